From an optimization exercise on the open Yosys and OpenROAD flow, aimed at small area; shortcuts taken in it are not production practice.
RTL that was checked went through simulation tests only; none was proved equivalent to the original.
The runs stand in the order in which they began. Some may have run side by side, so a run need not build on the results above it, and the first need not be the original design.
Some runs may be left out. An edit can pass the tests and still lose a function that they never use.
The RTL of run 2 was laid out without a check of its function.
Power is estimated from default activity; no workload was simulated.

==> flow/design.v <==
`timescale 1ns / 1ps
module Clockslow(
    input clk,
    input rst,
    output tick
    );
    integer num;
always @(posedge clk or posedge rst) begin
    if (rst)
        num <= 0;
    else if (num == 62_500)begin
        num <= 0;
    end
    else
        num <= num + 1;
end
assign tick = (num == 62_500);
endmodule
`timescale 1ns / 1ps
module debouncer(
    input btn,
    input clk,
    input rst,
    input en,
    output wire btnsig
    );
    reg q0, q1, q2;
    always @(posedge clk or posedge rst)begin
        if (rst) begin
            q0 <= 1'b0;
            q1 <= 1'b0;
            q2 <= 1'b0;
        end
        else if (en) begin
            q0 <= btn;
            q1 <= q0;
            q2 <= q1;
        end
    end
    assign btnsig = q2;
endmodule
 	`timescale 1ns / 1ps
module vga_controller(
    input clk_100MHz,    
    input reset,         
    output video_on,     
    output hsync,        
    output vsync,        
    output [9:0] x,      
    output [9:0] y       
    );
    parameter HD = 640;              
    parameter HF = 48;               
    parameter HB = 16;               
    parameter HR = 96;               
    parameter HMAX = HD+HF+HB+HR-1;  
    parameter VD = 480;              
    parameter VF = 10;               
    parameter VB = 33;               
    parameter VR = 2;                
    parameter VMAX = VD+VF+VB+VR-1;  
    reg [9:0] h_count_reg, h_count_next;
    reg [9:0] v_count_reg, v_count_next;
    reg v_sync_reg, h_sync_reg;
    wire v_sync_next, h_sync_next;
    always @(posedge clk_100MHz or posedge reset)
        if(reset) begin
            v_count_reg <= 0;
            h_count_reg <= 0;
            v_sync_reg  <= 1'b0;
            h_sync_reg  <= 1'b0;
        end
        else begin
            v_count_reg <= v_count_next;
            h_count_reg <= h_count_next;
            v_sync_reg  <= v_sync_next;
            h_sync_reg  <= h_sync_next;
        end
    always @(posedge clk_100MHz or posedge reset)       
        if(reset)
            h_count_next <= 0;
        else
            if(h_count_next == HMAX)                  
                h_count_next <= 0;
            else
                h_count_next <= h_count_next + 1;         
    always @(posedge clk_100MHz or posedge reset)
        if(reset)
            v_count_next <= 0;
        else
            if(h_count_next == HMAX)                  
                if((v_count_next == VMAX))            
                    v_count_next <= 0;
                else
                    v_count_next <= v_count_next + 1;
    assign h_sync_next = (h_count_reg >= (HD+HB) && h_count_reg <= (HD+HB+HR-1));
    assign v_sync_next = (v_count_reg >= (VD+VB) && v_count_reg <= (VD+VB+VR-1));
    assign video_on = (h_count_reg < HD) && (v_count_reg < VD);  
    assign hsync  = h_sync_reg;
    assign vsync  = v_sync_reg;
    assign x      = h_count_reg;
    assign y      = v_count_reg;
endmodule
module displaycontrol(
input clk_100MHz,
input btnL,
input btnR,
input rst,  
input video_on,
input [9:0] x,
input [9:0] y,
output reg[11:0] rgb
);
    parameter xmax = 639;
    parameter ymax = 479;
    wire refresh_tick;
    assign refresh_tick = ((y >= 481) && (y <= 488) && (x == 0)) ? 1 : 0;  
    parameter wall_height = 45;
    parameter goal_left = 259;
    parameter goal_right = 379;
    reg [9:0] padleftnext, pad_left;
    parameter pad_width = 100;
    parameter pad_top = 400;
    parameter pad_bot = 410;
    parameter pad_speed = 2;
    reg [9:0] gkleftnext, gk_left;
    parameter gk_width = 30;
    parameter gk_top = 40;
    parameter gk_bot = 70;
    parameter gk_speed = 1;
    reg gk_direction;
    reg [9:0] ballnextl, ball_left;
    reg [9:0] balltopnext, ball_top;
    parameter ball_size = 12;
    reg h_ball;
    reg v_ball;
    reg h_ball_next, v_ball_next;
    parameter ball_speed_h = 1;
    parameter ball_speed_v = 3;
    wire [9:0] ball_l, ball_r, ball_t, ball_b; 
    wire [9:0] pad_l, pad_r;
    wire [9:0] gk_l, gk_r;
    wire wall_on, ball_on, gk_on, pad_on;
    wire bounds;
    assign bounds = ((ball_b <= 0) || (ball_t >= ymax)) ? 1 : 0;
   assign ball_l = ball_left;
   assign ball_r = ball_left + ball_size;
   assign ball_t = ball_top;
   assign ball_b = ball_top + ball_size; 
   assign pad_l = pad_left;
   assign pad_r = pad_left + pad_width; 
   assign gk_l = gk_left;
   assign gk_r = gk_left + gk_width;
  assign wall_on = (y <= wall_height && ((x <= goal_left) || (x >= goal_right))) ? 1 : 0;
  assign ball_on = ((y <= ball_b) && (y >= ball_t) && (x <= ball_r) && (x >= ball_l)) ? 1 : 0;
  assign gk_on = ((y <= gk_bot) && (y >= gk_top) && (x <= gk_r) && (x >= gk_l)) ? 1 : 0;
  assign pad_on = ((y <= pad_bot) && (y >= pad_top) && (x <= pad_r) && (x >= pad_l)) ? 1 : 0;
    always @(posedge clk_100MHz or posedge rst)begin
        if (rst)begin
            pad_left <= 10'd269;
            gk_left <= 10'd304;
            ball_left <= xmax/2;
            ball_top <= ymax/2;
            h_ball <= 1;
            v_ball <= 1;
        end
        else if (bounds)begin
            ball_left <= xmax/2;
            ball_top <= ymax/2;
            h_ball <= ~h_ball;
            v_ball <= 0;
        end
        else begin
            pad_left <= padleftnext;
            gk_left <= gkleftnext;
            ball_left <= ballnextl;
            ball_top <= balltopnext;
            h_ball <= h_ball_next;
            v_ball <= v_ball_next;
        end     
    end
    always @(*)begin 
        padleftnext = pad_left;        
        if (refresh_tick)begin                 
                if (btnR && (pad_left <= 537))                    
                        padleftnext = pad_left + pad_speed;
                else if (btnR && (pad_left > 537))
                        padleftnext = 539;
                else if (btnL && (pad_left >= 2))
                    padleftnext = pad_left - pad_speed;
                else if (btnL & (pad_left < 2))
                    padleftnext = 0;                    
        end
    end    
    reg gk_dir_new;
    always @(*)begin
            gk_dir_new = gk_direction;
            if (gk_l <= goal_left & (gk_direction == 1))
                gk_dir_new = 0;
            else if (gk_r >= goal_right & (gk_direction == 0))
                gk_dir_new = 1;
    end
    always @(posedge clk_100MHz or posedge rst)begin 
        if (rst) begin
            gk_direction <= 0;
            gkleftnext <= 10'd304;
        end
        else begin
            if (refresh_tick) begin
                gk_direction <= gk_dir_new;
                if (gk_dir_new == 0)
                    gkleftnext <= gk_left + gk_speed;
                else
                    gkleftnext <= gk_left - gk_speed;        
            end
        end
    end
    reg h_ball_new, v_ball_new;
    reg [9:0] ballnextl_new, balltopnext_new;
    always @(*)begin  
         h_ball_new = h_ball;
         v_ball_new = v_ball;
        if (ball_t <= wall_height && ((ball_l <= goal_left) || (ball_r >= goal_right)))begin
            v_ball_new = 0;
        end
        if (ball_l <= 0)
            h_ball_new = 0;
        if  (ball_r >= xmax)
            h_ball_new = 1;
        if ((ball_t <= gk_bot) && (ball_b >= gk_top) && (ball_l <= gk_r) && (ball_r >= gk_l))begin
            v_ball_new = 0;
        end
        if ((ball_b >= pad_top) && (ball_t <= pad_bot) && (ball_l <= pad_r) && (ball_r >= pad_l))begin
            v_ball_new = 1;
            if((ball_left + 6) <= (pad_l + 50))
                h_ball_new = 1;
            else
                h_ball_new = 0;
        end
        if (h_ball == 0)
            ballnextl_new = ball_left + ball_speed_h;
        else
            ballnextl_new = ball_left - ball_speed_h;    
        if (v_ball == 0)
            balltopnext_new = ball_top + ball_speed_v;   
        else
            balltopnext_new = ball_top - ball_speed_v;
    end
    always @(posedge clk_100MHz or posedge rst)begin
        if (rst) begin
            ballnextl <= xmax/2;
            balltopnext <= ymax/2;
            h_ball_next <= 1;
            v_ball_next <= 1;
        end
        else if (bounds) begin  
            ballnextl <= xmax/2;
            balltopnext <= ymax/2;
            h_ball_next <= ~h_ball;
            v_ball_next <= 0;
        end
        else if (refresh_tick) begin
            ballnextl <= ballnextl_new;
            balltopnext <= balltopnext_new;
            h_ball_next <= h_ball_new;
            v_ball_next <= v_ball_new;
        end
    end
    always @(*) begin  
        if (~video_on)            
            rgb = 12'h000;
        else begin
            if (ball_on)
                rgb = 12'hFFF;
            else if (wall_on)
                rgb = 12'h444;            
           else if (gk_on)
                rgb = 12'h22F;
           else if (pad_on)
                rgb = 12'hFFF;            
            else
                rgb = 12'h0E1;
        end      
    end
 endmodule
`timescale 1ns / 1ps
module top(
input btnL,
input btnR,
input rst,
input clk,
output [11:0] rgb,
output hsync,
output vsync
    );
wire btnLsig, btnRsig;
reg [11:0] rgbreg;
wire [11:0] rgbnext;
wire [9:0] x_out, y_out;
wire slow_tick, vid_on;
Clockslow cs(
    .clk(clk),
    .rst(rst),
    .tick(slow_tick));
vga_controller vgacon(
    .clk_100MHz(clk),
    .reset(rst),        
    .video_on(vid_on),   
    .hsync(hsync),       
    .vsync(vsync),
    .x(x_out),
    .y(y_out)
    );      
debouncer d1(
    .btn(btnL),
    .clk(clk),
    .rst(rst),
    .en(slow_tick),
    .btnsig(btnLsig)
    );
debouncer d0(
    .btn(btnR),
    .clk(clk),
    .rst(rst),
    .en(slow_tick),
    .btnsig(btnRsig)
    );
displaycontrol dc(
    .clk_100MHz(clk),
    .btnL(btnLsig),
    .btnR(btnRsig),
    .rst(rst),
    .video_on(vid_on),
    .x(x_out),
    .y(y_out),
    .rgb(rgbnext));
always @(posedge clk)begin
    rgbreg <= rgbnext;
end
assign rgb = rgbreg;
endmodule
==> flow/run.sh <==
#!/bin/bash
# synth_recipe.tcl (not shown) runs the flow's synth.tcl, then flattens the netlist and writes it again
# the make line also repeats each setting of config.mk as NAME=value (left out here)
make -C /OpenROAD-flow-scripts/flow DESIGN_CONFIG=/design/flow/config.mk WORK_HOME=/design/flow/orfs CLKGATE_MAP_FILE= SYNTH_SCRIPT=/design/flow/synth_recipe.tcl finish
==> flow/config.mk <==
export PLATFORM = sky130hd
export DESIGN_NAME = top
export DESIGN_NICKNAME = top
export VERILOG_FILES = /design/flow/design.v
export SDC_FILE = /design/flow/constraint.sdc
export NUM_CORES = 4
export LEC_CHECK = 0
export CAP_MARGIN = 20
export CORE_MARGIN = 2
export CORE_UTILIZATION = 40
export SLEW_MARGIN = 20
==> flow/constraint.sdc <==
create_clock -name core_clock -period 10.0 [get_ports {clk}]
set_input_delay 2.0000 -clock core_clock [delete_from_list [all_inputs] [get_ports {clk}]]
set_output_delay 2.0000 -clock core_clock [all_outputs]
set_load 0.01 [all_outputs]
==> results.json, run 1 <==
{
  "worstPathRequired_ns": 10.30,
  "synth.area.mux_share_pct": 0.9994,
  "grt_pass1_vias": 8874,
  "syn_nets": 1451,
  "cts.repair.resized": 0,
  "synth-simple-area-share_pct": 18.46,
  "largest_register_ffs": 32,
  "hold_viol_final": 0,
  "worstSkewPairLatency_ns": 0.44,
  "wl_per_cell_um": 16.98,
  "io_pins": 18,
  "fmax_mhz": 220.2,
  "root_buffer": "clkbuf_16",
  "grt_max_degree": 87,
  "regMostFlops": "cs.num",
  "setup_tns_ns": 0,
  "drc_errors": 0,
  "synth-xor-area-share_pct": 7.591,
  "ys_warn_count": 5,
  "ctsHoldBuffers": 0,
  "crit_fanout": 10,
  "drt_first_pass_iters": 5,
  "period_share_pct": 45.41,
  "grt_setup_unrepaired": "false",
  "synthFlopType": "dfrtp_1",
  "clkSinkCount": 162,
  "cap_violations": 0,
  "post-cts-setup-buffers": 0,
  "die_h_um": 175.5,
  "setup_violations": 0,
  "grt_pass1_wl_um": 47350,
  "cts_made_buffers": 17,
  "synthTopCellsByArea": "dfrtp_1 24%, ha_1 18%, dfstp_2 9.4%",
  "cp-start-kind": "flip-flop",
  "cts_tree": "built",
  "drt_wl_total_um": 28550,
  "dr.first_iter.drc_count": 656,
  "track_usage_pct": 19.22,
  "ant_nets": 0,
  "core_area_um2": 28860,
  "die_area_um2": 30810,
  "place_congestion": 0.8774,
  "finalCriticalPeriod_ns": 4.541,
  "synth_top_family_by_area": "simple AND/OR/NAND/NOR gates",
  "layout_commonest_cell": "ha_1",
  "fp.dieW_um": 175.5,
  "synthesis.area_um2": 11770,
  "synth_top_area_cell": "dfrtp_1",
  "layout-area-overhead-vs-synth_pct": 9.855,
  "fin_nets": 1456,
  "final_cell_mix": "165 x ha_1, 113 x dfrtp_1, 104 x nand2_1",
  "cp-end-kind": "flip-flop",
  "worstMarginPinSlew_ns": 0.9636,
  "antenna_found_initial": 0,
  "ys_ff_latch": 162,
  "initial_core_util_pct": 40.78,
  "yosysSeqAreaShare_pct": 34.59,
  "h-tree-depth": 4,
  "finalCoreUtilization_pct": 44.80,
  "slew_violations": 0,
  "dp_hpwl_um": 20920,
  "clockBufferDepth": 2,
  "rows": 62,
  "async_flop_share_pct": 95.68,
  "io_buffers": 17,
  "gr-total-overflow": 0,
  "synth_top_area_share_pct": 24.03,
  "num_antenna_cells": 0,
  "yosys.area_share.adder_pct": 18.05,
  "ys_types": 80,
  "clk_pin_slew_worst_paths_ns": 0.07,
  "drive_gt1_share_pct": 8.173,
  "hold_class": "reg -> reg",
  "critPathKind": "reg -> reg",
  "relSlewSlack_pct": 35.76,
  "finalClockSkew_ns": 0.01553,
  "syn_inst": 1279,
  "status": "finished clean",
  "synth_area_per_cell_um2": 9.202,
  "viasPerCell": 5.629,
  "num_vias": 9463,
  "synth_edf_count": 0,
  "crit_arrival_ns": 4.84,
  "synth_compound_area_share_pct": 16.65
}
logic make-up after synthesis:
logic type / Yosys count
buf+inv: 106
compound gates: 308
fa+ha+maj: 168
mux: 11
flops: 162
simple gates: 422
xor+xnor: 102
synthesized netlist by cell type (10+ instances only):
cell type and instances:
a21o_1 24, o21ai_0 74, o21ai_1 10, nor3_1 26, nor4_1 17, xor2_1 33, nand2b_1 32, ha_1 165
dfrtp_1 113, nor2_1 85, nand4_1 25, nand2_1 104, a31oi_1 17, xnor2_1 69, nor2b_1 13, o211ai_1 21
inv_1 68, a211oi_1 13, nand3_1 45, dfstp_2 42, clkbuf_1 25, and3_1 17, a21oi_1 77
final timing paths:
| path | slack, ns | end | cells past startpoint | from |
|---|---|---|---|---|
| setup / recovery | 5.46 | dc.gkleftnext[9]$_DFFE_PP0P_ | 15 | dc.gk_left[1]$_DFFE_PP0N_ |
| setup reg to reg | 5.46 | dc.gkleftnext[9]$_DFFE_PP0P_ | 15 | dc.gk_left[1]$_DFFE_PP0N_ |
| hold reg to reg | 0.43 | vgacon.h_count_reg[1]$_DFF_PP0_ | 0 | vgacon.h_count_next[1]$_DFF_PP0_ |
| hold / removal | 0.43 | vgacon.h_count_reg[1]$_DFF_PP0_ | 0 | vgacon.h_count_next[1]$_DFF_PP0_ |
| max in group asynchronous | 6.53 | dc.gkleftnext[2]$_DFFE_PP0P_ | 3 | rst |
| min in group asynchronous | 2.04 | cs.num[24]$_DFF_PP0_ | 2 | rst |
layer usage:
layer / up-vias / track usage [%] / wire length [um]
li1: 4675 / - / -
met1: 4579 / 27.73 / 14100
met2: 171 / 29.61 / 12740
met3: 38 / 3.290 / 1232
met4: 0 / 5.510 / 476
met5: - / 0 / 0
through the flow:
step | area (um2) | worst slack (ns) | hold slack (ns) | cells
6_report | 12930 | 5.459 | 0.4345 | 1681
5_1_grt | 12930 | 5.149 | 0.4542 | 1681
4_1_cts | 12930 | 5.508 | 0.4410 | 1681
3_5_place_dp | 12320 | 5.533 | 0.4136 | 1649
3_3_place_gp | 12320 | 5.600 | 0.4134 | 1649
2_1_floorplan | 11770 | 3.891 | 0.3796 | 1279
worst max-delay path: stages, from the launching register on:
cell and delay (ns):
dfrtp_1 0.50, inv_1 0.16, ha_1 0.28, or3b_1 0.25, or4b_1 0.45, o311ai_1 0.11, a31oi_1 0.11, a21oi_1 0.79
ha_1 0.37, a21o_1 0.20, a41oi_1 0.21, o21ai_0 0.16, o31ai_1 0.39, o21ai_0 0.19, xor2_1 0.16, o21ai_1 0.08
final cells by class:
cell class / count / area [um2]
flip-flops and latches: 162 / 4071
clock buffers: 19 / 442.9
clock inverters: 13 / 167.7
multi-input cells: 1011 / 7291
well taps: 384 / 480.5
fillers: 2825 / 15930
inverters: 70 / 267.8
repair buffers: 22 / 207.7
Power of run 1 is not shown: the default activity estimate is doubtful for this run.
==> run 2, diff against run 1 <==
==> flow/design.v (replaced) <==
module Clockslow(
    input clk,
    input rst,
    output tick
    );
    reg [15:0] num;
    assign tick = (num == 16'h348B);
    wire fb = num[15] ^ num[11] ^ num[2] ^ num[0] ^ tick;
    always @(posedge clk or posedge rst)
        if (rst) num <= 16'h6916;
        else     num <= {num[14:0], fb};
endmodule
module debouncer(
    input btn,
    input clk,
    input rst,
    input en,
    output wire btnsig
    );
    reg q0, q1, q2;
    always @(posedge clk or posedge rst)
        if (rst) begin
            q0 <= 1'b0; q1 <= 1'b0; q2 <= 1'b0;
        end else if (en) begin
            q0 <= btn; q1 <= q0; q2 <= q1;
        end
    assign btnsig = q2;
endmodule
module vga_controller(
    input clk_100MHz,
    input reset,
    output video_on,
    output hsync,
    output vsync,
    output [9:0] x,
    output [9:0] y
    );
    reg [9:0] h, v;
    reg hold;
    wire hend = h[9] & h[8] & h[4] & h[3] & h[2] & h[1] & h[0];
    wire vend = v[9] & v[3] & v[2];
    reg [9:0] hinc, vinc;
    integer i;
    reg c;
    always @(*) begin
        c = ~hold;
        for (i = 0; i < 10; i = i + 1) begin hinc[i] = h[i] ^ c; c = c & h[i]; end
        c = 1'b1;
        for (i = 0; i < 10; i = i + 1) begin vinc[i] = v[i] ^ c; c = c & v[i]; end
    end
    always @(posedge clk_100MHz or posedge reset)
        if (reset) begin
            h <= 0; v <= 0; hold <= 1'b1;
        end else begin
            hold <= 1'b0;
            h <= hend ? 10'd0 : hinc;
            if (hend) v <= vend ? 10'd0 : vinc;
        end
    wire h0 = (h == 10'd0);
    assign hsync = h[9] & ~h[8] & ((h[7:0] >= 8'd145) & (h[7:0] <= 8'd240));
    assign vsync = v[9] & ~v[3] & ~v[2] & (h0 ? v[1] : (v[1] ^ v[0]));
    assign video_on = ~(h[9] & (h[8] | h[7])) & ~v[9] & ~(v[8] & v[7] & v[6] & v[5]);
    assign x = h;
    assign y = v;
endmodule
module displaycontrol(
input clk_100MHz,
input btnL,
input btnR,
input rst,
input video_on,
input [9:0] x,
input [9:0] y,
output [11:0] rgb
);
    function le10(input [9:0] a, input [9:0] b);
        integer i;
        reg r;
        begin
            r = 1'b1;
            for (i = 0; i < 10; i = i + 1) r = a[i] ? (b[i] & r) : (b[i] | r);
            le10 = r;
        end
    endfunction
    function [9:0] add10(input [9:0] a, input [9:0] k);
        integer i;
        reg c;
        begin
            c = 1'b0;
            for (i = 0; i < 10; i = i + 1) begin
                add10[i] = a[i] ^ k[i] ^ c;
                c = (a[i] & k[i]) | (c & (a[i] ^ k[i]));
            end
        end
    endfunction
    function [9:0] step10(input [9:0] q, input dn, input en);
        integer i;
        reg t;
        begin
            t = en;
            for (i = 0; i < 10; i = i + 1) begin
                step10[i] = q[i] ^ t;
                t = t & (q[i] ^ dn);
            end
        end
    endfunction
    wire x0 = (x == 10'd0);
    wire refresh_tick = x0 && ((y == 10'd488) || (y[9:3] == 7'b0111100 && y[2:0] != 3'b000));
    reg [8:0] pad_hi;       
    reg pad_lo;             
    reg [6:0] gk7;          
    reg gk_direction;
    reg [9:0] ball_left;
    reg [8:0] ball_top;     
    reg h_ball, v_ball;
    wire [9:0] pad_left = {pad_hi, pad_lo};
    wire [9:0] gk_left = {3'b010, gk7};
    wire [9:0] bt = {1'b0, ball_top};
    wire [9:0] ball_r = add10(ball_left, 10'd12);
    wire [9:0] ball_b = add10(bt, 10'd12);
    wire [9:0] pad_r = add10(pad_left, 10'd100);
    wire [9:0] gk_r = {3'b010, gk7 + 7'd30};
    wire ball_x = le10(x, ball_r) && le10(ball_left, x);
    wire gk_x = le10(x, gk_r) && le10(gk_left, x);
    wire pad_x = le10(x, pad_r) && le10(pad_left, x);
    wire wall_on = le10(y, 10'd45) && (le10(x, 10'd259) || le10(10'd379, x));
    wire ball_on = le10(y, ball_b) && le10(bt, y) && ball_x;
    wire gk_on = le10(y, 10'd70) && le10(10'd40, y) && gk_x;
    wire pad_on = le10(y, 10'd410) && le10(10'd400, y) && pad_x;
    wire c_white = video_on & (ball_on | (~wall_on & ~gk_on & pad_on));
    wire c_grey  = video_on & ~ball_on & wall_on;
    wire c_blue  = video_on & ~ball_on & ~wall_on & gk_on;
    wire c_green = video_on & ~ball_on & ~wall_on & ~gk_on & ~pad_on;
    reg q_white, q_grey, q_blue, q_green;
    reg ov_gk, ov_pad;
    always @(posedge clk_100MHz) begin
        q_white <= c_white; q_grey <= c_grey; q_blue <= c_blue; q_green <= c_green;
        ov_gk <= ~x0 & (ov_gk | (ball_x & gk_x));
        ov_pad <= ~x0 & (ov_pad | (ball_x & pad_x));
    end
    assign rgb[11] = q_white;
    assign rgb[10] = q_white | q_grey;
    assign rgb[9]  = q_white | q_blue;
    assign rgb[8]  = q_white;
    assign rgb[7]  = q_white | q_green;
    assign rgb[6]  = q_white | q_grey | q_green;
    assign rgb[5]  = q_white | q_blue | q_green;
    assign rgb[4]  = q_white;
    assign rgb[3]  = q_white | q_blue;
    assign rgb[2]  = q_white | q_grey | q_blue;
    assign rgb[1]  = q_white | q_blue;
    assign rgb[0]  = q_white | q_blue | q_green;
    wire pad_max = pad_hi[8] & pad_hi[3] & pad_hi[2] & pad_hi[0];   
    wire pad_min = (pad_hi == 9'd0);
    wire pad_up = btnR & ~pad_max;
    wire pad_dn = ~btnR & btnL & ~pad_min;
    wire gk_at_left = (gk7[6:2] == 5'd0);                             
    wire gk_at_right = gk7[6] & gk7[4] & gk7[3] & gk7[2] & gk7[0];    
    wire gk_dir_new = gk_direction ? ~gk_at_left : gk_at_right;
    wire wall_hit = le10(bt, 10'd45) && (le10(ball_left, 10'd259) || le10(10'd379, ball_r));
    wire gk_hit = le10(bt, 10'd70) && le10(10'd40, ball_b) && ov_gk;
    wire pad_hit = le10(10'd400, ball_b) && le10(bt, 10'd410) && ov_pad;
    wire pad_hleft = le10(ball_left, add10(pad_left, 10'd44));
    reg h_ball_new, v_ball_new;
    always @(*) begin
        h_ball_new = h_ball;
        v_ball_new = v_ball;
        if (wall_hit) v_ball_new = 1'b0;
        if (ball_left == 10'd0) h_ball_new = 1'b0;
        if (le10(10'd639, ball_r)) h_ball_new = 1'b1;
        if (gk_hit) v_ball_new = 1'b0;
        if (pad_hit) begin
            v_ball_new = 1'b1;
            h_ball_new = pad_hleft;
        end
    end
    wire out = v_ball ? (ball_top[8:2] == 7'd0)                                            
                      : (ball_top[8] & ball_top[7] & ball_top[6] & ball_top[4] & ball_top[3] & ball_top[2]);  
    wire [9:0] pad_next = step10({1'b0, pad_hi}, pad_dn, pad_up | pad_dn);
    wire [9:0] gk_next = step10({3'b000, gk7}, gk_dir_new, 1'b1);
    wire [9:0] bl_next = step10(ball_left, h_ball, 1'b1);
    wire [9:0] bt_next = add10(bt, v_ball ? 10'h3FD : 10'h003);
    always @(posedge clk_100MHz or posedge rst)
        if (rst) begin
            pad_hi <= 9'd134;
            pad_lo <= 1'b1;
            gk7 <= 7'd48;
            gk_direction <= 1'b0;
            ball_left <= 10'd319;
            ball_top <= 9'd239;
            h_ball <= 1'b1;
            v_ball <= 1'b1;
        end else if (refresh_tick) begin
            pad_hi <= pad_next[8:0];
            if (btnR & pad_max) pad_lo <= 1'b1;
            else if (~btnR & btnL & pad_min) pad_lo <= 1'b0;
            gk_direction <= gk_dir_new;
            gk7 <= gk_next[6:0];
            if (out) begin
                ball_left <= 10'd319;
                ball_top <= 9'd239;
                h_ball <= ~h_ball_new;
                v_ball <= 1'b0;
            end else begin
                ball_left <= bl_next;
                ball_top <= bt_next[8:0];
                h_ball <= h_ball_new;
                v_ball <= v_ball_new;
            end
        end
endmodule
`timescale 1ns / 1ps
module top(
input btnL,
input btnR,
input rst,
input clk,
output [11:0] rgb,
output hsync,
output vsync
    );
wire btnLsig, btnRsig;
wire [9:0] x_out, y_out;
wire slow_tick, vid_on;
Clockslow cs(.clk(clk), .rst(rst), .tick(slow_tick));
vga_controller vgacon(
    .clk_100MHz(clk), .reset(rst), .video_on(vid_on),
    .hsync(hsync), .vsync(vsync), .x(x_out), .y(y_out));
debouncer d1(.btn(btnL), .clk(clk), .rst(rst), .en(slow_tick), .btnsig(btnLsig));
debouncer d0(.btn(btnR), .clk(clk), .rst(rst), .en(slow_tick), .btnsig(btnRsig));
displaycontrol dc(
    .clk_100MHz(clk), .btnL(btnLsig), .btnR(btnRsig), .rst(rst),
    .video_on(vid_on), .x(x_out), .y(y_out), .rgb(rgb));
endmodule
==> run 2 against run 1 <==
Flip-flop and latch count down 74. Die area decreased by 45%. Non-clock buffer count is 2 lower. Global-route usage is 0.17 points lower. Critical endpoint is now vsync. Routed wire length fell by 47%. Maximum frequency grew 0.31%. Final area shrank 47%. Critical path depth is 10 lower. Synthesized cell count down 43%. Sequential share of layout area up 0.58 points. Utilization down 1.1 points.
==> results.json, run 2 <==
{
  "status": "finished clean",
  "relSlewSlack_pct": 50.67,
  "ys_warn_count": 4,
  "cts_made_buffers": 9,
  "cp-start-kind": "flip-flop",
  "synth_top_area_share_pct": 20.34,
  "reg2reg_depth": 15,
  "core_area_um2": 15770,
  "cp-end-kind": "output pin",
  "worstMarginPinSlew_ns": 0.7399,
  "hold_class": "reg -> reg",
  "dr.first_iter.drc_count": 391,
  "period_share_pct": 45.27,
  "fin_nets": 770,
  "regMostFlops": "cs.num",
  "h-tree-depth": 3,
  "grt_pass1_wl_um": 25660,
  "rows": 46,
  "cts.repair.resized": 0,
  "leakage_uw": 0.002892,
  "io_pins": 18,
  "synthesis.area_um2": 6396,
  "grt_setup_unrepaired": "false",
  "worstSkewPairLatency_ns": 0.35,
  "synth_commonest_cells": "62 x inv_1, 57 x nand2_1, 52 x dfrtp_1, 52 x nor2_1, 46 x ha_1",
  "wl_per_cell_um": 16.26,
  "clockBufferDepth": 2,
  "yosysSeqAreaShare_pct": 34.55,
  "fmax_mhz": 220.9,
  "initial_core_util_pct": 40.56,
  "hold_end": "cs.num[14]$_DFF_PP1_",
  "drive_gt1_share_pct": 10.45,
  "ctsHoldBuffers": 0,
  "fp.dieW_um": 130.5,
  "ys_ff_latch": 88,
  "ir_drop_v": 0.00008445,
  "antenna_found_initial": 0,
  "fillCellCount": 1548,
  "io_buffers": 17,
  "pwr-share-seq_pct": 44.0,
  "place_congestion": 0.8959,
  "setup_tns_ns": 0,
  "synth_top_area_cell": "dfrtp_1",
  "gr-total-overflow": 0,
  "final_cell_mix": "61 x inv_1, 57 x nand2_1, 52 x nor2_1, 52 x dfrtp_1, 46 x ha_1",
  "worstPathRequired_ns": 8.00,
  "yosysMostFrequentCell": "inv_1",
  "intPower_uw": 657.0,
  "critPathKind": "reg -> out",
  "hp-start": "cs.num[13]$_DFF_PP1_",
  "async_flop_share_pct": 93.18,
  "viasPerCell": 5.601,
  "synth_area_per_cell_um2": 8.798,
  "p_total_uw": 968.8,
  "swShare_pct": 32.19,
  "dp_hpwl_um": 11090,
  "die_area_um2": 17020,
  "power_switching_uw": 311.8,
  "setup_violations": 0,
  "ant_nets": 0,
  "whs_path_depth": 0,
  "regToRegEndpoint": "dc.ball_top[8]$_DFFE_PP0P_",
  "post-cts-setup-buffers": 0,
  "root_buffer": "clkbuf_16",
  "multi_input_area_um2": 3680,
  "slew_violations": 0,
  "crit_fanout": 12,
  "synthTopCellsByArea": "dfrtp_1 20%, dfstp_2 12%, ha_1 9.0%",
  "synthFlopType": "dfrtp_1",
  "clk_pin_slew_worst_paths_ns": 0.07,
  "finalCriticalPeriod_ns": 4.527,
  "finalClockSkew_ns": 0.008369,
  "hold_ws_ns": 0.3670,
  "syn_nets": 784,
  "num_vias": 5231,
  "largest_register_ffs": 16,
  "layout_commonest_cell": "inv_1",
  "layout-area-overhead-vs-synth_pct": 7.727,
  "die_h_um": 130.5,
  "num_antenna_cells": 0,
  "p_per_area_nw_per_um2": 140.6,
  "clkSinkCount": 88,
  "drc_errors": 0,
  "seq_area_um2": 2210,
  "track_usage_pct": 19.04,
  "cts_tree": "built",
  "r2r_setup_slack_ns": 5.58,
  "grt_max_degree": 83,
  "p_comb_share_pct": 21.5,
  "drt_first_pass_iters": 5,
  "hold_viol_final": 0,
  "cap_violations": 0,
  "drt_wl_total_um": 15190,
  "clock_power_share_pct": 34.5,
  "ys_types": 81,
  "synth_edf_count": 0,
  "syn_inst": 727,
  "crit_arrival_ns": 2.53,
  "reg2reg_from": "dc.v_ball$_DFFE_PP1P_",
  "grt_pass1_vias": 5121
}
==> run 2: cell families after synthesis <==
family / after synthesis / synth area share [%]
AOI/OAI and AO/OA: 176 / 18.41
xor gates and xnor gates: 37 / 5.066
adders and majority gates: 65 / 13.13
buffers and inverters: 109 / 7.922
DFF: 88 / 34.55
muxes: 8 / 1.369
other: 1 / 0.05863
and+or+nand+nor: 243 / 19.50
==> run 2: how the worst max path moves through the flow <==
stage / from / end / slack (ns) / cells past startpoint
after floorplan: dc.v_ball$_DFFE_PP1P_ / dc.ball_top[8]$_DFFE_PP0P_ / 5.86 / 15
after global placement: dc.v_ball$_DFFE_PP1P_ / dc.ball_top[8]$_DFFE_PP0P_ / 5.70 / 15
after detailed placement: dc.v_ball$_DFFE_PP1P_ / dc.ball_top[8]$_DFFE_PP0P_ / 5.59 / 15
after CTS: vgacon.h[7]$_DFF_PP0_ / vsync / 5.49 / 5
after global routing: vgacon.h[7]$_DFF_PP0_ / vsync / 5.33 / 5
final: vgacon.h[7]$_DFF_PP0_ / vsync / 5.47 / 5
==> run 2: through the flow <==
stage	instances	cell area (um2)	setup slack (ns)	utilization [%]
floorplan	727	6396	5.862	-
global placement	918	6594	5.704	41.81
detailed placement	918	6594	5.591	41.81
CTS	934	6887	5.489	43.67
global route	934	6890	5.326	43.69
finish	934	6890	5.473	43.69
==> run 2: cell type report <==
| type | count | area share (%) |
|---|---|---|
| multi-input combinational | 530 | 53.40 |
| timing repair buffer | 20 | 2.851 |
| inverter | 64 | 3.505 |
| clock inverter | 7 | 0.9806 |
| tap | 216 | 3.922 |
| clock buffer | 9 | 3.269 |
| sequential | 88 | 32.07 |
==> run 2: power by group through the flow <==
| stage | clock network [uW] | registers (uW) | logic (uW) |
|---|---|---|---|
| after floorplan | 0 | 394 | 176 |
| after global placement | 0 | 428 | 205 |
| after detailed placement | 0 | 431 | 209 |
| after CTS | 346 | 425 | 210 |
| after global routing | 358 | 432 | 231 |
| final | 334 | 426 | 209 |
==> run 2: worst max-delay path, cell delays in order, from the launching register on <==
cell	delay, ns
dfrtp_1	0.52
nor4_1	0.36
and3_1	0.34
mux2i_1	0.11
nor4_1	0.25
clkdlybuf4s50_1	0.60
==> run 2: layer usage <==
metal	track usage, %	part of all wire (%)	wire, um	vias to the layer above
met2	32.03	48	7260	127
met1	25.03	46	6956	2531
met5	0	0	0	-
met3	3.094	4.1	629	24
met4	6.696	2.3	345	0
li1	-	-	-	2549
==> run 3, diff against run 2 <==
==> flow/design.v (replaced) <==
module Clockslow(
    input clk,
    input rst,
    output tick
    );
    reg [15:0] num;
    assign tick = (num == 16'h348B);
    wire fb = num[15] ^ num[11] ^ num[2] ^ num[0] ^ tick;
    always @(posedge clk or posedge rst)
        if (rst) num <= 16'h6916;
        else     num <= {num[14:0], fb};
endmodule
module debouncer(
    input btn,
    input clk,
    input rst,
    input en,
    output wire btnsig
    );
    reg q0, q1, q2;
    always @(posedge clk or posedge rst)
        if (rst) begin
            q0 <= 1'b0; q1 <= 1'b0; q2 <= 1'b0;
        end else if (en) begin
            q0 <= btn; q1 <= q0; q2 <= q1;
        end
    assign btnsig = q2;
endmodule
module vga_controller(
    input clk_100MHz,
    input reset,
    output video_on,
    output hsync,
    output vsync,
    output [9:0] x,
    output [7:0] yq,
    output [1:0] yr
    );
    function le8(input [7:0] a, input [7:0] b);
        integer i;
        reg r;
        begin
            r = 1'b1;
            for (i = 0; i < 8; i = i + 1) r = a[i] ? (b[i] & r) : (b[i] | r);
            le8 = r;
        end
    endfunction
    reg [9:0] h;
    reg [7:0] q;
    reg [1:0] r;
    reg hold;
    wire hend = h[9] & h[8] & h[4] & h[3] & h[2] & h[1] & h[0];
    wire r2 = r[1];
    wire vclr = hend & r2 & q[7] & q[5] & q[3] & q[2] & q[1];
    reg [9:0] hinc;
    reg [7:0] qinc;
    integer i;
    reg c;
    always @(*) begin
        c = ~hold;
        for (i = 0; i < 10; i = i + 1) begin hinc[i] = h[i] ^ c; c = c & h[i]; end
        c = hend & r2;
        for (i = 0; i < 8; i = i + 1) begin qinc[i] = q[i] ^ c; c = c & q[i]; end
    end
    always @(posedge clk_100MHz or posedge reset)
        if (reset) begin
            h <= 0; q <= 0; r <= 0; hold <= 1'b1;
        end else begin
            hold <= 1'b0;
            h <= {hinc[9] & ~hend, hinc[8] & ~hend, hinc[7:6], hinc[5] & ~hend, hinc[4:0]};
            q <= vclr ? 8'd0 : qinc;
            if (hend) r <= {r[0], ~r[1] & ~r[0]};
        end
    wire h0 = (h == 10'd0);
    wire hs_rng = le8(8'd145, h[7:0]) & le8(h[7:0], 8'd240);
    assign hsync = h[9] & ~h[8] & hs_rng;
    assign vsync = (q == 8'd171) & (h0 ? (r != 2'd0) : ~r[1]);
    assign video_on = ~(h[9] & (h[8] | h[7])) & le8(q, 8'd159);
    assign x = h;
    assign yq = q;
    assign yr = r;
endmodule
module displaycontrol(
input clk_100MHz,
input btnL,
input btnR,
input rst,
input video_on,
input [9:0] x,
input [7:0] yq,      
input [1:0] yr,
output [11:0] rgb
);
    function le10(input [9:0] a, input [9:0] b);
        integer i;
        reg r;
        begin
            r = 1'b1;
            for (i = 0; i < 10; i = i + 1) r = a[i] ? (b[i] & r) : (b[i] | r);
            le10 = r;
        end
    endfunction
    function le8(input [7:0] a, input [7:0] b);
        integer i;
        reg r;
        begin
            r = 1'b1;
            for (i = 0; i < 8; i = i + 1) r = a[i] ? (b[i] & r) : (b[i] | r);
            le8 = r;
        end
    endfunction
    function [9:0] add10(input [9:0] a, input [9:0] k);
        integer i;
        reg c;
        begin
            c = 1'b0;
            for (i = 0; i < 10; i = i + 1) begin
                add10[i] = a[i] ^ k[i] ^ c;
                c = (a[i] & k[i]) | (c & (a[i] ^ k[i]));
            end
        end
    endfunction
    function [9:0] step10(input [9:0] q, input dn, input en);
        integer i;
        reg t;
        begin
            t = en;
            for (i = 0; i < 10; i = i + 1) begin
                step10[i] = q[i] ^ t;
                t = t & (q[i] ^ dn);
            end
        end
    endfunction
    wire x0 = (x == 10'd0);
    wire x1 = (x == 10'd1);
    wire hend = (x == 10'd799);
    wire r0 = (yr == 2'd0), r2 = yr[1];
    wire vlast = (yq == 8'd174) & r2;
    wire refresh_tick = x0 && (((yq == 8'd160) & ~r0) | (yq == 8'd161) | (yq == 8'd162));
    reg [8:0] pad_hi;       
    reg pad_lo;             
    reg [6:0] gk7;          
    reg gk_direction;
    reg [9:0] ball_left;
    reg [7:0] bk;           
    reg h_ball, v_ball;
    wire [9:0] pad_left = {pad_hi, pad_lo};
    wire pad_zero = (pad_left == 10'd0);
    wire bl_zero = (ball_left == 10'd0);
    wire [3:0] bl_end = ball_left[3:0] + 4'd12;
    wire b_start = (x == ball_left) | (x1 & bl_zero);
    wire b_endm = (x[3:0] == bl_end);
    reg b_run;
    wire b_on = b_start | b_run;
    wire [4:0] gk_end = gk7[4:0] + 5'd30;
    wire g_start = (x == {3'b010, gk7});
    wire g_endm = (x[4:0] == gk_end);
    reg g_run;
    wire g_on = g_start | g_run;
    wire [6:0] pad_end = pad_left[6:0] + 7'd100;
    wire [6:0] pad_mid = pad_left[6:0] + 7'd44;
    wire p_start = (x == pad_left) | (x1 & pad_zero);
    wire p_endm = (x[6:0] == pad_end);
    wire p_midm = (x[6:0] == pad_mid);
    reg p_run, pl_run;
    wire p_on = p_start | p_run;
    wire pl_on = p_start | pl_run;
    wire y_start = (yq == bk) & r2;
    wire y_endm = (yq[1:0] == bk[1:0]) & (yq[2] ^ bk[2]) & r2;
    reg y_run;
    wire y_on = y_start | y_run;
    always @(posedge clk_100MHz) begin
        b_run <= ~hend & ~b_endm & (b_run | (b_start & ~refresh_tick));
        g_run <= ~g_endm & (g_run | g_start);
        p_run <= ~p_endm & (p_run | (p_start & ~refresh_tick));
        pl_run <= ~p_midm & (pl_run | (p_start & ~refresh_tick));
    end
    always @(posedge clk_100MHz or posedge rst)
        if (rst) y_run <= 1'b0;
        else if (hend) y_run <= ~vlast & ~y_endm & (y_run | y_start);
    wire wall_on = (le8(yq, 8'd14) | ((yq == 8'd15) & r0)) && (le10(x, 10'd259) || le10(10'd379, x));
    wire ball_on = y_on & b_on;
    wire gk_on = (((yq == 8'd13) & ~r0) | (le8(8'd14, yq) & le8(yq, 8'd22)) | ((yq == 8'd23) & ~r2)) && g_on;
    wire pad_on = (((yq == 8'd133) & ~r0) | (le8(8'd134, yq) & le8(yq, 8'd136))) && p_on;
    wire c_grey  = ~ball_on & wall_on;
    wire c_blue  = ~ball_on & ~wall_on & gk_on;
    wire c_green = ~ball_on & ~wall_on & ~gk_on & ~pad_on;
    reg s1, s2, s3;
    reg ov_gk, ov_pad, ov_pl;
    always @(posedge clk_100MHz) begin
        s1 <= video_on & ~c_green;
        s2 <= video_on & ~c_grey;
        s3 <= video_on & ~c_blue;
        ov_gk <= ~x0 & (ov_gk | (b_on & g_on));
        ov_pad <= ~x0 & (ov_pad | (b_on & p_on));
        ov_pl <= ~x0 & (ov_pl | (b_on & pl_on));
    end
    wire wa = s1 & s3, wb = s1 & s2, wg = s2 & s3, w = s1 & s2 & s3;
    assign rgb = {w, wa, wb, w, wg, s3, s2, w, wb, s1, wb, s2};
    wire pad_max = pad_hi[8] & pad_hi[3] & pad_hi[2] & pad_hi[0];   
    wire pad_min = (pad_hi == 9'd0);
    wire pad_up = btnR & ~pad_max;
    wire pad_dn = ~btnR & btnL & ~pad_min;
    wire gk_at_left = (gk7[6:2] == 5'd0);                             
    wire gk_at_right = gk7[6] & gk7[4] & gk7[3] & gk7[2] & gk7[0];    
    wire gk_dir_new = gk_direction ? ~gk_at_left : gk_at_right;
    wire bl_in = le10(ball_left, 10'd1011);    
    wire wall_hit = le8(bk, 8'd14) && (le10(ball_left, 10'd259) || (le10(10'd367, ball_left) && bl_in));
    wire gk_hit = le8(bk, 8'd22) && le8(8'd9, bk) && ov_gk;        
    wire pad_hit = le8(8'd129, bk) && le8(bk, 8'd136) && ov_pad;   
    reg h_ball_new, v_ball_new;
    always @(*) begin
        h_ball_new = h_ball;
        v_ball_new = v_ball;
        if (wall_hit) v_ball_new = 1'b0;
        if (bl_zero) h_ball_new = 1'b0;
        if (le10(10'd627, ball_left) && bl_in) h_ball_new = 1'b1;
        if (gk_hit) v_ball_new = 1'b0;
        if (pad_hit) begin
            v_ball_new = 1'b1;
            h_ball_new = ov_pl;
        end
    end
    wire out = v_ball ? (bk == 8'd0) : (bk[7] & bk[4] & bk[3] & bk[2] & bk[1]);
    wire [9:0] pad_next = step10({1'b0, pad_hi}, pad_dn, pad_up | pad_dn);
    wire [9:0] gk_next = step10({3'b000, gk7}, gk_dir_new, 1'b1);
    wire [9:0] bl_next = step10(ball_left, h_ball, 1'b1);
    wire [9:0] bk_next = step10({2'b00, bk}, v_ball, 1'b1);
    always @(posedge clk_100MHz or posedge rst)
        if (rst) begin
            pad_hi <= 9'd134;
            pad_lo <= 1'b1;
            gk7 <= 7'd48;
            gk_direction <= 1'b0;
            ball_left <= 10'd319;
            bk <= 8'd79;
            h_ball <= 1'b1;
            v_ball <= 1'b1;
        end else if (refresh_tick) begin
            pad_hi <= pad_next[8:0];
            if (btnR & pad_max) pad_lo <= 1'b1;
            else if (~btnR & btnL & pad_min) pad_lo <= 1'b0;
            gk_direction <= gk_dir_new;
            gk7 <= gk_next[6:0];
            if (out) begin
                ball_left <= 10'd319;
                bk <= 8'd79;
                h_ball <= ~h_ball_new;
                v_ball <= 1'b0;
            end else begin
                ball_left <= bl_next;
                bk <= bk_next[7:0];
                h_ball <= h_ball_new;
                v_ball <= v_ball_new;
            end
        end
endmodule
`timescale 1ns / 1ps
module top(
input btnL,
input btnR,
input rst,
input clk,
output [11:0] rgb,
output hsync,
output vsync
    );
wire btnLsig, btnRsig;
wire [9:0] x_out;
wire [7:0] yq;
wire [1:0] yr;
wire slow_tick, vid_on;
Clockslow cs(.clk(clk), .rst(rst), .tick(slow_tick));
vga_controller vgacon(
    .clk_100MHz(clk), .reset(rst), .video_on(vid_on),
    .hsync(hsync), .vsync(vsync), .x(x_out), .yq(yq), .yr(yr));
debouncer d1(.btn(btnL), .clk(clk), .rst(rst), .en(slow_tick), .btnsig(btnLsig));
debouncer d0(.btn(btnR), .clk(clk), .rst(rst), .en(slow_tick), .btnsig(btnRsig));
displaycontrol dc(
    .clk_100MHz(clk), .btnL(btnLsig), .btnR(btnRsig), .rst(rst),
    .video_on(vid_on), .x(x_out), .yq(yq), .yr(yr), .rgb(rgb));
endmodule
--- a/flow/config.mk
+++ b/flow/config.mk
@@ -8,4 +8,5 @@
 export CAP_MARGIN = 20
 export CORE_MARGIN = 2
 export CORE_UTILIZATION = 40
+export CTS_BUF_LIST = sky130_fd_sc_hd__clkbuf_8
 export SLEW_MARGIN = 20
==> run 3 against run 2 <==
Still clean on timing, DRC and antenna. Power is 13% lower. Global-route usage is 2.1 points lower. Area after synthesis is 13% lower. Critical path depth stayed put. Die area is 12% lower. Sequential power is 3% higher. Sequential share of layout area is 6.6 points higher. First-iteration DRC count is 30% lower. Worst hold slack better by 0.0087 ns. Final cell count is 21% lower. Critical path type unchanged.
==> results.json, run 3 <==
{
  "status": "finished clean",
  "clkSinkCount": 92,
  "reg_top3": "cs.num x16, dc.ball_left x10, vgacon.h x10",
  "crit_family": "simple AND/OR/NAND/NOR gates",
  "h-tree-depth": 3,
  "ctsHoldBuffers": 0,
  "layout_commonest_cell": "dfrtp_1",
  "crit_path_end": "vsync",
  "ys_ff_latch": 92,
  "die_h_um": 122.1,
  "fp.dieW_um": 122.1,
  "track_usage_pct": 16.98,
  "num_vias": 4036,
  "slew_violations": 0,
  "critical_path_buf_inv_count": 1,
  "synthTopCellsByArea": "dfrtp_1 24%, dfstp_2 13%, xnor2_1 7.2%",
  "cap_violations": 0,
  "finalInstanceArea_um2": 5913,
  "io_pins": 18,
  "die_area_um2": 14900,
  "final_cell_mix": "54 x dfrtp_1, 46 x xnor2_1, 39 x xor2_1",
  "worstSkewPairLatency_ns": 0.39,
  "layout-area-overhead-vs-synth_pct": 6.012,
  "power_switching_uw": 270.4,
  "ys_warn_count": 4,
  "critPathKind": "reg -> out",
  "initial_core_util_pct": 40.50,
  "ir_drop_v": 0.00005943,
  "rows": 43,
  "drt_wl_total_um": 11700,
  "intPower_uw": 573.3,
  "drive_gt1_share_pct": 13.13,
  "relSlewSlack_pct": 41.27,
  "grt_setup_unrepaired": "false",
  "synth_edf_count": 0,
  "post-cts-setup-buffers": 0,
  "startpoint": "vgacon.h[1]$_DFF_PP0_",
  "hold_ws_ns": 0.3757,
  "yosysSeqAreaShare_pct": 41.00,
  "grt_pass1_vias": 3939,
  "drt_first_pass_iters": 4,
  "synth_area_per_cell_um2": 9.667,
  "clock_power_share_pct": 32.1,
  "fin_cells": 736,
  "r2r_setup_slack_ns": 7.17,
  "fmax_mhz": 199.3,
  "reg2reg_from": "vgacon.h[4]$_DFF_PP0_",
  "dpl-instance-area_um2": 5703,
  "cp.depth": 5,
  "cts_tree": "built",
  "finalClockSkew_ns": 0.01531,
  "finalCriticalPeriod_ns": 5.019,
  "largest_register_ffs": 16,
  "setup_violations": 0,
  "cp_cell_sequence": "nor4_2 -> and3_1 -> mux2_2 -> nor4_1 -> clkdlybuf4s50_1",
  "synthFlopType": "dfrtp_1",
  "dp_hpwl_um": 8318,
  "synth_commonest_cells": "54 x dfrtp_1, 46 x xnor2_1, 39 x xor2_1, 37 x nand2_1, 32 x nor2_1",
  "antenna_found_initial": 0,
  "yosysMostFrequentCell": "dfrtp_1",
  "reg2reg_depth": 13,
  "synth_top_area_cell": "dfrtp_1",
  "swShare_pct": 32.05,
  "regToRegEndpoint": "vgacon.q[7]$_DFF_PP0_",
  "core_area_um2": 13770,
  "p_per_area_nw_per_um2": 142.7,
  "cp-start-kind": "flip-flop",
  "period_share_pct": 50.19,
  "fillCellCount": 1388,
  "cts.repair.resized": 0,
  "ant_nets": 0,
  "ys_types": 73,
  "p_comb_share_pct": 15.7,
  "crit_arrival_ns": 3.02,
  "root_buffer": "clkbuf_8",
  "whs_path_depth": 0,
  "wl_per_cell_um": 15.89,
  "dp.cells": 720,
  "cp_slowest_cell": "clkdlybuf4s50_1",
  "dr.first_iter.drc_count": 272,
  "cp-end-kind": "output pin",
  "grt_max_degree": 83,
  "gr-total-overflow": 0,
  "worstMarginPinSlew_ns": 0.8810,
  "cts_made_buffers": 9,
  "syn_inst": 577,
  "max_stage_delay_ns": 0.62,
  "synth_top_area_share_pct": 24.23,
  "viasPerCell": 5.484,
  "crit_fanout": 9,
  "clockBufferDepth": 2,
  "regMostFlops": "cs.num",
  "setup_tns_ns": 0,
  "syn_nets": 602,
  "fin_nets": 576,
  "clk_pin_slew_worst_paths_ns": 0.10,
  "hold_viol_final": 0,
  "hold_class": "reg -> reg",
  "num_antenna_cells": 0,
  "grt_pass1_wl_um": 19940,
  "pwr-share-seq_pct": 52.2,
  "place_congestion": 0.8677,
  "async_flop_share_pct": 89.13,
  "synthesis.area_um2": 5578,
  "drc_errors": 0,
  "io_buffers": 17,
  "leakage_uw": 0.002553,
  "worstPathRequired_ns": 8.00
}
run 3: cell count changes in the layout (fill, tap and decap cells not counted), moves of 9 or more:
| cell | delta |
|---|---|
| ha_1 | -25 |
| a21oi_1 | -17 |
| xnor2_1 | +15 |
| xor2_1 | +33 |
| clkbuf_16 | -9 |
| inv_1 | -42 |
| nand2_1 | -20 |
| nor2_1 | -20 |
| nand3_1 | -10 |
| o21ai_0 | -22 |
| clkbuf_8 | +9 |
| maj3_1 | -9 |
run 3: layout make-up:
type	instances	area [um2]	share of cell area, %
timing repair buffer	19	188.9	3.195
clock buffer	9	123.9	2.095
sequential	92	2287	38.68
tap	180	225.2	3.809
clock inverter	7	82.58	1.397
inverter	19	72.57	1.227
multi-input combinational	410	2933	49.60
run 3: worst min path at each step:
stage | to | slack (ns) | startpoint
after detailed placement | cs.num[2]$_DFF_PP1_ | 0.36 | cs.num[1]$_DFF_PP1_
after floorplan | cs.num[4]$_DFF_PP1_ | 0.35 | cs.num[3]$_DFF_PP0_
after CTS | cs.num[2]$_DFF_PP1_ | 0.38 | cs.num[1]$_DFF_PP1_
after global routing | cs.num[2]$_DFF_PP1_ | 0.39 | cs.num[1]$_DFF_PP1_
final | cs.num[14]$_DFF_PP1_ | 0.38 | cs.num[13]$_DFF_PP1_
after global placement | cs.num[2]$_DFF_PP1_ | 0.36 | cs.num[1]$_DFF_PP1_
run 3: metal layers:
| metal | global-route usage, % | share of wire (%) | vias to the layer above |
|---|---|---|---|
| met1 | 22.45 | 47 | 1974 |
| met3 | 3.933 | 3.6 | 21 |
| met4 | 6.034 | 2.2 | 0 |
| li1 | - | - | 1964 |
| met5 | 0 | 0 | - |
| met2 | 27.30 | 47 | 77 |
run 3: metrics by stage:
stage | util (%) | setup slack [ns] | total power [uW]
4_1_cts | 42.91 | 4.999 | 852.0
3_3_place_gp | 41.41 | 5.514 | 574.6
3_5_place_dp | 41.41 | 5.436 | 579.8
2_1_floorplan | - | 5.938 | 554.5
6_report | 42.93 | 4.981 | 843.7
5_1_grt | 42.93 | 4.857 | 894.1
run 3: kinds of logic after synthesis:
logic type / share of synthesized area [%]
muxes: 2.580
and+or+nand+nor: 19.99
xor gates and xnor gates: 13.35
other: 0.06723
DFF: 41.01
AOI/OAI and AO/OA: 11.89
buffers and inverters: 6.415
adders and majority gates: 4.711
run 3: power groups by stage:
| stage | clock [uW] | combinational (uW) | sequential (uW) |
|---|---|---|---|
| final | 271 | 132 | 440 |
| after global placement | 0 | 131 | 444 |
| after CTS | 279 | 133 | 440 |
| after detailed placement | 0 | 133 | 447 |
| after global routing | 295 | 153 | 446 |
| after floorplan | 0 | 148 | 406 |
==> run 4, diff against run 3 <==
==> flow/flow/run.sh (new file) <==
#!/bin/bash
# Own layout flow: the standard ORFS flow (standard.sh), with
#  - an area-oriented ABC mapping script (flow/abc_area.script) in place of
#    ORFS's, and no separate half/full-adder extraction before ABC,
#  - port buffers made of the smallest buffer,
#  - clock tree synthesis without dummy loads.
# The registers, their names and cell types are the standard synthesis's.
set -euo pipefail
W=$(pwd)
rm -rf "$W/scripts"
cp -r "$FLOW_HOME/scripts" "$W/scripts"
cp "$W/flow/abc_area.script" "$W/scripts/abc_area.script"
bash "$W/standard.sh" \
    SCRIPTS_DIR="$W/scripts" \
    ABC_AREA=1 \
    ADDER_MAP_FILE= \
    BUFFER_PORTS_ARGS="-buffer_cell sky130_fd_sc_hd__buf_1" \
    CTS_ARGS="-sink_clustering_enable -repair_clock_nets -buf_list sky130_fd_sc_hd__clkbuf_8 -dont_use_dummy_load" \
    finish > "$W/orfs_make.log" 2>&1
==> flow/flow/abc_area.script (new file) <==
strash
dc2
dch
amap
topo
==> flow/standard.sh (new file) <==
#!/bin/bash
# synth_recipe.tcl (not shown) runs the flow's synth.tcl, then flattens the netlist and writes it again
# the make line also repeats each setting of config.mk as NAME=value (left out here)
make -C /OpenROAD-flow-scripts/flow DESIGN_CONFIG=/design/flow/config.mk WORK_HOME=/design/flow/orfs CLKGATE_MAP_FILE= SYNTH_SCRIPT=/design/flow/synth_recipe.tcl "${@:-finish}"
--- a/flow/config.mk
+++ b/flow/config.mk
@@ -5,6 +5,7 @@
 export SDC_FILE = /design/flow/constraint.sdc
 export NUM_CORES = 4
 export LEC_CHECK = 0
+export ABC_AREA = 1
 export CAP_MARGIN = 20
 export CORE_MARGIN = 2
 export CORE_UTILIZATION = 40
removed: flow/run.sh
==> run 4 against run 3 <==
Still clean on timing, DRC and antenna. Final cell count rose by 7.3%. Critical path depth rose by 2. Utilization rose by 0.80 points. Non-clock buffer count fell by 1. Clock-buffer cell count did not move. Flip-flop and latch count did not move. Via count rose by 13%. Clock power fell by 25%. Clock skew rose by 0.0060 ns. Register-to-register slack got worse by 1.0 ns. First-iteration DRC count rose by 29%. Critical endpoint unchanged. Highest routed layer unchanged.
==> results.json, run 4 <==
{
  "status": "finished clean",
  "drc_errors": 0,
  "period_share_pct": 41.42,
  "setup_tns_ns": 0,
  "fmax_mhz": 241.4,
  "synth_commonest_cells": "117 x nor2_1, 102 x clkinv_1, 54 x dfrtp_1, 38 x nand2_1, 33 x o21ai_0",
  "finalCriticalPeriod_ns": 4.142,
  "ant_nets": 0,
  "syn_nets": 611,
  "largest_register_ffs": 16,
  "synthFlopType": "dfrtp_1",
  "ctsHoldBuffers": 0,
  "gr-total-overflow": 0,
  "antenna_found_initial": 0,
  "grt_pass1_vias": 4448,
  "fillCellCount": 1215,
  "p_per_area_nw_per_um2": 146.0,
  "synthesis.area_um2": 4948,
  "slew_violations": 0,
  "finalCoreUtilization_pct": 43.73,
  "h-tree-depth": 3,
  "cp-start-kind": "flip-flop",
  "pwr-share-seq_pct": 54.6,
  "drt_wl_total_um": 13180,
  "num_antenna_cells": 0,
  "num_vias": 4574,
  "hold_class": "reg -> reg",
  "fp.dieW_um": 115.2,
  "drt_first_pass_iters": 5,
  "ys_types": 43,
  "worstMarginPinSlew_ns": 0.8517,
  "hp-start": "cs.num[13]$_DFF_PP1_",
  "startpoint": "vgacon.h[6]$_DFF_PP0_",
  "reg2reg_from": "vgacon.q[7]$_DFF_PP0_",
  "layout_commonest_cell": "nor2_1",
  "ys_ff_latch": 92,
  "clk_pin_slew_worst_paths_ns": 0.09,
  "crit_arrival_ns": 2.14,
  "final_cell_mix": "117 x nor2_1, 101 x clkinv_1, 54 x dfrtp_1",
  "wl_per_cell_um": 16.68,
  "worstPathRequired_ns": 8.00,
  "swShare_pct": 32.03,
  "die_h_um": 115.2,
  "regMostFlops": "cs.num",
  "relSlewSlack_pct": 41.75,
  "critPathKind": "reg -> out",
  "hold_viol_final": 0,
  "clock_power_share_pct": 26.4,
  "syn_inst": 607,
  "p_comb_share_pct": 18.9,
  "place_congestion": 0.9264,
  "io_buffers": 17,
  "reg_top3": "cs.num x16, dc.ball_left x10, vgacon.h x10",
  "setup_violations": 0,
  "cap_violations": 0,
  "grt_max_degree": 83,
  "clockBufferDepth": 2,
  "die_area_um2": 13280,
  "yosysSeqAreaShare_pct": 46.22,
  "synthTopCellsByArea": "dfrtp_1 27%, dfstp_2 15%, nor2_1 8.9%",
  "rows": 40,
  "root_buffer": "clkbuf_8",
  "synth_edf_count": 0,
  "finalClockSkew_ns": 0.02134,
  "grt_pass1_wl_um": 22000,
  "clkSinkCount": 92,
  "initial_core_util_pct": 41.03,
  "layout-area-overhead-vs-synth_pct": 6.599,
  "intPower_uw": 523.5,
  "cts.repair.resized": 0,
  "yosysMostFrequentCell": "nor2_1",
  "io_pins": 18,
  "async_flop_share_pct": 89.13,
  "cts_made_buffers": 9,
  "ys_warn_count": 4,
  "grt_setup_unrepaired": "false",
  "dr.first_iter.drc_count": 352,
  "cp-end-kind": "output pin",
  "crit_fanout": 8,
  "ir_drop_v": 0.00009883,
  "viasPerCell": 5.790,
  "synth_area_per_cell_um2": 8.152,
  "synth_top_area_cell": "dfrtp_1",
  "synth_top_area_share_pct": 27.31,
  "drive_gt1_share_pct": 6.431,
  "fin_nets": 628,
  "cts_tree": "built",
  "dp_hpwl_um": 9820,
  "core_area_um2": 12060,
  "worstSkewPairLatency_ns": 0.38,
  "post-cts-setup-buffers": 0,
  "track_usage_pct": 21.34,
  "power_switching_uw": 246.7,
  "leakage_uw": 0.001917
}
-- run 4: changes by cell type in the layout (fill, tap and decap cells not counted), sizes merged, moves of 15 or more --
cell / before / now
and2: 15 / 0
buf: 2 / 18
clkdlybuf4s50: 17 / 0
clkinv: 2 / 102
ha: 21 / 0
inv: 23 / 0
nor2: 33 / 117
o221ai: 2 / 22
o22ai: 3 / 31
xnor2: 46 / 0
xor2: 39 / 1
-- run 4: cell type report --
type | instances | area [um2] | share of cell area, %
Tap cell | 168 | 210.2 | 3.985
Sequential cell | 92 | 2287 | 43.36
Inverter | 102 | 384.1 | 7.282
Clock buffer | 9 | 123.9 | 2.348
Multi-Input combinational cell | 401 | 2195 | 41.60
Timing Repair Buffer | 18 | 75.07 | 1.423
-- run 4: logic make-up after synthesis --
kind of cell              after synthesis  share of synthesized area (%)
xor gates and xnor gates                1                         0.1770
buffers and inverters                 114                          9.558
DFF                                    92                          46.22
other                                   1                        0.07578
and+or+nand+nor                       223                          20.08
AOI/OAI and AO/OA                     176                          23.89
-- run 4: critical path, cell delays in order, from the launching register on --
cell      delay, ns
dfrtp_1        0.45
clkinv_1       0.28
nand4_1        0.20
nor2_1         0.06
nand2_1        0.12
clkinv_1       0.15
a221oi_1       0.32
buf_1          0.19
-- run 4: final timing paths --
check	endpoint	slack (ns)	depth (start not counted)
worst max-delay path	vsync	5.86	7
worst min-delay path	cs.num[14]$_DFF_PP1_	0.37	0
worst max register to register	dc.gk7[6]$_DFFE_PP0P_	6.14	13
worst min register to register	cs.num[14]$_DFF_PP1_	0.37	0
max in group asynchronous	vgacon.q[5]$_DFF_PP0_	7.65	3
min in group asynchronous	cs.num[3]$_DFF_PP0_	1.78	3
-- run 4: per-stage QoR --
| step | instances | worst slack (ns) | total power, uW | hold WS [ns] | instance area (um2) |
|---|---|---|---|---|---|
| CTS | 790 | 5.842 | 776.6 | 0.3734 | 5271 |
| detailed placement | 781 | 6.175 | 569.6 | 0.3588 | 5147 |
| global route | 790 | 5.680 | 809.8 | 0.3851 | 5275 |
| finish | 790 | 5.858 | 770.2 | 0.3736 | 5275 |
| floorplan | 607 | 6.646 | 527.0 | 0.3464 | 4949 |
| global placement | 781 | 6.333 | 564.1 | 0.3550 | 5141 |
-- run 4: per-layer routing --
layer / track usage [%] / vias up / routed length, um / part of all wire (%)
met4: 10.20 / 0 / 323 / 2.5
met5: 0 / - / 0 / 0
li1: - / 2218 / - / -
met1: 27.82 / 2176 / 5923 / 45
met3: 4.112 / 27 / 639 / 4.8
met2: 34.24 / 153 / 6295 / 48
-- run 4: power by group through the flow --
stage	logic, uW	clock network [uW]	registers [uW]
detailed placement	143	0	427
global placement	140	0	425
finish	146	204	421
CTS	143	213	420
global route	160	225	424
floorplan	110	0	417
==> run 5, diff against run 4 <==
--- a/flow/design.v
+++ b/flow/design.v
@@ -48,7 +48,7 @@
     reg [9:0] h;
     reg [7:0] q;
     reg [1:0] r;
-    reg hold;
+    reg run;    
     wire hend = h[9] & h[8] & h[4] & h[3] & h[2] & h[1] & h[0];
     wire r2 = r[1];
     wire vclr = hend & r2 & q[7] & q[5] & q[3] & q[2] & q[1];
@@ -57,16 +57,16 @@
     integer i;
     reg c;
     always @(*) begin
-        c = ~hold;
+        c = run;
         for (i = 0; i < 10; i = i + 1) begin hinc[i] = h[i] ^ c; c = c & h[i]; end
         c = hend & r2;
         for (i = 0; i < 8; i = i + 1) begin qinc[i] = q[i] ^ c; c = c & q[i]; end
     end
     always @(posedge clk_100MHz or posedge reset)
         if (reset) begin
-            h <= 0; q <= 0; r <= 0; hold <= 1'b1;
+            h <= 0; q <= 0; r <= 0; run <= 1'b0;
         end else begin
-            hold <= 1'b0;
+            run <= 1'b1;
             h <= {hinc[9] & ~hend, hinc[8] & ~hend, hinc[7:6], hinc[5] & ~hend, hinc[4:0]};
             q <= vclr ? 8'd0 : qinc;
             if (hend) r <= {r[0], ~r[1] & ~r[0]};
@@ -137,13 +137,19 @@
     wire r0 = (yr == 2'd0), r2 = yr[1];
     wire vlast = (yq == 8'd174) & r2;
     wire refresh_tick = x0 && (((yq == 8'd160) & ~r0) | (yq == 8'd161) | (yq == 8'd162));
-    reg [8:0] pad_hi;       
-    reg pad_lo;             
-    reg [6:0] gk7;          
+    reg [8:0] pad_hi_x;     
+    reg pad_lo_x;           
+    reg [6:0] gk7_x;        
     reg gk_direction;
-    reg [9:0] ball_left;
-    reg [7:0] bk;           
-    reg h_ball, v_ball;
+    reg [9:0] ball_left_x;
+    reg [7:0] bk_x;         
+    reg h_ball_x, v_ball_x;
+    wire [8:0] pad_hi = pad_hi_x ^ 9'd134;
+    wire pad_lo = ~pad_lo_x;
+    wire [6:0] gk7 = gk7_x ^ 7'd48;
+    wire [9:0] ball_left = ball_left_x ^ 10'd319;
+    wire [7:0] bk = bk_x ^ 8'd79;
+    wire h_ball = ~h_ball_x, v_ball = ~v_ball_x;
     wire [9:0] pad_left = {pad_hi, pad_lo};
     wire pad_zero = (pad_left == 10'd0);
     wire bl_zero = (ball_left == 10'd0);
@@ -228,30 +234,30 @@
     wire [9:0] bk_next = step10({2'b00, bk}, v_ball, 1'b1);
     always @(posedge clk_100MHz or posedge rst)
         if (rst) begin
-            pad_hi <= 9'd134;
-            pad_lo <= 1'b1;
-            gk7 <= 7'd48;
+            pad_hi_x <= 9'd0;
+            pad_lo_x <= 1'b0;
+            gk7_x <= 7'd0;
             gk_direction <= 1'b0;
-            ball_left <= 10'd319;
-            bk <= 8'd79;
-            h_ball <= 1'b1;
-            v_ball <= 1'b1;
+            ball_left_x <= 10'd0;
+            bk_x <= 8'd0;
+            h_ball_x <= 1'b0;
+            v_ball_x <= 1'b0;
         end else if (refresh_tick) begin
-            pad_hi <= pad_next[8:0];
-            if (btnR & pad_max) pad_lo <= 1'b1;
-            else if (~btnR & btnL & pad_min) pad_lo <= 1'b0;
+            pad_hi_x <= pad_next[8:0] ^ 9'd134;
+            if (btnR & pad_max) pad_lo_x <= 1'b0;
+            else if (~btnR & btnL & pad_min) pad_lo_x <= 1'b1;
             gk_direction <= gk_dir_new;
-            gk7 <= gk_next[6:0];
+            gk7_x <= gk_next[6:0] ^ 7'd48;
             if (out) begin
-                ball_left <= 10'd319;
-                bk <= 8'd79;
-                h_ball <= ~h_ball_new;
-                v_ball <= 1'b0;
+                ball_left_x <= 10'd0;
+                bk_x <= 8'd0;
+                h_ball_x <= h_ball_new;
+                v_ball_x <= 1'b1;
             end else begin
-                ball_left <= bl_next;
-                bk <= bk_next[7:0];
-                h_ball <= h_ball_new;
-                v_ball <= v_ball_new;
+                ball_left_x <= bl_next ^ 10'd319;
+                bk_x <= bk_next[7:0] ^ 8'd79;
+                h_ball_x <= ~h_ball_new;
+                v_ball_x <= ~v_ball_new;
             end
         end
 endmodule
--- a/flow/flow/run.sh
+++ b/flow/flow/run.sh
@@ -15,5 +15,5 @@
     ABC_AREA=1 \
     ADDER_MAP_FILE= \
     BUFFER_PORTS_ARGS="-buffer_cell sky130_fd_sc_hd__buf_1" \
-    CTS_ARGS="-sink_clustering_enable -repair_clock_nets -buf_list sky130_fd_sc_hd__clkbuf_8 -dont_use_dummy_load" \
+    CTS_ARGS="-sink_clustering_enable -repair_clock_nets -buf_list sky130_fd_sc_hd__clkbuf_8 -dont_use_dummy_load -sink_clustering_size 30 -sink_clustering_max_diameter 100" \
     finish > "$W/orfs_make.log" 2>&1
==> run 5 against run 4 <==
Sequential power down 3%. Final cell count down 2.3%. Global-route usage down 1.4 points. Clock skew up 0.0013 ns. Die area down 1.1%. Critical endpoint unchanged. Largest cell class unchanged.
==> results.json, run 5 <==
{
  "dr.first_iter.drc_count": 435,
  "clkSinkCount": 92,
  "fillCellCount": 1207,
  "antenna_found_initial": 0,
  "synth_top_area_cell": "dfrtp_1",
  "initial_core_util_pct": 40.88,
  "clockBufferDepth": 2,
  "cts_made_buffers": 9,
  "synthesis.area_um2": 4890,
  "slew_violations": 0,
  "dp_hpwl_um": 9148,
  "cts_tree": "built",
  "critPathKind": "reg -> out",
  "regMostFlops": "cs.num",
  "io_buffers": 17,
  "crit_arrival_ns": 2.15,
  "grt_pass1_vias": 4238,
  "num_antenna_cells": 0,
  "grt_setup_unrepaired": "false",
  "fin_nets": 631,
  "post-cts-setup-buffers": 0,
  "core_area_um2": 11960,
  "status": "finished clean",
  "synth_commonest_cells": "120 x nor2_1, 106 x clkinv_1, 75 x dfrtp_1, 39 x o21ai_0, 34 x nand2_1",
  "ys_types": 39,
  "cp-end-kind": "output pin",
  "setup_tns_ns": 0,
  "h-tree-depth": 3,
  "ys_ff_latch": 92,
  "layout-area-overhead-vs-synth_pct": 6.372,
  "cts.repair.resized": 0,
  "layout_commonest_cell": "nor2_1",
  "drt_wl_total_um": 12450,
  "yosysSeqAreaShare_pct": 46.24,
  "fp.dieW_um": 114.6,
  "hold_viol_final": 0,
  "drive_gt1_share_pct": 3.360,
  "final_cell_mix": "119 x nor2_1, 105 x clkinv_1, 75 x dfrtp_1",
  "drt_first_pass_iters": 5,
  "worstPathRequired_ns": 8.00,
  "relSlewSlack_pct": 42.10,
  "fin_cells": 772,
  "finalCriticalPeriod_ns": 4.154,
  "p_per_area_nw_per_um2": 143.0,
  "clk_pin_slew_worst_paths_ns": 0.08,
  "root_buffer": "clkbuf_8",
  "ir_drop_v": 0.0001447,
  "setup_violations": 0,
  "cap_violations": 0,
  "place_congestion": 0.9780,
  "ant_nets": 0,
  "async_flop_share_pct": 89.13,
  "synthFlopType": "dfrtp_1",
  "grt_max_degree": 83,
  "crit_fanout": 7,
  "period_share_pct": 41.54,
  "worstSkewPairLatency_ns": 0.38,
  "finalClockSkew_ns": 0.02262,
  "hold_class": "reg -> reg",
  "num_vias": 4500,
  "die_area_um2": 13130,
  "synth_area_per_cell_um2": 8.042,
  "io_pins": 18,
  "reg2reg_depth": 15,
  "largest_register_ffs": 16,
  "reg_top3": "cs.num x16, dc.ball_left_x x10, vgacon.h x10",
  "grt_pass1_wl_um": 20710,
  "synth_edf_count": 0,
  "rows": 40,
  "worstMarginPinSlew_ns": 0.8619,
  "ys_warn_count": 4,
  "syn_inst": 608,
  "drc_errors": 0,
  "gr-total-overflow": 0,
  "fmax_mhz": 240.7,
  "cp-start-kind": "flip-flop",
  "wl_per_cell_um": 16.12,
  "syn_nets": 612,
  "leakage_uw": 0.001968,
  "dp.cells": 763,
  "viasPerCell": 5.829,
  "track_usage_pct": 19.96,
  "synthTopCellsByArea": "dfrtp_1 38%, nor2_1 9.2%, clkinv_1 8.1%",
  "ctsHoldBuffers": 0,
  "hold_ws_ns": 0.3719,
  "synth_top_area_share_pct": 38.38,
  "whs_path_depth": 0,
  "die_h_um": 114.6,
  "yosysMostFrequentCell": "nor2_1"
}
run 5: final cells by class:
class	instances	area [um2]	share of cell area, %
clock buffers	9	123.9	2.382
multi-input cells	398	2143	41.21
flip-flops and latches	92	2261	43.47
repair buffers	20	90.09	1.732
inverters	106	399.1	7.674
well taps	147	183.9	3.536
run 5: cells by family (layout without fill, tap and decap cells):
| group | count (synthesis) | in the layout | share of synthesized area [%] |
|---|---|---|---|
| and+or+nand+nor | 215 | 215 | 18.88 |
| other | 1 | 1 | 0.07669 |
| xor gates and xnor gates | 1 | 1 | 0.1792 |
| AOI/OAI and AO/OA | 181 | 181 | 24.64 |
| DFF | 92 | 92 | 46.24 |
| buffers and inverters | 118 | 135 | 9.980 |
run 5: final timing paths:
check / slack, ns / to / startpoint
min in group asynchronous: 1.79 / cs.num[6]$_DFF_PP0_ / rst
setup reg to reg: 6.74 / dc.bk_x[4]$_DFFE_PP0P_ / vgacon.h[6]$_DFF_PP0_
max in group asynchronous: 7.67 / vgacon.q[4]$_DFF_PP0_ / rst
hold reg to reg: 0.37 / cs.num[2]$_DFF_PP1_ / cs.num[1]$_DFF_PP1_
setup / recovery: 5.85 / vsync / vgacon.h[6]$_DFF_PP0_
hold / removal: 0.37 / cs.num[2]$_DFF_PP1_ / cs.num[1]$_DFF_PP1_
run 5: critical path, stage by stage, from the launching register on:
cell and delay (ns):
dfrtp_1 0.46, clkinv_1 0.25, nand4_1 0.18, nor2_1 0.06
nand2_1 0.11, clkinv_1 0.15, a221oi_1 0.38, buf_1 0.19
run 5: power breakdown:
| part | internal (uW) | switching [uW] |
|---|---|---|
| combinational | 44.1 | 90.5 |
| sequential | 385 | 25.4 |
| clock | 80.7 | 118 |
| total | 510 | 234 |
run 5: per-stage QoR:
stage / total power, uW / setup WS, ns / utilization (%) / instance area, um2
global placement: 542.3 / 6.369 / 42.40 / 5071
CTS: 750.3 / 5.858 / 43.43 / 5195
finish: 743.6 / 5.846 / 43.48 / 5201
global route: 785.8 / 5.693 / 43.48 / 5201
floorplan: 511.8 / 6.640 / - / 4890
detailed placement: 546.6 / 6.274 / 42.40 / 5071
run 5: routing by layer:
metal	GRT usage, %	vias up	share of wire [%]
met1	26.19	2127	45
met2	32.27	139	48
li1	-	2211	-
met5	0	-	0
met4	7.236	0	2.0
met3	4.606	23	5.0
==> run 6, diff against run 5 <==
--- a/flow/flow/run.sh
+++ b/flow/flow/run.sh
@@ -15,5 +15,5 @@
     ABC_AREA=1 \
     ADDER_MAP_FILE= \
     BUFFER_PORTS_ARGS="-buffer_cell sky130_fd_sc_hd__buf_1" \
-    CTS_ARGS="-sink_clustering_enable -repair_clock_nets -buf_list sky130_fd_sc_hd__clkbuf_8 -dont_use_dummy_load -sink_clustering_size 30 -sink_clustering_max_diameter 100" \
+    CTS_ARGS="-sink_clustering_enable -repair_clock_nets -buf_list {sky130_fd_sc_hd__clkbuf_4 sky130_fd_sc_hd__clkbuf_8} -dont_use_dummy_load -sink_clustering_size 15" \
     finish > "$W/orfs_make.log" 2>&1
==> run 6 against run 5 <==
Clock skew is the same. Maximum frequency is the same. Still clean. Synthesized cell count is the same. Largest power group unchanged. Register-to-register slack about the same. Flip-flop and latch count unchanged.
==> results.json, run 6 <==
{
  "postLayoutSetupSlackWorst_ns": 5.846,
  "dp_hpwl_um": 9148,
  "track_usage_pct": 19.96,
  "worstPathRequired_ns": 8.00,
  "post-cts-setup-buffers": 0,
  "drc_errors": 0,
  "grt_pass1_wl_um": 20710,
  "cp-end-kind": "output pin",
  "place_congestion": 0.9780,
  "ctsHoldBuffers": 0,
  "worstMarginPinSlew_ns": 0.8619,
  "drt_first_pass_iters": 5,
  "ys_types": 39,
  "ys_warn_count": 4,
  "viasPerCell": 5.829,
  "fillCellCount": 1207,
  "cts.repair.resized": 0,
  "period_share_pct": 41.54,
  "synth_commonest_cells": "120 x nor2_1, 106 x clkinv_1, 75 x dfrtp_1, 39 x o21ai_0, 34 x nand2_1",
  "fp.dieW_um": 114.6,
  "crit_fanout": 7,
  "die_area_um2": 13130,
  "root_buffer": "clkbuf_8",
  "clkSinkCount": 92,
  "layout_commonest_cell": "nor2_1",
  "leakage_uw": 0.001968,
  "status": "finished clean",
  "async_flop_share_pct": 89.13,
  "setup_violations": 0,
  "fin_nets": 631,
  "synthTopCellsByArea": "dfrtp_1 38%, nor2_1 9.2%, clkinv_1 8.1%",
  "dr.first_iter.drc_count": 435,
  "synth_top_area_share_pct": 38.38,
  "cts_tree": "built",
  "h-tree-depth": 3,
  "largest_register_ffs": 16,
  "cp_cell_sequence": "clkinv_1 -> nand4_1 -> nor2_1 -> nand2_1 -> clkinv_1 -> a221oi_1 -> buf_1",
  "finalCriticalPeriod_ns": 4.154,
  "layout-area-overhead-vs-synth_pct": 6.372,
  "synth_edf_count": 0,
  "final_cell_mix": "119 x nor2_1, 105 x clkinv_1, 75 x dfrtp_1",
  "critical_path_buf_inv_count": 3,
  "hold_ws_ns": 0.3719,
  "slew_violations": 0,
  "clockBufferDepth": 2,
  "core_area_um2": 11960,
  "reg_top3": "cs.num x16, dc.ball_left_x x10, vgacon.h x10",
  "hold_class": "reg -> reg",
  "clk_pin_slew_worst_paths_ns": 0.08,
  "rows": 40,
  "die_h_um": 114.6,
  "ys_ff_latch": 92,
  "initial_core_util_pct": 40.88,
  "synthesis.area_um2": 4890,
  "worstSkewPairLatency_ns": 0.38,
  "num_vias": 4500,
  "wl_per_cell_um": 16.12,
  "grt_pass1_vias": 4238,
  "fmax_mhz": 240.7,
  "hold_viol_final": 0,
  "num_antenna_cells": 0,
  "yosysMostFrequentCell": "nor2_1",
  "yosysSeqAreaShare_pct": 46.24,
  "dp_slack_ns": 6.274,
  "cp.depth": 7,
  "crit_family": "buffers and inverters",
  "whs_path_depth": 0,
  "drt_wl_total_um": 12450,
  "reg2reg_depth": 15,
  "dp.cells": 763,
  "grt_max_degree": 83,
  "finalClockSkew_ns": 0.02262,
  "critPathKind": "reg -> out",
  "gr-total-overflow": 0,
  "cp-start-kind": "flip-flop",
  "cap_violations": 0,
  "max_stage_delay_ns": 0.46,
  "regMostFlops": "cs.num",
  "fin_cells": 772,
  "cp_slowest_cell": "dfrtp_1",
  "ir_drop_v": 0.0001447,
  "grt_setup_unrepaired": "false",
  "crit_arrival_ns": 2.15,
  "p_per_area_nw_per_um2": 143.0,
  "io_pins": 18,
  "relSlewSlack_pct": 42.10,
  "antenna_found_initial": 0,
  "io_buffers": 17,
  "synth_area_per_cell_um2": 8.042,
  "syn_nets": 612,
  "drive_gt1_share_pct": 3.360,
  "setup_tns_ns": 0,
  "synthFlopType": "dfrtp_1",
  "crit_top_cell": "clkinv_1",
  "cts_made_buffers": 9,
  "synth_top_area_cell": "dfrtp_1",
  "syn_inst": 608,
  "ant_nets": 0
}
==> run 6: cell counts after synthesis <==
No cell type changed its count.
==> run 6: final timing paths <==
kind | from | end | slack [ns]
worst max-delay path | vgacon.h[6]$_DFF_PP0_ | vsync | 5.85
worst min-delay path | cs.num[1]$_DFF_PP1_ | cs.num[2]$_DFF_PP1_ | 0.37
worst max register to register | vgacon.h[6]$_DFF_PP0_ | dc.bk_x[4]$_DFFE_PP0P_ | 6.74
worst min register to register | cs.num[1]$_DFF_PP1_ | cs.num[2]$_DFF_PP1_ | 0.37
max in group asynchronous | rst | vgacon.q[4]$_DFF_PP0_ | 7.67
min in group asynchronous | rst | cs.num[6]$_DFF_PP0_ | 1.79
==> run 6: area by class of cell <==
| cell class | count | area [um2] | area share, % |
|---|---|---|---|
| flip-flops and latches | 92 | 2261 | 43.47 |
| multi-input cells | 398 | 2143 | 41.21 |
| inverters | 106 | 399.1 | 7.674 |
| well taps | 147 | 183.9 | 3.536 |
| clock buffers | 9 | 123.9 | 2.382 |
| repair buffers | 20 | 90.09 | 1.732 |
==> run 6: logic make-up (layout without fill, tap and decap cells) <==
logic type	count (synthesis)	in the layout	synth area share, %
AND/OR/NAND/NOR	215	215	18.88
AO/OA/AOI/OAI	181	181	24.64
buffers and inverters	118	135	9.980
flip-flops	92	92	46.24
other	1	1	0.07669
XOR/XNOR	1	1	0.1792
==> run 6: metal layers <==
metal  global-route usage [%]  part of all wire (%)  vias up
li1                         -                     -     2211
met4                    7.236                   2.0        0
met2                    32.27                    48      139
met5                        0                     0        -
met1                    26.19                    45     2127
met3                    4.606                   5.0       23
==> run 6: where the power goes <==
part / switching (uW) / internal (uW)
clock: 118 / 80.7
combinational: 90.5 / 44.1
sequential: 25.4 / 385
==> run 6: through the flow <==
step	util [%]	instance area, um2	total power (uW)
2_1_floorplan	-	4890	511.8
3_3_place_gp	42.40	5071	542.3
3_5_place_dp	42.40	5071	546.6
4_1_cts	43.43	5195	750.3
5_1_grt	43.48	5201	785.8
6_report	43.48	5201	743.6
==> run 7, diff against run 6 <==
--- a/flow/flow/run.sh
+++ b/flow/flow/run.sh
@@ -15,5 +15,5 @@
     ABC_AREA=1 \
     ADDER_MAP_FILE= \
     BUFFER_PORTS_ARGS="-buffer_cell sky130_fd_sc_hd__buf_1" \
-    CTS_ARGS="-sink_clustering_enable -repair_clock_nets -buf_list {sky130_fd_sc_hd__clkbuf_4 sky130_fd_sc_hd__clkbuf_8} -dont_use_dummy_load -sink_clustering_size 15" \
+    CTS_ARGS="-sink_clustering_enable -repair_clock_nets -root_buf sky130_fd_sc_hd__clkbuf_8 -buf_list sky130_fd_sc_hd__clkbuf_4 -dont_use_dummy_load" \
     finish > "$W/orfs_make.log" 2>&1
==> run 7 against run 6 <==
Flip-flop and latch count unchanged. Power is the same. Area after synthesis unchanged. Worst hold slack unchanged. Die area unchanged. Worst setup slack unchanged. First-iteration DRC count unchanged. Utilization did not move. Largest power group unchanged. Clock skew unchanged. Routed wire length stayed put. Still clean. Clock power about the same.
==> results.json, run 7 <==
{
  "dp.cells": 763,
  "finalClockSkew_ns": 0.02262,
  "viasPerCell": 5.829,
  "worstMarginPinSlew_ns": 0.8619,
  "antenna_found_initial": 0,
  "ys_ff_latch": 92,
  "clockBufferDepth": 2,
  "yosys.area_share.adder_pct": 0,
  "wl_per_cell_um": 16.12,
  "clkSinkCount": 92,
  "synth_area_per_cell_um2": 8.042,
  "crit_arrival_ns": 2.15,
  "relSlewSlack_pct": 42.10,
  "grt_setup_unrepaired": "false",
  "cap_violations": 0,
  "synthTopCellsByArea": "dfrtp_1 38%, nor2_1 9.2%, clkinv_1 8.1%",
  "core_area_um2": 11960,
  "p_per_area_nw_per_um2": 143.0,
  "synth.area.mux_share_pct": 0,
  "layout-area-overhead-vs-synth_pct": 6.372,
  "final_cell_mix": "119 x nor2_1, 105 x clkinv_1, 75 x dfrtp_1",
  "synth_top_area_share_pct": 38.38,
  "clk_pin_slew_worst_paths_ns": 0.08,
  "synthesis.area_um2": 4890,
  "h-tree-depth": 3,
  "cp-start-kind": "flip-flop",
  "largest_register_ffs": 16,
  "drt_first_pass_iters": 5,
  "drt_wl_total_um": 12450,
  "synth_commonest_cells": "120 x nor2_1, 106 x clkinv_1, 75 x dfrtp_1, 39 x o21ai_0, 34 x nand2_1",
  "dp_hpwl_um": 9148,
  "ys_warn_count": 4,
  "synth_top_area_cell": "dfrtp_1",
  "syn_inst": 608,
  "cts.repair.resized": 0,
  "finalCriticalPeriod_ns": 4.154,
  "synth_top_family_by_area": "compound AO/OA/AOI/OAI gates",
  "gr-total-overflow": 0,
  "grt_pass1_wl_um": 20710,
  "syn_nets": 612,
  "hold_viol_final": 0,
  "leakage_uw": 0.001968,
  "initial_core_util_pct": 40.88,
  "critPathKind": "reg -> out",
  "fin_nets": 631,
  "synth_edf_count": 0,
  "synth-simple-area-share_pct": 18.88,
  "die_h_um": 114.6,
  "fin_cells": 772,
  "yosysMostFrequentCell": "nor2_1",
  "cp-end-kind": "output pin",
  "io_pins": 18,
  "cts_tree": "built",
  "die_area_um2": 13130,
  "num_vias": 4500,
  "drc_errors": 0,
  "ant_nets": 0,
  "fmax_mhz": 240.7,
  "num_antenna_cells": 0,
  "slew_violations": 0,
  "place_congestion": 0.9780,
  "worstPathRequired_ns": 8.00,
  "setup_violations": 0,
  "status": "finished clean",
  "synthFlopType": "dfrtp_1",
  "grt_pass1_vias": 4238,
  "ctsHoldBuffers": 0,
  "io_buffers": 17,
  "async_flop_share_pct": 89.13,
  "worstSkewPairLatency_ns": 0.38,
  "root_buffer": "clkbuf_8",
  "yosysSeqAreaShare_pct": 46.24,
  "setup_tns_ns": 0,
  "drive_gt1_share_pct": 3.360,
  "reg_top3": "cs.num x16, dc.ball_left_x x10, vgacon.h x10",
  "crit_fanout": 7,
  "synth_compound_area_share_pct": 24.64,
  "ys_types": 39,
  "cts_made_buffers": 9,
  "rows": 40,
  "regMostFlops": "cs.num",
  "dr.first_iter.drc_count": 435,
  "synth-xor-area-share_pct": 0.1791,
  "layout_commonest_cell": "nor2_1",
  "track_usage_pct": 19.96,
  "fp.dieW_um": 114.6,
  "grt_max_degree": 83,
  "hold_class": "reg -> reg",
  "period_share_pct": 41.54,
  "post-cts-setup-buffers": 0,
  "ir_drop_v": 0.0001447
}
run 7: worst max-delay path, cell delays in order, from the launching register on:
cell and delay [ns]:
dfrtp_1 0.46, clkinv_1 0.25, nand4_1 0.18, nor2_1 0.06
nand2_1 0.11, clkinv_1 0.15, a221oi_1 0.38, buf_1 0.19
run 7: path summary, 6_finish.rpt:
path                       slack [ns]                     end  cells past startpoint                  start
setup / recovery                 5.85                   vsync                      7  vgacon.h[6]$_DFF_PP0_
hold / removal                   0.37     cs.num[2]$_DFF_PP1_                      0    cs.num[1]$_DFF_PP1_
setup reg to reg                 6.74  dc.bk_x[4]$_DFFE_PP0P_                     15  vgacon.h[6]$_DFF_PP0_
hold reg to reg                  0.37     cs.num[2]$_DFF_PP1_                      0    cs.num[1]$_DFF_PP1_
max in group asynchronous        7.67   vgacon.q[4]$_DFF_PP0_                      3                    rst
min in group asynchronous        1.79     cs.num[6]$_DFF_PP0_                      3                    rst
run 7: cell type report:
type | instances | area (um2)
Tap cell | 147 | 183.9
Sequential cell | 92 | 2261
Timing Repair Buffer | 20 | 90.09
Inverter | 106 | 399.1
Fill cell | 1207 | 6760
Multi-Input combinational cell | 398 | 2143
Clock buffer | 9 | 123.9
run 7: power breakdown:
part	total [uW]	internal, uW	leakage (uW)	switching [uW]
combinational	135	44.1	0.000721	90.5
clock	199	80.7	0.0000647	118
sequential	410	385	0.00118	25.4
total	744	510	0.00197	234
run 7: layer usage:
layer,global-route usage (%),part of all wire (%),wire [um],vias to the layer above
met5,0,0,0,-
met4,7.236,2.0,252,0
met3,4.606,5.0,620,23
met2,32.27,48,5985,139
met1,26.19,45,5587,2127
li1,-,-,-,2211
run 7: through the flow:
stage	area, um2	hold WS (ns)	setup WS, ns	total power, uW	utilization, %
floorplan	4890	0.3464	6.640	511.8	-
global placement	5071	0.3525	6.369	542.3	42.40
detailed placement	5071	0.3579	6.274	546.6	42.40
CTS	5195	0.3750	5.858	750.3	43.43
global route	5201	0.3814	5.693	785.8	43.48
finish	5201	0.3719	5.846	743.6	43.48
run 7: logic make-up after synthesis:
group,count (synthesis)
simple gates,215
compound gates,181
buf+inv,118
flops,92
xor+xnor,1
other cells,1
==> run 8, diff against run 7 <==
--- a/flow/flow/run.sh
+++ b/flow/flow/run.sh
@@ -15,5 +15,5 @@
     ABC_AREA=1 \
     ADDER_MAP_FILE= \
     BUFFER_PORTS_ARGS="-buffer_cell sky130_fd_sc_hd__buf_1" \
-    CTS_ARGS="-sink_clustering_enable -repair_clock_nets -root_buf sky130_fd_sc_hd__clkbuf_8 -buf_list sky130_fd_sc_hd__clkbuf_4 -dont_use_dummy_load" \
+    CTS_ARGS="-sink_clustering_enable -repair_clock_nets -root_buf sky130_fd_sc_hd__clkbuf_16 -buf_list sky130_fd_sc_hd__clkbuf_2 -dont_use_dummy_load" \
     finish > "$W/orfs_make.log" 2>&1
==> run 8 against run 7 <==
Still clean. Maximum frequency increased by 0.47%. Area after synthesis unchanged. Register-to-register slack got worse by 0.02 ns. Clock-buffer cell count unchanged. Routed wire length about the same. Final area increased by 1.9%. Critical path type unchanged. Highest routed layer unchanged.
==> results.json, run 8 <==
{
  "cts_made_buffers": 9,
  "setup_tns_ns": 0,
  "synthTopCellsByArea": "dfrtp_1 38%, nor2_1 9.2%, clkinv_1 8.1%",
  "clockBufferDepth": 2,
  "finalCriticalPeriod_ns": 4.135,
  "crit_arrival_ns": 2.13,
  "fin_cells": 772,
  "synth_edf_count": 0,
  "regMostFlops": "cs.num",
  "io_pins": 18,
  "cap_violations": 0,
  "slew_violations": 0,
  "synth_compound_area_share_pct": 24.64,
  "reg_top3": "cs.num x16, dc.ball_left_x x10, vgacon.h x10",
  "clkSinkCount": 92,
  "syn_nets": 612,
  "cts_tree": "built",
  "drt_wl_total_um": 12440,
  "cp-end-kind": "output pin",
  "wl_per_cell_um": 16.12,
  "grt_setup_unrepaired": "false",
  "post-cts-setup-buffers": 0,
  "drt_first_pass_iters": 5,
  "yosys.area_share.adder_pct": 0,
  "ys_warn_count": 4,
  "hold_class": "reg -> reg",
  "die_h_um": 114.6,
  "synth-xor-area-share_pct": 0.1791,
  "grt_pass1_vias": 4222,
  "critPathKind": "reg -> out",
  "place_congestion": 0.9780,
  "critical_path_buf_inv_count": 3,
  "cp.depth": 7,
  "synth_area_per_cell_um2": 8.042,
  "ctsHoldBuffers": 0,
  "startpoint": "vgacon.h[4]$_DFF_PP0_",
  "rows": 40,
  "layout-area-overhead-vs-synth_pct": 8.444,
  "yosysMostFrequentCell": "nor2_1",
  "num_vias": 4500,
  "intPower_uw": 587.9,
  "antenna_found_initial": 0,
  "swShare_pct": 29.36,
  "crit_top_cell": "clkinv_1",
  "status": "finished clean",
  "cp_slowest_cell": "dfrtp_1",
  "dr.first_iter.drc_count": 393,
  "synth_top_area_share_pct": 38.38,
  "reg2reg_from": "vgacon.h[4]$_DFF_PP0_",
  "synthesis.area_um2": 4890,
  "hold_viol_final": 0,
  "dp.cells": 763,
  "dp_slack_ns": 6.274,
  "final_cell_mix": "119 x nor2_1, 105 x clkinv_1, 75 x dfrtp_1",
  "fmax_mhz": 241.8,
  "clk_pin_slew_worst_paths_ns": 0.06,
  "hp-start": "cs.num[1]$_DFF_PP1_",
  "worstSkewPairLatency_ns": 0.35,
  "p_comb_share_pct": 16.1,
  "p_per_area_nw_per_um2": 156.9,
  "cp_cell_sequence": "clkinv_1 -> nand4_1 -> nor2_1 -> nand2_1 -> clkinv_1 -> a221oi_1 -> buf_1",
  "period_share_pct": 41.35,
  "crit_fanout": 8,
  "fillCellCount": 1196,
  "worstMarginPinSlew_ns": 0.8412,
  "gr-total-overflow": 0,
  "crit_family": "buffers and inverters",
  "synth_commonest_cells": "120 x nor2_1, 106 x clkinv_1, 75 x dfrtp_1, 39 x o21ai_0, 34 x nand2_1",
  "cp-start-kind": "flip-flop",
  "drc_errors": 0,
  "reg2reg_depth": 15,
  "fp.dieW_um": 114.6,
  "power_switching_uw": 244.3,
  "largest_register_ffs": 16,
  "die_area_um2": 13130,
  "num_antenna_cells": 0,
  "synth_top_area_cell": "dfrtp_1",
  "ant_nets": 0,
  "ys_types": 39,
  "ir_drop_v": 0.0001223,
  "leakage_uw": 0.002014,
  "layout_commonest_cell": "nor2_1",
  "worstPathRequired_ns": 8.00,
  "async_flop_share_pct": 89.13,
  "finalClockSkew_ns": 0.01551,
  "initial_core_util_pct": 40.88,
  "h-tree-depth": 3,
  "yosysSeqAreaShare_pct": 46.24,
  "track_usage_pct": 19.91,
  "io_buffers": 17,
  "viasPerCell": 5.829,
  "clock_power_share_pct": 34.4,
  "core_area_um2": 11960,
  "syn_inst": 608,
  "setup_violations": 0,
  "whs_path_depth": 0,
  "grt_max_degree": 83,
  "synth.area.mux_share_pct": 0,
  "pwr-share-seq_pct": 49.4,
  "grt_pass1_wl_um": 20780,
  "drive_gt1_share_pct": 3.360,
  "fin_nets": 631,
  "synth-simple-area-share_pct": 18.88,
  "finalCoreUtilization_pct": 44.33,
  "postLayoutSetupSlackWorst_ns": 5.865,
  "root_buffer": "clkbuf_16",
  "dp_hpwl_um": 9148,
  "max_stage_delay_ns": 0.44,
  "synth_top_family_by_area": "compound AO/OA/AOI/OAI gates",
  "cts.repair.resized": 0,
  "relSlewSlack_pct": 43.49,
  "ys_ff_latch": 92,
  "synthFlopType": "dfrtp_1"
}
-- run 8: changes by cell type in the layout (fill, tap and decap cells not counted) --
cell,previous run,this run
clkbuf_16,0,9
clkbuf_8,9,0
-- run 8: cell type report --
| class | count | area (um2) | share of cell area, % |
|---|---|---|---|
| multi-input combinational | 398 | 2143 | 40.42 |
| clock buffer | 9 | 225.2 | 4.247 |
| timing repair buffer | 20 | 90.09 | 1.699 |
| sequential | 92 | 2261 | 42.64 |
| inverter | 106 | 399.1 | 7.527 |
| tap | 147 | 183.9 | 3.469 |
-- run 8: logic make-up (layout without fill, tap and decap cells) --
group                  count (synthesis)  after routing
AND/OR/NAND/NOR                      215            215
flip-flops                            92             92
XOR/XNOR                               1              1
AO/OA/AOI/OAI                        181            181
buffers and inverters                118            135
other                                  1              1
-- run 8: stage by stage --
step | power [uW] | hold WS, ns | cell area, um2
2_1_floorplan | 511.8 | 0.3464 | 4890
3_3_place_gp | 542.3 | 0.3525 | 5071
3_5_place_dp | 546.6 | 0.3579 | 5071
4_1_cts | 837.4 | 0.3711 | 5296
5_1_grt | 873.3 | 0.3760 | 5303
6_report | 832.2 | 0.3689 | 5303
-- run 8: final timing paths --
path,to,slack (ns)
min reg2reg,cs.num[2]$_DFF_PP1_,0.37
min,cs.num[2]$_DFF_PP1_,0.37
min in group asynchronous,cs.num[6]$_DFF_PP0_,1.84
max in group asynchronous,vgacon.q[6]$_DFF_PP0_,7.64
max reg2reg,dc.bk_x[4]$_DFFE_PP0P_,6.72
max,vsync,5.87
-- run 8: power by group through the flow --
stage / Sequential [uW] / Combinational (uW) / Clock [uW]
after floorplan: 409 / 103 / 0
after global placement: 414 / 129 / 0
after detailed placement: 416 / 130 / 0
after CTS: 410 / 132 / 296
after global routing: 413 / 150 / 310
final: 411 / 134 / 287
-- run 8: worst reg2reg max path, cell delays in order, from the launching register on --
cell       delay [ns]
dfrtp_1          0.44
clkinv_1         0.26
nand4_1          0.19
nor2_1           0.06
nand2_1          0.11
clkinv_1         0.15
o2111ai_1        0.12
buf_4            0.25
clkinv_1         0.48
o221ai_1         0.30
clkinv_1         0.15
o21ai_0          0.18
clkinv_1         0.15
o21ai_0          0.13
nor2_1           0.07
a211oi_1         0.17
-- run 8: layer usage --
metal  track usage (%)  vias to the layer above  routed length [um]
li1                  -                     2205                   -
met1             26.45                     2147                5675
met2             32.62                      126                5962
met3             4.341                       22                 601
met4             5.935                        0                 204
met5                 0                        -                   0
==> run 9, diff against run 8 <==
--- a/flow/flow/run.sh
+++ b/flow/flow/run.sh
@@ -15,5 +15,5 @@
     ABC_AREA=1 \
     ADDER_MAP_FILE= \
     BUFFER_PORTS_ARGS="-buffer_cell sky130_fd_sc_hd__buf_1" \
-    CTS_ARGS="-sink_clustering_enable -repair_clock_nets -root_buf sky130_fd_sc_hd__clkbuf_16 -buf_list sky130_fd_sc_hd__clkbuf_2 -dont_use_dummy_load" \
+    CTS_ARGS="-sink_clustering_enable -repair_clock_nets -buf_list sky130_fd_sc_hd__clkbuf_8 -dont_use_dummy_load" \
     finish > "$W/orfs_make.log" 2>&1
==> run 9 against run 8 <==
Clock skew increased by 0.0071 ns. Critical path depth unchanged. Clock power decreased by 31%.
==> results.json, run 9 <==
{
  "status": "finished clean",
  "wl_per_cell_um": 16.12,
  "yosysMostFrequentCell": "nor2_1",
  "cp-end-kind": "output pin",
  "cts_tree": "built",
  "ctsHoldBuffers": 0,
  "track_usage_pct": 19.96,
  "drc_errors": 0,
  "finalInstanceArea_um2": 5201,
  "synthTopCellsByArea": "dfrtp_1 38%, nor2_1 9.2%, clkinv_1 8.1%",
  "relSlewSlack_pct": 42.10,
  "synthFlopType": "dfrtp_1",
  "clockBufferDepth": 2,
  "period_share_pct": 41.54,
  "crit_fanout": 7,
  "drive_gt1_share_pct": 3.360,
  "setup_violations": 0,
  "fillCellCount": 1207,
  "io_buffers": 17,
  "critical_path_buf_inv_count": 3,
  "async_flop_share_pct": 89.13,
  "drt_wl_total_um": 12450,
  "dp_hpwl_um": 9148,
  "synth_area_per_cell_um2": 8.042,
  "synth_top_family_by_area": "compound AO/OA/AOI/OAI gates",
  "fin_nets": 631,
  "synth.area.mux_share_pct": 0,
  "use_met1_pct": 26.19,
  "grt-busiest-layer": "met2",
  "core_area_um2": 11960,
  "cp-start-kind": "flip-flop",
  "place_congestion": 0.9780,
  "grt_pass1_vias": 4238,
  "reg_top3": "cs.num x16, dc.ball_left_x x10, vgacon.h x10",
  "yosys.area_share.adder_pct": 0,
  "post-cts-setup-buffers": 0,
  "gr-total-overflow": 0,
  "grt_use_met3_pct": 4.606,
  "crit_arrival_ns": 2.15,
  "syn_nets": 612,
  "root_buffer": "clkbuf_8",
  "cp_slowest_cell": "dfrtp_1",
  "dpl-instance-area_um2": 5071,
  "slew_violations": 0,
  "synth-simple-area-share_pct": 18.88,
  "setup_tns_ns": 0,
  "cp_cell_sequence": "clkinv_1 -> nand4_1 -> nor2_1 -> nand2_1 -> clkinv_1 -> a221oi_1 -> buf_1",
  "num_antenna_cells": 0,
  "yosysSeqAreaShare_pct": 46.24,
  "max_stage_delay_ns": 0.46,
  "synth_compound_area_share_pct": 24.64,
  "grt_max_degree": 83,
  "antenna_found_initial": 0,
  "critPathKind": "reg -> out",
  "cts.repair.resized": 0,
  "die_area_um2": 13130,
  "crit_top_cell": "clkinv_1",
  "dr.first_iter.drc_count": 435,
  "syn_inst": 608,
  "ant_nets": 0,
  "ys_types": 39,
  "num_vias": 4500,
  "regMostFlops": "cs.num",
  "grt_setup_unrepaired": "false",
  "largest_register_ffs": 16,
  "io_pins": 18,
  "worstSkewPairLatency_ns": 0.38,
  "leakage_uw": 0.001968,
  "p_per_area_nw_per_um2": 143.0,
  "ir_drop_v": 0.0001447,
  "rows": 40,
  "layout_commonest_cell": "nor2_1",
  "cts_made_buffers": 9,
  "ys_ff_latch": 92,
  "cap_violations": 0,
  "finalCriticalPeriod_ns": 4.154,
  "initial_core_util_pct": 40.88,
  "viasPerCell": 5.829,
  "layout-area-overhead-vs-synth_pct": 6.372,
  "synthesis.area_um2": 4890,
  "finalCoreUtilization_pct": 43.48,
  "die_h_um": 114.6,
  "finalClockSkew_ns": 0.02262,
  "synth_top_area_cell": "dfrtp_1",
  "clkSinkCount": 92,
  "ys_warn_count": 4,
  "drt_first_pass_iters": 5,
  "grt_pass1_wl_um": 20710,
  "hold_class": "reg -> reg",
  "worstPathRequired_ns": 8.00,
  "fp.dieW_um": 114.6,
  "hold_viol_final": 0,
  "worstMarginPinSlew_ns": 0.8619,
  "synth_top_area_share_pct": 38.38,
  "synth-xor-area-share_pct": 0.1791,
  "synth_commonest_cells": "120 x nor2_1, 106 x clkinv_1, 75 x dfrtp_1, 39 x o21ai_0, 34 x nand2_1",
  "fmax_mhz": 240.7,
  "h-tree-depth": 3,
  "gr-usage-met2_pct": 32.27,
  "clk_pin_slew_worst_paths_ns": 0.08,
  "crit_family": "buffers and inverters",
  "final_cell_mix": "119 x nor2_1, 105 x clkinv_1, 75 x dfrtp_1",
  "synth_edf_count": 0
}
run 9: cell counts after synthesis:
Identical to the previous run, type by type.
run 9: worst paths after layout:
path / startpoint / end / slack (ns) / cells past startpoint
min in group asynchronous: rst / cs.num[6]$_DFF_PP0_ / 1.79 / 3
worst min register to register: cs.num[1]$_DFF_PP1_ / cs.num[2]$_DFF_PP1_ / 0.37 / 0
worst max-delay path: vgacon.h[6]$_DFF_PP0_ / vsync / 5.85 / 7
max in group asynchronous: rst / vgacon.q[4]$_DFF_PP0_ / 7.67 / 3
worst max register to register: vgacon.h[6]$_DFF_PP0_ / dc.bk_x[4]$_DFFE_PP0P_ / 6.74 / 15
worst min-delay path: cs.num[1]$_DFF_PP1_ / cs.num[2]$_DFF_PP1_ / 0.37 / 0
run 9: power by group:
group | switching, uW | leakage (uW) | internal (uW)
Sequential | 25.4 | 0.00118 | 385
Clock | 118 | 0.0000647 | 80.7
Combinational | 90.5 | 0.000721 | 44.1
run 9: final cells by class:
class / count / area [um2] / share of cell area [%]
flip-flops and latches: 92 / 2261 / 43.47
repair buffers: 20 / 90.09 / 1.732
multi-input cells: 398 / 2143 / 41.21
inverters: 106 / 399.1 / 7.674
clock buffers: 9 / 123.9 / 2.382
well taps: 147 / 183.9 / 3.536
run 9: cell families (layout without fill, tap and decap cells):
kind of cell,Yosys count,count (layout)
buffers and inverters,118,135
flip-flops,92,92
AO/OA/AOI/OAI,181,181
other,1,1
XOR/XNOR,1,1
AND/OR/NAND/NOR,215,215
run 9: through the flow:
stage,total power [uW],hold WS [ns],cells,worst slack (ns)
2_1_floorplan,511.8,0.3464,608,6.640
3_3_place_gp,542.3,0.3525,763,6.369
3_5_place_dp,546.6,0.3579,763,6.274
4_1_cts,750.3,0.3750,772,5.858
5_1_grt,785.8,0.3814,772,5.693
6_report,743.6,0.3719,772,5.846
run 9: routing by layer:
layer  wire length [um]  share of wire, %
met2               5985                48
met3                620               5.0
met1               5587                45
met5                  0                 0
met4                252               2.0
==> run 10, diff against run 9 <==
--- a/flow/flow/run.sh
+++ b/flow/flow/run.sh
@@ -15,5 +15,5 @@
     ABC_AREA=1 \
     ADDER_MAP_FILE= \
     BUFFER_PORTS_ARGS="-buffer_cell sky130_fd_sc_hd__buf_1" \
-    CTS_ARGS="-sink_clustering_enable -repair_clock_nets -buf_list sky130_fd_sc_hd__clkbuf_8 -dont_use_dummy_load" \
+    CTS_ARGS="-sink_clustering_enable -repair_clock_nets -root_buf sky130_fd_sc_hd__clkbuf_8 -tree_buf sky130_fd_sc_hd__clkbuf_4 -buf_list sky130_fd_sc_hd__clkbuf_4 -dont_use_dummy_load" \
     finish > "$W/orfs_make.log" 2>&1
==> run 10 against run 9 <==
Still clean on timing, DRC and antenna. Register-to-register slack barely moved. Sequential power about the same. Global-route usage unchanged. Non-clock buffer count unchanged. Worst setup slack unchanged. Critical path depth unchanged. Combinational power barely moved. Sequential share of layout area unchanged. Maximum frequency unchanged. Via count unchanged. Critical path type unchanged.
==> results.json, run 10 <==
{
  "status": "finished clean",
  "crit_top_cell": "clkinv_1",
  "dp_hpwl_um": 9148,
  "slew_violations": 0,
  "whs_path_depth": 0,
  "grt_pass1_wl_um": 20710,
  "rows": 40,
  "die_h_um": 114.6,
  "ys_ff_latch": 92,
  "cts.repair.resized": 0,
  "antenna_found_initial": 0,
  "yosysMostFrequentCell": "nor2_1",
  "regToRegEndpoint": "dc.bk_x[4]$_DFFE_PP0P_",
  "postLayoutSetupSlackWorst_ns": 5.846,
  "drt_first_pass_iters": 5,
  "leakage_uw": 0.001968,
  "seq_area_um2": 2261,
  "viasPerCell": 5.829,
  "drive_gt1_share_pct": 3.360,
  "synth-xor-area-share_pct": 0.1791,
  "relSlewSlack_pct": 42.10,
  "synth_area_per_cell_um2": 8.042,
  "fmax_mhz": 240.7,
  "cap_violations": 0,
  "h-tree-depth": 3,
  "post-cts-setup-buffers": 0,
  "ctsHoldBuffers": 0,
  "dpl-instance-area_um2": 5071,
  "yosysSeqAreaShare_pct": 46.24,
  "fin_nets": 631,
  "p_comb_share_pct": 18.1,
  "drt_wl_total_um": 12450,
  "fp.dieW_um": 114.6,
  "setup_violations": 0,
  "cts_tree": "built",
  "synth_compound_area_share_pct": 24.64,
  "ir_drop_v": 0.0001447,
  "layout-area-overhead-vs-synth_pct": 6.372,
  "power_switching_uw": 234.0,
  "ys_warn_count": 4,
  "ant_nets": 0,
  "synthFlopType": "dfrtp_1",
  "gr-total-overflow": 0,
  "synth-simple-area-share_pct": 18.88,
  "yosys.area_share.adder_pct": 0,
  "synthesis.area_um2": 4890,
  "clkSinkCount": 92,
  "dr.first_iter.drc_count": 435,
  "layout_commonest_cell": "nor2_1",
  "cts_made_buffers": 9,
  "max_stage_delay_ns": 0.46,
  "final_cell_mix": "119 x nor2_1, 105 x clkinv_1, 75 x dfrtp_1",
  "multi_input_area_um2": 2143,
  "grt_max_degree": 83,
  "ys_types": 39,
  "worstPathRequired_ns": 8.00,
  "reg_top3": "cs.num x16, dc.ball_left_x x10, vgacon.h x10",
  "core_area_um2": 11960,
  "critical_path_buf_inv_count": 3,
  "num_vias": 4500,
  "pwr-share-seq_pct": 55.2,
  "grt_setup_unrepaired": "false",
  "swShare_pct": 31.46,
  "critPathKind": "reg -> out",
  "cp_slowest_cell": "dfrtp_1",
  "hold_viol_final": 0,
  "fillCellCount": 1207,
  "worstMarginPinSlew_ns": 0.8619,
  "dp_slack_ns": 6.274,
  "synthTopCellsByArea": "dfrtp_1 38%, nor2_1 9.2%, clkinv_1 8.1%",
  "finalCriticalPeriod_ns": 4.154,
  "worstSkewPairLatency_ns": 0.38,
  "intPower_uw": 509.6,
  "synth_commonest_cells": "120 x nor2_1, 106 x clkinv_1, 75 x dfrtp_1, 39 x o21ai_0, 34 x nand2_1",
  "syn_nets": 612,
  "reg2reg_from": "vgacon.h[6]$_DFF_PP0_",
  "largest_register_ffs": 16,
  "r2r_setup_slack_ns": 6.74,
  "initial_core_util_pct": 40.88,
  "synth_top_area_cell": "dfrtp_1",
  "crit_family": "buffers and inverters",
  "die_area_um2": 13130,
  "hold_end": "cs.num[2]$_DFF_PP1_",
  "finalInstanceArea_um2": 5201,
  "p_per_area_nw_per_um2": 143.0,
  "io_buffers": 17,
  "hold_class": "reg -> reg",
  "period_share_pct": 41.54,
  "reg2reg_depth": 15,
  "track_usage_pct": 19.96,
  "crit_arrival_ns": 2.15,
  "cp-start-kind": "flip-flop",
  "num_antenna_cells": 0,
  "root_buffer": "clkbuf_8",
  "syn_inst": 608,
  "crit_fanout": 7,
  "async_flop_share_pct": 89.13,
  "synth_top_area_share_pct": 38.38,
  "wl_per_cell_um": 16.12,
  "clockBufferDepth": 2,
  "cp_cell_sequence": "clkinv_1 -> nand4_1 -> nor2_1 -> nand2_1 -> clkinv_1 -> a221oi_1 -> buf_1",
  "drc_errors": 0,
  "finalClockSkew_ns": 0.02262,
  "regMostFlops": "cs.num",
  "hp-start": "cs.num[1]$_DFF_PP1_",
  "clock_power_share_pct": 26.7,
  "io_pins": 18,
  "synth.area.mux_share_pct": 0,
  "synth_edf_count": 0,
  "place_congestion": 0.9780,
  "clk_pin_slew_worst_paths_ns": 0.08,
  "grt_pass1_vias": 4238,
  "setup_tns_ns": 0,
  "cp-end-kind": "output pin",
  "synth_top_family_by_area": "compound AO/OA/AOI/OAI gates"
}
-- run 10: worst max path at each step --
stage	start	endpoint	slack (ns)	cells past startpoint
floorplan	vgacon.h[6]$_DFF_PP0_	vsync	6.64	6
global placement	vgacon.h[4]$_DFF_PP0_	vsync	6.37	7
detailed placement	vgacon.h[6]$_DFF_PP0_	vsync	6.27	7
CTS	vgacon.h[4]$_DFF_PP0_	vsync	5.86	7
global route	vgacon.h[4]$_DFF_PP0_	vsync	5.69	7
finish	vgacon.h[6]$_DFF_PP0_	vsync	5.85	7
-- run 10: worst reg2reg max path: stages (launching register included) --
cell	delay, ns
dfrtp_1	0.46
clkinv_1	0.25
nand4_1	0.18
nor2_1	0.06
nand2_1	0.11
clkinv_1	0.15
o2111ai_1	0.12
buf_4	0.24
clkinv_1	0.47
o221ai_1	0.30
clkinv_1	0.16
o21ai_0	0.18
clkinv_1	0.15
o21ai_0	0.13
nor2_1	0.07
a211oi_1	0.16
-- run 10: power by group through the flow --
stage,Combinational [uW],Sequential [uW],Clock [uW]
after global routing,150,413,223
final,135,410,199
after floorplan,103,409,0
after global placement,129,414,0
after CTS,131,409,210
after detailed placement,130,416,0
-- run 10: per-stage QoR --
step | hold WS [ns] | std cells | util (%) | power [uW]
2_1_floorplan | 0.3464 | 608 | - | 511.8
3_3_place_gp | 0.3525 | 763 | 42.40 | 542.3
3_5_place_dp | 0.3579 | 763 | 42.40 | 546.6
4_1_cts | 0.3750 | 772 | 43.43 | 750.3
5_1_grt | 0.3814 | 772 | 43.48 | 785.8
6_report | 0.3719 | 772 | 43.48 | 743.6
-- run 10: routing by layer --
| metal | track usage [%] | part of all wire [%] |
|---|---|---|
| met1 | 26.19 | 45 |
| met2 | 32.27 | 48 |
| met3 | 4.606 | 5.0 |
| met4 | 7.236 | 2.0 |
| met5 | 0 | 0 |
-- run 10: cell type report --
class / instances / area share, %
Clock buffer: 9 / 2.382
Timing Repair Buffer: 20 / 1.732
Multi-Input combinational cell: 398 / 41.21
Tap cell: 147 / 3.536
Inverter: 106 / 7.674
Sequential cell: 92 / 43.47
-- run 10: cell families after synthesis --
family / Yosys count
xor gates and xnor gates: 1
other: 1
buffers and inverters: 118
and+or+nand+nor: 215
DFF: 92
AOI/OAI and AO/OA: 181
==> run 11, diff against run 10 <==
--- a/flow/design.v
+++ b/flow/design.v
@@ -34,7 +34,8 @@
     output vsync,
     output [9:0] x,
     output [7:0] yq,
-    output [1:0] yr
+    output [1:0] yr,
+    output running
     );
     function le8(input [7:0] a, input [7:0] b);
         integer i;
@@ -76,6 +77,7 @@
     assign hsync = h[9] & ~h[8] & hs_rng;
     assign vsync = (q == 8'd171) & (h0 ? (r != 2'd0) : ~r[1]);
     assign video_on = ~(h[9] & (h[8] | h[7])) & le8(q, 8'd159);
+    assign running = run;
     assign x = h;
     assign yq = q;
     assign yr = r;
@@ -85,6 +87,7 @@
 input btnL,
 input btnR,
 input rst,
+input run,           
 input video_on,
 input [9:0] x,
 input [7:0] yq,      
@@ -109,14 +112,14 @@
             le8 = r;
         end
     endfunction
-    function [9:0] add10(input [9:0] a, input [9:0] k);
+    function [9:0] add10(input [9:0] a, input [9:0] b);
         integer i;
         reg c;
         begin
             c = 1'b0;
             for (i = 0; i < 10; i = i + 1) begin
-                add10[i] = a[i] ^ k[i] ^ c;
-                c = (a[i] & k[i]) | (c & (a[i] ^ k[i]));
+                add10[i] = a[i] ^ b[i] ^ c;
+                c = (a[i] & b[i]) | (c & (a[i] ^ b[i]));
             end
         end
     endfunction
@@ -132,55 +135,35 @@
         end
     endfunction
     wire x0 = (x == 10'd0);
-    wire x1 = (x == 10'd1);
     wire hend = (x == 10'd799);
     wire r0 = (yr == 2'd0), r2 = yr[1];
     wire vlast = (yq == 8'd174) & r2;
     wire refresh_tick = x0 && (((yq == 8'd160) & ~r0) | (yq == 8'd161) | (yq == 8'd162));
-    reg [8:0] pad_hi_x;     
-    reg pad_lo_x;           
+    reg [9:0] bc_x;         
+    reg [9:0] pc_x;         
     reg [6:0] gk7_x;        
     reg gk_direction;
-    reg [9:0] ball_left_x;
     reg [7:0] bk_x;         
     reg h_ball_x, v_ball_x;
-    wire [8:0] pad_hi = pad_hi_x ^ 9'd134;
-    wire pad_lo = ~pad_lo_x;
+    wire [9:0] bc = bc_x ^ 10'd705;
+    wire [9:0] pc = pc_x ^ 10'd755;
     wire [6:0] gk7 = gk7_x ^ 7'd48;
-    wire [9:0] ball_left = ball_left_x ^ 10'd319;
     wire [7:0] bk = bk_x ^ 8'd79;
     wire h_ball = ~h_ball_x, v_ball = ~v_ball_x;
-    wire [9:0] pad_left = {pad_hi, pad_lo};
-    wire pad_zero = (pad_left == 10'd0);
-    wire bl_zero = (ball_left == 10'd0);
-    wire [3:0] bl_end = ball_left[3:0] + 4'd12;
-    wire b_start = (x == ball_left) | (x1 & bl_zero);
-    wire b_endm = (x[3:0] == bl_end);
-    reg b_run;
-    wire b_on = b_start | b_run;
+    wire b_on = le10(bc, 10'd12) & ((x[9:4] != 6'd0) | (x[3:0] >= bc[3:0]));
+    wire p_on = le10(pc, 10'd100);
+    wire pl_on = le10(pc, 10'd44);
     wire [4:0] gk_end = gk7[4:0] + 5'd30;
     wire g_start = (x == {3'b010, gk7});
     wire g_endm = (x[4:0] == gk_end);
     reg g_run;
     wire g_on = g_start | g_run;
-    wire [6:0] pad_end = pad_left[6:0] + 7'd100;
-    wire [6:0] pad_mid = pad_left[6:0] + 7'd44;
-    wire p_start = (x == pad_left) | (x1 & pad_zero);
-    wire p_endm = (x[6:0] == pad_end);
-    wire p_midm = (x[6:0] == pad_mid);
-    reg p_run, pl_run;
-    wire p_on = p_start | p_run;
-    wire pl_on = p_start | pl_run;
     wire y_start = (yq == bk) & r2;
     wire y_endm = (yq[1:0] == bk[1:0]) & (yq[2] ^ bk[2]) & r2;
     reg y_run;
     wire y_on = y_start | y_run;
-    always @(posedge clk_100MHz) begin
-        b_run <= ~hend & ~b_endm & (b_run | (b_start & ~refresh_tick));
+    always @(posedge clk_100MHz)
         g_run <= ~g_endm & (g_run | g_start);
-        p_run <= ~p_endm & (p_run | (p_start & ~refresh_tick));
-        pl_run <= ~p_midm & (pl_run | (p_start & ~refresh_tick));
-    end
     always @(posedge clk_100MHz or posedge rst)
         if (rst) y_run <= 1'b0;
         else if (hend) y_run <= ~vlast & ~y_endm & (y_run | y_start);
@@ -203,15 +186,25 @@
     end
     wire wa = s1 & s3, wb = s1 & s2, wg = s2 & s3, w = s1 & s2 & s3;
     assign rgb = {w, wa, wb, w, wg, s3, s2, w, wb, s1, wb, s2};
-    wire pad_max = pad_hi[8] & pad_hi[3] & pad_hi[2] & pad_hi[0];   
-    wire pad_min = (pad_hi == 9'd0);
-    wire pad_up = btnR & ~pad_max;
-    wire pad_dn = ~btnR & btnL & ~pad_min;
+    wire pad_538 = (pc == 10'd486);
+    wire pad_539 = (pc == 10'd485);
+    wire pad_0 = (pc == 10'd0);
+    wire pad_1 = (pc == 10'd1023);
+    reg [9:0] p_step;
+    always @(*) begin
+        if (btnR) p_step = pad_538 ? 10'd0 : pad_539 ? 10'd1 : 10'h3FF;   
+        else if (btnL) p_step = pad_0 ? 10'd1 : pad_1 ? 10'd2 : 10'd3;    
+        else p_step = 10'd1;
+    end
     wire gk_at_left = (gk7[6:2] == 5'd0);                             
     wire gk_at_right = gk7[6] & gk7[4] & gk7[3] & gk7[2] & gk7[0];    
     wire gk_dir_new = gk_direction ? ~gk_at_left : gk_at_right;
-    wire bl_in = le10(ball_left, 10'd1011);    
-    wire wall_hit = le8(bk, 8'd14) && (le10(ball_left, 10'd259) || (le10(10'd367, ball_left) && bl_in));
+    wire bl_zero = (bc == 10'd0);
+    wire bl_in = bl_zero | ~le10(bc, 10'd12);                
+    wire bl_le259 = bl_zero | le10(10'd765, bc);             
+    wire bl_367 = ~le10(bc, 10'd12) & le10(bc, 10'd657);     
+    wire bl_627 = ~le10(bc, 10'd12) & le10(bc, 10'd397);     
+    wire wall_hit = le8(bk, 8'd14) && (bl_le259 || bl_367);
     wire gk_hit = le8(bk, 8'd22) && le8(8'd9, bk) && ov_gk;        
     wire pad_hit = le8(8'd129, bk) && le8(bk, 8'd136) && ov_pad;   
     reg h_ball_new, v_ball_new;
@@ -220,7 +213,7 @@
         v_ball_new = v_ball;
         if (wall_hit) v_ball_new = 1'b0;
         if (bl_zero) h_ball_new = 1'b0;
-        if (le10(10'd627, ball_left) && bl_in) h_ball_new = 1'b1;
+        if (bl_627) h_ball_new = 1'b1;
         if (gk_hit) v_ball_new = 1'b0;
         if (pad_hit) begin
             v_ball_new = 1'b1;
@@ -228,36 +221,35 @@
         end
     end
     wire out = v_ball ? (bk == 8'd0) : (bk[7] & bk[4] & bk[3] & bk[2] & bk[1]);
-    wire [9:0] pad_next = step10({1'b0, pad_hi}, pad_dn, pad_up | pad_dn);
     wire [9:0] gk_next = step10({3'b000, gk7}, gk_dir_new, 1'b1);
-    wire [9:0] bl_next = step10(ball_left, h_ball, 1'b1);
     wire [9:0] bk_next = step10({2'b00, bk}, v_ball, 1'b1);
+    wire [9:0] x_step = ~run ? 10'd0 : hend ? 10'd225 : 10'd1;
+    wire [9:0] bc_next = add10(bc, refresh_tick ? (h_ball ? 10'd2 : 10'd0) : x_step);
+    wire [9:0] pc_next = add10(pc, refresh_tick ? p_step : x_step);
     always @(posedge clk_100MHz or posedge rst)
         if (rst) begin
-            pad_hi_x <= 9'd0;
-            pad_lo_x <= 1'b0;
+            bc_x <= 10'd0;
+            pc_x <= 10'd0;
             gk7_x <= 7'd0;
             gk_direction <= 1'b0;
-            ball_left_x <= 10'd0;
             bk_x <= 8'd0;
             h_ball_x <= 1'b0;
             v_ball_x <= 1'b0;
-        end else if (refresh_tick) begin
-            pad_hi_x <= pad_next[8:0] ^ 9'd134;
-            if (btnR & pad_max) pad_lo_x <= 1'b0;
-            else if (~btnR & btnL & pad_min) pad_lo_x <= 1'b1;
-            gk_direction <= gk_dir_new;
-            gk7_x <= gk_next[6:0] ^ 7'd48;
-            if (out) begin
-                ball_left_x <= 10'd0;
-                bk_x <= 8'd0;
-                h_ball_x <= h_ball_new;
-                v_ball_x <= 1'b1;
-            end else begin
-                ball_left_x <= bl_next ^ 10'd319;
-                bk_x <= bk_next[7:0] ^ 8'd79;
-                h_ball_x <= ~h_ball_new;
-                v_ball_x <= ~v_ball_new;
+        end else begin
+            pc_x <= pc_next ^ 10'd755;
+            bc_x <= (refresh_tick & out) ? 10'd706 ^ 10'd705 : bc_next ^ 10'd705;
+            if (refresh_tick) begin
+                gk_direction <= gk_dir_new;
+                gk7_x <= gk_next[6:0] ^ 7'd48;
+                if (out) begin
+                    bk_x <= 8'd0;
+                    h_ball_x <= h_ball_new;
+                    v_ball_x <= 1'b1;
+                end else begin
+                    bk_x <= bk_next[7:0] ^ 8'd79;
+                    h_ball_x <= ~h_ball_new;
+                    v_ball_x <= ~v_ball_new;
+                end
             end
         end
 endmodule
@@ -275,14 +267,14 @@
 wire [9:0] x_out;
 wire [7:0] yq;
 wire [1:0] yr;
-wire slow_tick, vid_on;
+wire slow_tick, vid_on, running;
 Clockslow cs(.clk(clk), .rst(rst), .tick(slow_tick));
 vga_controller vgacon(
     .clk_100MHz(clk), .reset(rst), .video_on(vid_on),
-    .hsync(hsync), .vsync(vsync), .x(x_out), .yq(yq), .yr(yr));
+    .hsync(hsync), .vsync(vsync), .x(x_out), .yq(yq), .yr(yr), .running(running));
 debouncer d1(.btn(btnL), .clk(clk), .rst(rst), .en(slow_tick), .btnsig(btnLsig));
 debouncer d0(.btn(btnR), .clk(clk), .rst(rst), .en(slow_tick), .btnsig(btnRsig));
 displaycontrol dc(
     .clk_100MHz(clk), .btnL(btnLsig), .btnR(btnRsig), .rst(rst),
-    .video_on(vid_on), .x(x_out), .yq(yq), .yr(yr), .rgb(rgb));
-endmodule
+    .run(running), .video_on(vid_on), .x(x_out), .yq(yq), .yr(yr), .rgb(rgb));
+endmodule
--- a/flow/flow/run.sh
+++ b/flow/flow/run.sh
@@ -15,5 +15,5 @@
     ABC_AREA=1 \
     ADDER_MAP_FILE= \
     BUFFER_PORTS_ARGS="-buffer_cell sky130_fd_sc_hd__buf_1" \
-    CTS_ARGS="-sink_clustering_enable -repair_clock_nets -root_buf sky130_fd_sc_hd__clkbuf_8 -tree_buf sky130_fd_sc_hd__clkbuf_4 -buf_list sky130_fd_sc_hd__clkbuf_4 -dont_use_dummy_load" \
+    CTS_ARGS="-sink_clustering_enable -repair_clock_nets -buf_list sky130_fd_sc_hd__clkbuf_8 -dont_use_dummy_load" \
     finish > "$W/orfs_make.log" 2>&1
==> run 11 against run 10 <==
Power increased by 15%. Sequential power increased by 12%. First-iteration DRC count decreased by 18%. Utilization decreased by 0.18 points. Critical endpoint is now dc.pc_x[9]$_DFF_PP0_. Non-clock buffer count unchanged. Register-to-register slack got worse by 1.1 ns. Largest power group unchanged. Final area decreased by 5.7%. Largest cell class unchanged. Sequential share of layout area increased by 1.4 points. Clock skew increased by 0.0054 ns. Clock-buffer cell count unchanged. Routed wire length decreased by 17%. Flip-flop and latch count decreased by 3.
==> results.json, run 11 <==
{
  "reg2reg_depth": 26,
  "largest_register_ffs": 16,
  "crit_fanout": 14,
  "grt_setup_unrepaired": "false",
  "crit_arrival_ns": 4.66,
  "p_per_area_nw_per_um2": 173.9,
  "root_buffer": "clkbuf_8",
  "swShare_pct": 34.32,
  "core_area_um2": 11320,
  "cts_tree": "built",
  "wl_per_cell_um": 14.34,
  "grt_pass1_wl_um": 18320,
  "clock_power_share_pct": 22.7,
  "ys_ff_latch": 89,
  "ys_warn_count": 4,
  "cp-start-kind": "flip-flop",
  "hold_viol_final": 0,
  "ir_drop_v": 0.00008726,
  "clockBufferDepth": 2,
  "num_antenna_cells": 0,
  "h-tree-depth": 3,
  "synth_top_area_cell": "dfrtp_1",
  "clk_pin_slew_worst_paths_ns": 0.09,
  "ys_types": 42,
  "synthesis.area_um2": 4592,
  "track_usage_pct": 18.03,
  "cts_made_buffers": 9,
  "clkSinkCount": 89,
  "p_comb_share_pct": 23.4,
  "fmax_mhz": 228.1,
  "dpl-instance-area_um2": 4775,
  "synth_edf_count": 0,
  "power_switching_uw": 292.6,
  "drive_gt1_share_pct": 3.646,
  "crit_path_end": "dc.pc_x[9]$_DFF_PP0_",
  "regMostFlops": "cs.num",
  "layout-area-overhead-vs-synth_pct": 6.757,
  "place_congestion": 0.8825,
  "syn_nets": 563,
  "synth_commonest_cells": "92 x nor2_1, 86 x clkinv_1, 75 x dfrtp_1, 53 x nand2_1, 35 x o21ai_0",
  "postLayoutSetupSlackWorst_ns": 5.616,
  "finalClockSkew_ns": 0.02798,
  "gr-total-overflow": 0,
  "grt_max_degree": 83,
  "io_buffers": 17,
  "period_share_pct": 43.84,
  "layout_commonest_cell": "nor2_1",
  "leakage_uw": 0.001920,
  "io_pins": 18,
  "yosysMostFrequentCell": "nor2_1",
  "intPower_uw": 559.8,
  "drt_wl_total_um": 10310,
  "post-cts-setup-buffers": 0,
  "initial_core_util_pct": 40.56,
  "hold_class": "reg -> reg",
  "drc_errors": 0,
  "cap_violations": 0,
  "drt_first_pass_iters": 4,
  "cts.repair.resized": 0,
  "regToRegEndpoint": "dc.pc_x[9]$_DFF_PP0_",
  "fin_nets": 582,
  "num_vias": 3956,
  "dp_hpwl_um": 7616,
  "worstMarginPinSlew_ns": 0.8598,
  "worstPathRequired_ns": 10.28,
  "setup_tns_ns": 0,
  "grt_pass1_vias": 3811,
  "status": "finished clean",
  "yosysSeqAreaShare_pct": 47.93,
  "viasPerCell": 5.502,
  "finalCriticalPeriod_ns": 4.384,
  "setup_violations": 0,
  "relSlewSlack_pct": 41.20,
  "synth_top_area_share_pct": 40.87,
  "synth_area_per_cell_um2": 8.214,
  "cp-end-kind": "flip-flop",
  "dp.cells": 710,
  "reg2reg_from": "vgacon.h[6]$_DFF_PP0_",
  "fin_cells": 719,
  "antenna_found_initial": 0,
  "dp_slack_ns": 5.729,
  "critPathKind": "reg -> reg",
  "finalInstanceArea_um2": 4902,
  "syn_inst": 559,
  "die_h_um": 111.1,
  "ctsHoldBuffers": 0,
  "worstSkewPairLatency_ns": 0.37,
  "synthTopCellsByArea": "dfrtp_1 41%, nor2_1 7.5%, clkinv_1 7.0%",
  "rows": 39,
  "fp.dieW_um": 111.1,
  "die_area_um2": 12350,
  "ant_nets": 0,
  "slew_violations": 0,
  "dr.first_iter.drc_count": 355,
  "async_flop_share_pct": 92.13,
  "r2r_setup_slack_ns": 5.62,
  "synthFlopType": "dfrtp_1",
  "final_cell_mix": "92 x nor2_1, 85 x clkinv_1, 75 x dfrtp_1",
  "pwr-share-seq_pct": 53.9,
  "startpoint": "vgacon.h[6]$_DFF_PP0_"
}
==> run 11: cell types whose count changed in the layout (fill, tap and decap cells not counted), moves of 6 or more <==
| cell | previous run | this run |
|---|---|---|
| o22ai_1 | 33 | 16 |
| nor2_1 | 119 | 92 |
| nand2_1 | 34 | 53 |
| a22oi_1 | 9 | 15 |
| clkinv_1 | 105 | 85 |
| nor3_1 | 26 | 33 |
| nand3_1 | 11 | 5 |
| o221ai_1 | 17 | 5 |
==> run 11: per-layer routing <==
metal	global-route usage (%)	vias to the layer above	routed length, um
met3	4.866	10	441
met2	28.63	69	4760
met5	0	-	0
met4	4.527	0	120
met1	24.64	1859	4989
li1	-	2018	-
==> run 11: worst min-delay path by stage <==
stage,start,cells past startpoint,slack [ns],end
CTS,cs.num[13]$_DFF_PP1_,0,0.36,cs.num[14]$_DFF_PP1_
global route,cs.num[13]$_DFF_PP1_,0,0.37,cs.num[14]$_DFF_PP1_
global placement,cs.num[13]$_DFF_PP1_,0,0.36,cs.num[14]$_DFF_PP1_
finish,cs.num[13]$_DFF_PP1_,0,0.36,cs.num[14]$_DFF_PP1_
floorplan,cs.num[10]$_DFF_PP0_,0,0.35,cs.num[11]$_DFF_PP1_
detailed placement,cs.num[13]$_DFF_PP1_,0,0.36,cs.num[14]$_DFF_PP1_
==> run 11: logic make-up (layout without fill, tap and decap cells) <==
kind of cell / after synthesis / in the layout / share of synthesized area [%]
other: 1 / 1 / 0.08167
buffers and inverters: 98 / 115 / 8.992
AOI/OAI and AO/OA: 157 / 157 / 22.56
DFF: 89 / 89 / 47.93
and+or+nand+nor: 214 / 214 / 20.44
==> run 11: through the flow <==
| step | util, % | hold slack (ns) | power [uW] |
|---|---|---|---|
| finish | 43.30 | 0.3614 | 852.4 |
| CTS | 43.27 | 0.3612 | 863.1 |
| global route | 43.30 | 0.3666 | 920.9 |
| global placement | 42.12 | 0.3569 | 659.4 |
| detailed placement | 42.18 | 0.3615 | 663.9 |
| floorplan | - | 0.3472 | 614.1 |
==> run 11: worst max-delay path, stage by stage (launching register included) <==
cell       delay (ns)
dfrtp_1          0.44
clkinv_1         0.11
nand4_1          0.11
nor3_1           0.35
nand2_1          0.16
clkinv_1         0.13
o2111ai_1        0.12
buf_4            0.22
nor2_1           0.41
clkinv_1         0.32
a22oi_1          0.28
nand2_1          0.11
o21ai_0          0.14
nand2_1          0.11
o21ai_0          0.11
nand2_1          0.09
o21ai_0          0.11
nand2_1          0.09
o21ai_0          0.11
nand2_1          0.09
o21ai_0          0.10
nand2_1          0.09
o21ai_0          0.11
nand2_1          0.11
o21ai_0          0.12
nor2_1           0.08
a21oi_1          0.11
==> run 11: power by group through the flow <==
| stage | clock (uW) | sequential (uW) | combinational [uW] |
|---|---|---|---|
| finish | 193 | 460 | 200 |
| global route | 218 | 468 | 235 |
| CTS | 205 | 459 | 199 |
| detailed placement | 0 | 466 | 198 |
| global placement | 0 | 464 | 196 |
| floorplan | 0 | 452 | 162 |
==> run 11: final cells by class <==
class	instances	area, um2
clock buffers	9	123.9
inverters	86	324.1
fillers	1154	6419
well taps	143	178.9
repair buffers	20	90.09
flip-flops and latches	89	2201
multi-input cells	372	1984
==> run 12, diff against run 11 <==
--- a/flow/design.v
+++ b/flow/design.v
@@ -35,7 +35,8 @@
     output [9:0] x,
     output [7:0] yq,
     output [1:0] yr,
-    output running
+    output running,
+    output yvis
     );
     function le8(input [7:0] a, input [7:0] b);
         integer i;
@@ -76,7 +77,8 @@
     wire hs_rng = le8(8'd145, h[7:0]) & le8(h[7:0], 8'd240);
     assign hsync = h[9] & ~h[8] & hs_rng;
     assign vsync = (q == 8'd171) & (h0 ? (r != 2'd0) : ~r[1]);
-    assign video_on = ~(h[9] & (h[8] | h[7])) & le8(q, 8'd159);
+    assign yvis = le8(q, 8'd159);
+    assign video_on = ~(h[9] & (h[8] | h[7])) & yvis;
     assign running = run;
     assign x = h;
     assign yq = q;
@@ -88,6 +90,7 @@
 input btnR,
 input rst,
 input run,           
+input yvis,          
 input video_on,
 input [9:0] x,
 input [7:0] yq,      
@@ -141,32 +144,20 @@
     wire refresh_tick = x0 && (((yq == 8'd160) & ~r0) | (yq == 8'd161) | (yq == 8'd162));
     reg [9:0] bc_x;         
     reg [9:0] pc_x;         
-    reg [6:0] gk7_x;        
+    reg [8:0] gc_x;         
     reg gk_direction;
-    reg [7:0] bk_x;         
+    reg [7:0] yc_x;         
     reg h_ball_x, v_ball_x;
     wire [9:0] bc = bc_x ^ 10'd705;
     wire [9:0] pc = pc_x ^ 10'd755;
-    wire [6:0] gk7 = gk7_x ^ 7'd48;
-    wire [7:0] bk = bk_x ^ 8'd79;
+    wire [8:0] gc = gc_x ^ 9'd208;
+    wire [7:0] yc = yc_x ^ 8'd177;
     wire h_ball = ~h_ball_x, v_ball = ~v_ball_x;
     wire b_on = le10(bc, 10'd12) & ((x[9:4] != 6'd0) | (x[3:0] >= bc[3:0]));
     wire p_on = le10(pc, 10'd100);
     wire pl_on = le10(pc, 10'd44);
-    wire [4:0] gk_end = gk7[4:0] + 5'd30;
-    wire g_start = (x == {3'b010, gk7});
-    wire g_endm = (x[4:0] == gk_end);
-    reg g_run;
-    wire g_on = g_start | g_run;
-    wire y_start = (yq == bk) & r2;
-    wire y_endm = (yq[1:0] == bk[1:0]) & (yq[2] ^ bk[2]) & r2;
-    reg y_run;
-    wire y_on = y_start | y_run;
-    always @(posedge clk_100MHz)
-        g_run <= ~g_endm & (g_run | g_start);
-    always @(posedge clk_100MHz or posedge rst)
-        if (rst) y_run <= 1'b0;
-        else if (hend) y_run <= ~vlast & ~y_endm & (y_run | y_start);
+    wire g_on = le10({1'b0, gc}, 10'd30);
+    wire y_on = ((yc == 8'd0) & r2) | ((yc != 8'd0) & le8(yc, 8'd4));
     wire wall_on = (le8(yq, 8'd14) | ((yq == 8'd15) & r0)) && (le10(x, 10'd259) || le10(10'd379, x));
     wire ball_on = y_on & b_on;
     wire gk_on = (((yq == 8'd13) & ~r0) | (le8(8'd14, yq) & le8(yq, 8'd22)) | ((yq == 8'd23) & ~r2)) && g_on;
@@ -196,17 +187,17 @@
         else if (btnL) p_step = pad_0 ? 10'd1 : pad_1 ? 10'd2 : 10'd3;    
         else p_step = 10'd1;
     end
-    wire gk_at_left = (gk7[6:2] == 5'd0);                             
-    wire gk_at_right = gk7[6] & gk7[4] & gk7[3] & gk7[2] & gk7[0];    
+    wire gk_at_left = (gc == 9'd253);                                 
+    wire gk_at_right = (gc == 9'd163);                                
     wire gk_dir_new = gk_direction ? ~gk_at_left : gk_at_right;
     wire bl_zero = (bc == 10'd0);
     wire bl_in = bl_zero | ~le10(bc, 10'd12);                
     wire bl_le259 = bl_zero | le10(10'd765, bc);             
     wire bl_367 = ~le10(bc, 10'd12) & le10(bc, 10'd657);     
     wire bl_627 = ~le10(bc, 10'd12) & le10(bc, 10'd397);     
-    wire wall_hit = le8(bk, 8'd14) && (bl_le259 || bl_367);
-    wire gk_hit = le8(bk, 8'd22) && le8(8'd9, bk) && ov_gk;        
-    wire pad_hit = le8(8'd129, bk) && le8(bk, 8'd136) && ov_pad;   
+    wire wall_hit = le8(8'd146, yc) && (bl_le259 || bl_367);        
+    wire gk_hit = le8(8'd138, yc) && le8(yc, 8'd151) && ov_gk;     
+    wire pad_hit = le8(8'd24, yc) && le8(yc, 8'd31) && ov_pad;     
     reg h_ball_new, v_ball_new;
     always @(*) begin
         h_ball_new = h_ball;
@@ -220,33 +211,34 @@
             h_ball_new = ov_pl;
         end
     end
-    wire out = v_ball ? (bk == 8'd0) : (bk[7] & bk[4] & bk[3] & bk[2] & bk[1]);
-    wire [9:0] gk_next = step10({3'b000, gk7}, gk_dir_new, 1'b1);
-    wire [9:0] bk_next = step10({2'b00, bk}, v_ball, 1'b1);
-    wire [9:0] x_step = ~run ? 10'd0 : hend ? 10'd225 : 10'd1;
+    wire out = v_ball ? (yc == 8'd160) : (yc == 8'd2);
+    wire [9:0] x_step = hend ? 10'd256 : (run & ~(x[9] & x[8])) ? 10'd1 : 10'd0;
+    wire [7:0] y_step = refresh_tick ? (v_ball ? 8'd1 : 8'd255) :
+                        (hend & r2) ? (vlast ? 8'd96 : yvis ? 8'd1 : 8'd0) : 8'd0;
+    wire [9:0] yc_next = add10({2'b00, yc}, {2'b00, y_step});
     wire [9:0] bc_next = add10(bc, refresh_tick ? (h_ball ? 10'd2 : 10'd0) : x_step);
     wire [9:0] pc_next = add10(pc, refresh_tick ? p_step : x_step);
+    wire [9:0] gc_next = add10({1'b0, gc}, refresh_tick ? (gk_dir_new ? 10'd2 : 10'd0) : x_step);
     always @(posedge clk_100MHz or posedge rst)
         if (rst) begin
             bc_x <= 10'd0;
             pc_x <= 10'd0;
-            gk7_x <= 7'd0;
+            gc_x <= 9'd0;
             gk_direction <= 1'b0;
-            bk_x <= 8'd0;
+            yc_x <= 8'd0;
             h_ball_x <= 1'b0;
             v_ball_x <= 1'b0;
         end else begin
             pc_x <= pc_next ^ 10'd755;
+            gc_x <= gc_next[8:0] ^ 9'd208;
             bc_x <= (refresh_tick & out) ? 10'd706 ^ 10'd705 : bc_next ^ 10'd705;
+            yc_x <= (refresh_tick & out) ? 8'd81 ^ 8'd177 : yc_next[7:0] ^ 8'd177;
             if (refresh_tick) begin
                 gk_direction <= gk_dir_new;
-                gk7_x <= gk_next[6:0] ^ 7'd48;
                 if (out) begin
-                    bk_x <= 8'd0;
                     h_ball_x <= h_ball_new;
                     v_ball_x <= 1'b1;
                 end else begin
-                    bk_x <= bk_next[7:0] ^ 8'd79;
                     h_ball_x <= ~h_ball_new;
                     v_ball_x <= ~v_ball_new;
                 end
@@ -267,14 +259,14 @@
 wire [9:0] x_out;
 wire [7:0] yq;
 wire [1:0] yr;
-wire slow_tick, vid_on, running;
+wire slow_tick, vid_on, running, yvis;
 Clockslow cs(.clk(clk), .rst(rst), .tick(slow_tick));
 vga_controller vgacon(
     .clk_100MHz(clk), .reset(rst), .video_on(vid_on),
-    .hsync(hsync), .vsync(vsync), .x(x_out), .yq(yq), .yr(yr), .running(running));
+    .hsync(hsync), .vsync(vsync), .x(x_out), .yq(yq), .yr(yr), .running(running), .yvis(yvis));
 debouncer d1(.btn(btnL), .clk(clk), .rst(rst), .en(slow_tick), .btnsig(btnLsig));
 debouncer d0(.btn(btnR), .clk(clk), .rst(rst), .en(slow_tick), .btnsig(btnRsig));
 displaycontrol dc(
     .clk_100MHz(clk), .btnL(btnLsig), .btnR(btnRsig), .rst(rst),
-    .run(running), .video_on(vid_on), .x(x_out), .yq(yq), .yr(yr), .rgb(rgb));
-endmodule
+    .run(running), .yvis(yvis), .video_on(vid_on), .x(x_out), .yq(yq), .yr(yr), .rgb(rgb));
+endmodule
==> run 12 against run 11 <==
Sequential share of layout area grew 1.6 points. Clock-buffer cell count is the same. Worst hold slack gained 0.0079 ns. Non-clock buffer count is the same. Register-to-register slack lost 0.03 ns. Final area shrank 3.1%. Maximum frequency shrank 0.79%. Via count shrank 6.7%. First-iteration DRC count shrank 40%. Critical path type unchanged. Highest routed layer unchanged.
==> results.json, run 12 <==
{
  "cp.depth": 20,
  "antenna_found_initial": 0,
  "reg2reg_from": "vgacon.h[5]$_DFF_PP0_",
  "setup_violations": 0,
  "ant_nets": 0,
  "synthFlopType": "dfrtp_1",
  "clk_pin_slew_worst_paths_ns": 0.08,
  "finalClockSkew_ns": 0.01446,
  "yosysMostFrequentCell": "nor2_1",
  "grt_setup_unrepaired": "false",
  "viasPerCell": 5.366,
  "dp_hpwl_um": 6583,
  "ys_ff_latch": 89,
  "worstPathRequired_ns": 10.22,
  "hold_viol_final": 0,
  "regMostFlops": "cs.num",
  "fp.dieW_um": 109.2,
  "grt_pass1_wl_um": 15610,
  "worstMarginPinSlew_ns": 0.8142,
  "regToRegEndpoint": "dc.yc_x[7]$_DFF_PP0_",
  "r2r_setup_slack_ns": 5.58,
  "drt_wl_total_um": 8936,
  "syn_inst": 531,
  "ys_warn_count": 4,
  "critPathKind": "reg -> reg",
  "setup_tns_ns": 0,
  "layout_commonest_cell": "nor2_1",
  "hold_end": "cs.num[14]$_DFF_PP1_",
  "drt_first_pass_iters": 4,
  "clockBufferDepth": 2,
  "wl_per_cell_um": 12.99,
  "cts_made_buffers": 9,
  "ir_drop_v": 0.0001198,
  "ys_types": 44,
  "synth_edf_count": 0,
  "cap_violations": 0,
  "syn_nets": 535,
  "finalCriticalPeriod_ns": 4.419,
  "drc_errors": 0,
  "p_per_area_nw_per_um2": 185.7,
  "initial_core_util_pct": 40.87,
  "crit_family": "simple AND/OR/NAND/NOR gates",
  "yosysSeqAreaShare_pct": 49.79,
  "die_area_um2": 11930,
  "crit_fanout": 9,
  "worstSkewPairLatency_ns": 0.36,
  "finalInstanceArea_um2": 4748,
  "grt_max_degree": 84,
  "post-cts-setup-buffers": 0,
  "cp_slowest_cell": "nor3_2",
  "synth_top_area_share_pct": 42.93,
  "layout-area-overhead-vs-synth_pct": 7.173,
  "io_pins": 18,
  "synth_commonest_cells": "98 x nor2_1, 78 x clkinv_1, 76 x dfrtp_1, 48 x nand2_1, 33 x o21ai_0",
  "reg2reg_depth": 20,
  "finalCoreUtilization_pct": 43.80,
  "largest_register_ffs": 16,
  "fmax_mhz": 226.3,
  "drive_gt1_share_pct": 4.197,
  "cp_cell_sequence": "nor3_1 -> nand2_1 -> nor3_1 -> nand2_1 -> nor3_2 -> clkinv_1 -> nor2_1 -> clkinv_1 -> nor2_1 -> a21oi_1 -> a21o_1 -> a21o_1 -> a21oi_1 -> nor2_1 -> nor2_1 -> nor2_1 -> nor2_1 -> o22ai_1 -> nand2_1 -> o211ai_1",
  "critical_path_buf_inv_count": 2,
  "max_stage_delay_ns": 0.56,
  "num_antenna_cells": 0,
  "cp-end-kind": "flip-flop",
  "gr-total-overflow": 0,
  "track_usage_pct": 16.68,
  "cp-start-kind": "flip-flop",
  "h-tree-depth": 3,
  "period_share_pct": 44.19,
  "crit_top_cell": "nor2_1",
  "synth_area_per_cell_um2": 8.344,
  "grt_pass1_vias": 3445,
  "async_flop_share_pct": 93.26,
  "core_area_um2": 10840,
  "final_cell_mix": "98 x nor2_1, 77 x clkinv_1, 76 x dfrtp_1",
  "cts.repair.resized": 0,
  "relSlewSlack_pct": 45.01,
  "dpl-instance-area_um2": 4609,
  "ctsHoldBuffers": 0,
  "root_buffer": "clkbuf_8",
  "synthTopCellsByArea": "dfrtp_1 43%, nor2_1 8.3%, clkinv_1 6.6%",
  "synthesis.area_um2": 4430,
  "crit_arrival_ns": 4.64,
  "whs_path_depth": 0,
  "dr.first_iter.drc_count": 214,
  "clkSinkCount": 89,
  "slew_violations": 0,
  "leakage_uw": 0.001920,
  "synth_top_area_cell": "dfrtp_1",
  "hp-start": "cs.num[13]$_DFF_PP1_",
  "status": "finished clean",
  "fin_nets": 554,
  "hold_class": "reg -> reg",
  "die_h_um": 109.2,
  "rows": 38,
  "cts_tree": "built",
  "place_congestion": 0.9202,
  "io_buffers": 17,
  "num_vias": 3692
}
[run 12: cell count changes after synthesis, sizes merged, moves of 3 or more]
cell,delta
o21a,+3
nand2,-5
nand3,+4
clkinv,-8
nor3,-9
nor2,+6
a21oi,-3
or2,+4
a21o,+6
a22oi,-8
nand4,+3
o22ai,-10
o22a,-3
[run 12: layout make-up]
cell class / count / area, um2
clock buffers: 9 / 123.9
fillers: 1066 / 6092
inverters: 78 / 294.0
multi-input cells: 352 / 1859
flip-flops and latches: 89 / 2206
well taps: 140 / 175.2
repair buffers: 20 / 90.09
[run 12: cell families after synthesis]
logic type | count (synthesis) | share of synthesized area [%]
xor+xnor | 1 | 0.1977
simple gates | 217 | 21.66
compound gates | 133 | 19.63
buf+inv | 90 | 8.642
flops | 89 | 49.79
other cells | 1 | 0.08464
[run 12: how the worst max path moves through the flow]
stage	from	endpoint
global route	vgacon.h[5]$_DFF_PP0_	dc.yc_x[7]$_DFF_PP0_
detailed placement	vgacon.h[5]$_DFF_PP0_	dc.yc_x[7]$_DFF_PP0_
CTS	vgacon.h[5]$_DFF_PP0_	dc.yc_x[7]$_DFF_PP0_
floorplan	vgacon.h[5]$_DFF_PP0_	dc.yc_x[7]$_DFF_PP0_
finish	vgacon.h[5]$_DFF_PP0_	dc.yc_x[7]$_DFF_PP0_
global placement	vgacon.h[5]$_DFF_PP0_	dc.bc_x[9]$_DFF_PP0_
[run 12: worst reg2reg max path, stage by stage, from the launching register on]
cell and delay (ns):
dfrtp_1 0.43, nor3_1 0.34, nand2_1 0.12, nor3_1 0.25, nand2_1 0.15, nor3_2 0.56, clkinv_1 0.39, nor2_1 0.27
clkinv_1 0.24, nor2_1 0.20, a21oi_1 0.10, a21o_1 0.20, a21o_1 0.20, a21oi_1 0.18, nor2_1 0.08, nor2_1 0.13
nor2_1 0.08, nor2_1 0.12, o22ai_1 0.10, nand2_1 0.08, o211ai_1 0.07
[run 12: metal layers]
| metal | up-vias | GRT usage, % | share of wire, % |
|---|---|---|---|
| li1 | 1890 | - | - |
| met1 | 1719 | 21.61 | 50 |
| met2 | 68 | 26.93 | 45 |
| met3 | 15 | 4.005 | 3.1 |
| met4 | 0 | 6.600 | 2.2 |
| met5 | - | 0 | 0 |
[run 12: power by group]
| group | internal, uW | switching [uW] | total, uW |
|---|---|---|---|
| Sequential | 422 | 62.9 | 485 |
| Combinational | 77.2 | 129 | 206 |
| Clock | 80.7 | 110 | 190 |
[run 12: through the flow]
stage	cells	worst slack [ns]	hold slack (ns)	total power [uW]
after detailed placement	679	5.107	0.3582	697.3
after global placement	679	5.424	0.3566	692.3
after global routing	688	5.011	0.3753	948.8
after floorplan	531	6.246	0.3472	645.7
final	688	5.581	0.3693	881.7
after CTS	688	5.092	0.3704	891.9
==> run 13, diff against run 12 <==
--- a/flow/design.v
+++ b/flow/design.v
@@ -177,9 +177,10 @@
     end
     wire wa = s1 & s3, wb = s1 & s2, wg = s2 & s3, w = s1 & s2 & s3;
     assign rgb = {w, wa, wb, w, wg, s3, s2, w, wb, s1, wb, s2};
-    wire pad_538 = (pc == 10'd486);
-    wire pad_539 = (pc == 10'd485);
-    wire pad_0 = (pc == 10'd0);
+    wire pad_53x = (pc[9:3] == 7'b0111100);             
+    wire pad_538 = pad_53x & ~pc[0];                    
+    wire pad_539 = pad_53x & ~pc[1];                    
+    wire pad_0 = ~pc[9] & ~pc[8];                       
     wire pad_1 = (pc == 10'd1023);
     reg [9:0] p_step;
     always @(*) begin
@@ -187,8 +188,8 @@
         else if (btnL) p_step = pad_0 ? 10'd1 : pad_1 ? 10'd2 : 10'd3;    
         else p_step = 10'd1;
     end
-    wire gk_at_left = (gc == 9'd253);                                 
-    wire gk_at_right = (gc == 9'd163);                                
+    wire gk_at_left = (gc[7:2] == 6'b111111) & gc[0];                 
+    wire gk_at_right = (gc[7:2] == 6'b101000);                        
     wire gk_dir_new = gk_direction ? ~gk_at_left : gk_at_right;
     wire bl_zero = (bc == 10'd0);
     wire bl_in = bl_zero | ~le10(bc, 10'd12);                
==> run 13 against run 12 <==
Sequential share of layout area up 0.91 points. Power down 1.7%. Still clean. Clock power about the same. Global-route usage down 0.062 points. Final cell count down 2.2%. Area after synthesis down 1.5%. Maximum frequency up 0.50%. Critical path type unchanged.
==> results.json, run 13 <==
{
  "synth_edf_count": 0,
  "ant_nets": 0,
  "num_antenna_cells": 0,
  "antenna_found_initial": 0,
  "crit_arrival_ns": 4.64,
  "cap_violations": 0,
  "clockBufferDepth": 2,
  "num_vias": 3518,
  "fp.dieW_um": 108.5,
  "yosysSeqAreaShare_pct": 50.54,
  "status": "finished clean",
  "synth_top_area_cell": "dfrtp_1",
  "h-tree-depth": 3,
  "cp_slowest_cell": "dfrtp_1",
  "grt_pass1_wl_um": 15290,
  "worstPathRequired_ns": 10.25,
  "regMostFlops": "cs.num",
  "final_cell_mix": "91 x nor2_1, 76 x dfrtp_1, 71 x clkinv_1",
  "period_share_pct": 43.97,
  "critPathKind": "reg -> reg",
  "max_stage_delay_ns": 0.42,
  "fillCellCount": 1102,
  "postLayoutSetupSlackWorst_ns": 5.603,
  "synthesis.area_um2": 4364,
  "crit_top_cell": "nand2_1",
  "hold_viol_final": 0,
  "ir_drop_v": 0.0001342,
  "synth_commonest_cells": "91 x nor2_1, 76 x dfrtp_1, 72 x clkinv_1, 43 x nand2_1, 38 x a21oi_1",
  "cts.repair.resized": 0,
  "ys_ff_latch": 89,
  "slew_violations": 0,
  "worstMarginPinSlew_ns": 1.014,
  "grt_pass1_vias": 3311,
  "dpl-instance-area_um2": 4529,
  "die_h_um": 108.5,
  "cts_made_buffers": 9,
  "io_pins": 18,
  "root_buffer": "clkbuf_8",
  "gr-total-overflow": 0,
  "fmax_mhz": 227.4,
  "dr.first_iter.drc_count": 183,
  "worstSkewPairLatency_ns": 0.36,
  "yosysMostFrequentCell": "nor2_1",
  "rows": 38,
  "p_per_area_nw_per_um2": 186.1,
  "track_usage_pct": 16.62,
  "synth_top_area_share_pct": 43.58,
  "fin_nets": 539,
  "viasPerCell": 5.227,
  "finalClockSkew_ns": 0.02207,
  "clk_pin_slew_worst_paths_ns": 0.08,
  "drc_errors": 0,
  "hold_class": "reg -> reg",
  "initial_core_util_pct": 40.61,
  "leakage_uw": 0.001874,
  "crit_fanout": 16,
  "grt_setup_unrepaired": "false",
  "cts_tree": "built",
  "syn_inst": 517,
  "largest_register_ffs": 16,
  "cp-end-kind": "flip-flop",
  "drive_gt1_share_pct": 3.565,
  "ctsHoldBuffers": 0,
  "layout-area-overhead-vs-synth_pct": 6.709,
  "ys_types": 45,
  "relSlewSlack_pct": 31.79,
  "place_congestion": 0.8724,
  "finalInstanceArea_um2": 4657,
  "synthTopCellsByArea": "dfrtp_1 44%, nor2_1 7.8%, clkinv_1 6.2%",
  "drt_wl_total_um": 8660,
  "io_buffers": 17,
  "cp-start-kind": "flip-flop",
  "wl_per_cell_um": 12.87,
  "ys_warn_count": 4,
  "synthFlopType": "dfrtp_1",
  "critical_path_buf_inv_count": 3,
  "drt_first_pass_iters": 8,
  "grt_max_degree": 84,
  "dp_slack_ns": 5.613,
  "post-cts-setup-buffers": 0,
  "clkSinkCount": 89,
  "synth_area_per_cell_um2": 8.441,
  "finalCriticalPeriod_ns": 4.397,
  "core_area_um2": 10750,
  "setup_tns_ns": 0,
  "die_area_um2": 11760,
  "async_flop_share_pct": 93.26,
  "crit_family": "simple AND/OR/NAND/NOR gates",
  "dp_hpwl_um": 6411,
  "setup_violations": 0,
  "syn_nets": 521,
  "layout_commonest_cell": "nor2_1"
}
## run 13: path summary, 6_finish.rpt
| kind | start | endpoint | slack [ns] | depth (start not counted) |
|---|---|---|---|---|
| min in group asynchronous | rst | d0.q1$_DFFE_PP0N_ | 1.81 | 3 |
| hold reg to reg | cs.num[13]$_DFF_PP1_ | cs.num[14]$_DFF_PP1_ | 0.36 | 0 |
| max in group asynchronous | rst | vgacon.q[0]$_DFF_PP0_ | 7.66 | 3 |
| setup reg to reg | vgacon.h[6]$_DFF_PP0_ | dc.pc_x[9]$_DFF_PP0_ | 5.60 | 25 |
| hold / removal | cs.num[13]$_DFF_PP1_ | cs.num[14]$_DFF_PP1_ | 0.36 | 0 |
| setup / recovery | vgacon.h[6]$_DFF_PP0_ | dc.pc_x[9]$_DFF_PP0_ | 5.60 | 25 |
## run 13: report_power, final
part           switching (uW)  internal (uW)
registers                57.9            423
clock network             109           80.6
logic                     122           74.4
## run 13: final cells by class
type / instances / area [um2] / area share (%)
Multi-Input combinational cell: 344 / 1798 / 38.61
Timing Repair Buffer: 19 / 82.58 / 1.773
Tap cell: 140 / 175.2 / 3.761
Inverter: 72 / 271.5 / 5.830
Clock buffer: 9 / 123.9 / 2.660
Sequential cell: 89 / 2206 / 47.37
## run 13: kinds of logic (layout without fill, tap and decap cells)
family / after synthesis / count (layout) / share of synthesized area [%]
simple gates: 203 / 203 / 20.73
compound gates: 139 / 139 / 20.18
buf+inv: 84 / 100 / 8.257
other cells: 1 / 1 / 0.08593
flops: 89 / 89 / 50.54
xor+xnor: 1 / 1 / 0.2007
## run 13: through the flow
stage	utilization, %	total power (uW)	cells	hold WS (ns)
6_report	43.34	866.8	673	0.3551
5_1_grt	43.34	936.6	673	0.3596
4_1_cts	43.30	879.3	673	0.3556
3_5_place_dp	42.15	685.1	664	0.3588
3_3_place_gp	42.15	680.9	664	0.3601
2_1_floorplan	-	636.4	517	0.3472
## run 13: per-layer routing
layer	vias up	GRT usage (%)	part of all wire (%)
li1	1831	-	-
met1	1617	22.44	49
met2	60	25.58	45
met3	10	4.641	4.4
met4	0	5.952	1.6
met5	-	0	0
==> run 14, diff against run 13 <==
--- a/flow/design.v
+++ b/flow/design.v
@@ -35,7 +35,6 @@
     output [9:0] x,
     output [7:0] yq,
     output [1:0] yr,
-    output running,
     output yvis
     );
     function le8(input [7:0] a, input [7:0] b);
@@ -50,8 +49,8 @@
     reg [9:0] h;
     reg [7:0] q;
     reg [1:0] r;
-    reg run;    
-    wire hend = h[9] & h[8] & h[4] & h[3] & h[2] & h[1] & h[0];
+    wire hend = h[9] & h[8] & ~h[7] & h[4] & h[3] & h[2] & h[1] & h[0];
+    wire hrst = h[9] & h[8] & h[7];    
     wire r2 = r[1];
     wire vclr = hend & r2 & q[7] & q[5] & q[3] & q[2] & q[1];
     reg [9:0] hinc;
@@ -59,16 +58,15 @@
     integer i;
     reg c;
     always @(*) begin
-        c = run;
+        c = 1'b1;
         for (i = 0; i < 10; i = i + 1) begin hinc[i] = h[i] ^ c; c = c & h[i]; end
         c = hend & r2;
         for (i = 0; i < 8; i = i + 1) begin qinc[i] = q[i] ^ c; c = c & q[i]; end
     end
     always @(posedge clk_100MHz or posedge reset)
         if (reset) begin
-            h <= 0; q <= 0; r <= 0; run <= 1'b0;
+            h <= 10'h3FF; q <= 0; r <= 0;
         end else begin
-            run <= 1'b1;
             h <= {hinc[9] & ~hend, hinc[8] & ~hend, hinc[7:6], hinc[5] & ~hend, hinc[4:0]};
             q <= vclr ? 8'd0 : qinc;
             if (hend) r <= {r[0], ~r[1] & ~r[0]};
@@ -78,8 +76,7 @@
     assign hsync = h[9] & ~h[8] & hs_rng;
     assign vsync = (q == 8'd171) & (h0 ? (r != 2'd0) : ~r[1]);
     assign yvis = le8(q, 8'd159);
-    assign video_on = ~(h[9] & (h[8] | h[7])) & yvis;
-    assign running = run;
+    assign video_on = (~(h[9] & (h[8] | h[7])) | hrst) & yvis;
     assign x = h;
     assign yq = q;
     assign yr = r;
@@ -89,7 +86,6 @@
 input btnL,
 input btnR,
 input rst,
-input run,           
 input yvis,          
 input video_on,
 input [9:0] x,
@@ -213,7 +209,7 @@
         end
     end
     wire out = v_ball ? (yc == 8'd160) : (yc == 8'd2);
-    wire [9:0] x_step = hend ? 10'd256 : (run & ~(x[9] & x[8])) ? 10'd1 : 10'd0;
+    wire [9:0] x_step = hend ? 10'd256 : ~(x[9] & x[8]) ? 10'd1 : 10'd0;
     wire [7:0] y_step = refresh_tick ? (v_ball ? 8'd1 : 8'd255) :
                         (hend & r2) ? (vlast ? 8'd96 : yvis ? 8'd1 : 8'd0) : 8'd0;
     wire [9:0] yc_next = add10({2'b00, yc}, {2'b00, y_step});
@@ -260,14 +256,14 @@
 wire [9:0] x_out;
 wire [7:0] yq;
 wire [1:0] yr;
-wire slow_tick, vid_on, running, yvis;
+wire slow_tick, vid_on, yvis;
 Clockslow cs(.clk(clk), .rst(rst), .tick(slow_tick));
 vga_controller vgacon(
     .clk_100MHz(clk), .reset(rst), .video_on(vid_on),
-    .hsync(hsync), .vsync(vsync), .x(x_out), .yq(yq), .yr(yr), .running(running), .yvis(yvis));
+    .hsync(hsync), .vsync(vsync), .x(x_out), .yq(yq), .yr(yr), .yvis(yvis));
 debouncer d1(.btn(btnL), .clk(clk), .rst(rst), .en(slow_tick), .btnsig(btnLsig));
 debouncer d0(.btn(btnR), .clk(clk), .rst(rst), .en(slow_tick), .btnsig(btnRsig));
 displaycontrol dc(
     .clk_100MHz(clk), .btnL(btnLsig), .btnR(btnRsig), .rst(rst),
-    .run(running), .yvis(yvis), .video_on(vid_on), .x(x_out), .yq(yq), .yr(yr), .rgb(rgb));
-endmodule
+    .yvis(yvis), .video_on(vid_on), .x(x_out), .yq(yq), .yr(yr), .rgb(rgb));
+endmodule
==> run 14 against run 13 <==
Global-route usage is 0.36 points higher. Still clean. Via count is 0.63% lower. Worst hold slack better by 0.018 ns. Sequential share of layout area is 0.065 points lower.
==> results.json, run 14 <==
{
  "status": "finished clean",
  "drc_errors": 0,
  "relSlewSlack_pct": 43.98,
  "critPathKind": "reg -> reg",
  "cp-end-kind": "flip-flop",
  "fp.dieW_um": 108.2,
  "synth_edf_count": 0,
  "syn_nets": 516,
  "dr.first_iter.drc_count": 203,
  "crit_arrival_ns": 4.75,
  "cp_cell_sequence": "clkinv_1 -> nand4_1 -> nor3_1 -> nand2_1 -> clkinv_1 -> o211ai_1 -> nor2_1 -> clkinv_1 -> a22oi_1 -> nand2_1 -> o21ai_0 -> nand2_1 -> o21ai_0 -> nand2_1 -> o21ai_0 -> nand2_1 -> o21ai_0 -> nand2_1 -> o21ai_0 -> nand2_1 -> o21ai_0 -> nand2_1 -> o21ai_0 -> o21ai_0",
  "track_usage_pct": 16.98,
  "fillCellCount": 1056,
  "h-tree-depth": 3,
  "cap_violations": 0,
  "r2r_setup_slack_ns": 5.49,
  "cp-start-kind": "flip-flop",
  "synth_area_per_cell_um2": 8.485,
  "cts_tree": "built",
  "setup_tns_ns": 0,
  "num_vias": 3496,
  "worstSkewPairLatency_ns": 0.36,
  "post-cts-setup-buffers": 0,
  "io_buffers": 17,
  "cp_slowest_cell": "nor2_1",
  "synth_top_area_share_pct": 37.44,
  "synth_commonest_cells": "88 x nor2_1, 74 x clkinv_1, 65 x dfrtp_1, 42 x a21oi_1, 40 x nand2_1",
  "cts.repair.resized": 0,
  "grt_setup_unrepaired": "false",
  "fmax_mhz": 221.5,
  "io_pins": 18,
  "max_stage_delay_ns": 0.50,
  "clkSinkCount": 88,
  "ctsHoldBuffers": 0,
  "fin_nets": 534,
  "finalClockSkew_ns": 0.02793,
  "startpoint": "vgacon.h[7]$_DFF_PP1_",
  "clk_pin_slew_worst_paths_ns": 0.10,
  "synthFlopType": "dfrtp_1",
  "layout_commonest_cell": "nor2_1",
  "finalCriticalPeriod_ns": 4.515,
  "synthTopCellsByArea": "dfrtp_1 37%, dfstp_2 10%, nor2_1 7.6%",
  "async_flop_share_pct": 93.18,
  "period_share_pct": 45.15,
  "grt_max_degree": 83,
  "grt_pass1_wl_um": 15640,
  "place_congestion": 0.8524,
  "ant_nets": 0,
  "yosysSeqAreaShare_pct": 50.49,
  "crit_family": "simple AND/OR/NAND/NOR gates",
  "rows": 38,
  "worstPathRequired_ns": 10.24,
  "syn_inst": 512,
  "gr-total-overflow": 0,
  "ys_ff_latch": 88,
  "dp_hpwl_um": 6621,
  "layout-area-overhead-vs-synth_pct": 6.740,
  "slew_violations": 0,
  "largest_register_ffs": 16,
  "die_area_um2": 11710,
  "grt_pass1_vias": 3429,
  "cts_made_buffers": 9,
  "die_h_um": 108.2,
  "hold_viol_final": 0,
  "critical_path_buf_inv_count": 3,
  "wl_per_cell_um": 13.34,
  "num_antenna_cells": 0,
  "setup_violations": 0,
  "root_buffer": "clkbuf_8",
  "crit_fanout": 16,
  "core_area_um2": 10700,
  "viasPerCell": 5.234,
  "regMostFlops": "cs.num",
  "drt_first_pass_iters": 4,
  "clockBufferDepth": 2,
  "initial_core_util_pct": 40.61,
  "synth_top_area_cell": "dfrtp_1",
  "worstMarginPinSlew_ns": 0.8294,
  "yosysMostFrequentCell": "nor2_1",
  "synthesis.area_um2": 4344,
  "hp-start": "cs.num[1]$_DFF_PP1_",
  "antenna_found_initial": 0,
  "reg2reg_from": "vgacon.h[7]$_DFF_PP1_",
  "drive_gt1_share_pct": 5.492,
  "ys_types": 46,
  "final_cell_mix": "88 x nor2_1, 73 x clkinv_1, 65 x dfrtp_1",
  "ys_warn_count": 4,
  "drt_wl_total_um": 8914,
  "hold_class": "reg -> reg"
}
-- run 14: cell types whose count changed after synthesis, sizes merged, moves of 3 or more --
cell    delta
dfrtp     -11
or3        -4
dfstp     +10
nand3      -3
a211oi     +4
a31oi      -4
a21oi      +4
nor2       -3
nand2      -3
-- run 14: logic make-up after synthesis --
family	synth area share, %
flops	50.49
compound gates	21.20
buf+inv	8.468
xor+xnor	0.2016
simple gates	19.64
-- run 14: final timing paths --
kind                                            to  cells after the start
min in group asynchronous      cs.num[9]$_DFF_PP0_                      3
setup / recovery              dc.pc_x[9]$_DFF_PP0_                     24
hold / removal                 cs.num[2]$_DFF_PP1_                      0
max in group asynchronous  vgacon.r[0]$_DFFE_PP0P_                      3
hold reg to reg                cs.num[2]$_DFF_PP1_                      0
setup reg to reg              dc.pc_x[9]$_DFF_PP0_                     24
-- run 14: worst reg2reg max path: cells and delay by family, from the launching register on --
kind	cells	cell delay [ns]
buffers and inverters	3	0.67
DFF	1	0.38
AOI/OAI and AO/OA	10	1.58
and+or+nand+nor	11	1.78
-- run 14: cell type report --
type / instances / area, um2 / area share [%]
clock buffer: 9 / 123.9 / 2.671
sequential: 88 / 2193 / 47.30
tap: 140 / 175.2 / 3.778
multi-input combinational: 338 / 1783 / 38.45
timing repair buffer: 19 / 82.58 / 1.781
inverter: 74 / 279.0 / 6.017
-- run 14: per-layer routing --
metal / track usage, % / up-vias / routed length (um)
met5: 0 / - / 0
met4: 5.678 / 0 / 123
met3: 3.315 / 14 / 391
met2: 27.09 / 64 / 3971
met1: 23.22 / 1605 / 4427
li1: - / 1813 / -
-- run 14: metrics by stage --
step,hold slack [ns],utilization (%),worst slack (ns),area (um2),cells
detailed placement,0.3585,42.15,5.524,4509,659
CTS,0.3747,43.31,5.522,4633,668
finish,0.3730,43.35,5.485,4637,668
global route,0.3744,43.35,4.867,4637,668
floorplan,0.3472,-,6.562,4344,512
global placement,0.3564,42.15,5.658,4509,659
Power of run 14 is not shown: the default activity estimate is doubtful for this run.

-- afterwards: timing with drivers on the ports --
In the flow no input, the clock included, has a driving cell. The finished layouts below were timed again as built, in two steps. Step 1: set_driving_cell puts a clkbuf_16 on clk and a buf_2 on each other input, an assumption about the parent block. Step 2 adds t to the input delays and takes it off the output delays; t is the mean of the earliest and latest rising clock arrival at the registers after step 1. Input paths then give back, and output paths get back, about the clock's delay inside the block. a / b / c = no drivers / after step 1 / after step 2; a / b = the first two.
| run | t, ns | setup WS [ns] | worst hold slack (ns) |
|---|---|---|---|
| run 1 | 0.487 | 5.459 / 5.459 / 5.459 | 0.435 / 0.435 / 0.435 |
| run 2 | 0.389 | 5.473 / 5.434 / 5.579 | 0.367 / 0.367 / 0.367 |
| run 3 | 0.418 | 4.981 / 4.946 / 5.364 | 0.376 / 0.376 / 0.376 |
| run 4 | 0.411 | 5.858 / 5.821 / 6.140 | 0.374 / 0.374 / 0.374 |
| run 5 | 0.403 | 5.846 / 5.812 / 6.215 | 0.372 / 0.372 / 0.372 |
| run 6 | 0.403 | 5.846 / 5.812 / 6.215 | 0.372 / 0.372 / 0.372 |
| run 7 | 0.403 | 5.846 / 5.812 / 6.215 | 0.372 / 0.372 / 0.372 |
| run 8 | 0.379 | 5.865 / 5.826 / 6.205 | 0.369 / 0.369 / 0.369 |
| run 9 | 0.403 | 5.846 / 5.812 / 6.215 | 0.372 / 0.372 / 0.372 |
| run 10 | 0.403 | 5.846 / 5.812 / 6.215 | 0.372 / 0.372 / 0.372 |
| run 11 | 0.390 | 5.616 / 5.616 / 5.616 | 0.361 / 0.361 / 0.361 |
| run 12 | 0.383 | 5.581 / 5.581 / 5.581 | 0.369 / 0.369 / 0.369 |
| run 13 | 0.384 | 5.603 / 5.603 / 5.603 | 0.355 / 0.355 / 0.355 |
| run 14 | 0.382 | 5.485 / 5.485 / 5.485 | 0.373 / 0.373 / 0.373 |
After both steps every run listed still meets setup and hold.
